This is an optimization exercise on Yosys and OpenROAD, whose aim is small area and a short achievable clock period, not a production implementation. Where RTL was checked, it was by simulation tests only, not by an equivalence proof against the original. The runs stand in the order in which they began. Some may have run side by side, so a run need not build on the results above it, and the first need not be the original design. The series may have gaps, and a smaller design here may also do less where the tests do not look. Only the layout flow was run in runs 2 to 8 and 11 to 13; the RTL was not checked for function there.

$ cat design.v
module FPGA #(parameter NUM_OF_TAPS = 6, SIZE = 20, NUM_OF_MODULES = 16) (
	input clk,
	input wire rst,
	input wire rx,
	output wire tx,
	output reg found_smth,
	output wire startedmod,
	output wire t1, t2, t3
);
wire [NUM_OF_MODULES*(NUM_OF_TAPS*8)-1:0] coefficient_buff;
wire [NUM_OF_MODULES-1:0] found;
wire [NUM_OF_MODULES-1:0] failure;
wire [NUM_OF_MODULES-1:0] res;
wire [NUM_OF_MODULES-1:0] ena;
assign startedmod = ena[0];
Interface #(
			.NUM_OF_TAPS		(NUM_OF_TAPS)		, 
			.NUM_OF_MODULES	(NUM_OF_MODULES)	)
	interfejs (	
		.clk		(clk)			,
		.rst		(rst)			,
		.rx 		(rx)			,
		.tx		(tx)			,
		.found	(found)		,
		.failure	(failure)	,
		.ena		(ena)			,
		.res		(res)			,
		.co_buf	(coefficient_buff),
		.test1  (t1),
		.test2 (t2),
		.test3 (t3)
);
genvar i;
generate
for (i=0; i<NUM_OF_MODULES; i=i+1) begin: Trololo
	NLFSR #(
				.NUM_OF_TAPS 	(NUM_OF_TAPS), 
				.SIZE 			(SIZE) )
		rejestr (
			.clk		(clk),
			.rst		(rst),
			.res		(res[i]),
			.ena		(ena[i]),
			.co_buf	(coefficient_buff[(i+1)*(NUM_OF_TAPS*8)-1-:NUM_OF_TAPS*8]),
			.failure	(failure[i]),
			.found	(found[i])
	);
end
endgenerate
always @ (posedge clk) begin
	if (rst) begin
		found_smth <= 1'b0;
	end else if (found != {NUM_OF_MODULES{1'b0}}) begin
		found_smth <= 1'b1;
	end
end
endmodule
module Interface #(parameter NUM_OF_TAPS = 5, NUM_OF_MODULES = 20)(
	input 	clk,
	input 	rst,
	input 	rx,
	output 	tx,
	input [NUM_OF_MODULES-1:0] found,
	input [NUM_OF_MODULES-1:0] failure,
	output reg [NUM_OF_MODULES-1:0] ena,
	output reg [NUM_OF_MODULES-1:0] res,
	output reg [NUM_OF_MODULES*(NUM_OF_TAPS*8)-1:0] co_buf,
	output reg test1, test2, test3
);
wire [7:0] 	byte_in;
reg [7:0] 	byte_out;
reg 								transmit_byte;
reg [(NUM_OF_TAPS*8)-1:0] 	buff;
reg [7:0] 						which;
reg [10:0] state;
parameter	IDLE 				= 11'b00000000001,
				RECEIVE 			= 11'b00000000010,
				ASSIGN_TO_REG	= 11'b00000000100,
				CONFIRM			= 11'b00000001000,
				TRANSMIT_POLY	= 11'b00000010000,
				FOUND				= 11'b00000100000,
				FAILURE			= 11'b00001000000,
				RESET				= 11'b00010000000,
				CAN_RECEIVE		= 11'b00100000000,
				WAIT_FOR_ACCK	= 11'b01000000000,
				SIGNAL_FOUND	= 11'b10000000000;
parameter 	START = 	8'hf0,
				END	=	8'hff,
				ACCK	=	8'hf1,
				ERR	=	8'hee,
				FAIL	=	8'hf2,
				CAN_REC = 8'hf4,
				SIG_FOUND = 8'hf3;
wire jeden; 
assign jeden = rst;
wire tx_ready;
wire take_byte;
wire transmit;
reg [5:0] receive_count;
reg [5:0] assign_count;
reg [5:0] i;
Transmitter transmitter (
	.clk		(clk)			,
	.res		(jeden)		,
	.drl		(transmit)	,
	.load		(tx_ready)	,
	.din		(byte_out)	,
	.tx		(tx)
);
Receiver receiver (
	.clk		(clk)			,
	.res		(jeden)		,
	.rx		(rx)			,
	.take		(take_byte)	,
	.dout		(byte_in)
);
task conf;
input [7:0] conf_byte;
begin
	byte_out <= conf_byte;
	transmit_byte <= 1'b1;
	state <= CONFIRM;
end
endtask
always @ (posedge clk) begin
	if (rst) begin
		byte_out <= 8'h00;
		transmit_byte <= 1'b0;
		buff <= {NUM_OF_TAPS{8'h00}};
		which <= 8'h00;
		state <= IDLE;
		receive_count <= 1;
		assign_count <= 0;
		i <= 0;
		ena <= {NUM_OF_MODULES{1'b0}};
		res <= {NUM_OF_MODULES{1'b0}};
		co_buf <= {NUM_OF_MODULES*NUM_OF_TAPS{8'h00}};
		test1 <= 1'b0;
		test2 <= 1'b0;
		test3 <= 1'b0;
	end else
	case (state)
		RESET: begin
			byte_out <= 8'h00;
			transmit_byte <= 1'b0;
			buff <= {NUM_OF_TAPS{8'h00}};
			which <= 8'h00;
			state <= IDLE;
			receive_count <= 1;
			assign_count <= 0;
			i <= 0;
			res <= {NUM_OF_MODULES{1'b0}};
		end
		IDLE: begin
			if (found != {NUM_OF_MODULES{1'b0}}) begin
				state <= SIGNAL_FOUND;
				transmit_byte <= 1'b1;
				byte_out <= SIG_FOUND;
			end else begin
				if (take_byte) begin
					if (byte_in == START && ena != {NUM_OF_MODULES{1'b1}}) begin
						state <= CAN_RECEIVE;
						transmit_byte <= 1'b1;
						byte_out <= CAN_REC;
					end
				end
			end
			if (failure != {NUM_OF_MODULES{1'b0}}) begin
				state <= FAILURE;
			end
		end
		CAN_RECEIVE: begin
			if (tx_ready) begin
				state <= RECEIVE;
				transmit_byte <= 1'b0;
			end
		end
		RECEIVE: begin
			if (take_byte) begin
				if (byte_in == END) begin
					state <= ASSIGN_TO_REG;
				end else begin
					if (receive_count >= 1 && receive_count <= NUM_OF_TAPS)
						buff[receive_count*8-1-:8] <= byte_in;
					receive_count <= receive_count + 1;
				end
			end
		end
		ASSIGN_TO_REG: begin
			if (ena[assign_count] == 1'b0) begin
				co_buf[(assign_count+1)*(NUM_OF_TAPS*8)-1-:NUM_OF_TAPS*8] <= buff;
				ena[assign_count] <= 1'b1;
				transmit_byte <= 1'b1;
				conf(ACCK);
			end else begin
				assign_count <= assign_count + 1;
			end
			if (assign_count >= NUM_OF_MODULES) begin
				conf(ERR);
			end
		end
		SIGNAL_FOUND: begin
			if (tx_ready) begin
				state <= WAIT_FOR_ACCK;
				transmit_byte <= 1'b0;
			end
		end
		WAIT_FOR_ACCK: begin
			if (take_byte) begin
				if (byte_in == ACCK) begin
					state <= FOUND;
				end else state <= IDLE;
			end
		end
		FOUND: begin
			if (found[i] == 1'b1) begin
				which <= i + 1;
				transmit_byte <= 1'b1;
				state <= TRANSMIT_POLY;
				i <= 0;
			end else i <= i + 1;
			if (i > NUM_OF_MODULES)
				conf(ERR);
		end
		TRANSMIT_POLY: begin
			if (tx_ready) begin
				if (i == 0) begin
					buff <= co_buf[which*(NUM_OF_TAPS*8)-1-:NUM_OF_TAPS*8];
				end
				if (i>0 && i<=NUM_OF_TAPS) begin
					byte_out <= buff[i*8-1-:8];
					ena[which-1] 		<= 1'b0;
				end
				if (i == NUM_OF_TAPS + 1) begin
					byte_out <= END;
					res[which-1] 		<= 1'b1;
				end
				if (i == NUM_OF_TAPS + 2) begin
					transmit_byte		<= 1'b0;
					co_buf[(which)*(NUM_OF_TAPS*8)-1-:NUM_OF_TAPS*8] <= {NUM_OF_TAPS{8'h00}};
					state	<= RESET;
				end 
				i <= i + 1;
			end
		end
		FAILURE: begin
			if (failure[i] == 1'b1) begin
				ena[i] <= 1'b0;
				res[i] <= 1'b1;
				co_buf[(i+1)*(NUM_OF_TAPS*8)-1-:NUM_OF_TAPS*8] <= {NUM_OF_TAPS{8'h00}};
				byte_out <= FAIL;
				transmit_byte <= 1'b1;
				state <= CONFIRM;
			end else i <= i + 1;
			if (i > NUM_OF_MODULES)
				conf(ERR);
		end
		CONFIRM: begin
			if (tx_ready) begin
				state <= RESET;
			end
		end
	endcase
end
assign transmit = (transmit_byte) ? 1'b1:1'b0;
endmodule
module NLFSR #(parameter SIZE = 24, NUM_OF_TAPS = 6)(
	input 								clk,
	input 								rst,
	input 								res,
	input 								ena,
	input [(NUM_OF_TAPS*8)-1:0]	co_buf,
	output reg	failure,
	output reg	found
);
parameter [35:0] period = (2**SIZE) - 1;
parameter INIT_VAL = {{SIZE-1{1'b0}},1'b1};
reg [35:0] i;
reg [SIZE-1:0] state;
reg [NUM_OF_TAPS:1] TAPS;
wire feedback;
assign feedback = state[0] ^ (TAPS[1] & TAPS[2]) ^ TAPS[3] ^ TAPS[4] ^ TAPS[5] ^ TAPS[6]; 
always @ (posedge clk) begin
	if (rst) begin
		state 	<= INIT_VAL;
		found 	<= 1'b0;
		failure 	<= 1'b0;
		i 			<= {36{1'b0}};
	end else begin
	if (res) begin
		state 	<= INIT_VAL;
		found 	<= 1'b0;
		failure 	<= 1'b0;
		i 			<= {36{1'b0}};
	end
	if (ena) begin
		if (!found && !failure) begin
			state <= {feedback, state[SIZE-1:1]};
			i <= i + 1;
		end
		if (state == INIT_VAL) begin
			if (i == period)
				found <= 1'b1; 
			if (i > 5 && i < period)
				failure <= 1'b1;
		end
		if (i > period + 3)
			failure <= 1'b1;
	end
	end
end
genvar j;
generate
for (j = 1; j <= NUM_OF_TAPS; j = j + 1) 
	begin: TAPSY
	always @ (*) begin
		begin
			case (co_buf[j*8-1-:8])
				8'h01 :	TAPS[j] = state[1];
				8'h02 :	TAPS[j] = state[2];
				8'h03 :	TAPS[j] = state[3];
				8'h04 :	TAPS[j] = state[4];
				8'h05 :	TAPS[j] = state[5];
				8'h06 :	TAPS[j] = state[6];
				8'h07 :	TAPS[j] = state[7];
				8'h08 :	TAPS[j] = state[8];
				8'h09 :	TAPS[j] = state[9];
				8'h0a :	TAPS[j] = state[10];
				8'h0b :	TAPS[j] = state[11];
				8'h0c :	TAPS[j] = state[12];
				8'h0d :	TAPS[j] = state[13];
				8'h0e :	TAPS[j] = state[14];
				8'h0f :	TAPS[j] = state[15];
				8'h10 :	TAPS[j] = state[16];
				8'h11 :	TAPS[j] = state[17];
				8'h12 :	TAPS[j] = state[18];
				8'h13 :	TAPS[j] = state[19];
				default : TAPS[j] = 1'b0;
			endcase
		end
	end
end
endgenerate
endmodule
module Receiver #(parameter [15:0] BIT_RATE_VAL = 16'h01B0) (
	input wire clk,
	input wire res,
	input wire rx,
	output wire take,
	output wire [7:0] dout
);
reg [3:0] FSM;
reg [3:0] bit_count;
reg [15:0] clk_count;
reg [9:0] received;
assign dout = received[8:1];
assign take = (FSM == 4'h5)? 1'b1:1'b0;
always @(posedge clk) begin
	if (res)
		FSM <= 4'h0;
	else begin
		case (FSM)
			4'h0: if (!rx) FSM <= 4'h1;
			4'h1: FSM <= 4'h2;
			4'h2: if (clk_count == 16'h0000) FSM <= 4'h3;
			4'h3: FSM <= 4'h4;
			4'h4: if (bit_count == 4'h0) FSM <= 4'h5; else FSM <= 4'h2;
			4'h5: FSM <= 4'h0;
			default: FSM <= 4'h0;
		endcase
	end
end
always @ (posedge clk) begin
	if (res)
		bit_count <= 4'h0;
	else begin
		if (FSM == 4'h1)
			bit_count <= 4'ha;
		if (FSM == 4'h3)
			bit_count <= bit_count - 1;
	end
end
always @ (posedge clk) begin
	if (res)
		clk_count <= 16'h0000;
	else begin
		if (FSM == 4'h1)
			clk_count <= {1'b0,BIT_RATE_VAL[15:1]};
		if (FSM == 4'h3)
			clk_count <= BIT_RATE_VAL;
		if (FSM == 4'h2)
			clk_count <= clk_count - 1;
	end
end
always @ (posedge clk) begin
	if (res)
		received <= {10{1'b0}};
	else begin
		if (FSM == 4'h0)
			received <= {10{1'b0}};
		if (FSM == 4'h3)
			received <= {rx,received[9:1]};
	end
end
endmodule
module Transmitter #(parameter BIT_RATE_VAL = 16'h01B0)(
	input wire clk,
	input wire res,
	input wire drl,
	output wire load,
	input wire [7:0] din,
	output wire tx
);
reg [3:0] FSM;
reg [3:0] bit_count;
reg [15:0] clk_count;
reg [9:0] transmit;
reg tx_reg;
assign tx = tx_reg;
assign load = (FSM == 4'h1)? 1'b1:1'b0;
always @(posedge clk) begin
	if (res)
		FSM <= 4'h0;
	else begin
		case (FSM)
			4'h0: if (drl) FSM <= 4'h1;
			4'h1: FSM <= 4'h2;
			4'h2: FSM <= 4'h3;
			4'h3: FSM <= 4'h4;
			4'h4: if (clk_count == 16'h0000) FSM <= 4'h5;
			4'h5: if (bit_count == 4'h0) FSM <= 4'h0; else FSM <= 4'h3;
			default: FSM <= 4'h0;
		endcase
	end
end
always @ (posedge clk) begin
	if (res) begin
		bit_count <= 4'h0;
	end
	else begin
		if (FSM == 4'h2)
			bit_count <= 4'ha;
		if (FSM == 4'h3)
			bit_count <= bit_count - 1;
	end
end
always @ (posedge clk) begin
	if (res)
		clk_count <= 16'h0000;
	else begin
		if (FSM == 4'h3)
			clk_count <= BIT_RATE_VAL;
		if (FSM == 4'h4)
			clk_count <= clk_count - 1;
	end
end
always @ (posedge clk) begin
	if (res)
		transmit <= {10{1'b0}};
	else begin
		if (FSM == 4'h2)
			transmit <= {1'b1,din,1'b0};
		if (FSM == 4'h3)
			transmit <= {1'b0,transmit[9:1]};
	end
end
always @ (posedge clk) begin
	if (res)
		tx_reg <= 1'b1;
	else begin 
		if (FSM == 4'h3) 
			tx_reg <= transmit[0];
	end
end
endmodule
$ cat run.sh
#!/bin/bash
# synth_recipe.tcl (not shown) runs the flow's synth.tcl, then flattens the netlist and writes it again
# the make line also repeats each setting of config.mk as NAME=value (left out here)
make -C /OpenROAD-flow-scripts/flow DESIGN_CONFIG=/design/flow/config.mk WORK_HOME=/design/flow/orfs CLKGATE_MAP_FILE= SYNTH_SCRIPT=/design/flow/synth_recipe.tcl finish
$ cat config.mk
export PLATFORM = sky130hd
export DESIGN_NAME = FPGA
export DESIGN_NICKNAME = FPGA
export VERILOG_FILES = /design/flow/design.v
export SDC_FILE = /design/flow/constraint.sdc
export NUM_CORES = 8
export LEC_CHECK = 0
export CAP_MARGIN = 30
export CORE_MARGIN = 2
export CORE_UTILIZATION = 40
export SLEW_MARGIN = 30
$ cat constraint.sdc
create_clock -name core_clock -period 10.0 [get_ports {clk}]
set_input_delay 2.0000 -clock core_clock [delete_from_list [all_inputs] [get_ports {clk}]]
set_output_delay 2.0000 -clock core_clock [all_outputs]
set_load 0.01 [all_outputs]
==> results_dict.tcl, run 1 <==
set metrics [dict create \
    relSlewSlack_pct 13.06 \
    worst-path-buf-inv 2 \
    worst_setup_path_class "reg2reg" \
    critPathArrivalTime_ns 8.44 \
    grt_start_max_net_pins 165 \
    yosys_warnings 5 \
    cts_resized 0 \
    cp_slowest_stage_delay_ns 1.10 \
    cts_buffer_depth 4 \
    start_of_the_worst_register_to_register_path "interfejs.assign_count[1]$_SDFFE_PP0P_" \
    drv_slew 0 \
    maxCapViolCount 0 \
    ys_dominant_reg_cell "dfxtp_1" \
    global_route.usage.total_pct 52.11 \
    setup_viol 0 \
    core_area_um2 326600 \
    post-cts-setup-buffer-count 0 \
    clk_latency_ns 1.07 \
    syn_area_per_cell_um2 8.360 \
    largest_register "interfejs.co_buf" \
    final_hold_viol_count 0 \
    p_r_area_growth_vs_syn_pct 12.31 \
    drc 0 \
    slowest_cell_on_crit_path "nand3_2" \
    tightestPinTransition_ns 1.300 \
    required_ns 10.87 \
    finalHoldWorstSlack_ns 0.4447 \
    critical_path.top_delay_family "simple AND/OR/NAND/NOR gates" \
    setup.reg_to_reg.worst_slack_ns 2.43 \
    rsz0062_at_grt "no" \
    fin_crit_sh_pct 75.73 \
    worst_hold_startpoint "found_smth$_SDFFE_PP0N_" \
    nets_final 15380 \
    die_y_um 576.2 \
    iteration_0_drc_count_of_the_detailed_router 27230 \
    area_of_the_die_um2 332000 \
    clock_tree_from_tritoncts "yes" \
    drt-total-wl_mm 895.0 \
    antenna_found_initial 221 \
    fin_tns_setup_ns 0 \
    cts_root_buffer "clkbuf_16" \
    clkSinkCount 1888 \
    post_synth_instance_area_um2 131000 \
    top_level_ports 9 \
    vias_in_the_first_global_route 127100 \
    period_minus_slack_ns 7.573 \
    grt_remaining_overflow 0 \
    clkTransAtPathRegs_ns 0.07 \
    vias 149300 \
    reg_top3 "interfejs.co_buf (768), Trololo.rejestr.i (576), Trololo.rejestr.state (320)" \
    final_core_utilization_pct 45.03 \
    groute.layer.met2.usage_pct 65.59 \
    crit_path_max_fanout 34 \
    die_width_um 576.2 \
    hold_path_end "found_smth$_SDFFE_PP0N_" \
    achievable-frequency_ghz 0.1320 \
    syn_inst 15660 \
    tritoncts.num_buffers 232 \
    detail_route.first_pass.iterations 13 \
    timing.hold.worst.class "reg2reg" \
    synth_seq_area_share_pct 28.86 \
    h-tree-depth 4 \
    ys_ff_latch 1888 \
    setup.worst_path.start_class "flop" \
    drive_above_1_share_pct 17.19 \
    worst_setup_path_end_kind "flop" \
    synth_cell_type_count 118 \
    layout.area.seq_um2 37840 \
    r2r_cells 15 \
    grtUsageMet1_pct 60.40 \
    timing.hold.worst_path_depth 2 \
    grt_pass1_wl_mm 1178 \
    global_route.usage.met3_pct 31.82 \
    via_per_inst 7.449 \
    post_cts_hold_buffer_count 0 \
    floorplan.rows 210 \
    largest_reg_flops 768 \
    ys_async_sr_fraction_pct 0 \
    ant_nets 0 \
    number_of_synthesized_flops_with_an_enable_pin 0 \
    place.detailed.hpwl_mm 659.2 \
    floorplan.initialDensity_pct 40.10 \
    startpoint "interfejs.assign_count[1]$_SDFFE_PP0P_" \
    globalplace.congestion 1.184 \
    routed_wire_length_per_instance_um 44.65 \
    top_usage_layer "met2" \
    worst_clock_skew_ns 0.08084 \
    multiInputGateArea_um2 88500 \
    rr_endpoint "interfejs.co_buf[622]$_SDFFE_PP0P_" \
    cell_breakdown_of_the_critical_path "inv_1, ha_4, fa_2, xor2_1, nor2_1, or4_1, a211oi_1, and2_1, and4_1, o311ai_4, buf_4, nor2_4, nand3_2, a21oi_1, nor3_1" \
    number_of_fill_cells_in_the_layout 32420 \
    outcome "finished clean" \
    io_buffers 5 \
]
-- layout by cell type (no fill, tap or decap), types with 122 or more instances in the layout --
| cell | instances |
|---|---|
| a21oi_1 | 1520 |
| xor2_1 | 166 |
| nor2_1 | 1478 |
| dfxtp_1 | 1860 |
| nor3_1 | 406 |
| a22o_1 | 209 |
| inv_1 | 208 |
| clkbuf_16 | 233 |
| a31oi_1 | 163 |
| buf_4 | 660 |
| nand3_1 | 590 |
| and3_1 | 272 |
| ha_1 | 122 |
| nand2_1 | 1755 |
| mux2_2 | 161 |
| diode_2 | 254 |
| nor4_1 | 333 |
| o21ai_0 | 859 |
| mux4_2 | 960 |
| xnor2_1 | 153 |
| nand4_1 | 223 |
| a22oi_1 | 385 |
| mux2i_1 | 258 |
| nand3b_1 | 230 |
-- through the flow --
step           cells  setup WS [ns]  instance area (um2)
2_1_floorplan  15670          4.498               131000
3_3_place_gp   19340          2.855               137300
3_5_place_dp   19350          2.844               137800
4_1_cts        19780          2.845               145900
5_1_grt        19880          2.414               146700
6_report       20040          2.427               147100
-- worst reg2reg max path: cells and delay by family, from the launching register on --
kind | cells | cell delay [ns]
xor gates and xnor gates | 1 | 0.69
AOI/OAI and AO/OA | 3 | 1.28
buffers and inverters | 2 | 0.43
DFF | 1 | 0.72
adders and majority gates | 2 | 1.07
and+or+nand+nor | 7 | 3.18
-- cells in the mapped netlist (64+ instances only) --
library cell  instances  area [um2]
and2_1               95       594.3
o31ai_1             121       908.4
mux4_2              960       21620
and3_1              279        1745
nand2_1            1780        6681
a21oi_1            1528        7647
ha_1                124        1551
nand3b_1            230        1727
xnor2_1             162        1419
nor3_1              437        2187
nand3_1             592        2963
or3_1                79       494.2
a31oi_1             172        1076
o21ai_0             922        4614
nor2_1             1545        5799
a211oi_1            107       803.3
nor4_1              350        2190
a22oi_1             385        2890
dfxtp_1            1888       37800
o211ai_1            113       848.3
o22ai_1             105       656.9
xor2_1              168        1471
mux2_2              161        1813
nor2b_1              64       400.4
nand4_1             223        1395
mux2i_1             261        2613
buf_2               110       550.5
clkbuf_1           1090        4091
buf_1               126       473.0
inv_1               210       788.3
a22o_1              209        1831
-- cell type report --
type / instances / area share, %
multi-input cells: 12210 / 60.17
flip-flops and latches: 1888 / 25.73
clock buffers: 324 / 4.564
repair buffers: 702 / 3.875
well taps: 4346 / 3.697
clock inverters: 105 / 0.9750
inverters: 215 / 0.5547
diodes: 254 / 0.4322
-- logic make-up (layout without fill, tap and decap cells) --
logic type	Yosys count	in the layout	synth area share, %
AND/OR/NAND/NOR	6018	6018	22.14
AO/OA/AOI/OAI	4336	4336	20.79
flip-flops	1888	1888	28.86
buffers and inverters	1574	1346	4.755
multiplexers	1382	1382	19.89
XOR/XNOR	338	338	2.348
adder cells (fa/ha/maj)	126	126	1.215
other	2	264	0.005735
-- worst max-delay path by stage --
stage | slack (ns) | to | cells after the start
CTS | 2.84 | interfejs.co_buf[169]$_SDFFE_PP0P_ | 19
global route | 2.41 | interfejs.co_buf[163]$_SDFFE_PP0P_ | 19
finish | 2.43 | interfejs.co_buf[622]$_SDFFE_PP0P_ | 15
floorplan | 4.50 | interfejs.buff[7]$_SDFFE_PP0P_ | 21
global placement | 2.85 | interfejs.co_buf[690]$_SDFFE_PP0P_ | 19
detailed placement | 2.84 | interfejs.co_buf[169]$_SDFFE_PP0P_ | 19
-- routing by layer --
| metal | share of wire, % | up-vias |
|---|---|---|
| li1 | - | 58640 |
| met1 | 36 | 73240 |
| met2 | 37 | 13230 |
| met3 | 17 | 4111 |
| met4 | 11 | 98 |
| met5 | 0.30 | - |
Power of run 1 is not shown: the default activity estimate is doubtful for this run.
==> run 2, diff against run 1 <==
==> design.v (replaced) <==
module FPGA #(parameter NUM_OF_TAPS = 6, SIZE = 20, NUM_OF_MODULES = 16) (
	input clk,
	input wire rst,
	input wire rx,
	output wire tx,
	output reg found_smth,
	output wire startedmod,
	output wire t1, t2, t3
);
assign t1 = 1'b0;
assign t2 = 1'b0;
assign t3 = 1'b0;
wire [NUM_OF_MODULES*48-1:0] co_all;
wire [NUM_OF_MODULES*6-1:0] co_we;
wire [7:0] wbus;
wire [NUM_OF_MODULES-1:0] found;
wire [NUM_OF_MODULES-1:0] failure;
wire [NUM_OF_MODULES-1:0] ena;
assign startedmod = ena[0];
Interface #(.NUM_OF_MODULES(NUM_OF_MODULES)) interfejs (
	.clk     (clk),
	.rst     (rst),
	.rx      (rx),
	.tx      (tx),
	.found   (found),
	.failure (failure),
	.ena     (ena),
	.co_we   (co_we),
	.wbus    (wbus),
	.co_all  (co_all)
);
genvar k;
generate
for (k = 0; k < NUM_OF_MODULES; k = k + 1) begin: eng
	NLFSR #(.SIZE(SIZE)) rejestr (
		.clk     (clk),
		.rst     (rst),
		.ena     (ena[k]),
		.we      (co_we[k*6 +: 6]),
		.wbus    (wbus),
		.co      (co_all[k*48 +: 48]),
		.failure (failure[k]),
		.found   (found[k])
	);
end
endgenerate
always @(posedge clk) begin
	if (rst)
		found_smth <= 1'b0;
	else if (found != {NUM_OF_MODULES{1'b0}})
		found_smth <= 1'b1;
end
endmodule
module Interface #(parameter NUM_OF_MODULES = 16)(
	input  clk,
	input  rst,
	input  rx,
	output tx,
	input  [NUM_OF_MODULES-1:0] found,
	input  [NUM_OF_MODULES-1:0] failure,
	output reg [NUM_OF_MODULES-1:0] ena,
	output [NUM_OF_MODULES*6-1:0]  co_we,
	output [7:0]                   wbus,
	input  [NUM_OF_MODULES*48-1:0] co_all
);
wire [7:0] byte_in;
reg  [7:0] byte_out;
reg        transmit_byte;
reg  [3:0] which;
localparam [3:0]
	IDLE          = 4'd0,
	RECEIVE       = 4'd1,
	ASSIGN_TO_REG = 4'd2,
	CONFIRM       = 4'd3,
	TRANSMIT_POLY = 4'd4,
	FOUND         = 4'd5,
	FAILURE       = 4'd6,
	RESET         = 4'd7,
	CAN_RECEIVE   = 4'd8,
	WAIT_FOR_ACCK = 4'd9,
	SIGNAL_FOUND  = 4'd10;
localparam [7:0]
	START     = 8'hf0,
	END       = 8'hff,
	ACCK      = 8'hf1,
	FAIL      = 8'hf2,
	CAN_REC   = 8'hf4,
	SIG_FOUND = 8'hf3;
reg [3:0] state;
reg [5:0] receive_count;
reg [3:0] assign_count;
reg [3:0] i;
wire tx_ready;
wire take_byte;
Transmitter transmitter (
	.clk  (clk),
	.res  (rst),
	.drl  (transmit_byte),
	.load (tx_ready),
	.din  (byte_out),
	.tx   (tx)
);
Receiver receiver (
	.clk  (clk),
	.res  (rst),
	.rx   (rx),
	.take (take_byte),
	.dout (byte_in)
);
wire [NUM_OF_MODULES-1:0] target = ~ena & (ena + 1'b1);
wire in_receive = (state == RECEIVE);
wire clear_tgt  = (state == CAN_RECEIVE);
wire wr_byte    = in_receive & take_byte & (byte_in != END);
wire [5:0] pos_we;
genvar p, e;
generate
for (p = 0; p < 6; p = p + 1) begin: POS
	assign pos_we[p] = clear_tgt | (wr_byte & (receive_count == p + 1));
end
for (e = 0; e < NUM_OF_MODULES; e = e + 1) begin: WE
	assign co_we[e*6 +: 6] = pos_we & {6{target[e]}};
end
endgenerate
assign wbus = byte_in & {8{in_receive}};
wire [47:0] rep_co = co_all[which*48 +: 48];
reg  [7:0]  rep_byte;
always @(*) begin
	case (i)
		4'd1: rep_byte = rep_co[7:0];
		4'd2: rep_byte = rep_co[15:8];
		4'd3: rep_byte = rep_co[23:16];
		4'd4: rep_byte = rep_co[31:24];
		4'd5: rep_byte = rep_co[39:32];
		default: rep_byte = rep_co[47:40];
	endcase
end
always @(posedge clk) begin
	if (rst) begin
		byte_out <= 8'h00;
		transmit_byte <= 1'b0;
		state <= IDLE;
		receive_count <= 1;
		assign_count <= 0;
		i <= 0;
		ena <= {NUM_OF_MODULES{1'b0}};
	end else
	case (state)
		RESET: begin
			byte_out <= 8'h00;
			transmit_byte <= 1'b0;
			state <= IDLE;
			receive_count <= 1;
			assign_count <= 0;
			i <= 0;
		end
		IDLE: begin
			if (found != {NUM_OF_MODULES{1'b0}}) begin
				state <= SIGNAL_FOUND;
				transmit_byte <= 1'b1;
				byte_out <= SIG_FOUND;
			end else if (take_byte && byte_in == START && ena != {NUM_OF_MODULES{1'b1}}) begin
				state <= CAN_RECEIVE;
				transmit_byte <= 1'b1;
				byte_out <= CAN_REC;
			end
			if (failure != {NUM_OF_MODULES{1'b0}})
				state <= FAILURE;
		end
		CAN_RECEIVE: begin
			if (tx_ready) begin
				state <= RECEIVE;
				transmit_byte <= 1'b0;
			end
		end
		RECEIVE: begin
			if (take_byte) begin
				if (byte_in == END)
					state <= ASSIGN_TO_REG;
				else
					receive_count <= receive_count + 1;
			end
		end
		ASSIGN_TO_REG: begin
			if (ena[assign_count] == 1'b0) begin
				ena[assign_count] <= 1'b1;
				byte_out <= ACCK;
				transmit_byte <= 1'b1;
				state <= CONFIRM;
			end else
				assign_count <= assign_count + 1;
		end
		SIGNAL_FOUND: begin
			if (tx_ready) begin
				state <= WAIT_FOR_ACCK;
				transmit_byte <= 1'b0;
			end
		end
		WAIT_FOR_ACCK: begin
			if (take_byte) begin
				if (byte_in == ACCK)
					state <= FOUND;
				else
					state <= IDLE;
			end
		end
		FOUND: begin
			if (found[i] == 1'b1) begin
				which <= i;
				transmit_byte <= 1'b1;
				state <= TRANSMIT_POLY;
				i <= 0;
			end else
				i <= i + 1;
		end
		TRANSMIT_POLY: begin
			if (tx_ready) begin
				if (i >= 4'd1 && i <= 4'd6) begin
					byte_out <= rep_byte;
					ena[which] <= 1'b0;
				end
				if (i == 4'd7)
					byte_out <= END;
				if (i == 4'd8) begin
					transmit_byte <= 1'b0;
					state <= RESET;
				end
				i <= i + 1;
			end
		end
		FAILURE: begin
			if (failure[i] == 1'b1) begin
				ena[i] <= 1'b0;
				byte_out <= FAIL;
				transmit_byte <= 1'b1;
				state <= CONFIRM;
			end else
				i <= i + 1;
		end
		CONFIRM: begin
			if (tx_ready)
				state <= RESET;
		end
		default: state <= state;
	endcase
end
endmodule
module NLFSR #(parameter SIZE = 20)(
	input             clk,
	input             rst,
	input             ena,
	input      [5:0]  we,
	input      [7:0]  wbus,
	output reg [47:0] co,
	output            failure,
	output            found
);
localparam [SIZE-1:0] INIT_VAL = {{SIZE-1{1'b0}}, 1'b1};
localparam [SIZE-1:0] CNT_INIT = {SIZE{1'b1}};
localparam integer CTAP = (SIZE == 9) ? 4 : (SIZE == 11) ? 2 : (SIZE == 7 || SIZE == 15) ? 1 : 3;
reg [SIZE-1:0] state;
reg [SIZE-1:0] cnt;
reg [1:0] st;
assign found   = st[1] & ~st[0];
assign failure = st[1] &  st[0];
integer b;
always @(posedge clk)
	for (b = 0; b < 6; b = b + 1)
		if (we[b]) co[b*8 +: 8] <= wbus;
wire [31:0] sx;
genvar k;
generate
for (k = 0; k < 32; k = k + 1) begin: SX
	if (k >= 1 && k < SIZE && k <= 19) assign sx[k] = state[k];
	else assign sx[k] = 1'b0;
end
endgenerate
wire [6:1] taps;
generate
for (k = 1; k <= 6; k = k + 1) begin: TAPSY
	wire [7:0] c = co[k*8-1 -: 8];
	assign taps[k] = (c[7:5] == 3'b000) & sx[c[4:0]];
end
endgenerate
wire feedback = state[0] ^ (taps[1] & taps[2]) ^ taps[3] ^ taps[4] ^ taps[5] ^ taps[6];
wire at_init  = (state == INIT_VAL);
wire cnt_home = (cnt == CNT_INIT);
always @(posedge clk) begin
	if (ena) begin
		state <= {feedback, state[SIZE-1:1]};
		cnt   <= {cnt[0] ^ cnt[CTAP], cnt[SIZE-1:1]};
	end else begin
		state <= INIT_VAL;
		cnt   <= CNT_INIT;
	end
end
always @(posedge clk) begin
	if (rst || !ena)
		st <= 2'b00;
	else if (st == 2'b00)
		st <= 2'b01;
	else if (st == 2'b01 && at_init)
		st <= cnt_home ? 2'b10 : 2'b11;
end
endmodule
module Receiver #(parameter [15:0] BIT_RATE_VAL = 16'h01B0) (
	input wire clk,
	input wire res,
	input wire rx,
	output wire take,
	output wire [7:0] dout
);
localparam [8:0] BR = BIT_RATE_VAL[8:0];
reg [2:0] FSM;
reg [3:0] bit_count;
reg [8:0] clk_count;
reg [8:0] received;
assign dout = received[7:0];
assign take = (FSM == 3'h5);
always @(posedge clk) begin
	if (res)
		FSM <= 3'h0;
	else begin
		case (FSM)
			3'h0: if (!rx) FSM <= 3'h1;
			3'h1: FSM <= 3'h2;
			3'h2: if (clk_count == 9'h000) FSM <= 3'h3;
			3'h3: FSM <= 3'h4;
			3'h4: if (bit_count == 4'h0) FSM <= 3'h5; else FSM <= 3'h2;
			default: FSM <= 3'h0;
		endcase
	end
end
always @(posedge clk) begin
	if (FSM == 3'h1)
		bit_count <= 4'ha;
	if (FSM == 3'h3)
		bit_count <= bit_count - 1;
end
always @(posedge clk) begin
	if (FSM == 3'h1)
		clk_count <= {1'b0, BR[8:1]};
	if (FSM == 3'h3)
		clk_count <= BR;
	if (FSM == 3'h2)
		clk_count <= clk_count - 1;
end
always @(posedge clk) begin
	if (FSM == 3'h3)
		received <= {rx, received[8:1]};
end
endmodule
module Transmitter #(parameter [15:0] BIT_RATE_VAL = 16'h01B0)(
	input wire clk,
	input wire res,
	input wire drl,
	output wire load,
	input wire [7:0] din,
	output wire tx
);
localparam [8:0] BR = BIT_RATE_VAL[8:0];
reg [2:0] FSM;
reg [3:0] bit_count;
reg [8:0] clk_count;
reg [9:0] transmit;
reg tx_reg;
assign tx = tx_reg;
assign load = (FSM == 3'h1);
always @(posedge clk) begin
	if (res)
		FSM <= 3'h0;
	else begin
		case (FSM)
			3'h0: if (drl) FSM <= 3'h1;
			3'h1: FSM <= 3'h2;
			3'h2: FSM <= 3'h3;
			3'h3: FSM <= 3'h4;
			3'h4: if (clk_count == 9'h000) FSM <= 3'h5;
			3'h5: if (bit_count == 4'h0) FSM <= 3'h0; else FSM <= 3'h3;
			default: FSM <= 3'h0;
		endcase
	end
end
always @(posedge clk) begin
	if (FSM == 3'h2)
		bit_count <= 4'ha;
	if (FSM == 3'h3)
		bit_count <= bit_count - 1;
end
always @(posedge clk) begin
	if (FSM == 3'h3)
		clk_count <= BR;
	if (FSM == 3'h4)
		clk_count <= clk_count - 1;
end
always @(posedge clk) begin
	if (FSM == 3'h2)
		transmit <= {1'b1, din, 1'b0};
	if (FSM == 3'h3)
		transmit <= {1'b0, transmit[9:1]};
end
always @(posedge clk) begin
	if (res)
		tx_reg <= 1'b1;
	else if (FSM == 3'h3)
		tx_reg <= transmit[0];
end
endmodule
==> run 2 against run 1 <==
Synthesized area down 44%; maximum frequency up 74%; final area down 45%; worst hold slack worse by 0.024 ns; non-clock buffer count down 648; global-route usage down 26 points; critical path depth down 13; setup slack better by 3.2 ns; count of clock-buffer cells in the layout down 109; utilization down 0.52 points; clock skew down 0.050 ns; first-iteration DRC count down 72%; largest cell class is now flip-flops and latches.
==> results_dict.tcl, run 2 <==
set metrics [dict create \
    reg_top3 "eng.rejestr.co (768), eng.rejestr.cnt (320), eng.rejestr.state (320)" \
    vias 50660 \
    synth_cell_type_count 84 \
    period_minus_slack_ns 4.358 \
    die_width_um 433.9 \
    yosysTopAreaCell "edfxtp_1" \
    worst_clock_skew_ns 0.03046 \
    core_area_um2 183300 \
    required_ns 8.00 \
    place.detailed.hpwl_mm 178.4 \
    io_buffers 5 \
    global_route.usage.total_pct 25.88 \
    layout.area.seq_um2 39000 \
    post_cts_hold_buffer_count 0 \
    area_of_the_die_um2 188200 \
    yosys_warnings 5 \
    tritoncts.num_buffers 160 \
    synthMuxAreaShare_pct 21.71 \
    iteration_0_drc_count_of_the_detailed_router 7600 \
    clock_tree_from_tritoncts "yes" \
    synth.top_cells.by_count "edfxtp_1, dfxtp_1, mux4_2" \
    floorplan.initialDensity_pct 40.33 \
    ys_async_sr_fraction_pct 0 \
    drc 0 \
    nets_final 5437 \
    timing.hold.worst_path_depth 0 \
    post_synth_instance_area_um2 73910 \
    p_r_area_growth_vs_syn_pct 10.38 \
    mostFrequentLayoutCell "edfxtp_1" \
    globalplace.congestion 0.9933 \
    cts_root_buffer "clkbuf_16" \
    r2r_cells 7 \
    number_of_synthesized_flops_with_an_enable_pin 816 \
    worst_setup_path_end_kind "output pin" \
    dominant_cell_by_count_in_the_synthesized_netlist "edfxtp_1" \
    antenna_found_initial 31 \
    synth-xor-area-share_pct 1.693 \
    achievable-frequency_ghz 0.2295 \
    clkTransAtPathRegs_ns 0.06 \
    synthAdderAreaFrac_pct 0.4063 \
    die_y_um 433.9 \
    crit_path_max_fanout 51 \
    ys_ff_latch 1540 \
    syn_inst 5551 \
    setup_viol 0 \
    vias_in_the_first_global_route 47880 \
    tightestPinTransition_ns 1.132 \
    drt-total-wl_mm 246.3 \
    h-tree-depth 4 \
    outcome "finished clean" \
    fin_crit_sh_pct 43.58 \
    number_of_fill_cells_in_the_layout 16310 \
    relSlewSlack_pct 22.61 \
    maxCapViolCount 0 \
    yosys.area_share.simple_pct 15.75 \
    clk_latency_ns 0.81 \
    routed_wire_length_per_instance_um 30.74 \
    grt_start_max_net_pins 127 \
    detail_route.first_pass.iterations 8 \
    grt_remaining_overflow 0 \
    grt_pass1_wl_mm 352.3 \
    via_per_inst 6.322 \
    post-cts-setup-buffer-count 0 \
    largest_register "eng.rejestr.co" \
    top_level_ports 9 \
    synth.top_cell.area_share_pct 33.15 \
    drv_slew 0 \
    multiInputGateArea_um2 33210 \
    timing.hold.worst.class "reg2reg" \
    cts_resized 0 \
    drive_above_1_share_pct 17.60 \
    mostFrequentLayoutCells "edfxtp_1, dfxtp_1, mux4_2" \
    post_synth_main_area_contributors "edfxtp_1, dfxtp_1, mux4_2" \
    floorplan.rows 157 \
    rsz0062_at_grt "no" \
    compound_gate_fraction_of_synth_area_pct 5.266 \
    largest_reg_flops 768 \
    critPathArrivalTime_ns 2.36 \
    ys_dominant_reg_cell "edfxtp_1" \
    ant_nets 0 \
    worst_setup_path_class "reg2out" \
    syn_area_per_cell_um2 13.32 \
    clkSinkCount 1540 \
    largest_family_of_logic_cells_by_synthesized_area "multiplexers" \
    cts_buffer_depth 3 \
    fin_tns_setup_ns 0 \
    setup.worst_path.start_class "flop" \
    synth_seq_area_share_pct 52.76 \
    final_hold_viol_count 0 \
]
## run 2: changes by cell type after synthesis, sizes merged, moves of 375 or more
| cell | change |
|---|---|
| nand2 | -1567 |
| a21oi | -1441 |
| nor2 | -1277 |
| dfxtp | -1164 |
| o21ai | -838 |
| edfxtp | +816 |
| clkbuf | -815 |
| nand3 | -511 |
| mux4 | -406 |
| nand2b | +375 |
## run 2: final timing paths
path	startpoint	end	slack, ns
max	interfejs.ena[0]$_SDFFE_PP0P_	startedmod	5.64
min	interfejs.receiver.received[8]$_DFFE_PP_	interfejs.receiver.received[7]$_DFFE_PP_	0.42
max reg2reg	interfejs.state[1]$_SDFFE_PP0P_	eng[8].rejestr.co[18]$_DFFE_PP_	5.86
min reg2reg	interfejs.receiver.received[8]$_DFFE_PP_	interfejs.receiver.received[7]$_DFFE_PP_	0.42
## run 2: worst max-delay path: stages, from the launching register on
cell	delay (ns)
dfxtp_2	0.33
buf_4	0.50
clkdlybuf4s50_1	0.66
## run 2: stage by stage
step | util [%] | worst slack (ns) | cell area (um2) | hold slack [ns] | std cells
after global placement | 41.49 | 5.820 | 76040 | 0.4038 | 7712
after CTS | 44.50 | 5.607 | 81560 | 0.4030 | 8010
after floorplan | - | 7.056 | 73920 | 0.4003 | 5553
after detailed placement | 41.49 | 5.780 | 76040 | 0.4080 | 7712
final | 44.52 | 5.642 | 81590 | 0.4203 | 8013
after global routing | 44.51 | 5.558 | 81580 | 0.4323 | 8012
## run 2: layout make-up
class                   count  area share, %
clock inverters            83          1.178
inverters                  86         0.3957
repair buffers             54         0.5429
well taps                2464          3.779
multi-input cells        3568          40.71
diodes                      3       0.009202
clock buffers             215          5.587
flip-flops and latches   1540          47.80
## run 2: cell families after synthesis
group,after synthesis
AO/OA/AOI/OAI,550
XOR/XNOR,90
adder cells (fa/ha/maj),24
buffers and inverters,445
flip-flops,1540
multiplexers,901
other,1
AND/OR/NAND/NOR,2000
## run 2: layer usage
metal,routed length (um),track usage [%],vias up
li1,-,-,21200
met1,93380,34.49,25650
met2,110900,39.64,3185
met3,28740,6.596,589
met4,13020,11.92,40
met5,256,0,-
Power of run 2 is not shown: the default activity estimate is doubtful for this run.
==> run 3, diff against run 2 <==
--- a/design.v
+++ b/design.v
@@ -12,4 +12,4 @@
 assign t3 = 1'b0;
-wire [NUM_OF_MODULES*48-1:0] co_all;
-wire [NUM_OF_MODULES*6-1:0] co_we;
+wire [NUM_OF_MODULES*8-1:0] heads;
+wire [NUM_OF_MODULES-1:0] rot;
 wire [7:0] wbus;
@@ -27,5 +27,5 @@
 	.ena     (ena),
-	.co_we   (co_we),
+	.rot     (rot),
 	.wbus    (wbus),
-	.co_all  (co_all)
+	.heads   (heads)
 );
@@ -38,5 +38,5 @@
 		.ena     (ena[k]),
-		.we      (co_we[k*6 +: 6]),
+		.rot     (rot[k]),
 		.wbus    (wbus),
-		.co      (co_all[k*48 +: 48]),
+		.head    (heads[k*8 +: 8]),
 		.failure (failure[k]),
@@ -61,5 +61,5 @@
 	output reg [NUM_OF_MODULES-1:0] ena,
-	output [NUM_OF_MODULES*6-1:0]  co_we,
-	output [7:0]                   wbus,
-	input  [NUM_OF_MODULES*48-1:0] co_all
+	output [NUM_OF_MODULES-1:0]   rot,
+	output [7:0]                  wbus,
+	input  [NUM_OF_MODULES*8-1:0] heads
 );
@@ -109,29 +109,40 @@
 );
-wire [NUM_OF_MODULES-1:0] target = ~ena & (ena + 1'b1);
-wire in_receive = (state == RECEIVE);
-wire clear_tgt  = (state == CAN_RECEIVE);
-wire wr_byte    = in_receive & take_byte & (byte_in != END);
-wire [5:0] pos_we;
-genvar p, e;
-generate
-for (p = 0; p < 6; p = p + 1) begin: POS
-	assign pos_we[p] = clear_tgt | (wr_byte & (receive_count == p + 1));
+reg [3:0] tgt;
+integer t;
+always @(*) begin
+	tgt = 4'd0;
+	for (t = NUM_OF_MODULES - 1; t >= 0; t = t - 1)
+		if (!ena[t]) tgt = t;
+end
+wire go_can = (state == IDLE) && found == {NUM_OF_MODULES{1'b0}} && failure == {NUM_OF_MODULES{1'b0}} &&
+              take_byte && byte_in == START && ena != {NUM_OF_MODULES{1'b1}};
+wire go_wr  = (state == RECEIVE) && take_byte && byte_in != END;
+reg       sq_busy;
+reg       sq_clr;
+reg [2:0] sq_cnt;
+always @(posedge clk) begin
+	if (rst)
+		sq_busy <= 1'b0;
+	else if (go_can || go_wr)
+		sq_busy <= 1'b1;
+	else if (sq_cnt == 3'd5)
+		sq_busy <= 1'b0;
+	if (go_can || go_wr) begin
+		sq_clr <= go_can;
+		sq_cnt <= 3'd0;
+	end else
+		sq_cnt <= sq_cnt + 1'b1;
 end
-for (e = 0; e < NUM_OF_MODULES; e = e + 1) begin: WE
-	assign co_we[e*6 +: 6] = pos_we & {6{target[e]}};
+wire rd_step = (state == TRANSMIT_POLY) && tx_ready && i >= 4'd1 && i <= 4'd6;
+wire [3:0] sel = (state == TRANSMIT_POLY) ? which : tgt;
+wire [7:0] head_sel = heads[sel*8 +: 8];
+wire inject = (receive_count == {3'b000, sq_cnt} + 6'd2);
+assign wbus = !sq_busy ? head_sel : sq_clr ? 8'h00 : inject ? byte_in : head_sel;
+wire do_rot = sq_busy | rd_step;
+genvar e;
+generate
+for (e = 0; e < NUM_OF_MODULES; e = e + 1) begin: ROT
+	assign rot[e] = do_rot && (sel == e);
 end
 endgenerate
-assign wbus = byte_in & {8{in_receive}};
-wire [47:0] rep_co = co_all[which*48 +: 48];
-reg  [7:0]  rep_byte;
-always @(*) begin
-	case (i)
-		4'd1: rep_byte = rep_co[7:0];
-		4'd2: rep_byte = rep_co[15:8];
-		4'd3: rep_byte = rep_co[23:16];
-		4'd4: rep_byte = rep_co[31:24];
-		4'd5: rep_byte = rep_co[39:32];
-		default: rep_byte = rep_co[47:40];
-	endcase
-end
 always @(posedge clk) begin
@@ -217,3 +228,3 @@
 				if (i >= 4'd1 && i <= 4'd6) begin
-					byte_out <= rep_byte;
+					byte_out <= head_sel;
 					ena[which] <= 1'b0;
@@ -250,5 +261,5 @@
 	input             ena,
-	input      [5:0]  we,
+	input             rot,
 	input      [7:0]  wbus,
-	output reg [47:0] co,
+	output     [7:0]  head,
 	output            failure,
@@ -256,6 +267,4 @@
 );
-localparam [SIZE-1:0] INIT_VAL = {{SIZE-1{1'b0}}, 1'b1};
-localparam [SIZE-1:0] CNT_INIT = {SIZE{1'b1}};
 localparam integer CTAP = (SIZE == 9) ? 4 : (SIZE == 11) ? 2 : (SIZE == 7 || SIZE == 15) ? 1 : 3;
-reg [SIZE-1:0] state;
+reg [SIZE-1:0] nstate;
 reg [SIZE-1:0] cnt;
@@ -264,6 +273,7 @@
 assign failure = st[1] &  st[0];
-integer b;
+reg [47:0] co;
 always @(posedge clk)
-	for (b = 0; b < 6; b = b + 1)
-		if (we[b]) co[b*8 +: 8] <= wbus;
+	if (rot) co <= {wbus, co[47:8]};
+assign head = co[7:0];
+wire [SIZE-1:0] state = {~nstate[SIZE-1:1], nstate[0]};
 wire [31:0] sx;
@@ -284,12 +294,7 @@
 wire feedback = state[0] ^ (taps[1] & taps[2]) ^ taps[3] ^ taps[4] ^ taps[5] ^ taps[6];
-wire at_init  = (state == INIT_VAL);
-wire cnt_home = (cnt == CNT_INIT);
+wire at_init  = &nstate;
+wire cnt_home = &cnt;
 always @(posedge clk) begin
-	if (ena) begin
-		state <= {feedback, state[SIZE-1:1]};
-		cnt   <= {cnt[0] ^ cnt[CTAP], cnt[SIZE-1:1]};
-	end else begin
-		state <= INIT_VAL;
-		cnt   <= CNT_INIT;
-	end
+	nstate <= {~(ena & feedback), nstate[SIZE-1:2], ~(ena & nstate[1])};
+	cnt    <= {~ena | (cnt[0] ^ cnt[CTAP]), cnt[SIZE-1:1]};
 end
==> flow/run.sh (new file) <==
#!/bin/bash
# The standard layout (standard.sh, which runs the standard synthesis
# unchanged), with repair_timing asked for more setup slack than the 10 ns
# clock needs, so that the layout's critical paths get sized and buffered
# down towards the period the design can reach.
set -euo pipefail
MARGIN=$(cat flow/setup_margin)
bash standard.sh SETUP_SLACK_MARGIN=$MARGIN finish > standard.log 2>&1
==> flow/setup_margin (new file) <==
6.8
==> standard.sh (new file) <==
#!/bin/bash
# synth_recipe.tcl (not shown) runs the flow's synth.tcl, then flattens the netlist and writes it again
# the make line also repeats each setting of config.mk as NAME=value (left out here)
make -C /OpenROAD-flow-scripts/flow DESIGN_CONFIG=/design/flow/config.mk WORK_HOME=/design/flow/orfs CLKGATE_MAP_FILE= SYNTH_SCRIPT=/design/flow/synth_recipe.tcl "${@:-finish}"
--- a/config.mk
+++ b/config.mk
@@ -7,5 +7,6 @@
 export LEC_CHECK = 0
-export CAP_MARGIN = 30
+export CAP_MARGIN = 20
 export CORE_MARGIN = 2
-export CORE_UTILIZATION = 40
-export SLEW_MARGIN = 30
+export CORE_UTILIZATION = 60
+export PLACE_DENSITY_LB_ADDON = 0.2
+export SLEW_MARGIN = 20
removed: run.sh
==> run 3 against run 2 <==
First-iteration DRC count is 22% lower; final area decreased by 11%; clock skew increased by 0.012 ns; worst hold slack got worse by 0.077 ns; critical path type is now reg2reg; non-clock buffer count rose by 99; register-to-register slack improved by 0.79 ns; critical path depth is 13 higher; synthesized cell count is 19% lower; setup slack better by 1.0 ns; maximum frequency increased by 30%.
==> results_dict.tcl, run 3 <==
set metrics [dict create \
    grt_pass1_wl_mm 252.7 \
    outcome "finished clean" \
    setup_viol 0 \
    dominant_cell_by_count_in_the_synthesized_netlist "edfxtp_1" \
    mostFrequentLayoutCells "edfxtp_1, dfxtp_1, mux4_2" \
    drive_above_1_share_pct 21.94 \
    placed_cells 5688 \
    io_buffers 5 \
    cts_root_buffer "clkbuf_16" \
    clk_latency_ns 0.78 \
    tritoncts.num_buffers 153 \
    tightestPinTransition_ns 1.002 \
    relSlewSlack_pct 33.07 \
    place.detailed.hpwl_mm 110.1 \
    synth.top_cell.area_share_pct 38.52 \
    achievable-frequency_ghz 0.2986 \
    iteration_0_drc_count_of_the_detailed_router 5932 \
    vias_in_the_first_global_route 40000 \
    h-tree-depth 4 \
    ant_nets 0 \
    ys_ff_latch 1545 \
    reg_top3 "eng.rejestr.co (768), eng.rejestr.cnt (320), eng.rejestr.nstate (320)" \
    worst-path-buf-inv 7 \
    ys_async_sr_fraction_pct 0 \
    crit_path_frequent_cell "buf_12" \
    required_ns 10.51 \
    clock_tree_from_tritoncts "yes" \
    die_width_um 329.8 \
    cell_breakdown_of_the_critical_path "buf_12, or4b_4, buf_6, nor2_4, a31oi_4, buf_12, buf_6, and3_4, a211oi_4, buf_4, o21ai_4, o311ai_4, o2111ai_4, buf_12, clkbuf_16" \
    multiInputGateArea_um2 24650 \
    worst_setup_path_end_kind "flop" \
    fin_tns_setup_ns 0 \
    post_synth_instance_area_um2 63690 \
    yosys_warnings 5 \
    top_level_ports 9 \
    grt_remaining_overflow 0 \
    crit_path_max_fanout 5 \
    maxCapViolCount 0 \
    critPathArrivalTime_ns 3.86 \
    vias 41850 \
    worst_clock_skew_ns 0.04228 \
    final_hold_viol_count 0 \
    syn_area_per_cell_um2 14.23 \
    area_of_the_die_um2 108800 \
    antenna_found_initial 13 \
    timing.hold.worst.class "reg2reg" \
    via_per_inst 6.850 \
    drv_slew 0 \
    die_y_um 329.8 \
    largest_reg_flops 768 \
    grt_start_max_net_pins 49 \
    rsz0062_at_grt "yes" \
    layout.area.seq_um2 39170 \
    largest_register "eng.rejestr.co" \
    nets_final 4610 \
    cp_slowest_stage_delay_ns 0.57 \
    post_synth_main_area_contributors "edfxtp_1, dfxtp_1, mux4_2" \
    yosysTopAreaCell "edfxtp_1" \
    global_route.usage.total_pct 30.79 \
    routed_wire_length_per_instance_um 27.58 \
    p_r_area_growth_vs_syn_pct 14.37 \
    clkSinkCount 1545 \
    period_minus_slack_ns 3.349 \
    floorplan.rows 119 \
    finalHoldWorstSlack_ns 0.3437 \
    worst_setup_path_class "reg2reg" \
    number_of_fill_cells_in_the_layout 6990 \
    synth_seq_area_share_pct 61.40 \
    slowest_cell_on_crit_path "or4b_4" \
    globalplace.congestion 0.9899 \
    mostFrequentLayoutCell "edfxtp_1" \
    core_area_um2 105300 \
    ys_dominant_reg_cell "edfxtp_1" \
    critical_path.top_delay_family "buffers and inverters" \
    layoutNonFillerInstCount 6109 \
    clkTransAtPathRegs_ns 0.06 \
    detail_route.first_pass.iterations 9 \
    floorplan.initialDensity_pct 60.50 \
    drc 0 \
    drt-total-wl_mm 168.5 \
    number_of_synthesized_flops_with_an_enable_pin 817 \
    synth_cell_type_count 82 \
    synth.top_cells.by_count "edfxtp_1, dfxtp_1, mux4_2" \
    syn_inst 4475 \
    setup.worst_path.start_class "flop" \
    fin_crit_sh_pct 33.49 \
    cts_buffer_depth 3 \
]
[run 3: cell types whose count changed after synthesis, sizes merged, moves of 64 or more]
cell / delta
a2111oi: -71
a211oi: +108
and2: -306
clkbuf: -95
mux2i: -147
mux4: -155
nand2: +66
nand2b: -423
nor3: +64
[run 3: metrics by stage]
step | cell area [um2] | worst slack (ns) | utilization [%]
final | 72840 | 6.651 | 69.20
after global routing | 72840 | 6.626 | 69.19
after CTS | 71630 | 6.721 | 68.04
after detailed placement | 65140 | 4.979 | 61.88
after global placement | 65140 | 4.979 | 61.88
after floorplan | 63850 | 6.675 | -
[run 3: repair_timing]
action | 4_1_cts | 5_1_grt
gates cloned | 7 | 7
pin swaps | 25 | 36
gates resized for setup | 146 | 117
hold buffers | 0 | 0
buffers inserted | 58 | 58
endpoints found under the setup margin | 924 | 782
[run 3: area by class of cell]
type                            instances  share of cell area, %
Multi-Input combinational cell       2667                  33.83
Tap cell                             1391                  2.389
Sequential cell                      1545                  53.77
Inverter                               62                 0.3195
Antenna cell                            5                0.01718
Timing Repair Buffer                  153                  2.393
Clock inverter                         60                 0.8210
Clock buffer                          226                  6.458
[run 3: kinds of logic after synthesis]
family / after synthesis / share of synthesized area, %
compound gates: 687 / 7.501
fa+ha+maj: 25 / 0.4911
simple gates: 1236 / 9.992
other cells: 1 / 0.005888
buf+inv: 275 / 1.690
xor+xnor: 122 / 1.786
flops: 1545 / 61.40
mux: 584 / 17.13
[run 3: final timing paths]
kind	start	to	slack [ns]	cells past startpoint
worst min register to register	eng[9].rejestr.cnt[10]$_DFF_P_	eng[9].rejestr.cnt[9]$_DFF_P_	0.34	0
worst min-delay path	eng[9].rejestr.cnt[10]$_DFF_P_	eng[9].rejestr.cnt[9]$_DFF_P_	0.34	0
worst max register to register	interfejs.state[1]$_SDFFE_PP0P_	eng[4].rejestr.co[45]$_DFFE_PP_	6.65	15
worst max-delay path	interfejs.state[1]$_SDFFE_PP0P_	eng[4].rejestr.co[45]$_DFFE_PP_	6.65	15
[run 3: routing by layer]
metal  global-route usage (%)  wire [um]  up-vias
met1                    44.87      67840    20880
met2                    45.15      74770     2427
met3                    6.702      17830      457
li1                         -          -    18080
met5                        0         46        -
met4                    13.05       7988        6
Power of run 3 is not shown: the default activity estimate is doubtful for this run.
==> run 4, diff against run 3 <==
--- a/design.v
+++ b/design.v
@@ -119,2 +119,3 @@
 wire go_wr  = (state == RECEIVE) && take_byte && byte_in != END;
+wire rd_step = (state == TRANSMIT_POLY) && tx_ready && i >= 4'd1 && i <= 4'd6;
 reg       sq_busy;
@@ -122,2 +123,4 @@
 reg [2:0] sq_cnt;
+reg       rot_q, zero_q, inj_q, rd_q;
+reg [3:0] sel_q;
 always @(posedge clk) begin
@@ -127,3 +130,3 @@
 		sq_busy <= 1'b1;
-	else if (sq_cnt == 3'd5)
+	else if (sq_cnt == 3'd6)
 		sq_busy <= 1'b0;
@@ -134,9 +137,10 @@
 		sq_cnt <= sq_cnt + 1'b1;
+	rot_q  <= sq_busy && sq_cnt <= 3'd5;
+	zero_q <= sq_busy && sq_clr;
+	inj_q  <= sq_busy && !sq_clr && receive_count == {3'b000, sq_cnt} + 6'd2;
+	rd_q   <= rd_step;
+	sel_q  <= (state == TRANSMIT_POLY) ? which : tgt;
 end
-wire rd_step = (state == TRANSMIT_POLY) && tx_ready && i >= 4'd1 && i <= 4'd6;
-wire [3:0] sel = (state == TRANSMIT_POLY) ? which : tgt;
-wire [7:0] head_sel = heads[sel*8 +: 8];
-wire inject = (receive_count == {3'b000, sq_cnt} + 6'd2);
-assign wbus = !sq_busy ? head_sel : sq_clr ? 8'h00 : inject ? byte_in : head_sel;
-wire do_rot = sq_busy | rd_step;
+wire [7:0] head_sel = heads[sel_q*8 +: 8];
+assign wbus = zero_q ? 8'h00 : inj_q ? byte_in : head_sel;
 genvar e;
@@ -144,3 +148,3 @@
 for (e = 0; e < NUM_OF_MODULES; e = e + 1) begin: ROT
-	assign rot[e] = do_rot && (sel == e);
+	assign rot[e] = (rot_q || rd_q) && (sel_q == e);
 end
@@ -194,4 +198,4 @@
 		ASSIGN_TO_REG: begin
-			if (ena[assign_count] == 1'b0) begin
-				ena[assign_count] <= 1'b1;
+			if (assign_count == tgt) begin
+				ena[tgt] <= 1'b1;
 				byte_out <= ACCK;
@@ -317,40 +321,33 @@
 localparam [8:0] BR = BIT_RATE_VAL[8:0];
-reg [2:0] FSM;
+localparam [8:0] FIRST = {1'b0, BR[8:1]} + 9'd2;
+localparam [8:0] NEXT  = BR + 9'd2;
+reg       busy;
 reg [3:0] bit_count;
 reg [8:0] clk_count;
-reg [8:0] received;
-assign dout = received[7:0];
-assign take = (FSM == 3'h5);
+reg [7:0] received;
+wire tick = (clk_count == 9'd0);
+assign take = busy & tick & (bit_count == 4'd0);
+assign dout = received;
 always @(posedge clk) begin
 	if (res)
-		FSM <= 3'h0;
-	else begin
-		case (FSM)
-			3'h0: if (!rx) FSM <= 3'h1;
-			3'h1: FSM <= 3'h2;
-			3'h2: if (clk_count == 9'h000) FSM <= 3'h3;
-			3'h3: FSM <= 3'h4;
-			3'h4: if (bit_count == 4'h0) FSM <= 3'h5; else FSM <= 3'h2;
-			default: FSM <= 3'h0;
-		endcase
-	end
+		busy <= 1'b0;
+	else if (!busy)
+		busy <= !rx;
+	else if (take)
+		busy <= 1'b0;
 end
 always @(posedge clk) begin
-	if (FSM == 3'h1)
+	if (!busy) begin
+		clk_count <= FIRST;
 		bit_count <= 4'ha;
-	if (FSM == 3'h3)
-		bit_count <= bit_count - 1;
-end
-always @(posedge clk) begin
-	if (FSM == 3'h1)
-		clk_count <= {1'b0, BR[8:1]};
-	if (FSM == 3'h3)
-		clk_count <= BR;
-	if (FSM == 3'h2)
-		clk_count <= clk_count - 1;
-end
-always @(posedge clk) begin
-	if (FSM == 3'h3)
-		received <= {rx, received[8:1]};
+	end else if (!tick)
+		clk_count <= clk_count - 1'b1;
+	else begin
+		clk_count <= (bit_count == 4'd1) ? 9'd1 : NEXT;
+		bit_count <= bit_count - 1'b1;
+	end
 end
+always @(posedge clk)
+	if (busy && tick && bit_count != 4'd0 && bit_count != 4'd1)
+		received <= {rx, received[7:1]};
 endmodule
==> flow/setup_margin (replaced) <==
6.9
--- a/config.mk
+++ b/config.mk
@@ -10,2 +10,4 @@
 export CORE_UTILIZATION = 60
+export CTS_CLUSTER_DIAMETER = 100
+export CTS_CLUSTER_SIZE = 24
 export PLACE_DENSITY_LB_ADDON = 0.2
==> run 4 against run 3 <==
Clock skew down 0.018 ns; die area down 0.87%; maximum frequency up 5.7%; largest cell class unchanged; still clean on timing, DRC and antenna; synthesized area down 0.88%; critical endpoint is now startedmod; critical path type is now reg2out; final area down 8.3%; worst hold slack worse by 0.0046 ns; critical path depth down 14; cell count down 7.6%; global-route usage down 3.5 points; highest routed layer unchanged; synthesized cell count down 4.2%; count of clock-buffer cells in the layout down 96; setup slack better by 0.18 ns.
==> results_dict.tcl, run 4 <==
set metrics [dict create \
    achievable-frequency_ghz 0.3157 \
    die_y_um 328.4 \
    timing.hold.worst.class "reg2reg" \
    grt_remaining_overflow 0 \
    outcome "finished clean" \
    relSlewSlack_pct 31.76 \
    mostFrequentLayoutCell "edfxtp_1" \
    fin_tns_setup_ns 0 \
    antenna_cells 0 \
    p_r_area_growth_vs_syn_pct 5.801 \
    start_of_the_worst_register_to_register_path "interfejs.ena[2]$_SDFFE_PP0P_" \
    post_synth_main_area_contributors "edfxtp_1, dfxtp_1, mux4_2" \
    syn_area_per_cell_um2 14.73 \
    worst_clock_skew_ns 0.02427 \
    post_cts_hold_buffer_count 0 \
    floorplan.rows 118 \
    vias 38190 \
    area_of_the_die_um2 107800 \
    drt-total-wl_mm 146.6 \
    ys_ff_latch 1550 \
    worst_setup_path_class "reg2out" \
    dominant_cell_by_count_in_the_synthesized_netlist "edfxtp_1" \
    tightestPinTransition_ns 1.016 \
    drc 0 \
    grt_pass1_wl_mm 225.1 \
    pre_cts_slack_ns 5.158 \
    worst-path-buf-inv 1 \
    setup.worst_path.start_class "flop" \
    clkTransAtPathRegs_ns 0.10 \
    via_per_inst 6.764 \
    iteration_0_drc_count_of_the_detailed_router 4554 \
    floorplan.initialDensity_pct 60.74 \
    syn_inst 4285 \
    die_width_um 328.4 \
    ys_dominant_reg_cell "edfxtp_1" \
    synth.top_cells.by_count "edfxtp_1, dfxtp_1, mux4_2" \
    global_route.usage.total_pct 27.27 \
    synth_cell_type_count 92 \
    cp_slowest_stage_delay_ns 0.36 \
    detail_route.first_pass.iterations 5 \
    largest_register "eng.rejestr.co" \
    post_synth_instance_area_um2 63130 \
    required_ns 8.00 \
    mostFrequentLayoutCells "edfxtp_1, dfxtp_1, mux4_2" \
    setup_viol 0 \
    worst_setup_path_endpoint "startedmod" \
    top_level_ports 9 \
    worst_setup_path_end_kind "output pin" \
    drive_above_1_share_pct 15.38 \
    largest_reg_flops 768 \
    core_area_um2 103900 \
    grt_start_max_net_pins 49 \
    number_of_fill_cells_in_the_layout 7486 \
    final_core_utilization_pct 64.26 \
    clk_latency_ns 0.69 \
    clkSinkCount 1550 \
    critical_path.top_delay_family "flip-flops" \
    io_buffers 5 \
    routed_wire_length_per_instance_um 25.97 \
    nets_final 4233 \
    crit_path_max_fanout 2 \
    layout_setup_ws_ns 6.832 \
    maxCapViolCount 0 \
    rsz0062_at_grt "yes" \
    ys_async_sr_fraction_pct 0 \
    critPathArrivalTime_ns 1.17 \
    period_minus_slack_ns 3.168 \
    drv_slew 0 \
    ant_nets 0 \
    synth.top_cell.area_share_pct 38.20 \
    cp_num_cells 1 \
    synth_seq_area_share_pct 61.89 \
    rr_endpoint "interfejs.ena[5]$_SDFFE_PP0P_" \
    r2r_cells 8 \
    final_hold_viol_count 0 \
    cts_buffer_depth 3 \
    tritoncts.num_buffers 74 \
    reg_top3 "eng.rejestr.co (768), eng.rejestr.cnt (320), eng.rejestr.nstate (320)" \
    setup.reg_to_reg.worst_slack_ns 7.00 \
    place.detailed.hpwl_mm 100.1 \
    startpoint "interfejs.ena[0]$_SDFFE_PP0P_" \
    h-tree-depth 3 \
    antenna_found_initial 7 \
    cell_breakdown_of_the_critical_path "buf_6" \
    clock_tree_from_tritoncts "yes" \
    yosys_warnings 5 \
    globalplace.congestion 0.9514 \
    yosysTopAreaCell "edfxtp_1" \
    fin_crit_sh_pct 31.68 \
    slowest_cell_on_crit_path "dfxtp_4" \
    number_of_synthesized_flops_with_an_enable_pin 803 \
    cts_root_buffer "clkbuf_16" \
    vias_in_the_first_global_route 36610 \
]
run 4: changes by cell type after synthesis, sizes merged, moves of 18 or more:
cell | previous run | this run
nor3 | 149 | 123
and3 | 30 | 11
nor2 | 240 | 210
a31oi | 21 | 3
nor2b | 55 | 25
dfxtp | 728 | 747
mux4 | 399 | 427
nor3b | 75 | 94
nor4 | 69 | 50
inv | 61 | 43
clkbuf | 181 | 162
run 4: timing repair:
item                       in CTS  in global routing
buffers inserted                1                  0
resized for setup              31                 11
setup endpoints to repair     123                 65
run 4: kinds of logic (layout without fill, tap and decap cells):
group | after synthesis | after routing | share of synthesized area, %
adder cells (fa/ha/maj) | 24 | 24 | 0.4757
other | 1 | 3 | 0.005940
multiplexers | 620 | 620 | 18.42
flip-flops | 1550 | 1550 | 61.89
XOR/XNOR | 117 | 117 | 1.819
buffers and inverters | 234 | 213 | 1.514
AND/OR/NAND/NOR | 1150 | 1150 | 9.631
AO/OA/AOI/OAI | 589 | 589 | 6.249
run 4: layer usage:
metal	vias to the layer above	wire (um)	track usage, %
li1	16900	-	-
met5	-	14	0
met4	2	4881	8.577
met2	1707	69240	42.54
met1	19320	61720	40.21
met3	267	10740	3.769
run 4: final cells by class:
| class | count | area, um2 | share of cell area, % |
|---|---|---|---|
| multi-input cells | 2503 | 23310 | 34.90 |
| flip-flops and latches | 1550 | 39090 | 58.53 |
| clock inverters | 6 | 75.07 | 0.1124 |
| clock buffers | 130 | 2126 | 3.183 |
| inverters | 45 | 185.2 | 0.2773 |
| well taps | 1380 | 1727 | 2.585 |
| repair buffers | 32 | 275.3 | 0.4121 |
run 4: through the flow:
stage               hold slack [ns]  area [um2]  cells
CTS                          0.3460       66770   5646
finish                       0.3391       66790   5646
global placement             0.3319       64520   5509
detailed placement           0.3357       64520   5509
floorplan                    0.3304       63180   4287
global route                 0.3499       66790   5646
run 4: worst min-delay path by stage:
stage                               startpoint  depth (start not counted)                         endpoint  slack, ns
6_report         eng[7].rejestr.cnt[2]$_DFF_P_                          0    eng[7].rejestr.cnt[1]$_DFF_P_       0.34
2_1_floorplan  eng[11].rejestr.cnt[16]$_DFF_P_                          0  eng[11].rejestr.cnt[15]$_DFF_P_       0.33
5_1_grt        eng[11].rejestr.cnt[11]$_DFF_P_                          0  eng[11].rejestr.cnt[10]$_DFF_P_       0.35
3_5_place_dp   eng[12].rejestr.cnt[10]$_DFF_P_                          0   eng[12].rejestr.cnt[9]$_DFF_P_       0.34
4_1_cts         eng[8].rejestr.cnt[18]$_DFF_P_                          0   eng[8].rejestr.cnt[17]$_DFF_P_       0.35
3_3_place_gp    eng[9].rejestr.cnt[16]$_DFF_P_                          0   eng[9].rejestr.cnt[15]$_DFF_P_       0.33
Power of run 4 is not shown: the default activity estimate is doubtful for this run.
==> run 5, diff against run 4 <==
--- a/design.v
+++ b/design.v
@@ -12,4 +12,4 @@
 assign t3 = 1'b0;
-wire [NUM_OF_MODULES*8-1:0] heads;
-wire [NUM_OF_MODULES-1:0] rot;
+wire [NUM_OF_MODULES*8-1:0] heads_a, heads_b;
+wire [NUM_OF_MODULES-1:0] inj_a, inj_b;
 wire [7:0] wbus;
@@ -27,5 +27,7 @@
 	.ena     (ena),
-	.rot     (rot),
+	.inj_a   (inj_a),
+	.inj_b   (inj_b),
 	.wbus    (wbus),
-	.heads   (heads)
+	.heads_a (heads_a),
+	.heads_b (heads_b)
 );
@@ -38,5 +40,7 @@
 		.ena     (ena[k]),
-		.rot     (rot[k]),
+		.inj_a   (inj_a[k]),
+		.inj_b   (inj_b[k]),
 		.wbus    (wbus),
-		.head    (heads[k*8 +: 8]),
+		.head_a  (heads_a[k*8 +: 8]),
+		.head_b  (heads_b[k*8 +: 8]),
 		.failure (failure[k]),
@@ -61,5 +65,7 @@
 	output reg [NUM_OF_MODULES-1:0] ena,
-	output [NUM_OF_MODULES-1:0]   rot,
+	output [NUM_OF_MODULES-1:0]   inj_a,
+	output [NUM_OF_MODULES-1:0]   inj_b,
 	output [7:0]                  wbus,
-	input  [NUM_OF_MODULES*8-1:0] heads
+	input  [NUM_OF_MODULES*8-1:0] heads_a,
+	input  [NUM_OF_MODULES*8-1:0] heads_b
 );
@@ -90,3 +96,2 @@
 reg [5:0] receive_count;
-reg [3:0] assign_count;
 reg [3:0] i;
@@ -116,37 +121,56 @@
 end
-wire go_can = (state == IDLE) && found == {NUM_OF_MODULES{1'b0}} && failure == {NUM_OF_MODULES{1'b0}} &&
-              take_byte && byte_in == START && ena != {NUM_OF_MODULES{1'b1}};
-wire go_wr  = (state == RECEIVE) && take_byte && byte_in != END;
-wire rd_step = (state == TRANSMIT_POLY) && tx_ready && i >= 4'd1 && i <= 4'd6;
-reg       sq_busy;
-reg       sq_clr;
-reg [2:0] sq_cnt;
-reg       rot_q, zero_q, inj_q, rd_q;
-reg [3:0] sel_q;
+wire any_found   = found != {NUM_OF_MODULES{1'b0}};
+wire any_failure = failure != {NUM_OF_MODULES{1'b0}};
+wire all_busy    = ena == {NUM_OF_MODULES{1'b1}};
+wire go_can = (state == IDLE) && !any_found && !any_failure && take_byte && byte_in == START && !all_busy;
+wire go_wr  = (state == RECEIVE) && take_byte && byte_in != END &&
+              receive_count >= 6'd1 && receive_count <= 6'd6;
+function phase_ok(input [2:0] p, input [1:0] f);
+	phase_ok = (p == 3'd1) ? !f[0] :
+	           (p == 3'd2) ?  f[0] :
+	           (f == p[1:0] + 2'd1);
+endfunction
+reg [1:0] ph;
+reg [2:0] clr_left;
+reg       wr_pend;
+reg       ia_q, ib_q, zero_q;
+wire [2:0] wr_pos = receive_count[2:0] - 3'd1;
+wire wr_now = wr_pend && phase_ok(wr_pos, ph + 2'd1);
 always @(posedge clk) begin
+	ph <= ph + 2'd1;
 	if (rst)
-		sq_busy <= 1'b0;
-	else if (go_can || go_wr)
-		sq_busy <= 1'b1;
-	else if (sq_cnt == 3'd6)
-		sq_busy <= 1'b0;
-	if (go_can || go_wr) begin
-		sq_clr <= go_can;
-		sq_cnt <= 3'd0;
-	end else
-		sq_cnt <= sq_cnt + 1'b1;
-	rot_q  <= sq_busy && sq_cnt <= 3'd5;
-	zero_q <= sq_busy && sq_clr;
-	inj_q  <= sq_busy && !sq_clr && receive_count == {3'b000, sq_cnt} + 6'd2;
-	rd_q   <= rd_step;
-	sel_q  <= (state == TRANSMIT_POLY) ? which : tgt;
+		clr_left <= 3'd0;
+	else if (go_can)
+		clr_left <= 3'd4;
+	else if (clr_left != 3'd0)
+		clr_left <= clr_left - 1'b1;
+	if (rst)
+		wr_pend <= 1'b0;
+	else if (go_wr)
+		wr_pend <= 1'b1;
+	else if (wr_now)
+		wr_pend <= 1'b0;
+	zero_q <= clr_left != 3'd0;
+	ia_q   <= clr_left != 3'd0 || (wr_now && wr_pos <= 3'd2);
+	ib_q   <= clr_left != 3'd0 || (wr_now && wr_pos >= 3'd3);
 end
-wire [7:0] head_sel = heads[sel_q*8 +: 8];
-assign wbus = zero_q ? 8'h00 : inj_q ? byte_in : head_sel;
+assign wbus = zero_q ? 8'h00 : byte_in;
 genvar e;
 generate
-for (e = 0; e < NUM_OF_MODULES; e = e + 1) begin: ROT
-	assign rot[e] = (rot_q || rd_q) && (sel_q == e);
+for (e = 0; e < NUM_OF_MODULES; e = e + 1) begin: INJ
+	assign inj_a[e] = ia_q && (tgt == e);
+	assign inj_b[e] = ib_q && (tgt == e);
 end
 endgenerate
+reg  [7:0] rd_a, rd_b;
+integer r;
+always @(*) begin
+	rd_a = 8'h00;
+	rd_b = 8'h00;
+	for (r = 0; r < NUM_OF_MODULES; r = r + 1) begin
+		rd_a = rd_a | (heads_a[r*8 +: 8] & {8{which == r}});
+		rd_b = rd_b | (heads_b[r*8 +: 8] & {8{which == r}});
+	end
+end
+wire rd_here = i >= 4'd1 && i <= 4'd6 && phase_ok(i[2:0], ph);
 always @(posedge clk) begin
@@ -157,3 +181,2 @@
 		receive_count <= 1;
-		assign_count <= 0;
 		i <= 0;
@@ -167,3 +190,2 @@
 			receive_count <= 1;
-			assign_count <= 0;
 			i <= 0;
@@ -171,3 +193,3 @@
 		IDLE: begin
-			if (found != {NUM_OF_MODULES{1'b0}}) begin
+			if (any_found) begin
 				state <= SIGNAL_FOUND;
@@ -175,3 +197,3 @@
 				byte_out <= SIG_FOUND;
-			end else if (take_byte && byte_in == START && ena != {NUM_OF_MODULES{1'b1}}) begin
+			end else if (take_byte && byte_in == START && !all_busy) begin
 				state <= CAN_RECEIVE;
@@ -180,3 +202,3 @@
 			end
-			if (failure != {NUM_OF_MODULES{1'b0}})
+			if (any_failure)
 				state <= FAILURE;
@@ -198,3 +220,3 @@
 		ASSIGN_TO_REG: begin
-			if (assign_count == tgt) begin
+			if (i == tgt) begin
 				ena[tgt] <= 1'b1;
@@ -204,3 +226,3 @@
 			end else
-				assign_count <= assign_count + 1;
+				i <= i + 1;
 		end
@@ -231,6 +253,4 @@
 			if (tx_ready) begin
-				if (i >= 4'd1 && i <= 4'd6) begin
-					byte_out <= head_sel;
+				if (i >= 4'd1 && i <= 4'd6)
 					ena[which] <= 1'b0;
-				end
 				if (i == 4'd7)
@@ -242,3 +262,4 @@
 				i <= i + 1;
-			end
+			end else if (rd_here)
+				byte_out <= (i <= 4'd2) ? rd_a : rd_b;
 		end
@@ -265,5 +286,7 @@
 	input             ena,
-	input             rot,
+	input             inj_a,
+	input             inj_b,
 	input      [7:0]  wbus,
-	output     [7:0]  head,
+	output     [7:0]  head_a,
+	output     [7:0]  head_b,
 	output            failure,
@@ -277,6 +300,11 @@
 assign failure = st[1] &  st[0];
-reg [47:0] co;
-always @(posedge clk)
-	if (rot) co <= {wbus, co[47:8]};
-assign head = co[7:0];
+reg [15:0] ra;
+reg [31:0] rb;
+always @(posedge clk) begin
+	ra <= {inj_a ? wbus : ra[7:0], ra[15:8]};
+	rb <= {inj_b ? wbus : rb[7:0], rb[31:8]};
+end
+assign head_a = ra[7:0];
+assign head_b = rb[7:0];
+wire [47:0] co = {rb, ra};
 wire [SIZE-1:0] state = {~nstate[SIZE-1:1], nstate[0]};
==> run 5 against run 4 <==
Still clean; sequential share of layout area shrank 8.3 points; final area decreased by 6.8%; maximum frequency shrank 1.8%; non-clock buffer count rose by 23; worst hold slack worse by 0.0087 ns; first-iteration DRC count is 20% higher; global-route usage rose by 7.3 points; synthesized area shrank 6.9%; setup slack worse by 0.057 ns; via count is 9.9% higher; register-to-register slack got worse by 0.18 ns; flip-flop and latch count shrank 8; highest routed layer unchanged.
==> results_dict.tcl, run 5 <==
set metrics [dict create \
    outcome "finished clean" \
    reg_top3 "eng.rejestr.rb (512), eng.rejestr.cnt (320), eng.rejestr.nstate (320)" \
    largest_register "eng.rejestr.rb" \
    cp_slowest_stage_delay_ns 0.41 \
    yosysTopAreaCell "dfxtp_1" \
    p_r_area_growth_vs_syn_pct 5.896 \
    post_synth_main_area_contributors "dfxtp_1, mux4_2, o21ai_0" \
    die_width_um 317.0 \
    ys_ff_latch 1542 \
    cts_root_buffer "clkbuf_16" \
    cell_breakdown_of_the_critical_path "buf_6" \
    achievable-frequency_ghz 0.3101 \
    multiInputGateArea_um2 26660 \
    syn_inst 4960 \
    worst_clock_skew_ns 0.03361 \
    globalplace.congestion 1.013 \
    tightestPinTransition_ns 1.250 \
    worst_setup_path_end_kind "output pin" \
    fin_tns_setup_ns 0 \
    vias 41980 \
    synth_seq_area_share_pct 53.09 \
    ys_async_sr_fraction_pct 0 \
    clkSinkCount 1542 \
    global_route.usage.total_pct 34.61 \
    routed_wire_length_per_instance_um 28.52 \
    crit_path_max_fanout 2 \
    core_area_um2 96850 \
    fin_crit_sh_pct 32.25 \
    grt_remaining_overflow 0 \
    iteration_0_drc_count_of_the_detailed_router 5444 \
    grt_pass1_wl_mm 260.1 \
    cts_buffer_depth 3 \
    area_of_the_die_um2 100500 \
    mostFrequentLayoutCells "dfxtp_1, nand2_1, mux4_2" \
    nets_final 4871 \
    ant_nets 0 \
    largest_reg_flops 512 \
    number_of_synthesized_flops_with_an_enable_pin 34 \
    critPathArrivalTime_ns 1.23 \
    drv_slew 0 \
    floorplan.rows 114 \
    synth_cell_type_count 85 \
    required_ns 8.00 \
    ys_dominant_reg_cell "dfxtp_1" \
    place.detailed.hpwl_mm 126.3 \
    mostFrequentLayoutCell "dfxtp_1" \
    die_y_um 317.0 \
    via_per_inst 6.846 \
    io_buffers 5 \
    syn_area_per_cell_um2 11.85 \
    relSlewSlack_pct 16.54 \
    final_hold_viol_count 0 \
    dominant_cell_by_count_in_the_synthesized_netlist "dfxtp_1" \
    number_of_fill_cells_in_the_layout 7449 \
    slowest_cell_on_crit_path "dfxtp_4" \
    synth.top_cell.area_share_pct 51.35 \
    layout.area.seq_um2 31250 \
    worst-path-buf-inv 1 \
    worst_setup_path_class "reg2out" \
    clock_tree_from_tritoncts "yes" \
    h-tree-depth 3 \
    setup.worst_path.start_class "flop" \
    vias_in_the_first_global_route 39720 \
    drive_above_1_share_pct 16.01 \
    setup_viol 0 \
    tritoncts.num_buffers 75 \
    clkTransAtPathRegs_ns 0.11 \
    antenna_found_initial 11 \
    rsz0062_at_grt "yes" \
    clk_latency_ns 0.70 \
    drc 0 \
    drt-total-wl_mm 174.9 \
    grt_start_max_net_pins 45 \
    floorplan.initialDensity_pct 60.70 \
    post_synth_instance_area_um2 58790 \
    critical_path.top_delay_family "flip-flops" \
    timing.hold.worst.class "reg2reg" \
    period_minus_slack_ns 3.225 \
    yosys_warnings 5 \
    detail_route.first_pass.iterations 6 \
    synth.top_cells.by_count "dfxtp_1, nand2_1, mux4_2" \
    maxCapViolCount 0 \
    top_level_ports 9 \
]
## run 5: changes by cell type after synthesis, sizes merged, moves of 22 or more
cell    previous run  this run
a22o               1        30
a22oi              5        51
clkbuf           162       209
dfxtp            747      1508
edfxtp           803        34
mux2              57       131
mux4             427       388
nand2            271       448
nand3             65        91
nor2             210       176
nor2b             25        56
nor3b             94       117
o211ai            40        62
o21ai            159       351
## run 5: metrics by stage
stage | instances | area [um2] | hold WS, ns | util [%] | setup WS, ns
floorplan | 4962 | 58810 | 0.3227 | - | 6.942
global placement | 6011 | 59620 | 0.3264 | 61.56 | 6.233
detailed placement | 6011 | 59620 | 0.3314 | 61.56 | 6.184
CTS | 6115 | 61960 | 0.3419 | 63.98 | 6.756
global route | 6131 | 62250 | 0.3504 | 64.28 | 6.749
finish | 6132 | 62250 | 0.3304 | 64.28 | 6.775
## run 5: timing repair
action                                  CTS  global route
gates resized for setup                  84            46
pin swaps                                 3             7
hold buffers                              0             0
buffers inserted                         12            15
endpoints found under the setup margin  292           127
## run 5: final timing paths
| kind | from | to | slack (ns) | cells past startpoint |
|---|---|---|---|---|
| max | found_smth$_SDFFE_PP0P_ | found_smth | 6.77 | 1 |
| min | eng[12].rejestr.rb[13]$_DFF_P_ | eng[12].rejestr.rb[5]$_DFF_P_ | 0.33 | 0 |
| max reg2reg | interfejs.which[1]$_DFFE_PP_ | interfejs.byte_out[3]$_SDFFE_PP0P_ | 6.82 | 12 |
| min reg2reg | eng[12].rejestr.rb[13]$_DFF_P_ | eng[12].rejestr.rb[5]$_DFF_P_ | 0.33 | 0 |
## run 5: final cells by class
cell class	instances	share of cell area, %
flip-flops and latches	1542	50.19
inverters	62	0.3738
diodes	2	0.008039
clock buffers	83	3.131
multi-input cells	3103	42.83
clock inverters	9	0.1789
repair buffers	55	0.7175
well taps	1276	2.565
## run 5: metal layers
layer,global-route usage [%],vias up,wire (um)
met5,0,-,94
met4,15.23,12,9054
met3,6.541,405,16710
met2,51.58,2149,76220
met1,49.49,20870,72780
li1,-,18550,-
## run 5: cells by family after synthesis
logic type	Yosys count	share of synthesized area, %
flops	1542	53.09
buf+inv	317	2.135
simple gates	1349	11.81
xor+xnor	113	1.918
mux	647	19.55
fa+ha+maj	29	0.6172
other cells	1	0.006379
compound gates	962	10.88
Power of run 5 is not shown: the default activity estimate is doubtful for this run.
==> run 6, diff against run 5 <==
--- a/design.v
+++ b/design.v
@@ -18,2 +18,3 @@
 wire [NUM_OF_MODULES-1:0] ena;
+wire any_found;
 assign startedmod = ena[0];
@@ -31,3 +32,4 @@
 	.heads_a (heads_a),
-	.heads_b (heads_b)
+	.heads_b (heads_b),
+	.any_found (any_found)
 );
@@ -38,3 +40,2 @@
 		.clk     (clk),
-		.rst     (rst),
 		.ena     (ena[k]),
@@ -53,3 +54,3 @@
 		found_smth <= 1'b0;
-	else if (found != {NUM_OF_MODULES{1'b0}})
+	else if (any_found)
 		found_smth <= 1'b1;
@@ -69,3 +70,4 @@
 	input  [NUM_OF_MODULES*8-1:0] heads_a,
-	input  [NUM_OF_MODULES*8-1:0] heads_b
+	input  [NUM_OF_MODULES*8-1:0] heads_b,
+	output any_found
 );
@@ -121,4 +123,7 @@
 end
-wire any_found   = found != {NUM_OF_MODULES{1'b0}};
-wire any_failure = failure != {NUM_OF_MODULES{1'b0}};
+reg rst_q;
+always @(posedge clk)
+	rst_q <= rst;
+assign any_found = !rst_q && found != {NUM_OF_MODULES{1'b0}};
+wire any_failure = !rst_q && failure != {NUM_OF_MODULES{1'b0}};
 wire all_busy    = ena == {NUM_OF_MODULES{1'b1}};
@@ -174,3 +179,9 @@
 end
-wire rd_here = i >= 4'd1 && i <= 4'd6 && phase_ok(i[2:0], ph);
+wire rd_here = (state == TRANSMIT_POLY) && i >= 4'd1 && i <= 4'd6 && phase_ok(i[2:0], ph);
+reg [7:0] nb;
+reg       rd_q;
+always @(posedge clk) begin
+	nb   <= (i <= 4'd2) ? rd_a : rd_b;
+	rd_q <= rd_here;
+end
 always @(posedge clk) begin
@@ -262,4 +273,4 @@
 				i <= i + 1;
-			end else if (rd_here)
-				byte_out <= (i <= 4'd2) ? rd_a : rd_b;
+			end else if (rd_q)
+				byte_out <= nb;
 		end
@@ -284,3 +295,2 @@
 	input             clk,
-	input             rst,
 	input             ena,
@@ -333,3 +343,3 @@
 always @(posedge clk) begin
-	if (rst || !ena)
+	if (!ena)
 		st <= 2'b00;
==> flow/run.sh (replaced) <==
#!/bin/bash
# The standard layout (standard.sh, which runs the standard synthesis
# unchanged), with three changes to how it is optimised:
#  - repair_timing is asked for more setup slack than the 10 ns clock needs
#    (flow/setup_margin), so the critical paths get sized and buffered down
#    towards the period the design can reach;
#  - sizing may swap a cell for any cell of the same function, not only one of
#    the same footprint;
#  - the port buffers are buf_4 cells instead of the delay buffers
#    buffer_ports picks by default.
set -euo pipefail
MARGIN=$(cat flow/setup_margin)
bash standard.sh \
	SETUP_SLACK_MARGIN=$MARGIN \
	MATCH_CELL_FOOTPRINT=0 \
	"BUFFER_PORTS_ARGS=-buffer_cell sky130_fd_sc_hd__buf_4" \
	finish > standard.log 2>&1
==> run 6 against run 5 <==
Worst hold slack improved by 0.0087 ns; maximum frequency is 1.3% higher; count of clock-buffer cells in the layout rose by 1; register-to-register slack hardly changed; synthesized area shrank 0.13%; final area decreased by 0.61%; utilization is 0.39 points lower; critical path depth stayed put; critical endpoint is now startedmod; largest cell class unchanged.
==> results_dict.tcl, run 6 <==
set metrics [dict create \
    setup.reg_to_reg.worst_slack_ns 6.83 \
    clkTransAtPathRegs_ns 0.10 \
    io_buffers 5 \
    grt_start_max_net_pins 36 \
    worst_hold_startpoint "eng[10].rejestr.ra[13]$_DFF_P_" \
    top_level_ports 9 \
    m1WireLength_mm 69.53 \
    grt_pass1_wl_mm 254.7 \
    die_y_um 316.8 \
    worst-path-buf-inv 1 \
    critical_path.top_delay_family "flip-flops" \
    slowest_cell_on_crit_path "dfxtp_4" \
    final_hold_viol_count 0 \
    required_ns 8.00 \
    worst_setup_path_class "reg2out" \
    vias_in_the_first_global_route 39510 \
    setup.worst_path.start_class "flop" \
    tritoncts.num_buffers 74 \
    area_of_the_die_um2 100400 \
    worst_clock_skew_ns 0.03230 \
    grt_remaining_overflow 0 \
    synth.top_cell.area_share_pct 51.76 \
    final_core_utilization_pct 63.89 \
    achievable-frequency_ghz 0.3141 \
    met2_wirelength_mm 73.87 \
    synth.top_cells.by_count "dfxtp_1, nand2_1, mux4_2" \
    cts_root_buffer "clkbuf_16" \
    timing.hold.worst.class "reg2reg" \
    place.detailed.hpwl_mm 121.2 \
    start_of_the_worst_register_to_register_path "interfejs.ena[14]$_SDFFE_PP0P_" \
    vias 41570 \
    post_synth_main_area_contributors "dfxtp_1, mux4_2, o21ai_0" \
    relSlewSlack_pct 19.49 \
    ys_ff_latch 1552 \
    yosys_warnings 5 \
    number_of_synthesized_flops_with_an_enable_pin 34 \
    dominant_cell_by_count_in_the_synthesized_netlist "dfxtp_1" \
    tightestPinTransition_ns 1.205 \
    global_route.usage.total_pct 33.63 \
    floorplan.rows 114 \
    mostFrequentLayoutCells "dfxtp_1, nand2_1, mux4_2" \
    nets_final 4819 \
    post_synth_instance_area_um2 58710 \
    clock_tree_from_tritoncts "yes" \
    fin_crit_sh_pct 31.84 \
    p_r_area_growth_vs_syn_pct 5.396 \
    period_minus_slack_ns 3.184 \
    post_cts_hold_buffer_count 0 \
    maxCapViolCount 0 \
    syn_inst 4948 \
    largest_register "eng.rejestr.rb" \
    detailroute.wirelength.met3_mm 16.79 \
    routed_wire_length_per_instance_um 27.87 \
    hold_path_end "eng[10].rejestr.ra[5]$_DFF_P_" \
    cts_buffer_depth 3 \
    synth_seq_area_share_pct 53.50 \
    yosysTopAreaCell "dfxtp_1" \
    syn_area_per_cell_um2 11.87 \
    outcome "finished clean" \
    crit_path_max_fanout 3 \
    ys_async_sr_fraction_pct 0 \
    cell_breakdown_of_the_critical_path "buf_6" \
    synth_cell_type_count 80 \
    rsz0062_at_grt "yes" \
    timing.hold.worst_path_depth 0 \
    drv_slew 0 \
    clk_latency_ns 0.70 \
    detail_route.first_pass.iterations 5 \
    drc 0 \
    rr_endpoint "eng[15].rejestr.rb[27]$_DFF_P_" \
    ant_nets 0 \
    largest_reg_flops 512 \
    fin_tns_setup_ns 0 \
    globalplace.congestion 1.025 \
    floorplan.initialDensity_pct 60.62 \
    via_per_inst 6.840 \
    cp_slowest_stage_delay_ns 0.38 \
    r2r_cells 7 \
    clkSinkCount 1552 \
    ys_dominant_reg_cell "dfxtp_1" \
    iteration_0_drc_count_of_the_detailed_router 4886 \
    drt-total-wl_mm 169.3 \
    antenna_found_initial 6 \
    worst_setup_path_end_kind "output pin" \
    h-tree-depth 3 \
    drive_above_1_share_pct 15.03 \
    critPathArrivalTime_ns 1.18 \
    reg_top3 "eng.rejestr.rb (512), eng.rejestr.cnt (320), eng.rejestr.nstate (320)" \
    mostFrequentLayoutCell "dfxtp_1" \
    core_area_um2 96850 \
    setup_viol 0 \
    maxUsedRoutingLayer "met5" \
    die_width_um 316.8 \
]
## run 6: changes by cell type after synthesis, sizes merged, moves of 13 or more
cell    previous run  this run
nor3             121        95
mux2             131       105
or3                9        25
a221oi            67        84
clkbuf           209       247
nand4            168       198
and2               4        19
a21boi             2        16
nand3             91        61
nand2            448       413
a211oi           112       125
## run 6: worst max-delay path by stage
stage / start / endpoint / depth (start not counted)
after floorplan: rst / interfejs.which[0]$_DFFE_PP_ / 3
after global placement: interfejs.ena[12]$_SDFFE_PP0P_ / eng[9].rejestr.ra[8]$_DFF_P_ / 7
after detailed placement: interfejs.ena[12]$_SDFFE_PP0P_ / eng[9].rejestr.rb[28]$_DFF_P_ / 7
after CTS: interfejs.ena[0]$_SDFFE_PP0P_ / startedmod / 1
after global routing: interfejs.ena[0]$_SDFFE_PP0P_ / startedmod / 1
final: interfejs.ena[0]$_SDFFE_PP0P_ / startedmod / 1
## run 6: layout make-up
cell class | count | area (um2)
Fill cell | 7458 | 34970
Sequential cell | 1552 | 31450
Multi-Input combinational cell | 3043 | 26250
Clock buffer | 84 | 1932
Tap cell | 1276 | 1597
Timing Repair Buffer | 41 | 331.6
Inverter | 74 | 277.8
Clock inverter | 3 | 33.78
Antenna cell | 4 | 10.01
## run 6: per-stage QoR
step | setup slack [ns] | cells | hold WS [ns] | instance area [um2]
finish | 6.816 | 6077 | 0.3390 | 61880
global route | 6.793 | 6075 | 0.3397 | 61870
CTS | 6.791 | 6063 | 0.3404 | 61600
detailed placement | 6.242 | 5969 | 0.3290 | 59420
global placement | 6.228 | 5969 | 0.3261 | 59420
floorplan | 6.945 | 4950 | 0.3227 | 58730
## run 6: cell families (layout without fill, tap and decap cells)
logic type / after synthesis / after routing / synth area share (%)
simple gates: 1290 / 1290 / 11.37
compound gates: 983 / 983 / 11.12
mux: 618 / 618 / 19.10
xor+xnor: 119 / 119 / 1.916
flops: 1552 / 1552 / 53.50
buf+inv: 355 / 202 / 2.340
fa+ha+maj: 30 / 30 / 0.6394
other cells: 1 / 7 / 0.006387
## run 6: what timing repair did
item,4_1_cts,5_1_grt
buffers inserted,7,10
pin swaps,1,2
resized for setup,48,46
endpoints found under the setup margin,288,221
## run 6: metal layers
layer	track usage, %	up-vias
met5	0	-
met4	15.19	4
met3	6.561	444
met2	50.29	2230
met1	47.65	20500
li1	-	18390
Power of run 6 is not shown: the default activity estimate is doubtful for this run.
==> run 7, diff against run 6 <==
--- a/config.mk
+++ b/config.mk
@@ -9,3 +9,3 @@
 export CORE_MARGIN = 2
-export CORE_UTILIZATION = 60
+export CORE_UTILIZATION = 70
 export CTS_CLUSTER_DIAMETER = 100
==> run 7 against run 6 <==
Still clean on timing, DRC and antenna; via count increased by 2.3%; synthesized cell count unchanged; sequential share of layout area increased by 0.26 points; flip-flop and latch count unchanged; count of clock-buffer cells in the layout is 1 higher; clock skew is 0.0030 ns higher; die area shrank 14%; critical path depth is the same; critical path type unchanged; highest routed layer unchanged.
==> results_dict.tcl, run 7 <==
set metrics [dict create \
    outcome "finished clean" \
    layout_setup_ws_ns 6.812 \
    tritoncts.num_buffers 74 \
    worst_setup_path_class "reg2out" \
    synth_seq_area_share_pct 53.50 \
    yosysTopAreaCell "dfxtp_1" \
    hold_path_end "eng[5].rejestr.ra[6]$_DFF_P_" \
    iteration_0_drc_count_of_the_detailed_router 5369 \
    final_hold_viol_count 0 \
    start_of_the_worst_register_to_register_path "interfejs.ena[11]$_SDFFE_PP0P_" \
    mostFrequentLayoutCells "dfxtp_1, nand2_1, mux4_2" \
    timing.hold.worst.class "reg2reg" \
    floorplan.rows 106 \
    clkSinkCount 1552 \
    post_synth_main_area_contributors "dfxtp_1, mux4_2, o21ai_0" \
    fin_crit_sh_pct 31.88 \
    nets_final 4814 \
    largest_register "eng.rejestr.rb" \
    syn_inst 4948 \
    synth_cell_type_count 80 \
    p_r_area_growth_vs_syn_pct 4.829 \
    critical_path.top_delay_family "flip-flops" \
    top_level_ports 9 \
    required_ns 8.00 \
    dominant_cell_by_count_in_the_synthesized_netlist "dfxtp_1" \
    cp_slowest_stage_delay_ns 0.40 \
    global_route.usage.total_pct 39.26 \
    drv_slew 0 \
    grt_remaining_overflow 0 \
    tightestPinTransition_ns 1.355 \
    setup.worst_path.start_class "flop" \
    cell_breakdown_of_the_critical_path "buf_6" \
    grt_start_max_net_pins 36 \
    worst_hold_startpoint "eng[5].rejestr.ra[14]$_DFF_P_" \
    timing.hold.worst_path_depth 0 \
    clk_latency_ns 0.67 \
    ys_async_sr_fraction_pct 0 \
    vias 42540 \
    reg_top3 "eng.rejestr.rb (512), eng.rejestr.cnt (320), eng.rejestr.nstate (320)" \
    layoutNonFillerInstCount 5878 \
    h-tree-depth 3 \
    clkTransAtPathRegs_ns 0.10 \
    grt_pass1_wl_mm 256.7 \
    fin_tns_setup_ns 0 \
    maxCapViolCount 0 \
    placed_cells 5774 \
    drc 0 \
    number_of_synthesized_flops_with_an_enable_pin 34 \
    rr_endpoint "eng[2].rejestr.ra[14]$_DFF_P_" \
    syn_area_per_cell_um2 11.87 \
    period_minus_slack_ns 3.188 \
    largest_reg_flops 512 \
    floorplan.initialDensity_pct 70.49 \
    worst-path-buf-inv 1 \
    synth.top_cells.by_count "dfxtp_1, nand2_1, mux4_2" \
    cts_root_buffer "clkbuf_16" \
    core_area_um2 83290 \
    area_of_the_die_um2 86200 \
    die_y_um 293.6 \
    yosys_warnings 5 \
    place.detailed.hpwl_mm 119.3 \
    achievable-frequency_ghz 0.3137 \
    slowest_cell_on_crit_path "dfxtp_4" \
    cts_buffer_depth 3 \
    clock_tree_from_tritoncts "yes" \
    critPathArrivalTime_ns 1.19 \
    startpoint "interfejs.ena[0]$_SDFFE_PP0P_" \
    crit_path_max_fanout 2 \
    io_buffers 5 \
    r2r_cells 9 \
    relSlewSlack_pct 9.543 \
    globalplace.congestion 1.056 \
    setup_viol 0 \
    rsz0062_at_grt "yes" \
    ant_nets 0 \
    worst_setup_path_end_kind "output pin" \
    antenna_found_initial 10 \
    pre_cts_slack_ns 6.085 \
    drive_above_1_share_pct 14.52 \
    worst_clock_skew_ns 0.03533 \
    die_width_um 293.6 \
    post_cts_hold_buffer_count 0 \
    drt-total-wl_mm 169.6 \
    routed_wire_length_per_instance_um 28.85 \
    mostFrequentLayoutCell "dfxtp_1" \
    detail_route.first_pass.iterations 8 \
    ys_ff_latch 1552 \
    post_synth_instance_area_um2 58710 \
    via_per_inst 7.237 \
    setup.reg_to_reg.worst_slack_ns 6.83 \
    synth.top_cell.area_share_pct 51.76 \
    ys_dominant_reg_cell "dfxtp_1" \
    vias_in_the_first_global_route 41070 \
]
run 7: changes by cell type in the layout (fill, tap and decap cells not counted), sizes merged:
| cell | before | now |
|---|---|---|
| inv | 76 | 78 |
| buf | 41 | 36 |
| clkbuf | 84 | 85 |
| diode | 4 | 3 |
run 7: final cells by class:
type / instances / area (um2)
Multi-Input combinational cell: 3043 / 26180
Inverter: 74 / 277.8
Clock buffer: 85 / 1936
Tap cell: 1080 / 1351
Clock inverter: 5 / 76.32
Timing Repair Buffer: 36 / 279.0
Antenna cell: 3 / 7.507
Sequential cell: 1552 / 31440
Fill cell: 5564 / 21750
run 7: kinds of logic after synthesis:
| family | Yosys count | share of synthesized area [%] |
|---|---|---|
| AOI/OAI and AO/OA | 983 | 11.12 |
| xor gates and xnor gates | 119 | 1.916 |
| adders and majority gates | 30 | 0.6394 |
| buffers and inverters | 355 | 2.340 |
| DFF | 1552 | 53.50 |
| muxes | 618 | 19.10 |
| other | 1 | 0.006387 |
| and+or+nand+nor | 1290 | 11.37 |
run 7: per-stage QoR:
step | hold slack [ns] | util (%) | area [um2]
global route | 0.3511 | 73.88 | 61540
detailed placement | 0.3330 | 71.07 | 59190
CTS | 0.3379 | 73.69 | 61370
global placement | 0.3277 | 71.06 | 59180
finish | 0.3375 | 73.89 | 61540
floorplan | 0.3227 | - | 58730
run 7: how the worst max path moves through the flow:
stage | slack (ns) | to | depth (start not counted)
floorplan | 6.95 | interfejs.which[0]$_DFFE_PP_ | 3
global placement | 6.38 | eng[9].rejestr.ra[10]$_DFF_P_ | 7
detailed placement | 6.08 | eng[9].rejestr.ra[8]$_DFF_P_ | 7
CTS | 6.80 | startedmod | 1
global route | 6.70 | eng[14].rejestr.ra[12]$_DFF_P_ | 9
finish | 6.81 | startedmod | 1
run 7: metal layers:
layer | wire length (um) | share of wire (%) | GRT usage (%)
met1 | 63660 | 38 | 53.16
met2 | 74000 | 44 | 58.78
met3 | 20840 | 12 | 9.426
met4 | 11020 | 6.5 | 21.35
met5 | 60 | 0.035 | 0
run 7: timing repair:
item,in CTS,in global routing
gates cloned,0,0
gates resized for setup,38,31
pin swaps,1,1
buffers inserted,6,4
setup endpoints to repair,263,229
run 7: worst reg2reg max path: cells and delay by family, from the launching register on:
kind | cells | cell delay [ns]
compound gates | 4 | 0.94
fa+ha+maj | 1 | 0.52
buf+inv | 2 | 0.29
flops | 1 | 0.56
simple gates | 2 | 0.73
Power of run 7 is not shown: the default activity estimate is doubtful for this run.
==> run 8, diff against run 7 <==
--- a/design.v
+++ b/design.v
@@ -141,2 +141,3 @@
 reg       ia_q, ib_q, zero_q;
+reg [3:0] sel_q;
 wire [2:0] wr_pos = receive_count[2:0] - 3'd1;
@@ -157,2 +158,3 @@
 		wr_pend <= 1'b0;
+	sel_q  <= tgt;
 	zero_q <= clr_left != 3'd0;
@@ -165,4 +167,4 @@
 for (e = 0; e < NUM_OF_MODULES; e = e + 1) begin: INJ
-	assign inj_a[e] = ia_q && (tgt == e);
-	assign inj_b[e] = ib_q && (tgt == e);
+	assign inj_a[e] = ia_q && (sel_q == e);
+	assign inj_b[e] = ib_q && (sel_q == e);
 end
@@ -186,5 +188,17 @@
 end
+wire ena_set = (state == ASSIGN_TO_REG) && i == tgt;
+wire ena_clr = (state == FAILURE) ? failure[i] :
+               (state == TRANSMIT_POLY) && tx_ready && i >= 4'd1 && i <= 4'd6;
+wire [3:0] clr_idx = (state == FAILURE) ? i : which;
+integer q;
+always @(posedge clk)
+	for (q = 0; q < NUM_OF_MODULES; q = q + 1)
+		if (rst)
+			ena[q] <= 1'b0;
+		else if (ena_set && tgt == q)
+			ena[q] <= 1'b1;
+		else if (ena_clr && clr_idx == q)
+			ena[q] <= 1'b0;
 always @(posedge clk) begin
 	if (rst) begin
-		byte_out <= 8'h00;
 		transmit_byte <= 1'b0;
@@ -193,3 +207,2 @@
 		i <= 0;
-		ena <= {NUM_OF_MODULES{1'b0}};
 	end else
@@ -197,3 +210,2 @@
 		RESET: begin
-			byte_out <= 8'h00;
 			transmit_byte <= 1'b0;
@@ -232,3 +244,2 @@
 			if (i == tgt) begin
-				ena[tgt] <= 1'b1;
 				byte_out <= ACCK;
@@ -264,4 +275,2 @@
 			if (tx_ready) begin
-				if (i >= 4'd1 && i <= 4'd6)
-					ena[which] <= 1'b0;
 				if (i == 4'd7)
@@ -278,3 +287,2 @@
 			if (failure[i] == 1'b1) begin
-				ena[i] <= 1'b0;
 				byte_out <= FAIL;
--- a/config.mk
+++ b/config.mk
@@ -9,3 +9,3 @@
 export CORE_MARGIN = 2
-export CORE_UTILIZATION = 70
+export CORE_UTILIZATION = 60
 export CTS_CLUSTER_DIAMETER = 100
==> run 8 against run 7 <==
Non-clock buffer count fell by 5; first-iteration DRC count fell by 5.6%; flip-flop and latch count rose by 4; clock skew rose by 0.0063 ns; sequential share of layout area rose by 0.21 points; maximum frequency rose by 0.16%; register-to-register slack improved by 0.11 ns; setup slack improved by 0.0051 ns; highest routed layer unchanged; synthesized cell count fell by 5.2%; global-route usage fell by 6.8 points; utilization fell by 10 points.
==> results_dict.tcl, run 8 <==
set metrics [dict create \
    die_width_um 316.2 \
    critPathArrivalTime_ns 1.18 \
    place.detailed.hpwl_mm 115.6 \
    timing.hold.worst.class "reg2reg" \
    global_route.usage.total_pct 32.48 \
    required_ns 8.00 \
    dominant_cell_by_count_in_the_synthesized_netlist "dfxtp_1" \
    ys_async_sr_fraction_pct 0 \
    period_minus_slack_ns 3.183 \
    drt-total-wl_mm 163.8 \
    fin_tns_setup_ns 0 \
    core_area_um2 96710 \
    ys_dominant_reg_cell "dfxtp_1" \
    iteration_0_drc_count_of_the_detailed_router 5070 \
    setup_viol 0 \
    floorplan.initialDensity_pct 60.47 \
    post_synth_instance_area_um2 58480 \
    largest_register "eng.rejestr.rb" \
    maxCapViolCount 0 \
    synth.top_cell.area_share_pct 51.83 \
    fin_crit_sh_pct 31.83 \
    post_cts_hold_buffer_count 0 \
    setup.worst_path.start_class "flop" \
    tightestPinTransition_ns 1.216 \
    largest_reg_flops 512 \
    io_buffers 5 \
    post_synth_main_area_contributors "dfxtp_1, mux4_2, mux2_2" \
    die_y_um 316.2 \
    cts_buffer_depth 3 \
    layoutNonFillerInstCount 5863 \
    rsz0062_at_grt "yes" \
    clkSinkCount 1556 \
    nets_final 4591 \
    critical_path.top_delay_family "flip-flops" \
    achievable-frequency_ghz 0.3142 \
    detail_route.first_pass.iterations 6 \
    syn_inst 4690 \
    clk_latency_ns 0.70 \
    drive_above_1_share_pct 17.60 \
    tritoncts.num_buffers 75 \
    worst_setup_path_class "reg2out" \
    number_of_synthesized_flops_with_an_enable_pin 42 \
    slowest_cell_on_crit_path "dfxtp_4" \
    top_level_ports 9 \
    cell_breakdown_of_the_critical_path "buf_6" \
    synth_cell_type_count 82 \
    drv_slew 0 \
    crit_path_max_fanout 2 \
    yosys_warnings 5 \
    via_per_inst 6.840 \
    vias 40100 \
    syn_area_per_cell_um2 12.47 \
    reg_top3 "eng.rejestr.rb (512), eng.rejestr.cnt (320), eng.rejestr.nstate (320)" \
    ant_nets 0 \
    outcome "finished clean" \
    worst_setup_path_end_kind "output pin" \
    placed_cells 5766 \
    clkTransAtPathRegs_ns 0.09 \
    final_hold_viol_count 0 \
    clock_tree_from_tritoncts "yes" \
    antenna_found_initial 5 \
    h-tree-depth 3 \
    routed_wire_length_per_instance_um 27.93 \
    grt_remaining_overflow 0 \
    grt_pass1_wl_mm 243.9 \
    number_of_fill_cells_in_the_layout 7387 \
    mostFrequentLayoutCells "dfxtp_1, mux4_2, nand2_1" \
    cp_slowest_stage_delay_ns 0.37 \
    globalplace.congestion 1.027 \
    relSlewSlack_pct 18.55 \
    cts_root_buffer "clkbuf_16" \
    synth_seq_area_share_pct 53.98 \
    worst_clock_skew_ns 0.04167 \
    yosysTopAreaCell "dfxtp_1" \
    floorplan.rows 114 \
    ys_ff_latch 1556 \
    vias_in_the_first_global_route 37650 \
    p_r_area_growth_vs_syn_pct 5.321 \
    worst-path-buf-inv 1 \
    area_of_the_die_um2 99980 \
    grt_start_max_net_pins 28 \
    mostFrequentLayoutCell "dfxtp_1" \
    synth.top_cells.by_count "dfxtp_1, mux4_2, nand2_1" \
    drc 0 \
]
-- run 8: cell types whose count changed after synthesis, moves of 19 or more --
cell and delta:
inv_1 -19, nand2_1 -113, o21ai_0 -127, clkbuf_1 -57
a21oi_1 -52, nor2_1 +45, mux2_2 +146
-- run 8: kinds of logic after synthesis --
| group | after synthesis | synth area share [%] |
|---|---|---|
| buf+inv | 286 | 1.968 |
| fa+ha+maj | 20 | 0.4279 |
| compound gates | 769 | 9.135 |
| other cells | 1 | 0.006412 |
| simple gates | 1180 | 10.53 |
| xor+xnor | 115 | 1.911 |
| flops | 1556 | 53.98 |
| mux | 763 | 22.03 |
-- run 8: timing repair --
item                                    in CTS  in global routing
endpoints found under the setup margin       8                 36
pin swaps                                    0                  0
setup buffers                                1                  0
resized for setup                            9                 17
-- run 8: final timing paths --
path                                  startpoint                              end  slack, ns  depth (start not counted)
setup / recovery   interfejs.ena[0]$_SDFFE_PP0P_                       startedmod       6.82                          1
hold / removal    eng[7].rejestr.cnt[17]$_DFF_P_   eng[7].rejestr.cnt[16]$_DFF_P_       0.33                          0
setup reg to reg  interfejs.ena[13]$_SDFFE_PP0P_  interfejs.state[1]$_SDFFE_PP0P_       6.94                          8
hold reg to reg   eng[7].rejestr.cnt[17]$_DFF_P_   eng[7].rejestr.cnt[16]$_DFF_P_       0.33                          0
-- run 8: through the flow --
stage	hold WS, ns	setup WS [ns]	area [um2]	utilization, %
finish	0.3322	6.817	61590	63.69
global route	0.3423	6.794	61590	63.68
CTS	0.3331	6.800	61540	63.63
detailed placement	0.3311	6.212	59450	61.47
global placement	0.3270	6.218	59450	61.47
floorplan	0.3227	6.908	58520	-
-- run 8: layout make-up --
cell class,instances,area [um2],area share (%)
Antenna cell,3,7.507,0.01219
Clock buffer,89,2014,3.270
Clock inverter,4,45.04,0.07313
Inverter,54,206.4,0.3352
Multi-Input combinational cell,2850,25890,42.03
Sequential cell,1556,31590,51.29
Tap cell,1276,1597,2.592
Timing Repair Buffer,31,244.0,0.3961
-- run 8: routing by layer --
metal / share of wire, % / global-route usage, %
met1: 41 / 45.09
met2: 44 / 48.15
met3: 10 / 8.051
met4: 5.4 / 15.16
met5: 0.018 / 0
-- run 8: worst register-to-register path, cell delays in order, from the launching register on --
cell and delay (ns):
dfxtp_1 0.65, inv_1 0.19, o21ai_0 0.31, a2111oi_2 0.13, nor2_1 0.37, mux2_2 0.41, a31oi_1 0.54, nor2_1 0.16
a41o_1 0.22
Power of run 8 is not shown: the default activity estimate is doubtful for this run.
==> run 9, diff against run 8 <==
--- a/design.v
+++ b/design.v
@@ -141,3 +141,2 @@
 reg       ia_q, ib_q, zero_q;
-reg [3:0] sel_q;
 wire [2:0] wr_pos = receive_count[2:0] - 3'd1;
@@ -158,3 +157,2 @@
 		wr_pend <= 1'b0;
-	sel_q  <= tgt;
 	zero_q <= clr_left != 3'd0;
@@ -167,4 +165,4 @@
 for (e = 0; e < NUM_OF_MODULES; e = e + 1) begin: INJ
-	assign inj_a[e] = ia_q && (sel_q == e);
-	assign inj_b[e] = ib_q && (sel_q == e);
+	assign inj_a[e] = ia_q && (tgt == e);
+	assign inj_b[e] = ib_q && (tgt == e);
 end
@@ -181,24 +179,6 @@
 end
-wire rd_here = (state == TRANSMIT_POLY) && i >= 4'd1 && i <= 4'd6 && phase_ok(i[2:0], ph);
-reg [7:0] nb;
-reg       rd_q;
-always @(posedge clk) begin
-	nb   <= (i <= 4'd2) ? rd_a : rd_b;
-	rd_q <= rd_here;
-end
-wire ena_set = (state == ASSIGN_TO_REG) && i == tgt;
-wire ena_clr = (state == FAILURE) ? failure[i] :
-               (state == TRANSMIT_POLY) && tx_ready && i >= 4'd1 && i <= 4'd6;
-wire [3:0] clr_idx = (state == FAILURE) ? i : which;
-integer q;
-always @(posedge clk)
-	for (q = 0; q < NUM_OF_MODULES; q = q + 1)
-		if (rst)
-			ena[q] <= 1'b0;
-		else if (ena_set && tgt == q)
-			ena[q] <= 1'b1;
-		else if (ena_clr && clr_idx == q)
-			ena[q] <= 1'b0;
+wire rd_here = i >= 4'd1 && i <= 4'd6 && phase_ok(i[2:0], ph);
 always @(posedge clk) begin
 	if (rst) begin
+		byte_out <= 8'h00;
 		transmit_byte <= 1'b0;
@@ -207,2 +187,3 @@
 		i <= 0;
+		ena <= {NUM_OF_MODULES{1'b0}};
 	end else
@@ -210,2 +191,3 @@
 		RESET: begin
+			byte_out <= 8'h00;
 			transmit_byte <= 1'b0;
@@ -244,2 +226,3 @@
 			if (i == tgt) begin
+				ena[tgt] <= 1'b1;
 				byte_out <= ACCK;
@@ -275,2 +258,4 @@
 			if (tx_ready) begin
+				if (i >= 4'd1 && i <= 4'd6)
+					ena[which] <= 1'b0;
 				if (i == 4'd7)
@@ -282,4 +267,4 @@
 				i <= i + 1;
-			end else if (rd_q)
-				byte_out <= nb;
+			end else if (rd_here)
+				byte_out <= (i <= 4'd2) ? rd_a : rd_b;
 		end
@@ -287,2 +272,3 @@
 			if (failure[i] == 1'b1) begin
+				ena[i] <= 1'b0;
 				byte_out <= FAIL;
==> run 9 against run 8 <==
Die area increased by 0.14%; highest routed layer unchanged; sequential share of layout area decreased by 0.62 points; setup slack got worse by 0.0048 ns; first-iteration DRC count decreased by 11%; critical path type unchanged.
==> results_dict.tcl, run 9 <==
set metrics [dict create \
    global_route.usage.total_pct 34.08 \
    syn_area_per_cell_um2 11.97 \
    cell_breakdown_of_the_critical_path "buf_6" \
    nets_final 4774 \
    setup_viol 0 \
    clk_latency_ns 0.70 \
    ys_async_sr_fraction_pct 0 \
    critPathArrivalTime_ns 1.19 \
    fin_crit_sh_pct 31.88 \
    worst-path-buf-inv 1 \
    die_y_um 316.4 \
    number_of_fill_cells_in_the_layout 7462 \
    required_ns 8.00 \
    drv_slew 0 \
    rr_endpoint "eng[2].rejestr.rb[25]$_DFF_P_" \
    timing.hold.worst.class "reg2reg" \
    reg_top3 "eng.rejestr.rb (512), eng.rejestr.cnt (320), eng.rejestr.nstate (320)" \
    detail_route.first_pass.iterations 6 \
    ys_dominant_reg_cell "dfxtp_1" \
    r2r_cells 8 \
    finalHoldWorstSlack_ns 0.3456 \
    place.detailed.hpwl_mm 125.8 \
    mostFrequentLayoutCell "dfxtp_1" \
    yosys_warnings 5 \
    vias_in_the_first_global_route 39040 \
    maxCapViolCount 0 \
    final_hold_viol_count 0 \
    drc 0 \
    crit_path_max_fanout 2 \
    tightestPinTransition_ns 1.125 \
    synth_cell_type_count 75 \
    clkTransAtPathRegs_ns 0.10 \
    syn_inst 4892 \
    die_width_um 316.4 \
    rsz0062_at_grt "yes" \
    antenna_found_initial 12 \
    ys_ff_latch 1543 \
    synth.top_cells.by_count "dfxtp_1, mux4_2, nand2_1" \
    grt_start_max_net_pins 47 \
    floorplan.rows 114 \
    via_per_inst 6.797 \
    worst_setup_path_class "reg2out" \
    setup.reg_to_reg.worst_slack_ns 6.93 \
    post_synth_instance_area_um2 58560 \
    largest_reg_flops 512 \
    ant_nets 0 \
    hold_path_end "eng[6].rejestr.cnt[13]$_DFF_P_" \
    top_level_ports 9 \
    drt-total-wl_mm 171.2 \
    worst_hold_startpoint "eng[6].rejestr.cnt[14]$_DFF_P_" \
    clock_tree_from_tritoncts "yes" \
    clkSinkCount 1543 \
    mostFrequentLayoutCells "dfxtp_1, mux4_2, nand2_1" \
    tritoncts.num_buffers 75 \
    timing.hold.worst_path_depth 0 \
    critical_path.top_delay_family "flip-flops" \
    dominant_cell_by_count_in_the_synthesized_netlist "dfxtp_1" \
    io_buffers 5 \
    globalplace.congestion 1.026 \
    setup.worst_path.start_class "flop" \
    achievable-frequency_ghz 0.3137 \
    synth_seq_area_share_pct 53.33 \
    worst_setup_path_end_kind "output pin" \
    slowest_cell_on_crit_path "dfxtp_4" \
    core_area_um2 96710 \
    grt_remaining_overflow 0 \
    outcome "finished clean" \
    yosysTopAreaCell "dfxtp_1" \
    period_minus_slack_ns 3.188 \
    grt_pass1_wl_mm 255.4 \
    fin_tns_setup_ns 0 \
    h-tree-depth 3 \
    floorplan.initialDensity_pct 60.56 \
    number_of_synthesized_flops_with_an_enable_pin 34 \
    p_r_area_growth_vs_syn_pct 5.392 \
    relSlewSlack_pct 24.31 \
    drive_above_1_share_pct 16.56 \
    worst_clock_skew_ns 0.02781 \
    cts_root_buffer "clkbuf_16" \
    vias 40980 \
    post_synth_main_area_contributors "dfxtp_1, mux4_2, mux2_2" \
    area_of_the_die_um2 100100 \
    iteration_0_drc_count_of_the_detailed_router 4491 \
    final_core_utilization_pct 63.82 \
    synth.top_cell.area_share_pct 51.58 \
    cts_buffer_depth 3 \
    cp_slowest_stage_delay_ns 0.37 \
    largest_register "eng.rejestr.rb" \
    routed_wire_length_per_instance_um 28.38 \
    start_of_the_worst_register_to_register_path "interfejs.ena[15]$_SDFFE_PP0P_" \
]
==> run 9: changes by cell type after synthesis, moves of 14 or more <==
| cell | previous run | this run |
|---|---|---|
| mux2_2 | 250 | 172 |
| nand2_1 | 300 | 376 |
| o21ai_0 | 214 | 284 |
| clkbuf_1 | 190 | 248 |
| a21oi_1 | 69 | 103 |
| a22oi_1 | 53 | 79 |
| o211ai_1 | 62 | 39 |
| buf_2 | 28 | 9 |
| mux2i_1 | 120 | 137 |
| nor2_1 | 216 | 232 |
| o22ai_1 | 3 | 18 |
| a211oi_1 | 120 | 134 |
| nand3b_1 | 19 | 33 |
==> run 9: worst max path at each step <==
| stage | slack (ns) | end | from | depth (start not counted) |
|---|---|---|---|---|
| finish | 6.81 | startedmod | interfejs.ena[0]$_SDFFE_PP0P_ | 1 |
| global route | 6.80 | startedmod | interfejs.ena[0]$_SDFFE_PP0P_ | 1 |
| CTS | 6.77 | startedmod | interfejs.ena[0]$_SDFFE_PP0P_ | 1 |
| detailed placement | 6.43 | eng[13].rejestr.rb[28]$_DFF_P_ | interfejs.ena[10]$_SDFFE_PP0P_ | 9 |
| global placement | 6.49 | eng[13].rejestr.rb[26]$_DFF_P_ | interfejs.ena[10]$_SDFFE_PP0P_ | 9 |
| floorplan | 6.92 | found_smth$_SDFFE_PP0P_ | rst | 4 |
==> run 9: cell families after synthesis <==
family                     Yosys count  synth area share (%)
and+or+nand+nor                   1318                 11.64
adders and majority gates           30                0.6409
xor gates and xnor gates           124                 1.948
AOI/OAI and AO/OA                  861                 9.717
buffers and inverters              316                 2.064
muxes                              699                 20.66
other                                1              0.006403
DFF                               1543                 53.33
==> run 9: per-layer routing <==
metal | up-vias | track usage (%) | wire length, um
li1 | 18150 | - | -
met1 | 20630 | 49.05 | 72610
met2 | 1822 | 51.10 | 75920
met3 | 368 | 5.415 | 14050
met4 | 10 | 15.29 | 8507
met5 | - | 0 | 67
==> run 9: stage by stage <==
| stage | std cells | instance area (um2) | setup slack (ns) |
|---|---|---|---|
| after global routing | 6029 | 61720 | 6.803 |
| final | 6030 | 61720 | 6.812 |
| after floorplan | 4894 | 58590 | 6.922 |
| after CTS | 6026 | 61620 | 6.771 |
| after detailed placement | 5933 | 59410 | 6.428 |
| after global placement | 5933 | 59410 | 6.488 |
==> run 9: what timing repair did <==
item,4_1_cts,5_1_grt
resized for setup,68,29
buffers inserted,4,3
hold buffers,0,0
pin swaps,1,1
endpoints found under the setup margin,255,101
==> run 9: cell type report <==
cell class | instances | area [um2] | share of cell area, %
diodes | 1 | 2.502 | 0.004054
clock buffers | 79 | 1892 | 3.065
clock inverters | 10 | 113.9 | 0.1845
inverters | 49 | 183.9 | 0.2980
multi-input cells | 3035 | 26370 | 42.73
flip-flops and latches | 1543 | 31270 | 50.67
well taps | 1276 | 1597 | 2.587
repair buffers | 37 | 289.0 | 0.4683
Power of run 9 is not shown: the default activity estimate is doubtful for this run.
==> run 10, diff against run 9 <==
--- a/design.v
+++ b/design.v
@@ -141,2 +141,3 @@
 reg       ia_q, ib_q, zero_q;
+reg [3:0] sel_q;
 wire [2:0] wr_pos = receive_count[2:0] - 3'd1;
@@ -144,3 +145,6 @@
 always @(posedge clk) begin
-	ph <= ph + 2'd1;
+	if (rst)
+		ph <= 2'd0;
+	else
+		ph <= ph + 2'd1;
 	if (rst)
@@ -157,2 +161,3 @@
 		wr_pend <= 1'b0;
+	sel_q  <= tgt;
 	zero_q <= clr_left != 3'd0;
@@ -165,4 +170,4 @@
 for (e = 0; e < NUM_OF_MODULES; e = e + 1) begin: INJ
-	assign inj_a[e] = ia_q && (tgt == e);
-	assign inj_b[e] = ib_q && (tgt == e);
+	assign inj_a[e] = ia_q && (sel_q == e);
+	assign inj_b[e] = ib_q && (sel_q == e);
 end
@@ -179,6 +184,24 @@
 end
-wire rd_here = i >= 4'd1 && i <= 4'd6 && phase_ok(i[2:0], ph);
+wire rd_here = (state == TRANSMIT_POLY) && i >= 4'd1 && i <= 4'd6 && phase_ok(i[2:0], ph);
+reg [7:0] nb;
+reg       rd_q;
+always @(posedge clk) begin
+	nb   <= (i <= 4'd2) ? rd_a : rd_b;
+	rd_q <= rd_here;
+end
+wire ena_set = (state == ASSIGN_TO_REG) && i == tgt;
+wire ena_clr = (state == FAILURE) ? failure[i] :
+               (state == TRANSMIT_POLY) && tx_ready && i >= 4'd1 && i <= 4'd6;
+wire [3:0] clr_idx = (state == FAILURE) ? i : which;
+integer q;
+always @(posedge clk)
+	for (q = 0; q < NUM_OF_MODULES; q = q + 1)
+		if (rst)
+			ena[q] <= 1'b0;
+		else if (ena_set && tgt == q)
+			ena[q] <= 1'b1;
+		else if (ena_clr && clr_idx == q)
+			ena[q] <= 1'b0;
 always @(posedge clk) begin
 	if (rst) begin
-		byte_out <= 8'h00;
 		transmit_byte <= 1'b0;
@@ -187,3 +210,2 @@
 		i <= 0;
-		ena <= {NUM_OF_MODULES{1'b0}};
 	end else
@@ -191,3 +213,2 @@
 		RESET: begin
-			byte_out <= 8'h00;
 			transmit_byte <= 1'b0;
@@ -226,3 +247,2 @@
 			if (i == tgt) begin
-				ena[tgt] <= 1'b1;
 				byte_out <= ACCK;
@@ -258,4 +278,2 @@
 			if (tx_ready) begin
-				if (i >= 4'd1 && i <= 4'd6)
-					ena[which] <= 1'b0;
 				if (i == 4'd7)
@@ -267,4 +285,4 @@
 				i <= i + 1;
-			end else if (rd_here)
-				byte_out <= (i <= 4'd2) ? rd_a : rd_b;
+			end else if (rd_q)
+				byte_out <= nb;
 		end
@@ -272,3 +290,2 @@
 			if (failure[i] == 1'b1) begin
-				ena[i] <= 1'b0;
 				byte_out <= FAIL;
==> run 10 against run 9 <==
Critical endpoint unchanged; clock skew rose by 0.0043 ns; utilization fell by 0.15 points; first-iteration DRC count rose by 8.9%; die area decreased by 0.14%.
==> results_dict.tcl, run 10 <==
set metrics [dict create \
    grtUsageMet1_pct 46.43 \
    antenna_found_initial 6 \
    ys_ff_latch 1556 \
    ys_async_sr_fraction_pct 0 \
    period_minus_slack_ns 3.198 \
    worst-path-buf-inv 1 \
    synth_seq_area_share_pct 53.98 \
    h-tree-depth 3 \
    syn_area_per_cell_um2 12.49 \
    floorplan.initialDensity_pct 60.47 \
    mostFrequentLayoutCell "dfxtp_1" \
    iteration_0_drc_count_of_the_detailed_router 4892 \
    post_synth_main_area_contributors "dfxtp_1, mux4_2, mux2_2" \
    crit_path_max_fanout 2 \
    fin_crit_sh_pct 31.98 \
    routed_wire_length_per_instance_um 27.89 \
    core_area_um2 96710 \
    clkTransAtPathRegs_ns 0.10 \
    syn_inst 4682 \
    die_y_um 316.2 \
    largest_register "eng.rejestr.rb" \
    post_synth_instance_area_um2 58480 \
    grt_start_max_net_pins 29 \
    detailed_place.area_um2 59470 \
    worst_setup_path_class "reg2out" \
    clkSinkCount 1556 \
    slowest_cell_on_crit_path "dfxtp_4" \
    io_buffers 5 \
    place.detailed.hpwl_mm 117.6 \
    startpoint "interfejs.ena[0]$_SDFFE_PP0P_" \
    clock_tree_from_tritoncts "yes" \
    yosysTopAreaCell "dfxtp_1" \
    cts_buffer_depth 3 \
    cts_root_buffer "clkbuf_16" \
    fin_tns_setup_ns 0 \
    p_r_area_growth_vs_syn_pct 5.286 \
    achievable-frequency_ghz 0.3127 \
    via_per_inst 6.798 \
    area_of_the_die_um2 99990 \
    synth.top_cell.area_share_pct 51.82 \
    cp_slowest_stage_delay_ns 0.40 \
    top_usage_layer "met2" \
    globalplace.congestion 1.024 \
    start_of_the_worst_register_to_register_path "interfejs.ena[8]$_SDFFE_PP0P_" \
    ys_dominant_reg_cell "dfxtp_1" \
    required_ns 8.00 \
    finish.instance_area_um2 61580 \
    worst_clock_skew_ns 0.03214 \
    number_of_fill_cells_in_the_layout 7361 \
    clk_latency_ns 0.70 \
    timing.hold.worst.class "reg2reg" \
    synth.top_cells.by_count "dfxtp_1, mux4_2, nand2_1" \
    drv_slew 0 \
    grt_remaining_overflow 0 \
    dominant_cell_by_count_in_the_synthesized_netlist "dfxtp_1" \
    tightestPinTransition_ns 1.215 \
    global_route.usage.met3_pct 6.436 \
    reg_top3 "eng.rejestr.rb (512), eng.rejestr.cnt (320), eng.rejestr.nstate (320)" \
    detail_route.first_pass.iterations 7 \
    maxCapViolCount 0 \
    synth_cell_type_count 76 \
    final_hold_viol_count 0 \
    cell_breakdown_of_the_critical_path "buf_6" \
    setup_viol 0 \
    floorplan.rows 114 \
    worst_setup_path_end_kind "output pin" \
    critical_path.top_delay_family "flip-flops" \
    ant_nets 0 \
    setup.worst_path.start_class "flop" \
    outcome "finished clean" \
    critPathArrivalTime_ns 1.20 \
    mostFrequentLayoutCells "dfxtp_1, mux4_2, nand2_1" \
    yosys_warnings 5 \
    tritoncts.num_buffers 75 \
    nets_final 4585 \
    vias_in_the_first_global_route 38040 \
    relSlewSlack_pct 18.84 \
    vias 39790 \
    drc 0 \
    worst_hold_startpoint "eng[1].rejestr.ra[13]$_DFF_P_" \
    top_level_ports 9 \
    global_route.usage.total_pct 32.50 \
    die_width_um 316.2 \
    number_of_synthesized_flops_with_an_enable_pin 42 \
    grt_pass1_wl_mm 244.8 \
    rsz0062_at_grt "yes" \
    post_cts_hold_buffer_count 0 \
    drive_above_1_share_pct 17.68 \
    groute.layer.met2.usage_pct 48.24 \
    drt-total-wl_mm 163.3 \
    largest_reg_flops 512 \
]
-- run 10: cell count changes after synthesis, sizes merged, moves of 22 or more --
| cell | change |
|---|---|
| o21ai | -96 |
| nand2 | -88 |
| mux2 | +72 |
| clkbuf | -47 |
| nor2 | -39 |
| o211ai | +37 |
| nor3b | +27 |
| a21oi | -24 |
| nand3 | -22 |
| o31ai | +22 |
-- run 10: cell type report --
class / instances / area (um2) / share of cell area (%)
Timing Repair Buffer: 36 / 281.5 / 0.4572
Clock buffer: 82 / 1934 / 3.141
Sequential cell: 1556 / 31590 / 51.30
Antenna cell: 1 / 2.502 / 0.004064
Tap cell: 1276 / 1597 / 2.593
Clock inverter: 8 / 91.34 / 0.1483
Multi-Input combinational cell: 2830 / 25840 / 41.97
Inverter: 64 / 242.7 / 0.3942
-- run 10: kinds of logic (layout without fill, tap and decap cells) --
logic type	Yosys count	in the layout	share of synthesized area (%)
multiplexers	756	756	21.85
flip-flops	1556	1556	53.98
buffers and inverters	298	190	1.996
AO/OA/AOI/OAI	775	775	9.287
other	1	4	0.006412
AND/OR/NAND/NOR	1164	1164	10.64
adder cells (fa/ha/maj)	19	19	0.4065
XOR/XNOR	113	113	1.833
-- run 10: path summary, 6_finish.rpt --
| path | endpoint | slack [ns] | cells after the start |
|---|---|---|---|
| min reg2reg | eng[1].rejestr.ra[5]$_DFF_P_ | 0.34 | 0 |
| max | startedmod | 6.80 | 1 |
| min | eng[1].rejestr.ra[5]$_DFF_P_ | 0.34 | 0 |
| max reg2reg | interfejs.byte_out[7]$_DFFE_PP_ | 7.06 | 7 |
-- run 10: repair_timing --
action                                  CTS  global route
endpoints found under the setup margin   13            32
setup buffers                             2             1
gates resized for setup                   9             7
pin swaps                                 1             0
-- run 10: metrics by stage --
step	utilization, %	cells	setup slack, ns	hold slack (ns)
final	63.67	5853	6.802	0.3395
after global routing	63.67	5852	6.774	0.3403
after CTS	63.63	5851	6.776	0.3421
after detailed placement	61.50	5759	6.660	0.3289
after global placement	61.50	5759	6.725	0.3258
after floorplan	-	4684	6.985	0.3227
-- run 10: routing by layer --
metal	vias to the layer above	wire length (um)
met5	-	13
li1	17630	-
met1	19740	67400
met4	2	8334
met3	389	16310
met2	2034	71220
Power of run 10 is not shown: the default activity estimate is doubtful for this run.
==> run 11, diff against run 10 <==
--- a/design.v
+++ b/design.v
@@ -442,4 +442,4 @@
 		clk_count <= BR;
-	if (FSM == 3'h4)
-		clk_count <= clk_count - 1;
+	else
+		clk_count <= clk_count - 1'b1;
 end
==> run 11 against run 10 <==
Utilization rose by 0.23 points; clock skew rose by 0.0065 ns; critical path depth increased by 9; non-clock buffer count is 8 higher; count of clock-buffer cells in the layout rose by 10; worst hold slack lost 0.0068 ns; cell count fell by 0.36%; flip-flop and latch count did not move; first-iteration DRC count grew 12%; critical path type is now reg2reg; highest routed layer is now met4.
==> results_dict.tcl, run 11 <==
set metrics [dict create \
    outcome "finished clean" \
    nets_final 4561 \
    mostFrequentLayoutCell "dfxtp_1" \
    ys_dominant_reg_cell "dfxtp_1" \
    clock_tree_from_tritoncts "yes" \
    drc 0 \
    ys_ff_latch 1556 \
    clkTransAtPathRegs_ns 0.09 \
    yosys_warnings 5 \
    number_of_synthesized_flops_with_an_enable_pin 33 \
    clkSinkCount 1556 \
    post_synth_main_area_contributors "dfxtp_1, mux4_2, mux2_2" \
    syn_inst 4649 \
    achievable-frequency_ghz 0.3079 \
    place.detailed.hpwl_mm 113.9 \
    timing.hold.worst.class "reg2reg" \
    period_minus_slack_ns 3.247 \
    maxCapViolCount 0 \
    ys_async_sr_fraction_pct 0 \
    final_core_utilization_pct 63.90 \
    h-tree-depth 3 \
    via_per_inst 6.850 \
    die_y_um 315.6 \
    antenna_found_initial 7 \
    post_synth_instance_area_um2 58240 \
    cts_root_buffer "clkbuf_16" \
    required_ns 10.54 \
    largest_reg_flops 512 \
    post_cts_hold_buffer_count 0 \
    relSlewSlack_pct 22.65 \
    global_route.usage.total_pct 31.94 \
    iteration_0_drc_count_of_the_detailed_router 5487 \
    globalplace.congestion 1.035 \
    fin_tns_setup_ns 0 \
    core_area_um2 96420 \
    reg_top3 "eng.rejestr.rb (512), eng.rejestr.cnt (320), eng.rejestr.nstate (320)" \
    floorplan.rows 114 \
    critPathArrivalTime_ns 3.79 \
    largest_register "eng.rejestr.rb" \
    final_hold_viol_count 0 \
    p_r_area_growth_vs_syn_pct 5.785 \
    setup.reg_to_reg.worst_slack_ns 6.75 \
    synth.top_cell.area_share_pct 52.35 \
    worst_setup_path_class "reg2reg" \
    synth_seq_area_share_pct 54.05 \
    number_of_fill_cells_in_the_layout 7416 \
    die_width_um 315.6 \
    floorplan.initialDensity_pct 60.41 \
    synth_cell_type_count 78 \
    worst_setup_path_end_kind "flop" \
    worst_clock_skew_ns 0.03862 \
    vias 39950 \
    vias_in_the_first_global_route 37650 \
    drv_slew 0 \
    ant_nets 0 \
    synth.top_cells.by_count "dfxtp_1, mux4_2, nand2_1" \
    clk_latency_ns 0.69 \
    setup.worst_path.start_class "flop" \
    mostFrequentLayoutCells "dfxtp_1, mux4_2, nand2_1" \
    syn_area_per_cell_um2 12.53 \
    tightestPinTransition_ns 1.156 \
    tritoncts.num_buffers 74 \
    grt_start_max_net_pins 27 \
    fin_crit_sh_pct 32.47 \
    io_buffers 5 \
    grt_pass1_wl_mm 241.0 \
    grt_remaining_overflow 0 \
    setup_viol 0 \
    cts_buffer_depth 3 \
    detail_route.first_pass.iterations 6 \
    routed_wire_length_per_instance_um 27.46 \
    rsz0062_at_grt "yes" \
    top_level_ports 9 \
    area_of_the_die_um2 99580 \
    drt-total-wl_mm 160.1 \
    drive_above_1_share_pct 18.69 \
    crit_path_max_fanout 4 \
    yosysTopAreaCell "dfxtp_1" \
    dominant_cell_by_count_in_the_synthesized_netlist "dfxtp_1" \
]
-- run 11: cell types whose count changed after synthesis, moves of 13 or more --
cell,before,now
a211o_1,20,6
nor2b_1,51,31
nand2_1,288,271
mux2_2,243,270
inv_1,59,46
a22oi_1,60,44
o21ai_0,184,201
nor2_1,193,210
a21oi_1,79,65
clkbuf_1,201,226
buf_2,25,0
-- run 11: logic make-up (layout without fill, tap and decap cells) --
kind of cell / after synthesis / count (layout) / share of synthesized area [%]
other: 1 / 6 / 0.006438
buffers and inverters: 284 / 186 / 1.850
xor gates and xnor gates: 114 / 114 / 1.880
muxes: 782 / 782 / 22.48
AOI/OAI and AO/OA: 740 / 740 / 8.797
and+or+nand+nor: 1151 / 1151 / 10.49
DFF: 1556 / 1556 / 54.05
adders and majority gates: 21 / 21 / 0.4511
-- run 11: final timing paths --
kind	endpoint	cells past startpoint	startpoint
max	interfejs.state[3]$_SDFFE_PP0P_	10	interfejs.receiver.clk_count[0]$_SDFF_PN0_
min	eng[5].rejestr.rb[14]$_DFF_P_	0	eng[5].rejestr.rb[22]$_DFF_P_
max reg2reg	interfejs.state[3]$_SDFFE_PP0P_	10	interfejs.receiver.clk_count[0]$_SDFF_PN0_
min reg2reg	eng[5].rejestr.rb[14]$_DFF_P_	0	eng[5].rejestr.rb[22]$_DFF_P_
-- run 11: stage by stage --
stage | setup WS, ns | hold WS (ns) | cells | cell area (um2)
after global placement | 5.927 | 0.3296 | 5722 | 59310
after floorplan | 6.896 | 0.3227 | 4651 | 58290
after detailed placement | 5.902 | 0.3301 | 5722 | 59310
final | 6.753 | 0.3327 | 5832 | 61610
after CTS | 6.746 | 0.3434 | 5824 | 61530
after global routing | 6.672 | 0.3437 | 5830 | 61610
-- run 11: timing repair --
item	CTS	global route
buffers inserted	10	5
pin swaps	7	2
resized for setup	15	14
setup endpoints to repair	32	34
endpoints found under the hold margin	0	0
-- run 11: layout make-up --
cell class	instances	area (um2)	share of cell area, %
flip-flops and latches	1556	31500	51.12
multi-input cells	2811	25870	41.98
clock buffers	92	2090	3.391
well taps	1276	1597	2.591
repair buffers	44	361.6	0.5869
inverters	50	195.2	0.3168
diodes	3	7.507	0.01218
-- run 11: critical path, cell delays in order (launching register included) --
cell      delay [ns]
dfxtp_2         0.33
inv_2           0.07
ha_4            0.13
or3b_4          0.39
nor4b_4         0.34
nand4_4         0.24
nor4b_4         0.37
nor4_2          0.09
or4_4           0.58
o311ai_1        0.43
o41ai_2         0.15
-- run 11: routing by layer --
metal	part of all wire, %	routed length [um]	GRT usage, %	up-vias
met5	0	0	0	-
met4	4.6	7350	13.31	0
met3	9.9	15880	6.553	349
met2	44	70750	47.79	2105
met1	41	66160	45.53	19970
li1	-	-	-	17530
Power of run 11 is not shown: the default activity estimate is doubtful for this run.
==> run 12, diff against run 11 <==
--- a/design.v
+++ b/design.v
@@ -377,3 +377,6 @@
 wire tick = (clk_count == 9'd0);
-assign take = busy & tick & (bit_count == 4'd0);
+reg take_r;
+always @(posedge clk)
+	take_r <= !res && busy && clk_count == 9'd1 && bit_count == 4'd0;
+assign take = take_r;
 assign dout = received;
==> run 12 against run 11 <==
Highest routed layer is now met5; critical path type is now reg2out; non-clock buffer count is 5 lower; cell count is 1.4% higher; utilization is 0.090 points lower; largest cell class unchanged; worst hold slack hardly changed; via count is 1.9% higher; synthesized area is 0.55% higher; still clean on timing, DRC and antenna; count of clock-buffer cells in the layout is 6 lower; global-route usage is 1.6 points higher; sequential share of layout area is 0.050 points lower.
==> results_dict.tcl, run 12 <==
set metrics [dict create \
    number_of_fill_cells_in_the_layout 7455 \
    tritoncts.num_buffers 75 \
    global_route.usage.total_pct 33.52 \
    place.detailed.hpwl_mm 120.7 \
    drv_slew 0 \
    clock_tree_from_tritoncts "yes" \
    critical_path.top_delay_family "flip-flops" \
    top_usage_layer "met2" \
    h-tree-depth 3 \
    ys_async_sr_fraction_pct 0 \
    setup.worst_path.start_class "flop" \
    synth_seq_area_share_pct 53.79 \
    ys_dominant_reg_cell "dfxtp_1" \
    critPathArrivalTime_ns 1.18 \
    dominant_cell_by_count_in_the_synthesized_netlist "dfxtp_1" \
    setup_viol 0 \
    achievable-frequency_ghz 0.3146 \
    floorplan.rows 114 \
    synth.top_cell.area_share_pct 52.10 \
    yosysTopAreaCell "dfxtp_1" \
    drc 0 \
    grt_remaining_overflow 0 \
    fin_crit_sh_pct 31.79 \
    largest_register "eng.rejestr.rb" \
    timing.hold.worst.class "reg2reg" \
    floorplan.initialDensity_pct 60.56 \
    groute.layer.met2.usage_pct 49.79 \
    post_synth_main_area_contributors "dfxtp_1, mux4_2, mux2_2" \
    cts_buffer_depth 3 \
    outcome "finished clean" \
    tightestPinTransition_ns 1.177 \
    relSlewSlack_pct 20.92 \
    p_r_area_growth_vs_syn_pct 5.371 \
    worst-path-buf-inv 1 \
    clkTransAtPathRegs_ns 0.09 \
    area_of_the_die_um2 100100 \
    yosys_warnings 5 \
    post_cts_hold_buffer_count 0 \
    cp_slowest_stage_delay_ns 0.38 \
    required_ns 8.00 \
    cts_root_buffer "clkbuf_16" \
    crit_path_max_fanout 2 \
    global_route.usage.met3_pct 7.521 \
    top_level_ports 9 \
    io_buffers 5 \
    ys_ff_latch 1557 \
    core_area_um2 96710 \
    worst_clock_skew_ns 0.03787 \
    cell_breakdown_of_the_critical_path "buf_6" \
    via_per_inst 6.882 \
    number_of_synthesized_flops_with_an_enable_pin 33 \
    period_minus_slack_ns 3.179 \
    synth.top_cells.by_count "dfxtp_1, mux4_2, nand2_1" \
    rsz0062_at_grt "yes" \
    die_y_um 316.4 \
    post_synth_instance_area_um2 58560 \
    worst_setup_path_class "reg2out" \
    fin_tns_setup_ns 0 \
    mostFrequentLayoutCell "dfxtp_1" \
    slowest_cell_on_crit_path "dfxtp_4" \
    mostFrequentLayoutCells "dfxtp_1, mux4_2, nand2_1" \
    routed_wire_length_per_instance_um 28.46 \
    grt_pass1_wl_mm 251.8 \
    iteration_0_drc_count_of_the_detailed_router 5444 \
    antenna_found_initial 13 \
    synth_cell_type_count 76 \
    die_width_um 316.4 \
    clk_latency_ns 0.69 \
    syn_area_per_cell_um2 12.35 \
    clkSinkCount 1557 \
    syn_inst 4742 \
    final_hold_viol_count 0 \
    drive_above_1_share_pct 17.32 \
    maxCapViolCount 0 \
    drt-total-wl_mm 168.3 \
    largest_reg_flops 512 \
    grt_start_max_net_pins 49 \
    vias 40700 \
    nets_final 4644 \
    reg_top3 "eng.rejestr.rb (512), eng.rejestr.cnt (320), eng.rejestr.nstate (320)" \
    vias_in_the_first_global_route 38440 \
    grtUsageMet1_pct 47.81 \
    globalplace.congestion 1.047 \
    ant_nets 0 \
    detail_route.first_pass.iterations 5 \
    worst_setup_path_end_kind "output pin" \
]
==> run 12: cell type report <==
| type | instances | area (um2) | area share (%) |
|---|---|---|---|
| antenna | 3 | 7.507 | 0.01217 |
| clock inverter | 4 | 45.04 | 0.07299 |
| inverter | 59 | 221.5 | 0.3589 |
| sequential | 1557 | 31510 | 51.07 |
| clock buffer | 86 | 1992 | 3.228 |
| timing repair buffer | 39 | 304.0 | 0.4927 |
| tap | 1276 | 1597 | 2.587 |
| multi-input combinational | 2890 | 26030 | 42.18 |
==> run 12: cells by family (layout without fill, tap and decap cells) <==
group                      count (synthesis)  after routing  share of synthesized area (%)
AOI/OAI and AO/OA                        805            805                          9.435
xor gates and xnor gates                 109            109                          1.865
adders and majority gates                 19             19                         0.4059
buffers and inverters                    297            188                          1.989
DFF                                     1557           1557                          53.79
muxes                                    749            749                          21.55
other                                      1              6                       0.006403
and+or+nand+nor                         1205           1205                          10.96
==> run 12: final timing paths <==
kind | from | slack [ns] | cells past startpoint | to
max | interfejs.ena[0]$_SDFFE_PP0P_ | 6.82 | 1 | startedmod
min | eng[10].rejestr.cnt[6]$_DFF_P_ | 0.33 | 0 | eng[10].rejestr.cnt[5]$_DFF_P_
max reg2reg | eng[11].rejestr.st[0]$_SDFFE_PN0P_ | 7.03 | 8 | interfejs.transmit_byte$_SDFFE_PP0P_
min reg2reg | eng[10].rejestr.cnt[6]$_DFF_P_ | 0.33 | 0 | eng[10].rejestr.cnt[5]$_DFF_P_
==> run 12: per-stage QoR <==
stage               worst slack (ns)  util [%]  instances  cell area [um2]  hold slack, ns
floorplan                      6.904         -       4744            58600          0.3227
global placement               6.439     61.62       5820            59590          0.3262
detailed placement             6.463     61.62       5820            59590          0.3297
CTS                            6.791     63.76       5911            61660          0.3421
global route                   6.791     63.80       5911            61700          0.3461
finish                         6.821     63.81       5914            61710          0.3331
==> run 12: timing repair <==
| item | 4_1_cts | 5_1_grt |
|---|---|---|
| buffers inserted | 1 | 0 |
| pin swaps | 0 | 0 |
| resized for setup | 12 | 11 |
| setup endpoints to repair | 18 | 37 |
==> run 12: routing by layer <==
metal,vias up,wire (um)
li1,17810,-
met1,20240,68780
met2,2236,73660
met3,411,17670
met4,4,8185
met5,-,15
Power of run 12 is not shown: the default activity estimate is doubtful for this run.
==> run 13, diff against run 12 <==
==> flow/setup_margin (replaced) <==
7.0
==> run 13 against run 12 <==
Clock skew fell by 0.011 ns; non-clock buffer count fell by 4; worst hold slack improved by 0.0012 ns; global-route usage rose by 0.45 points; first-iteration DRC count fell by 6.7%; sequential share of layout area barely moved; critical endpoint is now found_smth; largest cell class unchanged; highest routed layer unchanged.
==> results_dict.tcl, run 13 <==
set metrics [dict create \
    worst_setup_path_end_kind "output pin" \
    synth.top_cell.area_share_pct 52.10 \
    globalplace.congestion 1.059 \
    tightestPinTransition_ns 1.219 \
    vias_in_the_first_global_route 38310 \
    nets_final 4640 \
    floorplan.initialDensity_pct 60.56 \
    dominant_cell_by_count_in_the_synthesized_netlist "dfxtp_1" \
    drive_above_1_share_pct 17.60 \
    finalHoldWorstSlack_ns 0.3343 \
    grt_remaining_overflow 0 \
    synth_cell_type_count 76 \
    pre_cts_slack_ns 6.423 \
    ys_dominant_reg_cell "dfxtp_1" \
    outcome "finished clean" \
    required_ns 8.00 \
    mostFrequentLayoutCells "dfxtp_1, mux4_2, nand2_1" \
    detail_route.first_pass.iterations 8 \
    largest_reg_flops 512 \
    reg_top3 "eng.rejestr.rb (512), eng.rejestr.cnt (320), eng.rejestr.nstate (320)" \
    crit_path_max_fanout 2 \
    core_area_um2 96710 \
    ys_ff_latch 1557 \
    fin_tns_setup_ns 0 \
    fin_crit_sh_pct 31.55 \
    antenna_found_initial 11 \
    clk_latency_ns 0.68 \
    cts_root_buffer "clkbuf_16" \
    slowest_cell_on_crit_path "dfxtp_2" \
    io_buffers 5 \
    clkTransAtPathRegs_ns 0.10 \
    post_synth_instance_area_um2 58560 \
    achievable-frequency_ghz 0.3169 \
    drv_slew 0 \
    grt_pass1_wl_mm 253.8 \
    iteration_0_drc_count_of_the_detailed_router 5081 \
    maxCapViolCount 0 \
    timing.hold.worst.class "reg2reg" \
    synth.top_cells.by_count "dfxtp_1, mux4_2, nand2_1" \
    routed_wire_length_per_instance_um 28.93 \
    yosys_warnings 5 \
    period_minus_slack_ns 3.155 \
    place.detailed.hpwl_mm 124.2 \
    ant_nets 0 \
    post_cts_hold_buffer_count 0 \
    layout_setup_ws_ns 6.845 \
    grt_start_max_net_pins 49 \
    clkSinkCount 1557 \
    final_hold_viol_count 0 \
    floorplan.rows 114 \
    via_per_inst 6.910 \
    setup.worst_path.start_class "flop" \
    area_of_the_die_um2 100100 \
    post_synth_main_area_contributors "dfxtp_1, mux4_2, mux2_2" \
    relSlewSlack_pct 18.55 \
    critical_path.top_delay_family "flip-flops" \
    drt-total-wl_mm 171.0 \
    number_of_synthesized_flops_with_an_enable_pin 33 \
    cts_buffer_depth 3 \
    global_route.usage.total_pct 33.97 \
    p_r_area_growth_vs_syn_pct 5.408 \
    detailed_place.area_um2 59600 \
    cp_slowest_stage_delay_ns 0.37 \
    ys_async_sr_fraction_pct 0 \
    vias 40840 \
    setup_viol 0 \
    drc 0 \
    yosysTopAreaCell "dfxtp_1" \
    top_level_ports 9 \
    finish.instance_area_um2 61730 \
    rsz0062_at_grt "yes" \
    mostFrequentLayoutCell "dfxtp_1" \
    worst_clock_skew_ns 0.02713 \
    synth_seq_area_share_pct 53.79 \
    clock_tree_from_tritoncts "yes" \
    die_width_um 316.4 \
    syn_area_per_cell_um2 12.35 \
    worst_setup_path_class "reg2out" \
    worst-path-buf-inv 1 \
    die_y_um 316.4 \
    h-tree-depth 3 \
    critPathArrivalTime_ns 1.16 \
    syn_inst 4742 \
    cell_breakdown_of_the_critical_path "buf_6" \
    largest_register "eng.rejestr.rb" \
    tritoncts.num_buffers 75 \
]
run 13: area by class of cell:
class | count | area (um2)
Antenna cell | 4 | 10.01
Clock buffer | 84 | 1953
Clock inverter | 5 | 50.05
Fill cell | 7460 | 34980
Inverter | 59 | 221.5
Multi-Input combinational cell | 2890 | 26100
Sequential cell | 1557 | 31530
Tap cell | 1276 | 1597
Timing Repair Buffer | 35 | 274.0
run 13: logic make-up (layout without fill, tap and decap cells):
kind of cell	after synthesis	count (layout)	synth area share, %
mux	749	749	21.55
other cells	1	7	0.006403
flops	1557	1557	53.79
simple gates	1205	1205	10.96
compound gates	805	805	9.435
fa+ha+maj	19	19	0.4059
xor+xnor	109	109	1.865
buf+inv	297	183	1.989
run 13: per-stage QoR:
step	utilization [%]	cells
floorplan	-	4744
finish	63.83	5910
CTS	63.74	5906
detailed placement	61.63	5816
global route	63.82	5906
global placement	61.62	5816
run 13: worst paths after layout:
check	to	cells after the start	start	slack (ns)
worst min register to register	eng[8].rejestr.cnt[6]$_DFF_P_	0	eng[8].rejestr.cnt[7]$_DFF_P_	0.33
worst max register to register	interfejs.nb[2]$_DFF_P_	8	interfejs.which[2]$_DFFE_PP_	7.08
worst max-delay path	found_smth	1	found_smth$_SDFFE_PP0P_	6.84
worst min-delay path	eng[8].rejestr.cnt[6]$_DFF_P_	0	eng[8].rejestr.cnt[7]$_DFF_P_	0.33
run 13: metal layers:
| metal | up-vias | share of wire [%] | global-route usage [%] |
|---|---|---|---|
| met1 | 20340 | 41 | 48.35 |
| met5 | - | 0.12 | 0 |
| met3 | 433 | 10 | 7.678 |
| met4 | 12 | 5.3 | 15.24 |
| li1 | 17830 | - | - |
| met2 | 2229 | 43 | 49.85 |
run 13: what timing repair did:
action | CTS | global route
buffers inserted | 1 | 0
setup endpoints to repair | 31 | 37
resized for setup | 17 | 19
Power of run 13 is not shown: the default activity estimate is doubtful for this run.
==> run 14, diff against run 13 <==
--- a/design.v
+++ b/design.v
@@ -13,3 +13,3 @@
 wire [NUM_OF_MODULES*8-1:0] heads_a, heads_b;
-wire [NUM_OF_MODULES-1:0] inj_a, inj_b;
+wire [NUM_OF_MODULES-1:0] inj_a, inj_b, keep_a, keep_b;
 wire [7:0] wbus;
@@ -30,2 +30,4 @@
 	.inj_b   (inj_b),
+	.keep_a  (keep_a),
+	.keep_b  (keep_b),
 	.wbus    (wbus),
@@ -43,2 +45,4 @@
 		.inj_b   (inj_b[k]),
+		.keep_a  (keep_a[k]),
+		.keep_b  (keep_b[k]),
 		.wbus    (wbus),
@@ -68,2 +72,4 @@
 	output [NUM_OF_MODULES-1:0]   inj_b,
+	output [NUM_OF_MODULES-1:0]   keep_a,
+	output [NUM_OF_MODULES-1:0]   keep_b,
 	output [7:0]                  wbus,
@@ -140,3 +146,3 @@
 reg       wr_pend;
-reg       ia_q, ib_q, zero_q;
+reg       ia_q, ib_q, clr_q;
 reg [3:0] sel_q;
@@ -162,7 +168,7 @@
 	sel_q  <= tgt;
-	zero_q <= clr_left != 3'd0;
-	ia_q   <= clr_left != 3'd0 || (wr_now && wr_pos <= 3'd2);
-	ib_q   <= clr_left != 3'd0 || (wr_now && wr_pos >= 3'd3);
+	clr_q  <= clr_left != 3'd0;
+	ia_q   <= wr_now && wr_pos <= 3'd2;
+	ib_q   <= wr_now && wr_pos >= 3'd3;
 end
-assign wbus = zero_q ? 8'h00 : byte_in;
+assign wbus = byte_in;
 genvar e;
@@ -170,4 +176,6 @@
 for (e = 0; e < NUM_OF_MODULES; e = e + 1) begin: INJ
-	assign inj_a[e] = ia_q && (sel_q == e);
-	assign inj_b[e] = ib_q && (sel_q == e);
+	assign inj_a[e]  = ia_q && (sel_q == e);
+	assign inj_b[e]  = ib_q && (sel_q == e);
+	assign keep_a[e] = !((ia_q || clr_q) && (sel_q == e));
+	assign keep_b[e] = !((ib_q || clr_q) && (sel_q == e));
 end
@@ -309,2 +317,4 @@
 	input             inj_b,
+	input             keep_a,
+	input             keep_b,
 	input      [7:0]  wbus,
@@ -324,4 +334,4 @@
 always @(posedge clk) begin
-	ra <= {inj_a ? wbus : ra[7:0], ra[15:8]};
-	rb <= {inj_b ? wbus : rb[7:0], rb[31:8]};
+	ra <= {(ra[7:0] & {8{keep_a}}) | (wbus & {8{inj_a}}), ra[15:8]};
+	rb <= {(rb[7:0] & {8{keep_b}}) | (wbus & {8{inj_b}}), rb[31:8]};
 end
==> flow/setup_margin (replaced) <==
7.1
==> run 14 against run 13 <==
Critical path depth is the same; clock skew grew 0.0091 ns; register-to-register slack gained 0.08 ns; maximum frequency shrank 1.3%.
==> results_dict.tcl, run 14 <==
set metrics [dict create \
    fin_crit_sh_pct 31.97 \
    clkSinkCount 1557 \
    vias_in_the_first_global_route 38960 \
    required_ns 8.00 \
    drv_slew 0 \
    globalplace.congestion 1.043 \
    grt_pass1_wl_mm 257.5 \
    iteration_0_drc_count_of_the_detailed_router 5842 \
    worst_setup_path_end_kind "output pin" \
    syn_area_per_cell_um2 12.37 \
    ys_dominant_reg_cell "dfxtp_1" \
    vias 41470 \
    largest_reg_flops 512 \
    ys_ff_latch 1557 \
    synth.top_cell.area_share_pct 52.36 \
    critPathArrivalTime_ns 1.20 \
    yosys_warnings 5 \
    number_of_synthesized_flops_with_an_enable_pin 33 \
    place.detailed.hpwl_mm 123.2 \
    floorplan.initialDensity_pct 60.44 \
    largest_family_of_logic_cells_by_synthesized_area "multiplexers" \
    worst_setup_path_class "reg2out" \
    achievable-frequency_ghz 0.3128 \
    final_hold_viol_count 0 \
    cts_buffer_depth 3 \
    tightestPinTransition_ns 1.117 \
    clock_tree_from_tritoncts "yes" \
    setup_viol 0 \
    synth_cell_type_count 77 \
    drive_above_1_share_pct 14.67 \
    via_per_inst 7.068 \
    maxCapViolCount 0 \
    compound_gate_fraction_of_synth_area_pct 12.81 \
    mostFrequentLayoutCell "dfxtp_1" \
    die_width_um 315.6 \
    core_area_um2 96420 \
    tritoncts.num_buffers 74 \
    yosys.area_share.simple_pct 10.29 \
    antenna_found_initial 6 \
    largest_register "eng.rejestr.rb" \
    cell_breakdown_of_the_critical_path "buf_6" \
    cts_root_buffer "clkbuf_16" \
    rsz0062_at_grt "yes" \
    die_y_um 315.6 \
    synthAdderAreaFrac_pct 0.4294 \
    top_level_ports 9 \
    global_route.usage.total_pct 34.53 \
    routed_wire_length_per_instance_um 29.72 \
    critical_path.top_delay_family "flip-flops" \
    floorplan.rows 114 \
    drt-total-wl_mm 174.4 \
    mostFrequentLayoutCells "dfxtp_1, mux4_2, a22o_1" \
    h-tree-depth 3 \
    synth-xor-area-share_pct 1.847 \
    reg_top3 "eng.rejestr.rb (512), eng.rejestr.cnt (320), eng.rejestr.nstate (320)" \
    syn_inst 4711 \
    clkTransAtPathRegs_ns 0.11 \
    grt_start_max_net_pins 36 \
    p_r_area_growth_vs_syn_pct 5.632 \
    area_of_the_die_um2 99630 \
    dominant_cell_by_count_in_the_synthesized_netlist "dfxtp_1" \
    ant_nets 0 \
    post_synth_instance_area_um2 58270 \
    ys_async_sr_fraction_pct 0 \
    clk_latency_ns 0.70 \
    relSlewSlack_pct 24.87 \
    synthMuxAreaShare_pct 18.35 \
    drc 0 \
    cp_slowest_stage_delay_ns 0.38 \
    detail_route.first_pass.iterations 6 \
    synth_seq_area_share_pct 54.06 \
    crit_path_max_fanout 2 \
    period_minus_slack_ns 3.197 \
    post_synth_main_area_contributors "dfxtp_1, mux4_2, a22o_1" \
    grt_remaining_overflow 0 \
    slowest_cell_on_crit_path "dfxtp_4" \
    finalHoldWorstSlack_ns 0.3382 \
    outcome "finished clean" \
    worst-path-buf-inv 1 \
    setup.worst_path.start_class "flop" \
    nets_final 4598 \
    worst_clock_skew_ns 0.03622 \
    timing.hold.worst.class "reg2reg" \
    yosysTopAreaCell "dfxtp_1" \
    synth.top_cells.by_count "dfxtp_1, mux4_2, a22o_1" \
    io_buffers 5 \
    fin_tns_setup_ns 0 \
]
run 14: cell count changes after synthesis, sizes merged, moves of 28 or more:
cell    change
a21oi      -28
o21ai      -65
clkbuf     +36
a22o      +259
and2       +33
mux2      -173
nand2      -35
run 14: metrics by stage:
stage                     util [%]  instances  cell area, um2  setup slack [ns]
after floorplan                  -       4713           58320             6.990
after global placement       61.32       5750           59130             6.292
after detailed placement     61.33       5750           59140             6.272
after CTS                    63.51       5841           61240             6.782
after global routing         63.83       5863           61550             6.779
final                        63.84       5867           61560             6.803
run 14: timing repair:
item	in CTS	in global routing
hold buffers	0	0
resized for setup	33	47
setup buffers	3	20
pin swaps	1	4
gates cloned	0	2
endpoints found under the setup margin	40	44
run 14: area by class of cell:
type                    instances  area [um2]
flip-flops and latches       1557       31570
well taps                    1276        1597
fillers                      7416       34870
clock buffers                  83        1938
clock inverters                 5       66.31
diodes                          4       10.01
inverters                      59       227.7
multi-input cells            2825       25640
repair buffers                 58       510.5
run 14: path summary, 6_finish.rpt:
check	to	slack, ns	depth (start not counted)	from
worst max register to register	interfejs.byte_out[4]$_DFFE_PP_	7.16	9	eng[6].rejestr.st[0]$_SDFFE_PN0P_
worst min register to register	eng[2].rejestr.ra[7]$_DFF_P_	0.34	0	eng[2].rejestr.ra[15]$_DFF_P_
worst max-delay path	startedmod	6.80	1	interfejs.ena[0]$_SDFFE_PP0P_
worst min-delay path	eng[2].rejestr.ra[7]$_DFF_P_	0.34	0	eng[2].rejestr.ra[15]$_DFF_P_
run 14: logic make-up after synthesis:
family / Yosys count
flip-flops: 1557
AND/OR/NAND/NOR: 1128
AO/OA/AOI/OAI: 987
multiplexers: 572
buffers and inverters: 331
XOR/XNOR: 115
adder cells (fa/ha/maj): 20
other: 1
run 14: metal layers:
layer	share of wire, %	up-vias	GRT usage [%]	routed length [um]
met5	0.031	-	0	54
met4	5.6	8	16.03	9725
met3	11	501	8.015	18540
met2	44	2476	51.11	76080
met1	40	20590	48.41	69960
li1	-	17900	-	-
Power of run 14 is not shown: the default activity estimate is doubtful for this run.
==> run 15, diff against run 14 <==
==> flow/setup_margin (replaced) <==
7.0
==> run 15 against run 14 <==
Worst hold slack gained 0.0037 ns; final area down 0.37%; maximum frequency grew 0.70%; highest routed layer unchanged; utilization fell by 0.23 points; critical path type unchanged; setup slack gained 0.022 ns; via count down 0.73%; flip-flop and latch count did not move; count of clock-buffer cells in the layout up 3; critical endpoint unchanged; synthesized cell count stayed put; largest cell class unchanged; non-clock buffer count is 16 lower; still clean.
==> results_dict.tcl, run 15 <==
set metrics [dict create \
    outcome "finished clean" \
    fin_crit_sh_pct 31.75 \
    grt_remaining_overflow 0 \
    worst-path-buf-inv 1 \
    final_hold_viol_count 0 \
    drc 0 \
    die_width_um 315.6 \
    mostFrequentLayoutCells "dfxtp_1, mux4_2, a22o_1" \
    ys_dominant_reg_cell "dfxtp_1" \
    dominant_cell_by_count_in_the_synthesized_netlist "dfxtp_1" \
    h-tree-depth 3 \
    detailed_place.area_um2 59140 \
    timing.hold.worst_path_depth 0 \
    post_synth_instance_area_um2 58270 \
    clk_latency_ns 0.69 \
    via_per_inst 7.030 \
    clkTransAtPathRegs_ns 0.10 \
    cp_num_cells 1 \
    achievable-frequency_ghz 0.3150 \
    maxCapViolCount 0 \
    yosys_warnings 5 \
    floorplan.rows 114 \
    area_of_the_die_um2 99630 \
    vias 41170 \
    mostFrequentLayoutCell "dfxtp_1" \
    ys_ff_latch 1557 \
    iteration_0_drc_count_of_the_detailed_router 5142 \
    r2r_cells 8 \
    grt_start_max_net_pins 36 \
    fin_tns_setup_ns 0 \
    post_cts_hold_buffer_count 0 \
    relSlewSlack_pct 22.03 \
    post_synth_main_area_contributors "dfxtp_1, mux4_2, a22o_1" \
    grt_pass1_wl_mm 256.0 \
    largest_reg_flops 512 \
    timing.hold.worst.class "reg2reg" \
    syn_area_per_cell_um2 12.37 \
    setup.worst_path.start_class "flop" \
    die_y_um 315.6 \
    synth.top_cell.area_share_pct 52.36 \
    place.detailed.hpwl_mm 122.9 \
    clkSinkCount 1557 \
    cts_root_buffer "clkbuf_16" \
    tightestPinTransition_ns 1.159 \
    antenna_found_initial 5 \
    synth_cell_type_count 77 \
    setup_viol 0 \
    cell_breakdown_of_the_critical_path "buf_6" \
    critPathArrivalTime_ns 1.18 \
    tritoncts.num_buffers 74 \
    finish.instance_area_um2 61330 \
    syn_inst 4711 \
    core_area_um2 96420 \
    synth_seq_area_share_pct 54.06 \
    detail_route.first_pass.iterations 6 \
    worst_setup_path_end_kind "output pin" \
    ys_async_sr_fraction_pct 0 \
    io_buffers 5 \
    yosysTopAreaCell "dfxtp_1" \
    clock_tree_from_tritoncts "yes" \
    critical_path.top_delay_family "flip-flops" \
    number_of_synthesized_flops_with_an_enable_pin 33 \
    reg_top3 "eng.rejestr.rb (512), eng.rejestr.cnt (320), eng.rejestr.nstate (320)" \
    cts_buffer_depth 3 \
    largest_register "eng.rejestr.rb" \
    cp_slowest_stage_delay_ns 0.38 \
    slowest_cell_on_crit_path "dfxtp_4" \
    period_minus_slack_ns 3.175 \
    routed_wire_length_per_instance_um 29.42 \
    nets_final 4582 \
    p_r_area_growth_vs_syn_pct 5.245 \
    vias_in_the_first_global_route 38900 \
    drive_above_1_share_pct 13.94 \
    floorplan.initialDensity_pct 60.44 \
    crit_path_max_fanout 2 \
    globalplace.congestion 1.030 \
    layoutNonFillerInstCount 5856 \
    top_level_ports 9 \
    rsz0062_at_grt "yes" \
    placed_cells 5752 \
    required_ns 8.00 \
    ant_nets 0 \
    global_route.usage.total_pct 34.42 \
    drv_slew 0 \
    synth.top_cells.by_count "dfxtp_1, mux4_2, a22o_1" \
    drt-total-wl_mm 172.3 \
    worst_clock_skew_ns 0.03326 \
    worst_setup_path_class "reg2out" \
]
-- run 15: cell counts after synthesis --
Identical to the previous run, type by type.
-- run 15: per-stage QoR --
step	util [%]	worst slack [ns]	hold WS, ns
after floorplan	-	6.990	0.3227
after global placement	61.34	6.292	0.3292
after detailed placement	61.34	6.192	0.3349
after CTS	63.50	6.791	0.3429
after global routing	63.58	6.792	0.3512
final	63.61	6.825	0.3419
-- run 15: cell families after synthesis --
kind of cell               share of synthesized area, %
AOI/OAI and AO/OA                                 12.81
muxes                                             18.35
buffers and inverters                             2.205
and+or+nand+nor                                   10.29
DFF                                               54.06
adders and majority gates                        0.4294
other                                          0.006435
xor gates and xnor gates                          1.847
-- run 15: layer usage --
| layer | GRT usage, % | wire [um] |
|---|---|---|
| met5 | 0 | 23 |
| met4 | 15.44 | 8867 |
| met3 | 6.985 | 18020 |
| met1 | 48.84 | 70060 |
| met2 | 51.30 | 75340 |
-- run 15: layout make-up --
cell class              instances  area (um2)
multi-input cells            2825       25590
clock buffers                  86        2003
inverters                      59       225.2
clock inverters                 2       13.76
fillers                      7403       35090
diodes                          9       22.52
well taps                    1276        1597
repair buffers                 42       355.3
flip-flops and latches       1557       31530
-- run 15: timing repair --
item | CTS | global route
setup buffers | 3 | 4
gates resized for setup | 19 | 21
hold endpoints to repair | 0 | 0
pin swaps | 1 | 1
endpoints found under the setup margin | 29 | 33
-- run 15: path summary, 6_finish.rpt --
kind,endpoint,slack [ns],startpoint
setup / recovery,startedmod,6.82,interfejs.ena[0]$_SDFFE_PP0P_
hold reg to reg,eng[4].rejestr.rb[23]$_DFF_P_,0.34,eng[4].rejestr.rb[31]$_DFF_P_
hold / removal,eng[4].rejestr.rb[23]$_DFF_P_,0.34,eng[4].rejestr.rb[31]$_DFF_P_
setup reg to reg,interfejs.state[0]$_SDFFE_PP0P_,6.96,eng[11].rejestr.st[1]$_SDFFE_PP0P_
Power of run 15 is not shown: the default activity estimate is doubtful for this run.
==> run 16, diff against run 15 <==
--- a/config.mk
+++ b/config.mk
@@ -11,3 +11,3 @@
 export CTS_CLUSTER_DIAMETER = 100
-export CTS_CLUSTER_SIZE = 24
+export CTS_CLUSTER_SIZE = 27
 export PLACE_DENSITY_LB_ADDON = 0.2
==> run 16 against run 15 <==
Largest cell class unchanged; first-iteration DRC count increased by 5.1%; cell count about the same; register-to-register slack improved by 0.10 ns; still clean; critical endpoint unchanged.
==> results_dict.tcl, run 16 <==
set metrics [dict create \
    yosys_warnings 5 \
    critical_path.top_delay_family "flip-flops" \
    tritoncts.num_buffers 68 \
    worst_setup_path_end_kind "output pin" \
    core_area_um2 96420 \
    timing.hold.worst.class "reg2reg" \
    fin_tns_setup_ns 0 \
    largest_family_of_logic_cells_by_synthesized_area "multiplexers" \
    iteration_0_drc_count_of_the_detailed_router 5402 \
    drt-total-wl_mm 172.1 \
    die_y_um 315.6 \
    clkTransAtPathRegs_ns 0.11 \
    setup.worst_path.start_class "flop" \
    worst_clock_skew_ns 0.04298 \
    period_minus_slack_ns 3.192 \
    synthMuxAreaShare_pct 18.35 \
    synth-xor-area-share_pct 1.847 \
    final_hold_viol_count 0 \
    cts_root_buffer "clkbuf_16" \
    grt_pass1_wl_mm 256.3 \
    h-tree-depth 3 \
    required_ns 8.00 \
    place.detailed.hpwl_mm 122.9 \
    fin_crit_sh_pct 31.92 \
    largest_register "eng.rejestr.rb" \
    synth_seq_area_share_pct 54.06 \
    vias_in_the_first_global_route 38940 \
    cp_slowest_stage_delay_ns 0.38 \
    achievable-frequency_ghz 0.3133 \
    setup_viol 0 \
    drive_above_1_share_pct 13.90 \
    cts_buffer_depth 3 \
    nets_final 4577 \
    finish.instance_area_um2 61160 \
    syn_inst 4711 \
    finalHoldWorstSlack_ns 0.3398 \
    post_synth_instance_area_um2 58270 \
    cell_breakdown_of_the_critical_path "buf_6" \
    floorplan.initialDensity_pct 60.44 \
    io_buffers 5 \
    clk_latency_ns 0.71 \
    relSlewSlack_pct 16.18 \
    ys_async_sr_fraction_pct 0 \
    detail_route.first_pass.iterations 10 \
    worst_setup_path_class "reg2out" \
    yosysTopAreaCell "dfxtp_1" \
    number_of_synthesized_flops_with_an_enable_pin 33 \
    synth.top_cell.area_share_pct 52.36 \
    p_r_area_growth_vs_syn_pct 4.962 \
    dominant_cell_by_count_in_the_synthesized_netlist "dfxtp_1" \
    top_level_ports 9 \
    synthAdderAreaFrac_pct 0.4294 \
    compound_gate_fraction_of_synth_area_pct 12.81 \
    clkSinkCount 1557 \
    outcome "finished clean" \
    ant_nets 0 \
    detailed_place.area_um2 59140 \
    ys_dominant_reg_cell "dfxtp_1" \
    floorplan.rows 114 \
    drc 0 \
    post_synth_main_area_contributors "dfxtp_1, mux4_2, a22o_1" \
    slowest_cell_on_crit_path "dfxtp_4" \
    mostFrequentLayoutCell "dfxtp_1" \
    syn_area_per_cell_um2 12.37 \
    antenna_found_initial 7 \
    die_width_um 315.6 \
    critPathArrivalTime_ns 1.19 \
    ys_ff_latch 1557 \
    routed_wire_length_per_instance_um 29.40 \
    reg_top3 "eng.rejestr.rb (512), eng.rejestr.cnt (320), eng.rejestr.nstate (320)" \
    globalplace.congestion 1.030 \
    synth_cell_type_count 77 \
    grt_start_max_net_pins 36 \
    drv_slew 0 \
    global_route.usage.total_pct 34.44 \
    largest_reg_flops 512 \
    vias 41080 \
    mostFrequentLayoutCells "dfxtp_1, mux4_2, a22o_1" \
    yosys.area_share.simple_pct 10.29 \
    rsz0062_at_grt "yes" \
    worst-path-buf-inv 1 \
    crit_path_max_fanout 2 \
    maxCapViolCount 0 \
    clock_tree_from_tritoncts "yes" \
    via_per_inst 7.020 \
    area_of_the_die_um2 99630 \
    grt_remaining_overflow 0 \
    synth.top_cells.by_count "dfxtp_1, mux4_2, a22o_1" \
    tightestPinTransition_ns 1.246 \
]
-- run 16: worst paths after layout --
| path | startpoint | endpoint | slack [ns] | cells after the start |
|---|---|---|---|---|
| worst min-delay path | eng[13].rejestr.ra[13]$_DFF_P_ | eng[13].rejestr.ra[5]$_DFF_P_ | 0.34 | 0 |
| worst max register to register | eng[11].rejestr.st[0]$_SDFFE_PN0P_ | interfejs.i[2]$_SDFFE_PP0P_ | 7.06 | 7 |
| worst max-delay path | interfejs.ena[0]$_SDFFE_PP0P_ | startedmod | 6.81 | 1 |
| worst min register to register | eng[13].rejestr.ra[13]$_DFF_P_ | eng[13].rejestr.ra[5]$_DFF_P_ | 0.34 | 0 |
-- run 16: what timing repair did --
action	CTS	global route
hold buffers	0	0
resized for setup	19	22
buffers inserted	3	4
setup endpoints to repair	29	29
pin swaps	1	1
-- run 16: final cells by class --
class                      count  area (um2)
antenna                        7       17.52
clock buffer                  76        1753
clock inverter                 9       96.34
fill                        7438       35260
inverter                      59       225.2
multi-input combinational   2825       25590
sequential                  1557       31530
tap                         1276        1597
timing repair buffer          43       362.8
-- run 16: cell families after synthesis --
family | Yosys count
fa+ha+maj | 20
xor+xnor | 115
flops | 1557
buf+inv | 331
mux | 572
other cells | 1
compound gates | 987
simple gates | 1128
-- run 16: through the flow --
stage	utilization [%]	setup slack, ns	std cells
2_1_floorplan	-	6.990	4713
3_5_place_dp	61.34	6.192	5752
5_1_grt	63.42	6.789	5845
4_1_cts	63.32	6.777	5840
6_report	63.43	6.808	5852
3_3_place_gp	61.34	6.292	5752
-- run 16: metal layers --
metal	routed length (um)	global-route usage, %	share of wire [%]	up-vias
li1	-	-	-	17880
met1	69830	48.73	41	20470
met2	74960	51.11	44	2299
met3	18200	6.959	11	430
met4	9045	16.35	5.3	4
met5	25	0	0.015	-
Power of run 16 is not shown: the default activity estimate is doubtful for this run.

## separate check: timing with driven ports
The flow's constraints put no driver on any port. The routed layouts listed below were extracted and timed again, unchanged, in two steps. Step 1 sets driving cells, clkbuf_16 on the clock port and buf_2 on the other inputs (assumed; they add their load-dependent delay and slew). Step 2 moves the port delays by t, midway between the first and last clock arrival at a register: inputs arrive t later, outputs are due t later. That takes back most of the time a late clock gives input paths. Three values: ideal, step 1, step 2; two values: the first two.
run	t, ns	slack for setup (ns)	worst data-port slew with drivers (ns)	pins driven straight from the clock port
run 1	1.127	2.427 / 2.427 / 2.427	0.09	1
run 2	0.879	5.642 / 5.560 / 5.739	0.06	1
run 3	0.831	6.651 / 6.651 / 6.092	0.03	1
run 4	0.749	6.832 / 6.758 / 6.195	0.05	1
run 5	0.762	6.775 / 6.699 / 6.276	0.03	1
run 6	0.756	6.816 / 6.743 / 6.498	0.03	1
run 7	0.722	6.812 / 6.743 / 6.460	0.08	1
run 8	0.752	6.817 / 6.749 / 6.320	0.03	1
run 9	0.760	6.812 / 6.734 / 6.636	0.04	1
run 10	0.762	6.802 / 6.723 / 6.617	0.03	1
run 11	0.742	6.753 / 6.708 / 6.339	0.03	1
run 12	0.746	6.821 / 6.746 / 6.752	0.04	1
run 13	0.740	6.845 / 6.774 / 6.777	0.03	1
run 14	0.760	6.803 / 6.726 / 6.631	0.03	1
run 15	0.753	6.825 / 6.745 / 6.489	0.03	1
run 16	0.767	6.808 / 6.731 / 6.503	0.03	1
After both steps setup and hold are still met in every run listed. For run 4, which loses most, drivers alone change the setup slack by -0.074 ns; drivers and shift together by -0.637 ns.
